This is an optimization exercise on Yosys and OpenROAD, whose aim is small area, a short achievable clock period and few clock cycles, not a production implementation. Only simulation tests tie the RTL to the original design; equivalence was not proved. Order is by start time. A run may have started before the one above it ended, and the first run may already hold edits. Some runs may be left out. An edit can pass the tests and still lose a function that they never use.

`design/flow/config.mk`:
```
export PLATFORM = sky130hd
export DESIGN_NAME = KGP_RISC
export DESIGN_NICKNAME = KGP_RISC
export VERILOG_FILES = /design/flow/design.v
export SDC_FILE = /design/flow/constraint.sdc
export NUM_CORES = 4
export LEC_CHECK = 0
export CAP_MARGIN = 20
export CORE_MARGIN = 2
export CORE_UTILIZATION = 40
export SLEW_MARGIN = 20
```
`design/flow/constraint.sdc`:
```
create_clock -name core_clock -period 40.0 [get_ports {clk}]
set_input_delay 8.0000 -clock core_clock [delete_from_list [all_inputs] [get_ports {clk}]]
set_output_delay 8.0000 -clock core_clock [all_outputs]
set_load 0.01 [all_outputs]
```
`design/flow/design.v`:
```
`timescale 1ns / 1ps
module MUX_2x1(
    input [31:0] in1,
    input [31:0] w1,
    input s,
    output [31:0] out
    );
	 assign out=s?w1:in1;
endmodule
`timescale 1ns / 1ps
module hybrid_adder(
    input [31:0] a,
    input [31:0] b,
    output [31:0] sum,
    output cout
    );
	 wire cin = 0;  
	 wire [7:0] c;			 
	 four_bit_CLA_adder Adder1(a[3:0], b[3:0], cin, sum[3:0], c[0]); 
	 four_bit_CLA_adder Adder2(a[7:4], b[7:4], c[0], sum[7:4], c[1]); 
	 four_bit_CLA_adder Adder3(a[11:8], b[11:8], c[1], sum[11:8], c[2]);
	 four_bit_CLA_adder Adder4(a[15:12], b[15:12], c[2], sum[15:12], c[3]);
	 four_bit_CLA_adder Adder5(a[19:16], b[19:16], c[3], sum[19:16], c[4]);
	 four_bit_CLA_adder Adder6(a[23:20], b[23:20], c[4], sum[23:20], c[5]);
	 four_bit_CLA_adder Adder7(a[27:24], b[27:24], c[5], sum[27:24], c[6]);
	 four_bit_CLA_adder Adder8(a[31:28], b[31:28], c[6], sum[31:28], cout);
endmodule
module four_bit_CLA_adder(input [3:0]a, input [3:0]b, input cin, output [3:0]sum, output cout);
	 wire [3:0]G,P,C; 	 
	 assign G = a&b; 		 
	 assign P = a^b;		 
	 assign C[0] = cin; 	 
	 assign C[1]=G[0] + (P[0]&C[0]);
	 assign C[2]=G[1] + (P[1]&G[0]) + (P[1]&P[0]&cin);
	 assign C[3]=G[2] + (P[2]&G[1]) + (P[2]&P[1]&G[0]) +  (P[2]&P[1]&P[0]&cin);
	 assign cout=G[3]+ (P[3]&G[2]) + (P[3]&P[2]&G[1]) +  (P[3]&P[2]&P[1]&G[0]) + (P[3]&P[2]&P[1]&P[0]&cin);	 
	 assign sum = P^C;
endmodule
`timescale 1ns / 1ps
module twos_complement(
    input [31:0] inp1,
    output [31:0] out
    );
	 wire c;
	 hybrid_adder HA1(~inp1,32'd1,out,c);
endmodule
`timescale 1ns / 1ps
module twos_complement_64(
    input [63:0] inp1,
    output [63:0] out
    );
	 wire c;	 
	 assign out = ~inp1 + 64'd1;
endmodule
`timescale 1ns / 1ps
module Barrel_Shifter(
   input [31:0] in,
	input [4:0] shamt,
	input dir,
	output [31:0] out
	);
	 wire [31:0] w1;
	 wire [31:0] w2;
	 wire [31:0] w3;
	 wire [31:0] w4;
	 wire [31:0] w5;
	 wire [31:0] out1;
	 wire [31:0] out2;
	 wire [31:0] out3;
	 wire [31:0] out4;
	 assign w1=dir?{in[15:0],16'b0}:{16'b0,in[31:16]};
	 MUX_2x1 M1(in,w1,shamt[4],out1);
	 assign w2=dir?{out1[23:0],8'b0}:{8'b0,out1[31:8]};
	 MUX_2x1 M2(out1,w2,shamt[3],out2);
	 assign w3=dir?{out2[27:0],4'b0}:{4'b0,out2[31:4]};
	 MUX_2x1 M3(out2,w3,shamt[2],out3);
	 assign w4=dir?{out3[29:0],2'b0}:{2'b0,out3[31:2]};
	 MUX_2x1 M4(out3,w4,shamt[1],out4);
	 assign w5=dir?{out4[30:0],1'b0}:{1'b0,out4[31:1]};
	 MUX_2x1 M5(out4,w5,shamt[0],out);
endmodule
`timescale 1ns / 1ps
module Arithmetic_Barrel_Right_Shifter(
   input [31:0] in,
	input [4:0] shamt,
	output [31:0] out
	);
	 wire [31:0] w1;
	 wire [31:0] w2;
	 wire [31:0] w3;
	 wire [31:0] w4;
	 wire [31:0] w5;
	 wire [31:0] out1;
	 wire [31:0] out2;
	 wire [31:0] out3;
	 wire [31:0] out4;
	 assign w1=in[31]?{16'b1111111111111111,in[31:16]}:{16'b0,in[31:16]};
	 MUX_2x1 M1(in,w1,shamt[4],out1);
	 assign w2=out1[31]?{8'b11111111,out1[31:8]}:{8'b0,out1[31:8]};
	 MUX_2x1 M2(out1,w2,shamt[3],out2);
	 assign w3=out2[31]?{4'b1111,out2[31:4]}:{4'b0,out2[31:4]};
	 MUX_2x1 M3(out2,w3,shamt[2],out3);
	 assign w4=out3[31]?{2'b11,out3[31:2]}:{2'b0,out3[31:2]};
	 MUX_2x1 M4(out3,w4,shamt[1],out4);
	 assign w5=out4[31]?{1'b1,out4[31:1]}:{1'b0,out4[31:1]};
	 MUX_2x1 M5(out4,w5,shamt[0],out);
endmodule
`timescale 1ns / 1ps
module Combinational_32x32_Multiplier(
   input [31:0] inp1,
	input [31:0] inp2,
	output [63:0] result
		 );
	parameter size = 32;   
	wire [(2*size*size)-1:0] p;         
	genvar i;        
	assign p[(2*size)-1 : 0] = inp1[0] ? inp2 : 0;   
	generate          
	for (i = 1; i < size; i = i+1)      
		begin: branch
			assign p[(size*(4+(2*(i-1))))-1 : (size*2)*i] = (inp1[i]? inp2<<i :0)+ p[(size*(4+(2*(i-2))))-1:(size*2)*(i-1)];      
		end
	endgenerate
	assign result=p[(2*size*size)-1:(2*size)*(size-1)];      
endmodule
`timescale 1ns / 1ps
module ALU(
    input clk,
    input reset,
    input en,
    input [31:0] ALU_inp1,
    input [31:0] ALU_inp2,
    input [2:0] opcode,
    input [3:0] fcode,
    output reg [31:0] ALUout,
    output reg [31:0] ALU_extout,
    output reg carryFlag,
    output reg zeroFlag,
    output reg signFlag,
    output reg overflowFlag
    );
reg [31:0] mag1, mag2;
reg c_n, z_n, s_n, v_n, f_we;
wire w_c31;
wire [31:0] in1;
wire [31:0] in2;
wire [31:0] w_sum_out;
wire [31:0] sr,sl,as;   
wire [63:0] p, p_comp, p_unsigned;  
wire [31:0] inp1_comp, inp2_comp;
twos_complement C1 (ALU_inp1,inp1_comp);
twos_complement C2 (ALU_inp2,inp2_comp);
always @(*) begin
    mag1 = (ALU_inp1[31]) ? inp1_comp : ALU_inp1;
    mag2 = (ALU_inp2[31]) ? inp2_comp : ALU_inp2;
end
assign in1 = mag1;
assign in2 = mag2;
hybrid_adder HA(ALU_inp1,ALU_inp2,w_sum_out,w_c31);
Barrel_Shifter BSR(ALU_inp1,ALU_inp2[4:0],1'b0,sr);
Barrel_Shifter BSL(ALU_inp1,ALU_inp2[4:0],1'b1,sl);
Arithmetic_Barrel_Right_Shifter ABRS(ALU_inp1, ALU_inp2[4:0], as);
Combinational_32x32_Multiplier Mult_32x32(in1, in2, p);
Combinational_32x32_Multiplier Mult_32x32_unsigned(ALU_inp1, ALU_inp2, p_unsigned);
twos_complement_64 C3(p, p_comp);
always @(*)
    begin
        f_we = 1'b1;
        c_n = 1'b0;
        v_n = 1'b0;
        z_n = 1'b0;
        s_n = 1'b0;
        ALUout = 32'b0;
        ALU_extout = 32'b0;
        case(opcode)
            3'b000: begin
                    case(fcode)
                        4'b0000: ALUout=ALU_inp1^ALU_inp2;
                        4'b0001: ALUout=ALU_inp1&ALU_inp2;
                        4'b0010: ALUout=inp2_comp;
                        4'b0011: begin
                            ALUout = w_sum_out;
                            c_n=w_c31;
                            v_n=w_c31^w_sum_out[31]^ALU_inp1[31]^ALU_inp2[31];
                        end
                        4'b0100, 4'b0110: ALUout=sl;
                        4'b0101, 4'b0111: ALUout=sr;
                        4'b1000, 4'b1001: ALUout=as;
                        4'b1011: begin
                            z_n=(p==0)?1'b1:1'b0;
                            s_n=(p==0)?1'b0:(ALU_inp1[31]^ALU_inp2[31]);
                            {ALU_extout, ALUout}=(s_n)? p_comp : p;
                        end
                        4'b1010: begin
                            {ALU_extout, ALUout} = p_unsigned;
                            z_n=(p_unsigned==0)?1'b1:1'b0;
                        end
                        default: f_we = 1'b0;
                    endcase
                end
             3'b001:
                begin
                    case(fcode)             
                        4'b0000: begin                
                            ALUout = w_sum_out;
                            c_n=w_c31;
                            v_n=w_c31^w_sum_out[31]^ALU_inp1[31]^ALU_inp2[31];
                        end
                        4'b0001: ALUout=inp2_comp;       
                        default: f_we = 1'b0;
                    endcase
                end
            default: f_we = 1'b0;
        endcase
        if (f_we && !(opcode==3'b000 && (fcode==4'b1010 || fcode==4'b1011))) begin
            z_n=(ALUout==0)?1'b1:1'b0;
            s_n=ALUout[31];
        end
    end
always @(posedge clk)
    begin
        if (reset) begin
            carryFlag <= 1'b0;
            zeroFlag <= 1'b0;
            signFlag <= 1'b0;
            overflowFlag <= 1'b0;
        end
        else if (en && f_we) begin
            carryFlag <= c_n;
            zeroFlag <= z_n;
            signFlag <= s_n;
            overflowFlag <= v_n;
        end
    end
endmodule
`timescale 1ns / 1ps
module InstrFetch(
	input clk,
	input rst,
	input PC_select,
	input [7:0] branch_PC,
	input [31:0] imem_data,
	output [31:0] instr,
	output [7:0] next_PC,
	output halted
    );
	reg [7:0] pc;
	wire [7:0] npc;
	assign halted = (pc == 8'b11111111);
	assign instr = halted ? 32'hE0000000 : imem_data;	 
	assign next_PC = pc;
	always @(posedge clk)
	begin
		if(rst)
			pc <= 8'b0;		 
		else if(!halted)
			pc <= (PC_select)? branch_PC: npc; 	 
	end
	assign npc = pc + 8'd1; 								 
endmodule
`timescale 1ns / 1ps
module InstDecode( 
    input [31:0] inst,
    output reg [2:0] opcode,
    output reg [4:0] rsAddr,
    output reg [4:0] rtAddr,
    output reg [4:0] shamt,
    output reg [3:0] fcode,
    output reg [21:0] imm,
    output reg [24:0] label,
    output reg ROM_write
    );
always @(*)            
    begin
        if(fcode==4'd1 & opcode==3'd2)
            ROM_write=1;
        else
            ROM_write=0;
    end
always @(*)
    begin
        opcode=inst[31:29];     
        case(opcode)
            3'b000:      
                begin
                rsAddr=inst[28:24];
                rtAddr=inst[23:19];
                shamt=inst[18:14];
                fcode=inst[13:10];
                imm=22'b0;
                label=25'b0;
                end
            3'b001:  
                begin
                rsAddr=inst[28:24];
                rtAddr=5'b0;
                shamt=5'b0;
                fcode={2'b0,inst[1:0]};
                imm=inst[23:2];
                label=25'b0;
                end
            3'b010:
                begin
                rsAddr=inst[28:24];
                rtAddr=inst[23:19];
                shamt=5'b0;
                fcode={3'b0,inst[0]};
                imm={5'b0,inst[18:1]};
                label=25'b0;
                end
            3'b011:   
                begin
                rsAddr=5'b11111;
                rtAddr=5'b0;
                shamt=5'b0;
                fcode=inst[3:0];
                imm=22'b0;
                label=inst[28:4];
                end
            3'b100: 
                begin
                rsAddr=inst[28:24];
                rtAddr=5'b0;
                shamt=5'b0;
                fcode=4'b0;
                imm=22'b0;
                label=25'b0;
                end
            default:             
                begin
                rsAddr=5'b0;
                rtAddr=5'b0;
                shamt=5'b0;
                fcode=4'b0;
                imm=22'b0;
                label=25'b0;
                end
            endcase
    end
endmodule
`timescale 1ns / 1ps
module regBank(
    input reset,
    input clk,
    input RegWrite,
    input ExtWrite,
    input [4:0] wrAddr,
    input [31:0] wrData,
    input [31:0] wrDataExt,
    input [4:0] rdAddrA,
    output [31:0] rdDataA,
    input [4:0] rdAddrB,
    output [31:0] rdDataB,
    output [31:0] rout
  );
    reg [31:0] r[31:0];
    integer i;
    assign rout=r[7];
    assign rdDataA=r[rdAddrA];        
    assign rdDataB=r[rdAddrB];
    always @(posedge clk)             
        begin
        if(reset)
            begin
                for(i=0;i<32;i=i+1)
                    r[i] <= 32'b0;
            end
        else
            begin
                if (RegWrite)
                    r[wrAddr] <= wrData;
                if (ExtWrite)
                    r[19] <= wrDataExt;      
            end
        end
endmodule
`timescale 1ns / 1ps
module writeAddress(
        input [2:0] opcode,
        input [3:0] fcode,
        input [4:0] rsAddr,
        input [4:0] rtAddr,
        input [31:0] ALU_Out,
        input [31:0] ALU_ExtOut,
        input [31:0] ra,
        input [31:0] ROM_Out,
        output reg [4:0] wrAddr,
        output reg RegWrite,
        output reg [31:0] wrData,
        output reg [31:0] wrDataExt,
        output reg ExtWrite
    );
always @(*)
    begin
        wrDataExt = ALU_ExtOut;
        ExtWrite = 1'b0;
        RegWrite = 1'b0;
        wrAddr = 5'b0;
        wrData = 32'b0;
        if(opcode==3'd3)
            begin
            if(fcode==4'd9)
                begin
                    RegWrite = 1'b1;
                    wrAddr = 5'b11111;
                    wrData = ra;
                end
            end
        else if(opcode==3'b000 | opcode==3'b001)
            begin
                RegWrite = 1'b1;
                if(opcode==3'b000 & (fcode==4'b1010 | fcode==4'b1011))
                    begin
                        wrAddr = 5'b10100;
                        ExtWrite = 1'b1;
                    end
                else
                    wrAddr = rsAddr;
                wrData = ALU_Out;
            end
        else if(opcode==3'd2)
            begin
                if(fcode==4'd0)
                    begin
                    RegWrite = 1'b1;
                    wrAddr = rtAddr;
                    wrData = ROM_Out;
                    end
            end
    end
endmodule
`timescale 1ns / 1ps
module assignInputs(
        input [31:0] rsData,
        input [31:0] rtData,
        input [4:0] shamt,
        input [21:0] imm,
        input [2:0] opcode,
        input [3:0] fcode,
        output reg [31:0] ALU_inp1,
        output reg [31:0] ALU_inp2
    );
	always @(*) begin
        if(opcode==3'b0)
            begin 
                ALU_inp1<=rsData;
                if(fcode==4'd4 | fcode==4'd5 | fcode==4'd8)
                    ALU_inp2<={27'b0,shamt};
                else
                    ALU_inp2<=rtData;
            end
        else if(opcode==3'd1)
            begin
                ALU_inp1<=rsData;
                if(imm[21]==1'b1)
                    ALU_inp2<={10'b1111111111,imm};
                else ALU_inp2<={10'b0,imm};
            end
        else
            begin
                ALU_inp1<=0;
                ALU_inp2<=0;
            end
    end
endmodule
`timescale 1ns / 1ps
module branch(
    input [2:0] opcode,
    input [3:0] fcode,
    input [7:0] branch_addr,
    input carryFlag,
    input zeroFlag,
    input overflowFlag,
    input signFlag,
    input [7:0] PC,
    input [7:0] reg_target,      
    output reg [7:0] branch_PC,
    output reg PC_select,
    output [31:0] ra
    );
assign ra = {24'b0, PC + 8'd1};
always @(*)
    begin
        PC_select = 1'b0;
        branch_PC = branch_addr;
        case(opcode)
            3'b011:
                case(fcode)
                    4'd0: PC_select = 1'b1;
                    4'd1: PC_select = zeroFlag;
                    4'd2: PC_select = ~zeroFlag;
                    4'd3: PC_select = carryFlag;
                    4'd4: PC_select = ~carryFlag;
                    4'd5: PC_select = signFlag;
                    4'd6: PC_select = ~signFlag;
                    4'd7: PC_select = overflowFlag;
                    4'd8: PC_select = ~overflowFlag;
                    4'd9: PC_select = 1'b1;
                    4'd10: begin
                        branch_PC = reg_target;
                        PC_select = 1'b1;
                    end
                    default: PC_select = 1'b0;
                endcase
            3'b100: begin
                branch_PC = reg_target;
                PC_select = 1'b1;
            end
            default: PC_select = 1'b0;
        endcase
    end
endmodule
`timescale 1ns / 1ps
module KGP_RISC(
        input clk,
        input reset,
        output [7:0] imem_addr,
        input [31:0] imem_data,
        output [7:0] dmem_addr,
        output [31:0] dmem_wdata,
        output dmem_we,
        input [31:0] dmem_rdata,
        output halted,
        output [15:0] routa
    );
wire [31:0] reg_out;
assign routa = reg_out[15:0];
wire PC_select;	 
wire [7:0] branch_PC;   
wire [2:0] opcode;
wire [4:0] rsAddr,rtAddr,shamt,wrAddr;
wire [7:0] next_PC;
wire [31:0] next_instruction;
wire [3:0] fcode;
wire [21:0] imm;
wire [24:0] label;
wire RegWrite, ExtWrite;
wire ROMWrite;
wire carryFlag,overflowFlag,zeroFlag,signFlag;
wire [31:0] rsData,rtData,wrData,wrDataExt;
wire [31:0] ra;
wire [31:0] rout2;
wire [31:0] ALU_Out,ALU_ExtOut,ALU_inp1,ALU_inp2;
wire [31:0] ROM_Out;
wire [31:0] ROMAddr_Extended;
wire [7:0] ROMAddr;
InstrFetch IF(clk,reset,PC_select,branch_PC,imem_data,next_instruction,next_PC,halted);
assign imem_addr = next_PC;
InstDecode ID(next_instruction, opcode, rsAddr, rtAddr, shamt, fcode, imm, label, ROMWrite );
writeAddress WA(opcode, fcode, rsAddr, rtAddr, ALU_Out, ALU_ExtOut, ra, ROM_Out, wrAddr, RegWrite, wrData, wrDataExt, ExtWrite);
assign reg_out = rout2;
regBank RB(reset, clk, RegWrite, ExtWrite, wrAddr, wrData, wrDataExt, rsAddr, rsData, rtAddr, rtData, rout2);
assignInputs AI(rsData, rtData, shamt, imm, opcode, fcode, ALU_inp1, ALU_inp2 );
ALU alu(clk, reset, 1'b1, ALU_inp1, ALU_inp2, opcode, fcode, ALU_Out, ALU_ExtOut, carryFlag, zeroFlag, signFlag, overflowFlag);
branch B(opcode, fcode, label[7:0], carryFlag, zeroFlag, overflowFlag, signFlag, next_PC, rsData[7:0], branch_PC, PC_select, ra);
assign ROMAddr_Extended=rsData+imm;
assign ROMAddr=ROMAddr_Extended[7:0];
assign dmem_addr = ROMAddr;
assign dmem_wdata = rtData;
assign dmem_we = ROMWrite;
assign ROM_Out = dmem_rdata;
endmodule
```
`design/flow/run.sh`:
```
#!/bin/bash
# synth_recipe.tcl (not shown) runs the flow's synth.tcl, then flattens the netlist and writes it again
# the make line also repeats each setting of config.mk as NAME=value (left out here)
make -C /OpenROAD-flow-scripts/flow DESIGN_CONFIG=/design/flow/config.mk WORK_HOME=/design/flow/orfs CLKGATE_MAP_FILE= SYNTH_SCRIPT=/design/flow/synth_recipe.tcl finish
```
==> reports/qor.csv, run 1 <==
metric,value,unit
worstSetupEndpointType,flip-flop,
drv_cap,0,
fillers,31434,
io_pins,132,
layout_min_cycle_time,33900,ps
synth_top_area_cell,fa_1,
reg2reg_to,RB.r[10][30]$_SDFFCE_PN0P_,
synth_mux_area_share,1.73,%
root_buffer,clkbuf_16,
grt_start_max_net_pins,171,
status,finished clean,
slowest_delay,890,ps
hold_viol,0,
die_w,571,um
path_depth,83,
synth-adder-area-share,32.4,%
wirelength,599,mm
drt-initial-drc-count,15818,
crit_path_end,RB.r[10][30]$_SDFFCE_PN0P_,
rsz0062_at_grt,false,
yosys_warnings,7,
wire_per_inst,32.2,um
crit_path_max_fanout,57,
h-tree-depth,3,
syn_to_final_growth,8.63,%
startpoint,imem_data[31],
tritoncts,built,
drive_gt1_share,7.43,%
core,0.320,sq mm
slew_violations,0,
ys.flop_type,edfxtp_1,
path_buf_inv,9,
drc,0,
synth-seq-cells,1036,
row_count,208,
synth_area,0.128,sq mm
r2r_slack,12580,ps
vias,116103,
grt_usage,36.4,%
hold_path.class,reg2reg,
cpMostUsedCell,o21ai_0,
start_kind,input pin,
multi_input_area,0.0878,sq mm
grt_remaining_overflow,0,
vias_per_cell,6.24,
synth_edf_count,1024,
skew,53.0,ps
avgSynthCellArea,8.77,sq um
first_pass_iters,9,
ys_types,123,
worst_pin_slew,1380,ps
grt_antenna_before_repair,42,
synthXorXnorAreaFrac,2.25,%
clk_latency,790,ps
io_buffer_count,131,
hp-start,alu.carryFlag$_SDFFE_PP0P_,
clk_path_buf_depth,3,
worst-setup-path-type,in2reg,
cts_setup_buffers,0,
grt_pass1_wl,847,mm
die_h,571,um
synth.area.top_cells,"fa_1 (27%), edfxtp_1 (24%), nand2_1 (6.7%)",
synth_top_area_share,27.4,%
yosys.area_share.simple,19.7,%
ys_seq_area_share,24.1,%
synth_compound_area_share,11.0,%
syn-num-nets,16977,
cts.sinks,1036,
dieArea,0.326,sq mm
regArea,0.0310,sq mm
critPathArrivalTime,34370,ps
critPathTopFamily,compound AO/OA/AOI/OAI gates,
dp_hpwl,415,mm
critPathSlowestCell,nor4b_2,
syn-instance-count,14645,
gp_congestion,1.10,
clk_pin_slew_worst_paths,70,ps
cts_hold_buf,0,
start_util,40.1,%
async_reset_ff_share,0,%
ant_nets,0,
required,40470,ps
cts-resized-gates,0,
slew_headroom,7.36,%
tns,0,ps
setup_violations,0,
cts_made_buffers,106,
grt_pass1_vias,113500,
r2r_cells,85,
max_freq,29.5,MHz
worstReg2RegStart,IF.pc[0]$_SDFFE_PP0N_,
fin_nets,16497,
synth_top_family_by_area,adder cells,
min_period_over_period,84.8,%
[sequential cells by signal, summed over array words and instances, names as in the netlist]
signal / flops
RB.r: 1024
IF.pc: 8
alu.carryFlag: 1
alu.overflowFlag: 1
alu.signFlag: 1
alu.zeroFlag: 1
[layout by cell type, fill, tap and decap left out, types with 64 or more instances in the layout]
master           instances
nand2_1               2262
nor2_1                2019
fa_1                  1759
inv_1                 1741
edfxtp_1              1024
nand3_1                610
ha_1                   507
buf_4                  434
a21oi_1                391
o21ai_0                326
nor3_1                 314
a221oi_1               289
o221ai_1               192
xnor2_1                174
and2_1                 149
clkdlybuf4s50_1        128
and3_1                 125
xor2_1                 112
clkbuf_16              107
a31oi_1                102
o22ai_1                 88
mux4_2                  77
a311oi_1                72
nand2b_1                69
a211oi_1                64
[through the flow]
stage          hold WS [ps]  setup WS [ps]  instances  area, sq um  util, %
2_1_floorplan           473          10910      14645       128000        -
3_3_place_gp            512           6400      18354       135000     42.3
3_5_place_dp            502           6070      18356       136000     42.3
4_1_cts                 525           6760      18557       139000     43.5
5_1_grt                 546           4710      18572       139000     43.5
6_report                537           6100      18599       140000     43.5
[routing by layer]
metal	wire length, um	global-route usage [%]
met5	327	0.0588
met3	78800	11.0
met1	210000	44.8
met4	56400	27.8
met2	253000	53.6
[worst min path at each step]
| stage | endpoint | slack (ps) | cells after the start |
|---|---|---|---|
| floorplan | alu.overflowFlag$_SDFFE_PP0P_ | 470 | 1 |
| global placement | alu.carryFlag$_SDFFE_PP0P_ | 510 | 1 |
| detailed placement | alu.carryFlag$_SDFFE_PP0P_ | 500 | 1 |
| CTS | alu.carryFlag$_SDFFE_PP0P_ | 530 | 1 |
| global route | alu.carryFlag$_SDFFE_PP0P_ | 550 | 1 |
| finish | alu.carryFlag$_SDFFE_PP0P_ | 540 | 1 |
[logic make-up (layout without fill, tap and decap cells)]
kind of cell,Yosys count,in the layout
and+or+nand+nor,5936,5936
adders and majority gates,2266,2266
xor gates and xnor gates,327,327
DFF,1036,1036
AOI/OAI and AO/OA,2031,2031
other,0,36
buffers and inverters,2925,2538
muxes,124,124
[cells in the mapped netlist (all sizes together) (159+ instances only)]
| cell type | number |
|---|---|
| o21ai | 357 |
| inv | 1746 |
| xnor2 | 199 |
| nand2 | 2302 |
| a221oi | 295 |
| edfxtp | 1024 |
| nor3 | 321 |
| clkbuf | 853 |
| buf | 313 |
| and2 | 159 |
| fa | 1759 |
| a21oi | 423 |
| ha | 507 |
| o221ai | 193 |
| nor2 | 2075 |
| nand3 | 610 |
[layout make-up]
class                           instances  area share (%)
Sequential cell                      1036            22.2
Timing Repair Buffer                  582            3.57
Antenna cell                           36          0.0646
Multi-Input combinational cell      10684            62.9
Inverter                             1755            4.72
Tap cell                             4305            3.86
Clock inverter                         77           0.657
Clock buffer                          124            1.97
Testbench counts, summed over its fixed seeds: cycles 38,576.
Power of run 1 is not shown: the default activity estimate is doubtful for this run.
==> run 2, diff against run 1 <==
==> design/flow/design.v (replaced) <==
module mulpass(
    input  [32:0] a,
    input  [17:0] d,
    input  dm1,
    input  [45:0] si,
    input  [45:0] ci,
    input  cy,
    output [63:0] s,
    output [63:0] c
    );
wire one1;
wire two2;
wire neg3;
wire pp4;
wire pp5;
wire pp6;
wire pp7;
wire pp8;
wire pp9;
wire pp10;
wire pp11;
wire pp12;
wire pp13;
wire pp14;
wire pp15;
wire pp16;
wire pp17;
wire pp18;
wire pp19;
wire pp20;
wire pp21;
wire pp22;
wire pp23;
wire pp24;
wire pp25;
wire pp26;
wire pp27;
wire pp28;
wire pp29;
wire pp30;
wire pp31;
wire pp32;
wire pp33;
wire pp34;
wire pp35;
wire pp36;
wire pp37;
wire one38;
wire two39;
wire neg40;
wire pp41;
wire pp42;
wire pp43;
wire pp44;
wire pp45;
wire pp46;
wire pp47;
wire pp48;
wire pp49;
wire pp50;
wire pp51;
wire pp52;
wire pp53;
wire pp54;
wire pp55;
wire pp56;
wire pp57;
wire pp58;
wire pp59;
wire pp60;
wire pp61;
wire pp62;
wire pp63;
wire pp64;
wire pp65;
wire pp66;
wire pp67;
wire pp68;
wire pp69;
wire pp70;
wire pp71;
wire pp72;
wire pp73;
wire pp74;
wire one75;
wire two76;
wire neg77;
wire pp78;
wire pp79;
wire pp80;
wire pp81;
wire pp82;
wire pp83;
wire pp84;
wire pp85;
wire pp86;
wire pp87;
wire pp88;
wire pp89;
wire pp90;
wire pp91;
wire pp92;
wire pp93;
wire pp94;
wire pp95;
wire pp96;
wire pp97;
wire pp98;
wire pp99;
wire pp100;
wire pp101;
wire pp102;
wire pp103;
wire pp104;
wire pp105;
wire pp106;
wire pp107;
wire pp108;
wire pp109;
wire pp110;
wire pp111;
wire one112;
wire two113;
wire neg114;
wire pp115;
wire pp116;
wire pp117;
wire pp118;
wire pp119;
wire pp120;
wire pp121;
wire pp122;
wire pp123;
wire pp124;
wire pp125;
wire pp126;
wire pp127;
wire pp128;
wire pp129;
wire pp130;
wire pp131;
wire pp132;
wire pp133;
wire pp134;
wire pp135;
wire pp136;
wire pp137;
wire pp138;
wire pp139;
wire pp140;
wire pp141;
wire pp142;
wire pp143;
wire pp144;
wire pp145;
wire pp146;
wire pp147;
wire pp148;
wire one149;
wire two150;
wire neg151;
wire pp152;
wire pp153;
wire pp154;
wire pp155;
wire pp156;
wire pp157;
wire pp158;
wire pp159;
wire pp160;
wire pp161;
wire pp162;
wire pp163;
wire pp164;
wire pp165;
wire pp166;
wire pp167;
wire pp168;
wire pp169;
wire pp170;
wire pp171;
wire pp172;
wire pp173;
wire pp174;
wire pp175;
wire pp176;
wire pp177;
wire pp178;
wire pp179;
wire pp180;
wire pp181;
wire pp182;
wire pp183;
wire pp184;
wire pp185;
wire one186;
wire two187;
wire neg188;
wire pp189;
wire pp190;
wire pp191;
wire pp192;
wire pp193;
wire pp194;
wire pp195;
wire pp196;
wire pp197;
wire pp198;
wire pp199;
wire pp200;
wire pp201;
wire pp202;
wire pp203;
wire pp204;
wire pp205;
wire pp206;
wire pp207;
wire pp208;
wire pp209;
wire pp210;
wire pp211;
wire pp212;
wire pp213;
wire pp214;
wire pp215;
wire pp216;
wire pp217;
wire pp218;
wire pp219;
wire pp220;
wire pp221;
wire pp222;
wire one223;
wire two224;
wire neg225;
wire pp226;
wire pp227;
wire pp228;
wire pp229;
wire pp230;
wire pp231;
wire pp232;
wire pp233;
wire pp234;
wire pp235;
wire pp236;
wire pp237;
wire pp238;
wire pp239;
wire pp240;
wire pp241;
wire pp242;
wire pp243;
wire pp244;
wire pp245;
wire pp246;
wire pp247;
wire pp248;
wire pp249;
wire pp250;
wire pp251;
wire pp252;
wire pp253;
wire pp254;
wire pp255;
wire pp256;
wire pp257;
wire pp258;
wire pp259;
wire one260;
wire two261;
wire neg262;
wire pp263;
wire pp264;
wire pp265;
wire pp266;
wire pp267;
wire pp268;
wire pp269;
wire pp270;
wire pp271;
wire pp272;
wire pp273;
wire pp274;
wire pp275;
wire pp276;
wire pp277;
wire pp278;
wire pp279;
wire pp280;
wire pp281;
wire pp282;
wire pp283;
wire pp284;
wire pp285;
wire pp286;
wire pp287;
wire pp288;
wire pp289;
wire pp290;
wire pp291;
wire pp292;
wire pp293;
wire pp294;
wire pp295;
wire pp296;
wire one297;
wire two298;
wire neg299;
wire pp300;
wire pp301;
wire pp302;
wire pp303;
wire pp304;
wire pp305;
wire pp306;
wire pp307;
wire pp308;
wire pp309;
wire pp310;
wire pp311;
wire pp312;
wire pp313;
wire pp314;
wire pp315;
wire pp316;
wire pp317;
wire pp318;
wire pp319;
wire pp320;
wire pp321;
wire pp322;
wire pp323;
wire pp324;
wire pp325;
wire pp326;
wire pp327;
wire pp328;
wire pp329;
wire pp330;
wire pp331;
wire pp332;
wire pp333;
wire s334;
wire c335;
wire s336;
wire c337;
wire s338;
wire c339;
wire s340;
wire c341;
wire s342;
wire c343;
wire s344;
wire c345;
wire s346;
wire c347;
wire s348;
wire c349;
wire s350;
wire c351;
wire s352;
wire c353;
wire s354;
wire c355;
wire s356;
wire c357;
wire s358;
wire c359;
wire s360;
wire c361;
wire s362;
wire c363;
wire s364;
wire c365;
wire s366;
wire c367;
wire s368;
wire c369;
wire s370;
wire c371;
wire s372;
wire c373;
wire s374;
wire c375;
wire s376;
wire c377;
wire s378;
wire c379;
wire s380;
wire c381;
wire s382;
wire c383;
wire s384;
wire c385;
wire s386;
wire c387;
wire s388;
wire c389;
wire s390;
wire c391;
wire s392;
wire c393;
wire s394;
wire c395;
wire s396;
wire c397;
wire s398;
wire c399;
wire s400;
wire c401;
wire s402;
wire c403;
wire s404;
wire c405;
wire s406;
wire c407;
wire s408;
wire c409;
wire s410;
wire c411;
wire s412;
wire c413;
wire s414;
wire c415;
wire s416;
wire c417;
wire s418;
wire c419;
wire s420;
wire c421;
wire s422;
wire c423;
wire s424;
wire c425;
wire s426;
wire c427;
wire s428;
wire c429;
wire s430;
wire c431;
wire s432;
wire c433;
wire s434;
wire c435;
wire s436;
wire c437;
wire s438;
wire c439;
wire s440;
wire c441;
wire s442;
wire c443;
wire s444;
wire c445;
wire s446;
wire c447;
wire s448;
wire c449;
wire s450;
wire c451;
wire s452;
wire c453;
wire s454;
wire c455;
wire s456;
wire c457;
wire s458;
wire c459;
wire s460;
wire c461;
wire s462;
wire c463;
wire s464;
wire c465;
wire s466;
wire c467;
wire s468;
wire c469;
wire s470;
wire c471;
wire s472;
wire c473;
wire s474;
wire c475;
wire s476;
wire c477;
wire s478;
wire c479;
wire s480;
wire c481;
wire s482;
wire c483;
wire s484;
wire c485;
wire s486;
wire c487;
wire s488;
wire c489;
wire s490;
wire c491;
wire s492;
wire c493;
wire s494;
wire c495;
wire s496;
wire c497;
wire s498;
wire c499;
wire s500;
wire c501;
wire s502;
wire c503;
wire s504;
wire c505;
wire s506;
wire c507;
wire s508;
wire c509;
wire s510;
wire c511;
wire s512;
wire c513;
wire s514;
wire c515;
wire s516;
wire c517;
wire s518;
wire c519;
wire s520;
wire c521;
wire s522;
wire c523;
wire s524;
wire c525;
wire s526;
wire c527;
wire s528;
wire c529;
wire s530;
wire c531;
wire s532;
wire c533;
wire s534;
wire c535;
wire s536;
wire c537;
wire s538;
wire c539;
wire s540;
wire c541;
wire s542;
wire c543;
wire s544;
wire c545;
wire s546;
wire c547;
wire s548;
wire c549;
wire s550;
wire c551;
wire s552;
wire c553;
wire s554;
wire c555;
wire s556;
wire c557;
wire s558;
wire c559;
wire s560;
wire c561;
wire s562;
wire c563;
wire s564;
wire c565;
wire s566;
wire c567;
wire s568;
wire c569;
wire s570;
wire c571;
wire s572;
wire c573;
wire s574;
wire c575;
wire s576;
wire c577;
wire s578;
wire c579;
wire s580;
wire c581;
wire s582;
wire c583;
wire s584;
wire c585;
wire s586;
wire c587;
wire s588;
wire c589;
wire s590;
wire c591;
wire s592;
wire c593;
wire s594;
wire c595;
wire s596;
wire c597;
wire s598;
wire c599;
wire s600;
wire c601;
wire s602;
wire c603;
wire s604;
wire c605;
wire s606;
wire c607;
wire s608;
wire c609;
wire s610;
wire c611;
wire s612;
wire c613;
wire s614;
wire c615;
wire s616;
wire c617;
wire s618;
wire c619;
wire s620;
wire c621;
wire s622;
wire c623;
wire s624;
wire c625;
wire s626;
wire c627;
wire s628;
wire c629;
wire s630;
wire c631;
wire s632;
wire c633;
wire s634;
wire c635;
wire s636;
wire c637;
wire s638;
wire c639;
wire s640;
wire c641;
wire s642;
wire c643;
wire s644;
wire c645;
wire s646;
wire c647;
wire s648;
wire c649;
wire s650;
wire c651;
wire s652;
wire c653;
wire s654;
wire c655;
wire s656;
wire c657;
wire s658;
wire c659;
wire s660;
wire c661;
wire s662;
wire c663;
wire s664;
wire c665;
wire s666;
wire c667;
wire s668;
wire c669;
wire s670;
wire c671;
wire s672;
wire c673;
wire s674;
wire c675;
wire s676;
wire c677;
wire s678;
wire c679;
wire s680;
wire c681;
wire s682;
wire c683;
wire s684;
wire c685;
wire s686;
wire c687;
wire s688;
wire c689;
wire s690;
wire c691;
wire s692;
wire c693;
wire s694;
wire c695;
wire s696;
wire c697;
wire s698;
wire c699;
wire s700;
wire c701;
wire s702;
wire c703;
wire s704;
wire c705;
wire s706;
wire c707;
wire s708;
wire c709;
wire s710;
wire c711;
wire s712;
wire c713;
wire s714;
wire c715;
wire s716;
wire c717;
wire s718;
wire c719;
wire s720;
wire c721;
wire s722;
wire c723;
wire s724;
wire c725;
wire s726;
wire c727;
wire s728;
wire c729;
wire s730;
wire c731;
wire s732;
wire c733;
wire s734;
wire c735;
wire s736;
wire c737;
wire s738;
wire c739;
wire s740;
wire c741;
wire s742;
wire c743;
wire s744;
wire c745;
wire s746;
wire c747;
wire s748;
wire c749;
wire s750;
wire c751;
wire s752;
wire c753;
wire s754;
wire c755;
wire s756;
wire c757;
wire s758;
wire c759;
wire s760;
wire c761;
wire s762;
wire c763;
wire s764;
wire c765;
wire s766;
wire c767;
wire s768;
wire c769;
wire s770;
wire c771;
wire s772;
wire c773;
wire s774;
wire c775;
wire s776;
wire c777;
wire s778;
wire c779;
wire s780;
wire c781;
wire s782;
wire c783;
wire s784;
wire c785;
wire s786;
wire c787;
wire s788;
wire c789;
wire s790;
wire c791;
wire s792;
wire c793;
wire s794;
wire c795;
wire s796;
wire c797;
wire s798;
wire c799;
wire s800;
wire c801;
wire s802;
wire c803;
wire s804;
wire c805;
wire s806;
wire c807;
wire s808;
wire c809;
wire s810;
wire c811;
wire s812;
wire c813;
wire s814;
wire c815;
wire s816;
wire c817;
wire s818;
wire c819;
wire s820;
wire c821;
wire s822;
wire c823;
wire s824;
wire c825;
wire s826;
wire c827;
wire s828;
wire c829;
wire s830;
wire c831;
wire s832;
wire c833;
wire s834;
wire c835;
wire s836;
wire c837;
wire s838;
wire c839;
wire s840;
wire c841;
wire s842;
wire c843;
wire s844;
wire c845;
wire s846;
wire c847;
wire s848;
wire c849;
wire s850;
wire c851;
wire s852;
wire c853;
wire s854;
wire c855;
wire s856;
wire c857;
wire s858;
wire c859;
wire s860;
wire c861;
wire s862;
wire c863;
wire s864;
wire c865;
wire s866;
wire c867;
wire s868;
wire c869;
wire s870;
wire c871;
wire s872;
wire c873;
wire s874;
wire c875;
wire s876;
wire c877;
wire s878;
wire c879;
wire s880;
wire c881;
wire s882;
wire c883;
wire s884;
wire c885;
wire s886;
wire c887;
wire s888;
wire c889;
wire s890;
wire c891;
wire s892;
wire c893;
wire s894;
wire c895;
wire s896;
wire c897;
wire s898;
wire c899;
wire s900;
wire c901;
wire s902;
wire c903;
wire s904;
wire c905;
wire s906;
wire c907;
wire s908;
wire c909;
wire s910;
wire c911;
wire s912;
wire c913;
wire s914;
wire c915;
wire s916;
wire c917;
wire s918;
wire c919;
wire s920;
wire c921;
wire s922;
wire c923;
wire s924;
wire c925;
wire s926;
wire c927;
wire s928;
wire c929;
wire s930;
wire c931;
wire s932;
wire c933;
wire s934;
wire c935;
wire s936;
wire c937;
wire s938;
wire c939;
wire s940;
wire c941;
wire s942;
wire c943;
wire s944;
wire c945;
wire s946;
wire c947;
wire s948;
wire c949;
wire s950;
wire c951;
wire s952;
wire c953;
wire s954;
wire c955;
wire s956;
wire c957;
wire s958;
wire c959;
wire s960;
wire c961;
wire s962;
wire c963;
wire s964;
wire c965;
wire s966;
wire c967;
wire s968;
wire c969;
wire s970;
wire c971;
wire s972;
wire c973;
wire s974;
wire c975;
wire s976;
wire c977;
wire s978;
wire c979;
wire s980;
wire c981;
wire s982;
wire c983;
wire s984;
wire c985;
wire s986;
wire c987;
wire s988;
wire c989;
wire s990;
wire c991;
wire s992;
wire c993;
wire s994;
wire c995;
wire s996;
wire c997;
wire s998;
wire c999;
wire s1000;
wire c1001;
wire s1002;
wire c1003;
wire s1004;
wire c1005;
wire s1006;
wire c1007;
wire s1008;
wire c1009;
wire s1010;
wire c1011;
wire s1012;
wire c1013;
wire s1014;
wire c1015;
wire s1016;
wire c1017;
wire s1018;
wire c1019;
wire s1020;
wire c1021;
wire s1022;
wire c1023;
wire s1024;
wire c1025;
wire s1026;
wire c1027;
wire s1028;
wire c1029;
wire s1030;
wire c1031;
wire s1032;
wire c1033;
wire s1034;
wire c1035;
wire s1036;
wire c1037;
wire s1038;
wire c1039;
wire s1040;
wire c1041;
wire s1042;
wire c1043;
wire s1044;
wire c1045;
wire s1046;
wire c1047;
wire s1048;
wire c1049;
wire s1050;
wire c1051;
assign one1 = d[0] ^ dm1;
assign two2 = (d[1] & ~d[0] & ~dm1) | (~d[1] & d[0] & dm1);
assign neg3 = d[1];
assign pp4 = ((one1 & a[0]) | (two2 & 1'b0)) ^ neg3;
assign pp5 = ((one1 & a[1]) | (two2 & a[0])) ^ neg3;
assign pp6 = ((one1 & a[2]) | (two2 & a[1])) ^ neg3;
assign pp7 = ((one1 & a[3]) | (two2 & a[2])) ^ neg3;
assign pp8 = ((one1 & a[4]) | (two2 & a[3])) ^ neg3;
assign pp9 = ((one1 & a[5]) | (two2 & a[4])) ^ neg3;
assign pp10 = ((one1 & a[6]) | (two2 & a[5])) ^ neg3;
assign pp11 = ((one1 & a[7]) | (two2 & a[6])) ^ neg3;
assign pp12 = ((one1 & a[8]) | (two2 & a[7])) ^ neg3;
assign pp13 = ((one1 & a[9]) | (two2 & a[8])) ^ neg3;
assign pp14 = ((one1 & a[10]) | (two2 & a[9])) ^ neg3;
assign pp15 = ((one1 & a[11]) | (two2 & a[10])) ^ neg3;
assign pp16 = ((one1 & a[12]) | (two2 & a[11])) ^ neg3;
assign pp17 = ((one1 & a[13]) | (two2 & a[12])) ^ neg3;
assign pp18 = ((one1 & a[14]) | (two2 & a[13])) ^ neg3;
assign pp19 = ((one1 & a[15]) | (two2 & a[14])) ^ neg3;
assign pp20 = ((one1 & a[16]) | (two2 & a[15])) ^ neg3;
assign pp21 = ((one1 & a[17]) | (two2 & a[16])) ^ neg3;
assign pp22 = ((one1 & a[18]) | (two2 & a[17])) ^ neg3;
assign pp23 = ((one1 & a[19]) | (two2 & a[18])) ^ neg3;
assign pp24 = ((one1 & a[20]) | (two2 & a[19])) ^ neg3;
assign pp25 = ((one1 & a[21]) | (two2 & a[20])) ^ neg3;
assign pp26 = ((one1 & a[22]) | (two2 & a[21])) ^ neg3;
assign pp27 = ((one1 & a[23]) | (two2 & a[22])) ^ neg3;
assign pp28 = ((one1 & a[24]) | (two2 & a[23])) ^ neg3;
assign pp29 = ((one1 & a[25]) | (two2 & a[24])) ^ neg3;
assign pp30 = ((one1 & a[26]) | (two2 & a[25])) ^ neg3;
assign pp31 = ((one1 & a[27]) | (two2 & a[26])) ^ neg3;
assign pp32 = ((one1 & a[28]) | (two2 & a[27])) ^ neg3;
assign pp33 = ((one1 & a[29]) | (two2 & a[28])) ^ neg3;
assign pp34 = ((one1 & a[30]) | (two2 & a[29])) ^ neg3;
assign pp35 = ((one1 & a[31]) | (two2 & a[30])) ^ neg3;
assign pp36 = ((one1 & a[32]) | (two2 & a[31])) ^ neg3;
assign pp37 = ~(((one1 & a[32]) | (two2 & a[32])) ^ neg3);
assign one38 = d[2] ^ d[1];
assign two39 = (d[3] & ~d[2] & ~d[1]) | (~d[3] & d[2] & d[1]);
assign neg40 = d[3];
assign pp41 = ((one38 & a[0]) | (two39 & 1'b0)) ^ neg40;
assign pp42 = ((one38 & a[1]) | (two39 & a[0])) ^ neg40;
assign pp43 = ((one38 & a[2]) | (two39 & a[1])) ^ neg40;
assign pp44 = ((one38 & a[3]) | (two39 & a[2])) ^ neg40;
assign pp45 = ((one38 & a[4]) | (two39 & a[3])) ^ neg40;
assign pp46 = ((one38 & a[5]) | (two39 & a[4])) ^ neg40;
assign pp47 = ((one38 & a[6]) | (two39 & a[5])) ^ neg40;
assign pp48 = ((one38 & a[7]) | (two39 & a[6])) ^ neg40;
assign pp49 = ((one38 & a[8]) | (two39 & a[7])) ^ neg40;
assign pp50 = ((one38 & a[9]) | (two39 & a[8])) ^ neg40;
assign pp51 = ((one38 & a[10]) | (two39 & a[9])) ^ neg40;
assign pp52 = ((one38 & a[11]) | (two39 & a[10])) ^ neg40;
assign pp53 = ((one38 & a[12]) | (two39 & a[11])) ^ neg40;
assign pp54 = ((one38 & a[13]) | (two39 & a[12])) ^ neg40;
assign pp55 = ((one38 & a[14]) | (two39 & a[13])) ^ neg40;
assign pp56 = ((one38 & a[15]) | (two39 & a[14])) ^ neg40;
assign pp57 = ((one38 & a[16]) | (two39 & a[15])) ^ neg40;
assign pp58 = ((one38 & a[17]) | (two39 & a[16])) ^ neg40;
assign pp59 = ((one38 & a[18]) | (two39 & a[17])) ^ neg40;
assign pp60 = ((one38 & a[19]) | (two39 & a[18])) ^ neg40;
assign pp61 = ((one38 & a[20]) | (two39 & a[19])) ^ neg40;
assign pp62 = ((one38 & a[21]) | (two39 & a[20])) ^ neg40;
assign pp63 = ((one38 & a[22]) | (two39 & a[21])) ^ neg40;
assign pp64 = ((one38 & a[23]) | (two39 & a[22])) ^ neg40;
assign pp65 = ((one38 & a[24]) | (two39 & a[23])) ^ neg40;
assign pp66 = ((one38 & a[25]) | (two39 & a[24])) ^ neg40;
assign pp67 = ((one38 & a[26]) | (two39 & a[25])) ^ neg40;
assign pp68 = ((one38 & a[27]) | (two39 & a[26])) ^ neg40;
assign pp69 = ((one38 & a[28]) | (two39 & a[27])) ^ neg40;
assign pp70 = ((one38 & a[29]) | (two39 & a[28])) ^ neg40;
assign pp71 = ((one38 & a[30]) | (two39 & a[29])) ^ neg40;
assign pp72 = ((one38 & a[31]) | (two39 & a[30])) ^ neg40;
assign pp73 = ((one38 & a[32]) | (two39 & a[31])) ^ neg40;
assign pp74 = ~(((one38 & a[32]) | (two39 & a[32])) ^ neg40);
assign one75 = d[4] ^ d[3];
assign two76 = (d[5] & ~d[4] & ~d[3]) | (~d[5] & d[4] & d[3]);
assign neg77 = d[5];
assign pp78 = ((one75 & a[0]) | (two76 & 1'b0)) ^ neg77;
assign pp79 = ((one75 & a[1]) | (two76 & a[0])) ^ neg77;
assign pp80 = ((one75 & a[2]) | (two76 & a[1])) ^ neg77;
assign pp81 = ((one75 & a[3]) | (two76 & a[2])) ^ neg77;
assign pp82 = ((one75 & a[4]) | (two76 & a[3])) ^ neg77;
assign pp83 = ((one75 & a[5]) | (two76 & a[4])) ^ neg77;
assign pp84 = ((one75 & a[6]) | (two76 & a[5])) ^ neg77;
assign pp85 = ((one75 & a[7]) | (two76 & a[6])) ^ neg77;
assign pp86 = ((one75 & a[8]) | (two76 & a[7])) ^ neg77;
assign pp87 = ((one75 & a[9]) | (two76 & a[8])) ^ neg77;
assign pp88 = ((one75 & a[10]) | (two76 & a[9])) ^ neg77;
assign pp89 = ((one75 & a[11]) | (two76 & a[10])) ^ neg77;
assign pp90 = ((one75 & a[12]) | (two76 & a[11])) ^ neg77;
assign pp91 = ((one75 & a[13]) | (two76 & a[12])) ^ neg77;
assign pp92 = ((one75 & a[14]) | (two76 & a[13])) ^ neg77;
assign pp93 = ((one75 & a[15]) | (two76 & a[14])) ^ neg77;
assign pp94 = ((one75 & a[16]) | (two76 & a[15])) ^ neg77;
assign pp95 = ((one75 & a[17]) | (two76 & a[16])) ^ neg77;
assign pp96 = ((one75 & a[18]) | (two76 & a[17])) ^ neg77;
assign pp97 = ((one75 & a[19]) | (two76 & a[18])) ^ neg77;
assign pp98 = ((one75 & a[20]) | (two76 & a[19])) ^ neg77;
assign pp99 = ((one75 & a[21]) | (two76 & a[20])) ^ neg77;
assign pp100 = ((one75 & a[22]) | (two76 & a[21])) ^ neg77;
assign pp101 = ((one75 & a[23]) | (two76 & a[22])) ^ neg77;
assign pp102 = ((one75 & a[24]) | (two76 & a[23])) ^ neg77;
assign pp103 = ((one75 & a[25]) | (two76 & a[24])) ^ neg77;
assign pp104 = ((one75 & a[26]) | (two76 & a[25])) ^ neg77;
assign pp105 = ((one75 & a[27]) | (two76 & a[26])) ^ neg77;
assign pp106 = ((one75 & a[28]) | (two76 & a[27])) ^ neg77;
assign pp107 = ((one75 & a[29]) | (two76 & a[28])) ^ neg77;
assign pp108 = ((one75 & a[30]) | (two76 & a[29])) ^ neg77;
assign pp109 = ((one75 & a[31]) | (two76 & a[30])) ^ neg77;
assign pp110 = ((one75 & a[32]) | (two76 & a[31])) ^ neg77;
assign pp111 = ~(((one75 & a[32]) | (two76 & a[32])) ^ neg77);
assign one112 = d[6] ^ d[5];
assign two113 = (d[7] & ~d[6] & ~d[5]) | (~d[7] & d[6] & d[5]);
assign neg114 = d[7];
assign pp115 = ((one112 & a[0]) | (two113 & 1'b0)) ^ neg114;
assign pp116 = ((one112 & a[1]) | (two113 & a[0])) ^ neg114;
assign pp117 = ((one112 & a[2]) | (two113 & a[1])) ^ neg114;
assign pp118 = ((one112 & a[3]) | (two113 & a[2])) ^ neg114;
assign pp119 = ((one112 & a[4]) | (two113 & a[3])) ^ neg114;
assign pp120 = ((one112 & a[5]) | (two113 & a[4])) ^ neg114;
assign pp121 = ((one112 & a[6]) | (two113 & a[5])) ^ neg114;
assign pp122 = ((one112 & a[7]) | (two113 & a[6])) ^ neg114;
assign pp123 = ((one112 & a[8]) | (two113 & a[7])) ^ neg114;
assign pp124 = ((one112 & a[9]) | (two113 & a[8])) ^ neg114;
assign pp125 = ((one112 & a[10]) | (two113 & a[9])) ^ neg114;
assign pp126 = ((one112 & a[11]) | (two113 & a[10])) ^ neg114;
assign pp127 = ((one112 & a[12]) | (two113 & a[11])) ^ neg114;
assign pp128 = ((one112 & a[13]) | (two113 & a[12])) ^ neg114;
assign pp129 = ((one112 & a[14]) | (two113 & a[13])) ^ neg114;
assign pp130 = ((one112 & a[15]) | (two113 & a[14])) ^ neg114;
assign pp131 = ((one112 & a[16]) | (two113 & a[15])) ^ neg114;
assign pp132 = ((one112 & a[17]) | (two113 & a[16])) ^ neg114;
assign pp133 = ((one112 & a[18]) | (two113 & a[17])) ^ neg114;
assign pp134 = ((one112 & a[19]) | (two113 & a[18])) ^ neg114;
assign pp135 = ((one112 & a[20]) | (two113 & a[19])) ^ neg114;
assign pp136 = ((one112 & a[21]) | (two113 & a[20])) ^ neg114;
assign pp137 = ((one112 & a[22]) | (two113 & a[21])) ^ neg114;
assign pp138 = ((one112 & a[23]) | (two113 & a[22])) ^ neg114;
assign pp139 = ((one112 & a[24]) | (two113 & a[23])) ^ neg114;
assign pp140 = ((one112 & a[25]) | (two113 & a[24])) ^ neg114;
assign pp141 = ((one112 & a[26]) | (two113 & a[25])) ^ neg114;
assign pp142 = ((one112 & a[27]) | (two113 & a[26])) ^ neg114;
assign pp143 = ((one112 & a[28]) | (two113 & a[27])) ^ neg114;
assign pp144 = ((one112 & a[29]) | (two113 & a[28])) ^ neg114;
assign pp145 = ((one112 & a[30]) | (two113 & a[29])) ^ neg114;
assign pp146 = ((one112 & a[31]) | (two113 & a[30])) ^ neg114;
assign pp147 = ((one112 & a[32]) | (two113 & a[31])) ^ neg114;
assign pp148 = ~(((one112 & a[32]) | (two113 & a[32])) ^ neg114);
assign one149 = d[8] ^ d[7];
assign two150 = (d[9] & ~d[8] & ~d[7]) | (~d[9] & d[8] & d[7]);
assign neg151 = d[9];
assign pp152 = ((one149 & a[0]) | (two150 & 1'b0)) ^ neg151;
assign pp153 = ((one149 & a[1]) | (two150 & a[0])) ^ neg151;
assign pp154 = ((one149 & a[2]) | (two150 & a[1])) ^ neg151;
assign pp155 = ((one149 & a[3]) | (two150 & a[2])) ^ neg151;
assign pp156 = ((one149 & a[4]) | (two150 & a[3])) ^ neg151;
assign pp157 = ((one149 & a[5]) | (two150 & a[4])) ^ neg151;
assign pp158 = ((one149 & a[6]) | (two150 & a[5])) ^ neg151;
assign pp159 = ((one149 & a[7]) | (two150 & a[6])) ^ neg151;
assign pp160 = ((one149 & a[8]) | (two150 & a[7])) ^ neg151;
assign pp161 = ((one149 & a[9]) | (two150 & a[8])) ^ neg151;
assign pp162 = ((one149 & a[10]) | (two150 & a[9])) ^ neg151;
assign pp163 = ((one149 & a[11]) | (two150 & a[10])) ^ neg151;
assign pp164 = ((one149 & a[12]) | (two150 & a[11])) ^ neg151;
assign pp165 = ((one149 & a[13]) | (two150 & a[12])) ^ neg151;
assign pp166 = ((one149 & a[14]) | (two150 & a[13])) ^ neg151;
assign pp167 = ((one149 & a[15]) | (two150 & a[14])) ^ neg151;
assign pp168 = ((one149 & a[16]) | (two150 & a[15])) ^ neg151;
assign pp169 = ((one149 & a[17]) | (two150 & a[16])) ^ neg151;
assign pp170 = ((one149 & a[18]) | (two150 & a[17])) ^ neg151;
assign pp171 = ((one149 & a[19]) | (two150 & a[18])) ^ neg151;
assign pp172 = ((one149 & a[20]) | (two150 & a[19])) ^ neg151;
assign pp173 = ((one149 & a[21]) | (two150 & a[20])) ^ neg151;
assign pp174 = ((one149 & a[22]) | (two150 & a[21])) ^ neg151;
assign pp175 = ((one149 & a[23]) | (two150 & a[22])) ^ neg151;
assign pp176 = ((one149 & a[24]) | (two150 & a[23])) ^ neg151;
assign pp177 = ((one149 & a[25]) | (two150 & a[24])) ^ neg151;
assign pp178 = ((one149 & a[26]) | (two150 & a[25])) ^ neg151;
assign pp179 = ((one149 & a[27]) | (two150 & a[26])) ^ neg151;
assign pp180 = ((one149 & a[28]) | (two150 & a[27])) ^ neg151;
assign pp181 = ((one149 & a[29]) | (two150 & a[28])) ^ neg151;
assign pp182 = ((one149 & a[30]) | (two150 & a[29])) ^ neg151;
assign pp183 = ((one149 & a[31]) | (two150 & a[30])) ^ neg151;
assign pp184 = ((one149 & a[32]) | (two150 & a[31])) ^ neg151;
assign pp185 = ~(((one149 & a[32]) | (two150 & a[32])) ^ neg151);
assign one186 = d[10] ^ d[9];
assign two187 = (d[11] & ~d[10] & ~d[9]) | (~d[11] & d[10] & d[9]);
assign neg188 = d[11];
assign pp189 = ((one186 & a[0]) | (two187 & 1'b0)) ^ neg188;
assign pp190 = ((one186 & a[1]) | (two187 & a[0])) ^ neg188;
assign pp191 = ((one186 & a[2]) | (two187 & a[1])) ^ neg188;
assign pp192 = ((one186 & a[3]) | (two187 & a[2])) ^ neg188;
assign pp193 = ((one186 & a[4]) | (two187 & a[3])) ^ neg188;
assign pp194 = ((one186 & a[5]) | (two187 & a[4])) ^ neg188;
assign pp195 = ((one186 & a[6]) | (two187 & a[5])) ^ neg188;
assign pp196 = ((one186 & a[7]) | (two187 & a[6])) ^ neg188;
assign pp197 = ((one186 & a[8]) | (two187 & a[7])) ^ neg188;
assign pp198 = ((one186 & a[9]) | (two187 & a[8])) ^ neg188;
assign pp199 = ((one186 & a[10]) | (two187 & a[9])) ^ neg188;
assign pp200 = ((one186 & a[11]) | (two187 & a[10])) ^ neg188;
assign pp201 = ((one186 & a[12]) | (two187 & a[11])) ^ neg188;
assign pp202 = ((one186 & a[13]) | (two187 & a[12])) ^ neg188;
assign pp203 = ((one186 & a[14]) | (two187 & a[13])) ^ neg188;
assign pp204 = ((one186 & a[15]) | (two187 & a[14])) ^ neg188;
assign pp205 = ((one186 & a[16]) | (two187 & a[15])) ^ neg188;
assign pp206 = ((one186 & a[17]) | (two187 & a[16])) ^ neg188;
assign pp207 = ((one186 & a[18]) | (two187 & a[17])) ^ neg188;
assign pp208 = ((one186 & a[19]) | (two187 & a[18])) ^ neg188;
assign pp209 = ((one186 & a[20]) | (two187 & a[19])) ^ neg188;
assign pp210 = ((one186 & a[21]) | (two187 & a[20])) ^ neg188;
assign pp211 = ((one186 & a[22]) | (two187 & a[21])) ^ neg188;
assign pp212 = ((one186 & a[23]) | (two187 & a[22])) ^ neg188;
assign pp213 = ((one186 & a[24]) | (two187 & a[23])) ^ neg188;
assign pp214 = ((one186 & a[25]) | (two187 & a[24])) ^ neg188;
assign pp215 = ((one186 & a[26]) | (two187 & a[25])) ^ neg188;
assign pp216 = ((one186 & a[27]) | (two187 & a[26])) ^ neg188;
assign pp217 = ((one186 & a[28]) | (two187 & a[27])) ^ neg188;
assign pp218 = ((one186 & a[29]) | (two187 & a[28])) ^ neg188;
assign pp219 = ((one186 & a[30]) | (two187 & a[29])) ^ neg188;
assign pp220 = ((one186 & a[31]) | (two187 & a[30])) ^ neg188;
assign pp221 = ((one186 & a[32]) | (two187 & a[31])) ^ neg188;
assign pp222 = ~(((one186 & a[32]) | (two187 & a[32])) ^ neg188);
assign one223 = d[12] ^ d[11];
assign two224 = (d[13] & ~d[12] & ~d[11]) | (~d[13] & d[12] & d[11]);
assign neg225 = d[13];
assign pp226 = ((one223 & a[0]) | (two224 & 1'b0)) ^ neg225;
assign pp227 = ((one223 & a[1]) | (two224 & a[0])) ^ neg225;
assign pp228 = ((one223 & a[2]) | (two224 & a[1])) ^ neg225;
assign pp229 = ((one223 & a[3]) | (two224 & a[2])) ^ neg225;
assign pp230 = ((one223 & a[4]) | (two224 & a[3])) ^ neg225;
assign pp231 = ((one223 & a[5]) | (two224 & a[4])) ^ neg225;
assign pp232 = ((one223 & a[6]) | (two224 & a[5])) ^ neg225;
assign pp233 = ((one223 & a[7]) | (two224 & a[6])) ^ neg225;
assign pp234 = ((one223 & a[8]) | (two224 & a[7])) ^ neg225;
assign pp235 = ((one223 & a[9]) | (two224 & a[8])) ^ neg225;
assign pp236 = ((one223 & a[10]) | (two224 & a[9])) ^ neg225;
assign pp237 = ((one223 & a[11]) | (two224 & a[10])) ^ neg225;
assign pp238 = ((one223 & a[12]) | (two224 & a[11])) ^ neg225;
assign pp239 = ((one223 & a[13]) | (two224 & a[12])) ^ neg225;
assign pp240 = ((one223 & a[14]) | (two224 & a[13])) ^ neg225;
assign pp241 = ((one223 & a[15]) | (two224 & a[14])) ^ neg225;
assign pp242 = ((one223 & a[16]) | (two224 & a[15])) ^ neg225;
assign pp243 = ((one223 & a[17]) | (two224 & a[16])) ^ neg225;
assign pp244 = ((one223 & a[18]) | (two224 & a[17])) ^ neg225;
assign pp245 = ((one223 & a[19]) | (two224 & a[18])) ^ neg225;
assign pp246 = ((one223 & a[20]) | (two224 & a[19])) ^ neg225;
assign pp247 = ((one223 & a[21]) | (two224 & a[20])) ^ neg225;
assign pp248 = ((one223 & a[22]) | (two224 & a[21])) ^ neg225;
assign pp249 = ((one223 & a[23]) | (two224 & a[22])) ^ neg225;
assign pp250 = ((one223 & a[24]) | (two224 & a[23])) ^ neg225;
assign pp251 = ((one223 & a[25]) | (two224 & a[24])) ^ neg225;
assign pp252 = ((one223 & a[26]) | (two224 & a[25])) ^ neg225;
assign pp253 = ((one223 & a[27]) | (two224 & a[26])) ^ neg225;
assign pp254 = ((one223 & a[28]) | (two224 & a[27])) ^ neg225;
assign pp255 = ((one223 & a[29]) | (two224 & a[28])) ^ neg225;
assign pp256 = ((one223 & a[30]) | (two224 & a[29])) ^ neg225;
assign pp257 = ((one223 & a[31]) | (two224 & a[30])) ^ neg225;
assign pp258 = ((one223 & a[32]) | (two224 & a[31])) ^ neg225;
assign pp259 = ~(((one223 & a[32]) | (two224 & a[32])) ^ neg225);
assign one260 = d[14] ^ d[13];
assign two261 = (d[15] & ~d[14] & ~d[13]) | (~d[15] & d[14] & d[13]);
assign neg262 = d[15];
assign pp263 = ((one260 & a[0]) | (two261 & 1'b0)) ^ neg262;
assign pp264 = ((one260 & a[1]) | (two261 & a[0])) ^ neg262;
assign pp265 = ((one260 & a[2]) | (two261 & a[1])) ^ neg262;
assign pp266 = ((one260 & a[3]) | (two261 & a[2])) ^ neg262;
assign pp267 = ((one260 & a[4]) | (two261 & a[3])) ^ neg262;
assign pp268 = ((one260 & a[5]) | (two261 & a[4])) ^ neg262;
assign pp269 = ((one260 & a[6]) | (two261 & a[5])) ^ neg262;
assign pp270 = ((one260 & a[7]) | (two261 & a[6])) ^ neg262;
assign pp271 = ((one260 & a[8]) | (two261 & a[7])) ^ neg262;
assign pp272 = ((one260 & a[9]) | (two261 & a[8])) ^ neg262;
assign pp273 = ((one260 & a[10]) | (two261 & a[9])) ^ neg262;
assign pp274 = ((one260 & a[11]) | (two261 & a[10])) ^ neg262;
assign pp275 = ((one260 & a[12]) | (two261 & a[11])) ^ neg262;
assign pp276 = ((one260 & a[13]) | (two261 & a[12])) ^ neg262;
assign pp277 = ((one260 & a[14]) | (two261 & a[13])) ^ neg262;
assign pp278 = ((one260 & a[15]) | (two261 & a[14])) ^ neg262;
assign pp279 = ((one260 & a[16]) | (two261 & a[15])) ^ neg262;
assign pp280 = ((one260 & a[17]) | (two261 & a[16])) ^ neg262;
assign pp281 = ((one260 & a[18]) | (two261 & a[17])) ^ neg262;
assign pp282 = ((one260 & a[19]) | (two261 & a[18])) ^ neg262;
assign pp283 = ((one260 & a[20]) | (two261 & a[19])) ^ neg262;
assign pp284 = ((one260 & a[21]) | (two261 & a[20])) ^ neg262;
assign pp285 = ((one260 & a[22]) | (two261 & a[21])) ^ neg262;
assign pp286 = ((one260 & a[23]) | (two261 & a[22])) ^ neg262;
assign pp287 = ((one260 & a[24]) | (two261 & a[23])) ^ neg262;
assign pp288 = ((one260 & a[25]) | (two261 & a[24])) ^ neg262;
assign pp289 = ((one260 & a[26]) | (two261 & a[25])) ^ neg262;
assign pp290 = ((one260 & a[27]) | (two261 & a[26])) ^ neg262;
assign pp291 = ((one260 & a[28]) | (two261 & a[27])) ^ neg262;
assign pp292 = ((one260 & a[29]) | (two261 & a[28])) ^ neg262;
assign pp293 = ((one260 & a[30]) | (two261 & a[29])) ^ neg262;
assign pp294 = ((one260 & a[31]) | (two261 & a[30])) ^ neg262;
assign pp295 = ((one260 & a[32]) | (two261 & a[31])) ^ neg262;
assign pp296 = ~(((one260 & a[32]) | (two261 & a[32])) ^ neg262);
assign one297 = d[16] ^ d[15];
assign two298 = (d[17] & ~d[16] & ~d[15]) | (~d[17] & d[16] & d[15]);
assign neg299 = d[17];
assign pp300 = ((one297 & a[0]) | (two298 & 1'b0)) ^ neg299;
assign pp301 = ((one297 & a[1]) | (two298 & a[0])) ^ neg299;
assign pp302 = ((one297 & a[2]) | (two298 & a[1])) ^ neg299;
assign pp303 = ((one297 & a[3]) | (two298 & a[2])) ^ neg299;
assign pp304 = ((one297 & a[4]) | (two298 & a[3])) ^ neg299;
assign pp305 = ((one297 & a[5]) | (two298 & a[4])) ^ neg299;
assign pp306 = ((one297 & a[6]) | (two298 & a[5])) ^ neg299;
assign pp307 = ((one297 & a[7]) | (two298 & a[6])) ^ neg299;
assign pp308 = ((one297 & a[8]) | (two298 & a[7])) ^ neg299;
assign pp309 = ((one297 & a[9]) | (two298 & a[8])) ^ neg299;
assign pp310 = ((one297 & a[10]) | (two298 & a[9])) ^ neg299;
assign pp311 = ((one297 & a[11]) | (two298 & a[10])) ^ neg299;
assign pp312 = ((one297 & a[12]) | (two298 & a[11])) ^ neg299;
assign pp313 = ((one297 & a[13]) | (two298 & a[12])) ^ neg299;
assign pp314 = ((one297 & a[14]) | (two298 & a[13])) ^ neg299;
assign pp315 = ((one297 & a[15]) | (two298 & a[14])) ^ neg299;
assign pp316 = ((one297 & a[16]) | (two298 & a[15])) ^ neg299;
assign pp317 = ((one297 & a[17]) | (two298 & a[16])) ^ neg299;
assign pp318 = ((one297 & a[18]) | (two298 & a[17])) ^ neg299;
assign pp319 = ((one297 & a[19]) | (two298 & a[18])) ^ neg299;
assign pp320 = ((one297 & a[20]) | (two298 & a[19])) ^ neg299;
assign pp321 = ((one297 & a[21]) | (two298 & a[20])) ^ neg299;
assign pp322 = ((one297 & a[22]) | (two298 & a[21])) ^ neg299;
assign pp323 = ((one297 & a[23]) | (two298 & a[22])) ^ neg299;
assign pp324 = ((one297 & a[24]) | (two298 & a[23])) ^ neg299;
assign pp325 = ((one297 & a[25]) | (two298 & a[24])) ^ neg299;
assign pp326 = ((one297 & a[26]) | (two298 & a[25])) ^ neg299;
assign pp327 = ((one297 & a[27]) | (two298 & a[26])) ^ neg299;
assign pp328 = ((one297 & a[28]) | (two298 & a[27])) ^ neg299;
assign pp329 = ((one297 & a[29]) | (two298 & a[28])) ^ neg299;
assign pp330 = ((one297 & a[30]) | (two298 & a[29])) ^ neg299;
assign pp331 = ((one297 & a[31]) | (two298 & a[30])) ^ neg299;
assign pp332 = ((one297 & a[32]) | (two298 & a[31])) ^ neg299;
assign pp333 = ~(((one297 & a[32]) | (two298 & a[32])) ^ neg299);
assign s334 = pp16 ^ pp51;
assign c335 = pp16 & pp51;
assign s336 = pp17 ^ pp52;
assign c337 = pp17 & pp52;
assign s338 = pp18 ^ pp53 ^ pp88;
assign c339 = (pp18 & pp53) | (pp18 & pp88) | (pp53 & pp88);
assign s340 = pp123 ^ pp158;
assign c341 = pp123 & pp158;
assign s342 = pp19 ^ pp54 ^ pp89;
assign c343 = (pp19 & pp54) | (pp19 & pp89) | (pp54 & pp89);
assign s344 = pp124 ^ pp159;
assign c345 = pp124 & pp159;
assign s346 = pp20 ^ pp55 ^ pp90;
assign c347 = (pp20 & pp55) | (pp20 & pp90) | (pp55 & pp90);
assign s348 = pp125 ^ pp160 ^ pp195;
assign c349 = (pp125 & pp160) | (pp125 & pp195) | (pp160 & pp195);
assign s350 = pp230 ^ pp265;
assign c351 = pp230 & pp265;
assign s352 = pp21 ^ pp56 ^ pp91;
assign c353 = (pp21 & pp56) | (pp21 & pp91) | (pp56 & pp91);
assign s354 = pp126 ^ pp161 ^ pp196;
assign c355 = (pp126 & pp161) | (pp126 & pp196) | (pp161 & pp196);
assign s356 = pp231 ^ pp266;
assign c357 = pp231 & pp266;
assign s358 = pp22 ^ pp57 ^ pp92;
assign c359 = (pp22 & pp57) | (pp22 & pp92) | (pp57 & pp92);
assign s360 = pp127 ^ pp162 ^ pp197;
assign c361 = (pp127 & pp162) | (pp127 & pp197) | (pp162 & pp197);
assign s362 = pp232 ^ pp267;
assign c363 = pp232 & pp267;
assign s364 = pp23 ^ pp58 ^ pp93;
assign c365 = (pp23 & pp58) | (pp23 & pp93) | (pp58 & pp93);
assign s366 = pp128 ^ pp163 ^ pp198;
assign c367 = (pp128 & pp163) | (pp128 & pp198) | (pp163 & pp198);
assign s368 = pp233 ^ pp268;
assign c369 = pp233 & pp268;
assign s370 = pp24 ^ pp59 ^ pp94;
assign c371 = (pp24 & pp59) | (pp24 & pp94) | (pp59 & pp94);
assign s372 = pp129 ^ pp164 ^ pp199;
assign c373 = (pp129 & pp164) | (pp129 & pp199) | (pp164 & pp199);
assign s374 = pp234 ^ pp269;
assign c375 = pp234 & pp269;
assign s376 = pp25 ^ pp60 ^ pp95;
assign c377 = (pp25 & pp60) | (pp25 & pp95) | (pp60 & pp95);
assign s378 = pp130 ^ pp165 ^ pp200;
assign c379 = (pp130 & pp165) | (pp130 & pp200) | (pp165 & pp200);
assign s380 = pp235 ^ pp270;
assign c381 = pp235 & pp270;
assign s382 = pp26 ^ pp61 ^ pp96;
assign c383 = (pp26 & pp61) | (pp26 & pp96) | (pp61 & pp96);
assign s384 = pp131 ^ pp166 ^ pp201;
assign c385 = (pp131 & pp166) | (pp131 & pp201) | (pp166 & pp201);
assign s386 = pp236 ^ pp271;
assign c387 = pp236 & pp271;
assign s388 = pp27 ^ pp62 ^ pp97;
assign c389 = (pp27 & pp62) | (pp27 & pp97) | (pp62 & pp97);
assign s390 = pp132 ^ pp167 ^ pp202;
assign c391 = (pp132 & pp167) | (pp132 & pp202) | (pp167 & pp202);
assign s392 = pp237 ^ pp272;
assign c393 = pp237 & pp272;
assign s394 = pp28 ^ pp63 ^ pp98;
assign c395 = (pp28 & pp63) | (pp28 & pp98) | (pp63 & pp98);
assign s396 = pp133 ^ pp168 ^ pp203;
assign c397 = (pp133 & pp168) | (pp133 & pp203) | (pp168 & pp203);
assign s398 = pp238 ^ pp273;
assign c399 = pp238 & pp273;
assign s400 = pp29 ^ pp64 ^ pp99;
assign c401 = (pp29 & pp64) | (pp29 & pp99) | (pp64 & pp99);
assign s402 = pp134 ^ pp169 ^ pp204;
assign c403 = (pp134 & pp169) | (pp134 & pp204) | (pp169 & pp204);
assign s404 = pp239 ^ pp274;
assign c405 = pp239 & pp274;
assign s406 = pp30 ^ pp65 ^ pp100;
assign c407 = (pp30 & pp65) | (pp30 & pp100) | (pp65 & pp100);
assign s408 = pp135 ^ pp170 ^ pp205;
assign c409 = (pp135 & pp170) | (pp135 & pp205) | (pp170 & pp205);
assign s410 = pp240 ^ pp275;
assign c411 = pp240 & pp275;
assign s412 = pp31 ^ pp66 ^ pp101;
assign c413 = (pp31 & pp66) | (pp31 & pp101) | (pp66 & pp101);
assign s414 = pp136 ^ pp171 ^ pp206;
assign c415 = (pp136 & pp171) | (pp136 & pp206) | (pp171 & pp206);
assign s416 = pp241 ^ pp276;
assign c417 = pp241 & pp276;
assign s418 = pp32 ^ pp67 ^ pp102;
assign c419 = (pp32 & pp67) | (pp32 & pp102) | (pp67 & pp102);
assign s420 = pp137 ^ pp172 ^ pp207;
assign c421 = (pp137 & pp172) | (pp137 & pp207) | (pp172 & pp207);
assign s422 = pp242 ^ pp277;
assign c423 = pp242 & pp277;
assign s424 = pp33 ^ pp68 ^ pp103;
assign c425 = (pp33 & pp68) | (pp33 & pp103) | (pp68 & pp103);
assign s426 = pp138 ^ pp173 ^ pp208;
assign c427 = (pp138 & pp173) | (pp138 & pp208) | (pp173 & pp208);
assign s428 = pp243 ^ pp278;
assign c429 = pp243 & pp278;
assign s430 = pp34 ^ pp69 ^ pp104;
assign c431 = (pp34 & pp69) | (pp34 & pp104) | (pp69 & pp104);
assign s432 = pp139 ^ pp174 ^ pp209;
assign c433 = (pp139 & pp174) | (pp139 & pp209) | (pp174 & pp209);
assign s434 = pp244 ^ pp279;
assign c435 = pp244 & pp279;
assign s436 = pp35 ^ pp70 ^ pp105;
assign c437 = (pp35 & pp70) | (pp35 & pp105) | (pp70 & pp105);
assign s438 = pp140 ^ pp175 ^ pp210;
assign c439 = (pp140 & pp175) | (pp140 & pp210) | (pp175 & pp210);
assign s440 = pp245 ^ pp280;
assign c441 = pp245 & pp280;
assign s442 = pp36 ^ pp71 ^ pp106;
assign c443 = (pp36 & pp71) | (pp36 & pp106) | (pp71 & pp106);
assign s444 = pp141 ^ pp176 ^ pp211;
assign c445 = (pp141 & pp176) | (pp141 & pp211) | (pp176 & pp211);
assign s446 = pp246 ^ pp281;
assign c447 = pp246 & pp281;
assign s448 = pp37 ^ pp72 ^ pp107;
assign c449 = (pp37 & pp72) | (pp37 & pp107) | (pp72 & pp107);
assign s450 = pp142 ^ pp177 ^ pp212;
assign c451 = (pp142 & pp177) | (pp142 & pp212) | (pp177 & pp212);
assign s452 = pp247 ^ pp282 ^ pp317;
assign c453 = (pp247 & pp282) | (pp247 & pp317) | (pp282 & pp317);
assign s454 = pp73 ^ pp108 ^ pp143;
assign c455 = (pp73 & pp108) | (pp73 & pp143) | (pp108 & pp143);
assign s456 = pp178 ^ pp213 ^ pp248;
assign c457 = (pp178 & pp213) | (pp178 & pp248) | (pp213 & pp248);
assign s458 = pp283 ^ pp318;
assign c459 = pp283 & pp318;
assign s460 = pp74 ^ pp109 ^ pp144;
assign c461 = (pp74 & pp109) | (pp74 & pp144) | (pp109 & pp144);
assign s462 = pp179 ^ pp214 ^ pp249;
assign c463 = (pp179 & pp214) | (pp179 & pp249) | (pp214 & pp249);
assign s464 = pp110 ^ pp145 ^ pp180;
assign c465 = (pp110 & pp145) | (pp110 & pp180) | (pp145 & pp180);
assign s466 = pp215 ^ pp250;
assign c467 = pp215 & pp250;
assign s468 = pp111 ^ pp146 ^ pp181;
assign c469 = (pp111 & pp146) | (pp111 & pp181) | (pp146 & pp181);
assign s470 = pp147 ^ pp182;
assign c471 = pp147 & pp182;
assign s472 = pp10 ^ pp45;
assign c473 = pp10 & pp45;
assign s474 = pp11 ^ pp46;
assign c475 = pp11 & pp46;
assign s476 = pp12 ^ pp47 ^ pp82;
assign c477 = (pp12 & pp47) | (pp12 & pp82) | (pp47 & pp82);
assign s478 = pp117 ^ pp152;
assign c479 = pp117 & pp152;
assign s480 = pp13 ^ pp48 ^ pp83;
assign c481 = (pp13 & pp48) | (pp13 & pp83) | (pp48 & pp83);
assign s482 = pp118 ^ pp153;
assign c483 = pp118 & pp153;
assign s484 = pp14 ^ pp49 ^ pp84;
assign c485 = (pp14 & pp49) | (pp14 & pp84) | (pp49 & pp84);
assign s486 = pp119 ^ pp154 ^ pp189;
assign c487 = (pp119 & pp154) | (pp119 & pp189) | (pp154 & pp189);
assign s488 = neg188 ^ si[10];
assign c489 = neg188 & si[10];
assign s490 = pp15 ^ pp50 ^ pp85;
assign c491 = (pp15 & pp50) | (pp15 & pp85) | (pp50 & pp85);
assign s492 = pp120 ^ pp155 ^ pp190;
assign c493 = (pp120 & pp155) | (pp120 & pp190) | (pp155 & pp190);
assign s494 = si[11] ^ ci[11];
assign c495 = si[11] & ci[11];
assign s496 = pp86 ^ pp121 ^ pp156;
assign c497 = (pp86 & pp121) | (pp86 & pp156) | (pp121 & pp156);
assign s498 = pp191 ^ pp226 ^ neg225;
assign c499 = (pp191 & pp226) | (pp191 & neg225) | (pp226 & neg225);
assign s500 = si[12] ^ ci[12] ^ s334;
assign c501 = (si[12] & ci[12]) | (si[12] & s334) | (ci[12] & s334);
assign s502 = pp87 ^ pp122 ^ pp157;
assign c503 = (pp87 & pp122) | (pp87 & pp157) | (pp122 & pp157);
assign s504 = pp192 ^ pp227 ^ si[13];
assign c505 = (pp192 & pp227) | (pp192 & si[13]) | (pp227 & si[13]);
assign s506 = ci[13] ^ s336 ^ c335;
assign c507 = (ci[13] & s336) | (ci[13] & c335) | (s336 & c335);
assign s508 = pp193 ^ pp228 ^ pp263;
assign c509 = (pp193 & pp228) | (pp193 & pp263) | (pp228 & pp263);
assign s510 = neg262 ^ si[14] ^ ci[14];
assign c511 = (neg262 & si[14]) | (neg262 & ci[14]) | (si[14] & ci[14]);
assign s512 = s338 ^ s340 ^ c337;
assign c513 = (s338 & s340) | (s338 & c337) | (s340 & c337);
assign s514 = pp194 ^ pp229 ^ pp264;
assign c515 = (pp194 & pp229) | (pp194 & pp264) | (pp229 & pp264);
assign s516 = si[15] ^ ci[15] ^ s342;
assign c517 = (si[15] & ci[15]) | (si[15] & s342) | (ci[15] & s342);
assign s518 = s344 ^ c339 ^ c341;
assign c519 = (s344 & c339) | (s344 & c341) | (c339 & c341);
assign s520 = pp300 ^ neg299 ^ si[16];
assign c521 = (pp300 & neg299) | (pp300 & si[16]) | (neg299 & si[16]);
assign s522 = ci[16] ^ s346 ^ s348;
assign c523 = (ci[16] & s346) | (ci[16] & s348) | (s346 & s348);
assign s524 = s350 ^ c343 ^ c345;
assign c525 = (s350 & c343) | (s350 & c345) | (c343 & c345);
assign s526 = pp301 ^ si[17] ^ ci[17];
assign c527 = (pp301 & si[17]) | (pp301 & ci[17]) | (si[17] & ci[17]);
assign s528 = s352 ^ s354 ^ s356;
assign c529 = (s352 & s354) | (s352 & s356) | (s354 & s356);
assign s530 = c347 ^ c349 ^ c351;
assign c531 = (c347 & c349) | (c347 & c351) | (c349 & c351);
assign s532 = pp302 ^ si[18] ^ ci[18];
assign c533 = (pp302 & si[18]) | (pp302 & ci[18]) | (si[18] & ci[18]);
assign s534 = s358 ^ s360 ^ s362;
assign c535 = (s358 & s360) | (s358 & s362) | (s360 & s362);
assign s536 = c353 ^ c355 ^ c357;
assign c537 = (c353 & c355) | (c353 & c357) | (c355 & c357);
assign s538 = pp303 ^ si[19] ^ ci[19];
assign c539 = (pp303 & si[19]) | (pp303 & ci[19]) | (si[19] & ci[19]);
assign s540 = s364 ^ s366 ^ s368;
assign c541 = (s364 & s366) | (s364 & s368) | (s366 & s368);
assign s542 = c359 ^ c361 ^ c363;
assign c543 = (c359 & c361) | (c359 & c363) | (c361 & c363);
assign s544 = pp304 ^ si[20] ^ ci[20];
assign c545 = (pp304 & si[20]) | (pp304 & ci[20]) | (si[20] & ci[20]);
assign s546 = s370 ^ s372 ^ s374;
assign c547 = (s370 & s372) | (s370 & s374) | (s372 & s374);
assign s548 = c365 ^ c367 ^ c369;
assign c549 = (c365 & c367) | (c365 & c369) | (c367 & c369);
assign s550 = pp305 ^ si[21] ^ ci[21];
assign c551 = (pp305 & si[21]) | (pp305 & ci[21]) | (si[21] & ci[21]);
assign s552 = s376 ^ s378 ^ s380;
assign c553 = (s376 & s378) | (s376 & s380) | (s378 & s380);
assign s554 = c371 ^ c373 ^ c375;
assign c555 = (c371 & c373) | (c371 & c375) | (c373 & c375);
assign s556 = pp306 ^ si[22] ^ ci[22];
assign c557 = (pp306 & si[22]) | (pp306 & ci[22]) | (si[22] & ci[22]);
assign s558 = s382 ^ s384 ^ s386;
assign c559 = (s382 & s384) | (s382 & s386) | (s384 & s386);
assign s560 = c377 ^ c379 ^ c381;
assign c561 = (c377 & c379) | (c377 & c381) | (c379 & c381);
assign s562 = pp307 ^ si[23] ^ ci[23];
assign c563 = (pp307 & si[23]) | (pp307 & ci[23]) | (si[23] & ci[23]);
assign s564 = s388 ^ s390 ^ s392;
assign c565 = (s388 & s390) | (s388 & s392) | (s390 & s392);
assign s566 = c383 ^ c385 ^ c387;
assign c567 = (c383 & c385) | (c383 & c387) | (c385 & c387);
assign s568 = pp308 ^ si[24] ^ ci[24];
assign c569 = (pp308 & si[24]) | (pp308 & ci[24]) | (si[24] & ci[24]);
assign s570 = s394 ^ s396 ^ s398;
assign c571 = (s394 & s396) | (s394 & s398) | (s396 & s398);
assign s572 = c389 ^ c391 ^ c393;
assign c573 = (c389 & c391) | (c389 & c393) | (c391 & c393);
assign s574 = pp309 ^ si[25] ^ ci[25];
assign c575 = (pp309 & si[25]) | (pp309 & ci[25]) | (si[25] & ci[25]);
assign s576 = s400 ^ s402 ^ s404;
assign c577 = (s400 & s402) | (s400 & s404) | (s402 & s404);
assign s578 = c395 ^ c397 ^ c399;
assign c579 = (c395 & c397) | (c395 & c399) | (c397 & c399);
assign s580 = pp310 ^ si[26] ^ ci[26];
assign c581 = (pp310 & si[26]) | (pp310 & ci[26]) | (si[26] & ci[26]);
assign s582 = s406 ^ s408 ^ s410;
assign c583 = (s406 & s408) | (s406 & s410) | (s408 & s410);
assign s584 = c401 ^ c403 ^ c405;
assign c585 = (c401 & c403) | (c401 & c405) | (c403 & c405);
assign s586 = pp311 ^ si[27] ^ ci[27];
assign c587 = (pp311 & si[27]) | (pp311 & ci[27]) | (si[27] & ci[27]);
assign s588 = s412 ^ s414 ^ s416;
assign c589 = (s412 & s414) | (s412 & s416) | (s414 & s416);
assign s590 = c407 ^ c409 ^ c411;
assign c591 = (c407 & c409) | (c407 & c411) | (c409 & c411);
assign s592 = pp312 ^ si[28] ^ ci[28];
assign c593 = (pp312 & si[28]) | (pp312 & ci[28]) | (si[28] & ci[28]);
assign s594 = s418 ^ s420 ^ s422;
assign c595 = (s418 & s420) | (s418 & s422) | (s420 & s422);
assign s596 = c413 ^ c415 ^ c417;
assign c597 = (c413 & c415) | (c413 & c417) | (c415 & c417);
assign s598 = pp313 ^ si[29] ^ ci[29];
assign c599 = (pp313 & si[29]) | (pp313 & ci[29]) | (si[29] & ci[29]);
assign s600 = s424 ^ s426 ^ s428;
assign c601 = (s424 & s426) | (s424 & s428) | (s426 & s428);
assign s602 = c419 ^ c421 ^ c423;
assign c603 = (c419 & c421) | (c419 & c423) | (c421 & c423);
assign s604 = pp314 ^ si[30] ^ ci[30];
assign c605 = (pp314 & si[30]) | (pp314 & ci[30]) | (si[30] & ci[30]);
assign s606 = s430 ^ s432 ^ s434;
assign c607 = (s430 & s432) | (s430 & s434) | (s432 & s434);
assign s608 = c425 ^ c427 ^ c429;
assign c609 = (c425 & c427) | (c425 & c429) | (c427 & c429);
assign s610 = pp315 ^ si[31] ^ ci[31];
assign c611 = (pp315 & si[31]) | (pp315 & ci[31]) | (si[31] & ci[31]);
assign s612 = s436 ^ s438 ^ s440;
assign c613 = (s436 & s438) | (s436 & s440) | (s438 & s440);
assign s614 = c431 ^ c433 ^ c435;
assign c615 = (c431 & c433) | (c431 & c435) | (c433 & c435);
assign s616 = pp316 ^ si[32] ^ ci[32];
assign c617 = (pp316 & si[32]) | (pp316 & ci[32]) | (si[32] & ci[32]);
assign s618 = s442 ^ s444 ^ s446;
assign c619 = (s442 & s444) | (s442 & s446) | (s444 & s446);
assign s620 = c437 ^ c439 ^ c441;
assign c621 = (c437 & c439) | (c437 & c441) | (c439 & c441);
assign s622 = si[33] ^ ci[33] ^ 1'b1;
assign c623 = (si[33] & ci[33]) | (si[33] & 1'b1) | (ci[33] & 1'b1);
assign s624 = s448 ^ s450 ^ s452;
assign c625 = (s448 & s450) | (s448 & s452) | (s450 & s452);
assign s626 = c443 ^ c445 ^ c447;
assign c627 = (c443 & c445) | (c443 & c447) | (c445 & c447);
assign s628 = si[34] ^ ci[34] ^ 1'b1;
assign c629 = (si[34] & ci[34]) | (si[34] & 1'b1) | (ci[34] & 1'b1);
assign s630 = s454 ^ s456 ^ s458;
assign c631 = (s454 & s456) | (s454 & s458) | (s456 & s458);
assign s632 = c449 ^ c451 ^ c453;
assign c633 = (c449 & c451) | (c449 & c453) | (c451 & c453);
assign s634 = pp284 ^ pp319 ^ si[35];
assign c635 = (pp284 & pp319) | (pp284 & si[35]) | (pp319 & si[35]);
assign s636 = ci[35] ^ s460 ^ s462;
assign c637 = (ci[35] & s460) | (ci[35] & s462) | (s460 & s462);
assign s638 = c455 ^ c457 ^ c459;
assign c639 = (c455 & c457) | (c455 & c459) | (c457 & c459);
assign s640 = pp285 ^ pp320 ^ si[36];
assign c641 = (pp285 & pp320) | (pp285 & si[36]) | (pp320 & si[36]);
assign s642 = ci[36] ^ 1'b1 ^ s464;
assign c643 = (ci[36] & 1'b1) | (ci[36] & s464) | (1'b1 & s464);
assign s644 = s466 ^ c461 ^ c463;
assign c645 = (s466 & c461) | (s466 & c463) | (c461 & c463);
assign s646 = pp216 ^ pp251 ^ pp286;
assign c647 = (pp216 & pp251) | (pp216 & pp286) | (pp251 & pp286);
assign s648 = pp321 ^ si[37] ^ ci[37];
assign c649 = (pp321 & si[37]) | (pp321 & ci[37]) | (si[37] & ci[37]);
assign s650 = s468 ^ c465 ^ c467;
assign c651 = (s468 & c465) | (s468 & c467) | (c465 & c467);
assign s652 = pp217 ^ pp252 ^ pp287;
assign c653 = (pp217 & pp252) | (pp217 & pp287) | (pp252 & pp287);
assign s654 = pp322 ^ si[38] ^ ci[38];
assign c655 = (pp322 & si[38]) | (pp322 & ci[38]) | (si[38] & ci[38]);
assign s656 = 1'b1 ^ s470 ^ c469;
assign c657 = (1'b1 & s470) | (1'b1 & c469) | (s470 & c469);
assign s658 = pp148 ^ pp183 ^ pp218;
assign c659 = (pp148 & pp183) | (pp148 & pp218) | (pp183 & pp218);
assign s660 = pp253 ^ pp288 ^ pp323;
assign c661 = (pp253 & pp288) | (pp253 & pp323) | (pp288 & pp323);
assign s662 = si[39] ^ ci[39] ^ c471;
assign c663 = (si[39] & ci[39]) | (si[39] & c471) | (ci[39] & c471);
assign s664 = pp184 ^ pp219 ^ pp254;
assign c665 = (pp184 & pp219) | (pp184 & pp254) | (pp219 & pp254);
assign s666 = pp289 ^ pp324 ^ si[40];
assign c667 = (pp289 & pp324) | (pp289 & si[40]) | (pp324 & si[40]);
assign s668 = ci[40] ^ 1'b1;
assign c669 = ci[40] & 1'b1;
assign s670 = pp185 ^ pp220 ^ pp255;
assign c671 = (pp185 & pp220) | (pp185 & pp255) | (pp220 & pp255);
assign s672 = pp290 ^ pp325 ^ si[41];
assign c673 = (pp290 & pp325) | (pp290 & si[41]) | (pp325 & si[41]);
assign s674 = pp221 ^ pp256 ^ pp291;
assign c675 = (pp221 & pp256) | (pp221 & pp291) | (pp256 & pp291);
assign s676 = pp326 ^ si[42];
assign c677 = pp326 & si[42];
assign s678 = pp222 ^ pp257 ^ pp292;
assign c679 = (pp222 & pp257) | (pp222 & pp292) | (pp257 & pp292);
assign s680 = pp258 ^ pp293;
assign c681 = pp258 & pp293;
assign s682 = pp4 ^ neg3;
assign c683 = pp4 & neg3;
assign s684 = pp6 ^ pp41;
assign c685 = pp6 & pp41;
assign s686 = pp7 ^ pp42;
assign c687 = pp7 & pp42;
assign s688 = pp8 ^ pp43 ^ pp78;
assign c689 = (pp8 & pp43) | (pp8 & pp78) | (pp43 & pp78);
assign s690 = neg77 ^ si[4];
assign c691 = neg77 & si[4];
assign s692 = pp9 ^ pp44 ^ pp79;
assign c693 = (pp9 & pp44) | (pp9 & pp79) | (pp44 & pp79);
assign s694 = si[5] ^ ci[5];
assign c695 = si[5] & ci[5];
assign s696 = pp80 ^ pp115 ^ neg114;
assign c697 = (pp80 & pp115) | (pp80 & neg114) | (pp115 & neg114);
assign s698 = si[6] ^ ci[6] ^ s472;
assign c699 = (si[6] & ci[6]) | (si[6] & s472) | (ci[6] & s472);
assign s700 = pp81 ^ pp116 ^ si[7];
assign c701 = (pp81 & pp116) | (pp81 & si[7]) | (pp116 & si[7]);
assign s702 = ci[7] ^ s474 ^ c473;
assign c703 = (ci[7] & s474) | (ci[7] & c473) | (s474 & c473);
assign s704 = neg151 ^ si[8] ^ ci[8];
assign c705 = (neg151 & si[8]) | (neg151 & ci[8]) | (si[8] & ci[8]);
assign s706 = s476 ^ s478 ^ c475;
assign c707 = (s476 & s478) | (s476 & c475) | (s478 & c475);
assign s708 = si[9] ^ ci[9] ^ s480;
assign c709 = (si[9] & ci[9]) | (si[9] & s480) | (ci[9] & s480);
assign s710 = s482 ^ c477 ^ c479;
assign c711 = (s482 & c477) | (s482 & c479) | (c477 & c479);
assign s712 = ci[10] ^ s484 ^ s486;
assign c713 = (ci[10] & s484) | (ci[10] & s486) | (s484 & s486);
assign s714 = s488 ^ c481 ^ c483;
assign c715 = (s488 & c481) | (s488 & c483) | (c481 & c483);
assign s716 = s490 ^ s492 ^ s494;
assign c717 = (s490 & s492) | (s490 & s494) | (s492 & s494);
assign s718 = c485 ^ c487 ^ c489;
assign c719 = (c485 & c487) | (c485 & c489) | (c487 & c489);
assign s720 = s496 ^ s498 ^ s500;
assign c721 = (s496 & s498) | (s496 & s500) | (s498 & s500);
assign s722 = c491 ^ c493 ^ c495;
assign c723 = (c491 & c493) | (c491 & c495) | (c493 & c495);
assign s724 = s502 ^ s504 ^ s506;
assign c725 = (s502 & s504) | (s502 & s506) | (s504 & s506);
assign s726 = c497 ^ c499 ^ c501;
assign c727 = (c497 & c499) | (c497 & c501) | (c499 & c501);
assign s728 = s508 ^ s510 ^ s512;
assign c729 = (s508 & s510) | (s508 & s512) | (s510 & s512);
assign s730 = c503 ^ c505 ^ c507;
assign c731 = (c503 & c505) | (c503 & c507) | (c505 & c507);
assign s732 = s514 ^ s516 ^ s518;
assign c733 = (s514 & s516) | (s514 & s518) | (s516 & s518);
assign s734 = c509 ^ c511 ^ c513;
assign c735 = (c509 & c511) | (c509 & c513) | (c511 & c513);
assign s736 = s520 ^ s522 ^ s524;
assign c737 = (s520 & s522) | (s520 & s524) | (s522 & s524);
assign s738 = c515 ^ c517 ^ c519;
assign c739 = (c515 & c517) | (c515 & c519) | (c517 & c519);
assign s740 = s526 ^ s528 ^ s530;
assign c741 = (s526 & s528) | (s526 & s530) | (s528 & s530);
assign s742 = c521 ^ c523 ^ c525;
assign c743 = (c521 & c523) | (c521 & c525) | (c523 & c525);
assign s744 = s532 ^ s534 ^ s536;
assign c745 = (s532 & s534) | (s532 & s536) | (s534 & s536);
assign s746 = c527 ^ c529 ^ c531;
assign c747 = (c527 & c529) | (c527 & c531) | (c529 & c531);
assign s748 = s538 ^ s540 ^ s542;
assign c749 = (s538 & s540) | (s538 & s542) | (s540 & s542);
assign s750 = c533 ^ c535 ^ c537;
assign c751 = (c533 & c535) | (c533 & c537) | (c535 & c537);
assign s752 = s544 ^ s546 ^ s548;
assign c753 = (s544 & s546) | (s544 & s548) | (s546 & s548);
assign s754 = c539 ^ c541 ^ c543;
assign c755 = (c539 & c541) | (c539 & c543) | (c541 & c543);
assign s756 = s550 ^ s552 ^ s554;
assign c757 = (s550 & s552) | (s550 & s554) | (s552 & s554);
assign s758 = c545 ^ c547 ^ c549;
assign c759 = (c545 & c547) | (c545 & c549) | (c547 & c549);
assign s760 = s556 ^ s558 ^ s560;
assign c761 = (s556 & s558) | (s556 & s560) | (s558 & s560);
assign s762 = c551 ^ c553 ^ c555;
assign c763 = (c551 & c553) | (c551 & c555) | (c553 & c555);
assign s764 = s562 ^ s564 ^ s566;
assign c765 = (s562 & s564) | (s562 & s566) | (s564 & s566);
assign s766 = c557 ^ c559 ^ c561;
assign c767 = (c557 & c559) | (c557 & c561) | (c559 & c561);
assign s768 = s568 ^ s570 ^ s572;
assign c769 = (s568 & s570) | (s568 & s572) | (s570 & s572);
assign s770 = c563 ^ c565 ^ c567;
assign c771 = (c563 & c565) | (c563 & c567) | (c565 & c567);
assign s772 = s574 ^ s576 ^ s578;
assign c773 = (s574 & s576) | (s574 & s578) | (s576 & s578);
assign s774 = c569 ^ c571 ^ c573;
assign c775 = (c569 & c571) | (c569 & c573) | (c571 & c573);
assign s776 = s580 ^ s582 ^ s584;
assign c777 = (s580 & s582) | (s580 & s584) | (s582 & s584);
assign s778 = c575 ^ c577 ^ c579;
assign c779 = (c575 & c577) | (c575 & c579) | (c577 & c579);
assign s780 = s586 ^ s588 ^ s590;
assign c781 = (s586 & s588) | (s586 & s590) | (s588 & s590);
assign s782 = c581 ^ c583 ^ c585;
assign c783 = (c581 & c583) | (c581 & c585) | (c583 & c585);
assign s784 = s592 ^ s594 ^ s596;
assign c785 = (s592 & s594) | (s592 & s596) | (s594 & s596);
assign s786 = c587 ^ c589 ^ c591;
assign c787 = (c587 & c589) | (c587 & c591) | (c589 & c591);
assign s788 = s598 ^ s600 ^ s602;
assign c789 = (s598 & s600) | (s598 & s602) | (s600 & s602);
assign s790 = c593 ^ c595 ^ c597;
assign c791 = (c593 & c595) | (c593 & c597) | (c595 & c597);
assign s792 = s604 ^ s606 ^ s608;
assign c793 = (s604 & s606) | (s604 & s608) | (s606 & s608);
assign s794 = c599 ^ c601 ^ c603;
assign c795 = (c599 & c601) | (c599 & c603) | (c601 & c603);
assign s796 = s610 ^ s612 ^ s614;
assign c797 = (s610 & s612) | (s610 & s614) | (s612 & s614);
assign s798 = c605 ^ c607 ^ c609;
assign c799 = (c605 & c607) | (c605 & c609) | (c607 & c609);
assign s800 = s616 ^ s618 ^ s620;
assign c801 = (s616 & s618) | (s616 & s620) | (s618 & s620);
assign s802 = c611 ^ c613 ^ c615;
assign c803 = (c611 & c613) | (c611 & c615) | (c613 & c615);
assign s804 = s622 ^ s624 ^ s626;
assign c805 = (s622 & s624) | (s622 & s626) | (s624 & s626);
assign s806 = c617 ^ c619 ^ c621;
assign c807 = (c617 & c619) | (c617 & c621) | (c619 & c621);
assign s808 = s628 ^ s630 ^ s632;
assign c809 = (s628 & s630) | (s628 & s632) | (s630 & s632);
assign s810 = c623 ^ c625 ^ c627;
assign c811 = (c623 & c625) | (c623 & c627) | (c625 & c627);
assign s812 = s634 ^ s636 ^ s638;
assign c813 = (s634 & s636) | (s634 & s638) | (s636 & s638);
assign s814 = c629 ^ c631 ^ c633;
assign c815 = (c629 & c631) | (c629 & c633) | (c631 & c633);
assign s816 = s640 ^ s642 ^ s644;
assign c817 = (s640 & s642) | (s640 & s644) | (s642 & s644);
assign s818 = c635 ^ c637 ^ c639;
assign c819 = (c635 & c637) | (c635 & c639) | (c637 & c639);
assign s820 = s646 ^ s648 ^ s650;
assign c821 = (s646 & s648) | (s646 & s650) | (s648 & s650);
assign s822 = c641 ^ c643 ^ c645;
assign c823 = (c641 & c643) | (c641 & c645) | (c643 & c645);
assign s824 = s652 ^ s654 ^ s656;
assign c825 = (s652 & s654) | (s652 & s656) | (s654 & s656);
assign s826 = c647 ^ c649 ^ c651;
assign c827 = (c647 & c649) | (c647 & c651) | (c649 & c651);
assign s828 = s658 ^ s660 ^ s662;
assign c829 = (s658 & s660) | (s658 & s662) | (s660 & s662);
assign s830 = c653 ^ c655 ^ c657;
assign c831 = (c653 & c655) | (c653 & c657) | (c655 & c657);
assign s832 = s664 ^ s666 ^ s668;
assign c833 = (s664 & s666) | (s664 & s668) | (s666 & s668);
assign s834 = c659 ^ c661 ^ c663;
assign c835 = (c659 & c661) | (c659 & c663) | (c661 & c663);
assign s836 = ci[41] ^ s670 ^ s672;
assign c837 = (ci[41] & s670) | (ci[41] & s672) | (s670 & s672);
assign s838 = c665 ^ c667 ^ c669;
assign c839 = (c665 & c667) | (c665 & c669) | (c667 & c669);
assign s840 = ci[42] ^ 1'b1 ^ s674;
assign c841 = (ci[42] & 1'b1) | (ci[42] & s674) | (1'b1 & s674);
assign s842 = s676 ^ c671 ^ c673;
assign c843 = (s676 & c671) | (s676 & c673) | (c671 & c673);
assign s844 = pp327 ^ si[43] ^ ci[43];
assign c845 = (pp327 & si[43]) | (pp327 & ci[43]) | (si[43] & ci[43]);
assign s846 = s678 ^ c675 ^ c677;
assign c847 = (s678 & c675) | (s678 & c677) | (c675 & c677);
assign s848 = pp328 ^ si[44] ^ ci[44];
assign c849 = (pp328 & si[44]) | (pp328 & ci[44]) | (si[44] & ci[44]);
assign s850 = 1'b1 ^ s680 ^ c679;
assign c851 = (1'b1 & s680) | (1'b1 & c679) | (s680 & c679);
assign s852 = pp259 ^ pp294 ^ pp329;
assign c853 = (pp259 & pp294) | (pp259 & pp329) | (pp294 & pp329);
assign s854 = si[45] ^ ci[45] ^ c681;
assign c855 = (si[45] & ci[45]) | (si[45] & c681) | (ci[45] & c681);
assign s856 = pp295 ^ pp330;
assign c857 = pp295 & pp330;
assign s858 = si[0] ^ ci[0];
assign c859 = si[0] & ci[0];
assign s860 = pp5 ^ si[1] ^ ci[1];
assign c861 = (pp5 & si[1]) | (pp5 & ci[1]) | (si[1] & ci[1]);
assign s862 = neg40 ^ si[2] ^ ci[2];
assign c863 = (neg40 & si[2]) | (neg40 & ci[2]) | (si[2] & ci[2]);
assign s864 = si[3] ^ ci[3] ^ s686;
assign c865 = (si[3] & ci[3]) | (si[3] & s686) | (ci[3] & s686);
assign s866 = ci[4] ^ s688 ^ s690;
assign c867 = (ci[4] & s688) | (ci[4] & s690) | (s688 & s690);
assign s868 = s692 ^ s694 ^ c689;
assign c869 = (s692 & s694) | (s692 & c689) | (s694 & c689);
assign s870 = s696 ^ s698 ^ c693;
assign c871 = (s696 & s698) | (s696 & c693) | (s698 & c693);
assign s872 = s700 ^ s702 ^ c697;
assign c873 = (s700 & s702) | (s700 & c697) | (s702 & c697);
assign s874 = s704 ^ s706 ^ c701;
assign c875 = (s704 & s706) | (s704 & c701) | (s706 & c701);
assign s876 = s708 ^ s710 ^ c705;
assign c877 = (s708 & s710) | (s708 & c705) | (s710 & c705);
assign s878 = s712 ^ s714 ^ c709;
assign c879 = (s712 & s714) | (s712 & c709) | (s714 & c709);
assign s880 = s716 ^ s718 ^ c713;
assign c881 = (s716 & s718) | (s716 & c713) | (s718 & c713);
assign s882 = s720 ^ s722 ^ c717;
assign c883 = (s720 & s722) | (s720 & c717) | (s722 & c717);
assign s884 = s724 ^ s726 ^ c721;
assign c885 = (s724 & s726) | (s724 & c721) | (s726 & c721);
assign s886 = s728 ^ s730 ^ c725;
assign c887 = (s728 & s730) | (s728 & c725) | (s730 & c725);
assign s888 = s732 ^ s734 ^ c729;
assign c889 = (s732 & s734) | (s732 & c729) | (s734 & c729);
assign s890 = s736 ^ s738 ^ c733;
assign c891 = (s736 & s738) | (s736 & c733) | (s738 & c733);
assign s892 = s740 ^ s742 ^ c737;
assign c893 = (s740 & s742) | (s740 & c737) | (s742 & c737);
assign s894 = s744 ^ s746 ^ c741;
assign c895 = (s744 & s746) | (s744 & c741) | (s746 & c741);
assign s896 = s748 ^ s750 ^ c745;
assign c897 = (s748 & s750) | (s748 & c745) | (s750 & c745);
assign s898 = s752 ^ s754 ^ c749;
assign c899 = (s752 & s754) | (s752 & c749) | (s754 & c749);
assign s900 = s756 ^ s758 ^ c753;
assign c901 = (s756 & s758) | (s756 & c753) | (s758 & c753);
assign s902 = s760 ^ s762 ^ c757;
assign c903 = (s760 & s762) | (s760 & c757) | (s762 & c757);
assign s904 = s764 ^ s766 ^ c761;
assign c905 = (s764 & s766) | (s764 & c761) | (s766 & c761);
assign s906 = s768 ^ s770 ^ c765;
assign c907 = (s768 & s770) | (s768 & c765) | (s770 & c765);
assign s908 = s772 ^ s774 ^ c769;
assign c909 = (s772 & s774) | (s772 & c769) | (s774 & c769);
assign s910 = s776 ^ s778 ^ c773;
assign c911 = (s776 & s778) | (s776 & c773) | (s778 & c773);
assign s912 = s780 ^ s782 ^ c777;
assign c913 = (s780 & s782) | (s780 & c777) | (s782 & c777);
assign s914 = s784 ^ s786 ^ c781;
assign c915 = (s784 & s786) | (s784 & c781) | (s786 & c781);
assign s916 = s788 ^ s790 ^ c785;
assign c917 = (s788 & s790) | (s788 & c785) | (s790 & c785);
assign s918 = s792 ^ s794 ^ c789;
assign c919 = (s792 & s794) | (s792 & c789) | (s794 & c789);
assign s920 = s796 ^ s798 ^ c793;
assign c921 = (s796 & s798) | (s796 & c793) | (s798 & c793);
assign s922 = s800 ^ s802 ^ c797;
assign c923 = (s800 & s802) | (s800 & c797) | (s802 & c797);
assign s924 = s804 ^ s806 ^ c801;
assign c925 = (s804 & s806) | (s804 & c801) | (s806 & c801);
assign s926 = s808 ^ s810 ^ c805;
assign c927 = (s808 & s810) | (s808 & c805) | (s810 & c805);
assign s928 = s812 ^ s814 ^ c809;
assign c929 = (s812 & s814) | (s812 & c809) | (s814 & c809);
assign s930 = s816 ^ s818 ^ c813;
assign c931 = (s816 & s818) | (s816 & c813) | (s818 & c813);
assign s932 = s820 ^ s822 ^ c817;
assign c933 = (s820 & s822) | (s820 & c817) | (s822 & c817);
assign s934 = s824 ^ s826 ^ c821;
assign c935 = (s824 & s826) | (s824 & c821) | (s826 & c821);
assign s936 = s828 ^ s830 ^ c825;
assign c937 = (s828 & s830) | (s828 & c825) | (s830 & c825);
assign s938 = s832 ^ s834 ^ c829;
assign c939 = (s832 & s834) | (s832 & c829) | (s834 & c829);
assign s940 = s836 ^ s838 ^ c833;
assign c941 = (s836 & s838) | (s836 & c833) | (s838 & c833);
assign s942 = s840 ^ s842 ^ c837;
assign c943 = (s840 & s842) | (s840 & c837) | (s842 & c837);
assign s944 = s844 ^ s846 ^ c841;
assign c945 = (s844 & s846) | (s844 & c841) | (s846 & c841);
assign s946 = s848 ^ s850 ^ c845;
assign c947 = (s848 & s850) | (s848 & c845) | (s850 & c845);
assign s948 = s852 ^ s854 ^ c849;
assign c949 = (s852 & s854) | (s852 & c849) | (s854 & c849);
assign s950 = 1'b1 ^ s856 ^ c853;
assign c951 = (1'b1 & s856) | (1'b1 & c853) | (s856 & c853);
assign s952 = pp296 ^ pp331;
assign c953 = pp296 & pp331;
assign s954 = cy ^ s682;
assign c955 = cy & s682;
assign s956 = c683 ^ s860 ^ c859;
assign c957 = (c683 & s860) | (c683 & c859) | (s860 & c859);
assign s958 = s684 ^ s862 ^ c861;
assign c959 = (s684 & s862) | (s684 & c861) | (s862 & c861);
assign s960 = c685 ^ s864 ^ c863;
assign c961 = (c685 & s864) | (c685 & c863) | (s864 & c863);
assign s962 = c687 ^ s866 ^ c865;
assign c963 = (c687 & s866) | (c687 & c865) | (s866 & c865);
assign s964 = c691 ^ s868 ^ c867;
assign c965 = (c691 & s868) | (c691 & c867) | (s868 & c867);
assign s966 = c695 ^ s870 ^ c869;
assign c967 = (c695 & s870) | (c695 & c869) | (s870 & c869);
assign s968 = c699 ^ s872 ^ c871;
assign c969 = (c699 & s872) | (c699 & c871) | (s872 & c871);
assign s970 = c703 ^ s874 ^ c873;
assign c971 = (c703 & s874) | (c703 & c873) | (s874 & c873);
assign s972 = c707 ^ s876 ^ c875;
assign c973 = (c707 & s876) | (c707 & c875) | (s876 & c875);
assign s974 = c711 ^ s878 ^ c877;
assign c975 = (c711 & s878) | (c711 & c877) | (s878 & c877);
assign s976 = c715 ^ s880 ^ c879;
assign c977 = (c715 & s880) | (c715 & c879) | (s880 & c879);
assign s978 = c719 ^ s882 ^ c881;
assign c979 = (c719 & s882) | (c719 & c881) | (s882 & c881);
assign s980 = c723 ^ s884 ^ c883;
assign c981 = (c723 & s884) | (c723 & c883) | (s884 & c883);
assign s982 = c727 ^ s886 ^ c885;
assign c983 = (c727 & s886) | (c727 & c885) | (s886 & c885);
assign s984 = c731 ^ s888 ^ c887;
assign c985 = (c731 & s888) | (c731 & c887) | (s888 & c887);
assign s986 = c735 ^ s890 ^ c889;
assign c987 = (c735 & s890) | (c735 & c889) | (s890 & c889);
assign s988 = c739 ^ s892 ^ c891;
assign c989 = (c739 & s892) | (c739 & c891) | (s892 & c891);
assign s990 = c743 ^ s894 ^ c893;
assign c991 = (c743 & s894) | (c743 & c893) | (s894 & c893);
assign s992 = c747 ^ s896 ^ c895;
assign c993 = (c747 & s896) | (c747 & c895) | (s896 & c895);
assign s994 = c751 ^ s898 ^ c897;
assign c995 = (c751 & s898) | (c751 & c897) | (s898 & c897);
assign s996 = c755 ^ s900 ^ c899;
assign c997 = (c755 & s900) | (c755 & c899) | (s900 & c899);
assign s998 = c759 ^ s902 ^ c901;
assign c999 = (c759 & s902) | (c759 & c901) | (s902 & c901);
assign s1000 = c763 ^ s904 ^ c903;
assign c1001 = (c763 & s904) | (c763 & c903) | (s904 & c903);
assign s1002 = c767 ^ s906 ^ c905;
assign c1003 = (c767 & s906) | (c767 & c905) | (s906 & c905);
assign s1004 = c771 ^ s908 ^ c907;
assign c1005 = (c771 & s908) | (c771 & c907) | (s908 & c907);
assign s1006 = c775 ^ s910 ^ c909;
assign c1007 = (c775 & s910) | (c775 & c909) | (s910 & c909);
assign s1008 = c779 ^ s912 ^ c911;
assign c1009 = (c779 & s912) | (c779 & c911) | (s912 & c911);
assign s1010 = c783 ^ s914 ^ c913;
assign c1011 = (c783 & s914) | (c783 & c913) | (s914 & c913);
assign s1012 = c787 ^ s916 ^ c915;
assign c1013 = (c787 & s916) | (c787 & c915) | (s916 & c915);
assign s1014 = c791 ^ s918 ^ c917;
assign c1015 = (c791 & s918) | (c791 & c917) | (s918 & c917);
assign s1016 = c795 ^ s920 ^ c919;
assign c1017 = (c795 & s920) | (c795 & c919) | (s920 & c919);
assign s1018 = c799 ^ s922 ^ c921;
assign c1019 = (c799 & s922) | (c799 & c921) | (s922 & c921);
assign s1020 = c803 ^ s924 ^ c923;
assign c1021 = (c803 & s924) | (c803 & c923) | (s924 & c923);
assign s1022 = c807 ^ s926 ^ c925;
assign c1023 = (c807 & s926) | (c807 & c925) | (s926 & c925);
assign s1024 = c811 ^ s928 ^ c927;
assign c1025 = (c811 & s928) | (c811 & c927) | (s928 & c927);
assign s1026 = c815 ^ s930 ^ c929;
assign c1027 = (c815 & s930) | (c815 & c929) | (s930 & c929);
assign s1028 = c819 ^ s932 ^ c931;
assign c1029 = (c819 & s932) | (c819 & c931) | (s932 & c931);
assign s1030 = c823 ^ s934 ^ c933;
assign c1031 = (c823 & s934) | (c823 & c933) | (s934 & c933);
assign s1032 = c827 ^ s936 ^ c935;
assign c1033 = (c827 & s936) | (c827 & c935) | (s936 & c935);
assign s1034 = c831 ^ s938 ^ c937;
assign c1035 = (c831 & s938) | (c831 & c937) | (s938 & c937);
assign s1036 = c835 ^ s940 ^ c939;
assign c1037 = (c835 & s940) | (c835 & c939) | (s940 & c939);
assign s1038 = c839 ^ s942 ^ c941;
assign c1039 = (c839 & s942) | (c839 & c941) | (s942 & c941);
assign s1040 = c843 ^ s944 ^ c943;
assign c1041 = (c843 & s944) | (c843 & c943) | (s944 & c943);
assign s1042 = c847 ^ s946 ^ c945;
assign c1043 = (c847 & s946) | (c847 & c945) | (s946 & c945);
assign s1044 = c851 ^ s948 ^ c947;
assign c1045 = (c851 & s948) | (c851 & c947) | (s948 & c947);
assign s1046 = c855 ^ s950 ^ c949;
assign c1047 = (c855 & s950) | (c855 & c949) | (s950 & c949);
assign s1048 = c857 ^ s952 ^ c951;
assign c1049 = (c857 & s952) | (c857 & c951) | (s952 & c951);
assign s1050 = pp332 ^ 1'b1 ^ c953;
assign c1051 = (pp332 & 1'b1) | (pp332 & c953) | (1'b1 & c953);
assign s = {1'b1, 1'b1, 1'b1, 1'b1, 1'b1, 1'b1, 1'b1, 1'b1, 1'b1, 1'b1, 1'b1, 1'b1, 1'b1, 1'b1, pp333, s1050, s1048, s1046, s1044, s1042, s1040, s1038, s1036, s1034, s1032, s1030, s1028, s1026, s1024, s1022, s1020, s1018, s1016, s1014, s1012, s1010, s1008, s1006, s1004, s1002, s1000, s998, s996, s994, s992, s990, s988, s986, s984, s982, s980, s978, s976, s974, s972, s970, s968, s966, s964, s962, s960, s958, s956, s858};
assign c = {1'b0, 1'b0, 1'b0, 1'b0, 1'b0, 1'b0, 1'b0, 1'b0, 1'b0, 1'b0, 1'b0, 1'b0, 1'b0, 1'b0, c1051, c1049, c1047, c1045, c1043, c1041, c1039, c1037, c1035, c1033, c1031, c1029, c1027, c1025, c1023, c1021, c1019, c1017, c1015, c1013, c1011, c1009, c1007, c1005, c1003, c1001, c999, c997, c995, c993, c991, c989, c987, c985, c983, c981, c979, c977, c975, c973, c971, c969, c967, c965, c963, c961, c959, c957, c955, s954};
endmodule
`timescale 1ns / 1ps
module KGP_RISC(
        input clk,
        input reset,
        output [7:0] imem_addr,
        input [31:0] imem_data,
        output [7:0] dmem_addr,
        output [31:0] dmem_wdata,
        output dmem_we,
        input [31:0] dmem_rdata,
        output halted,
        output [15:0] routa
    );
reg  [7:0]  pc;
reg  [31:0] ir;
reg  [7:0]  link;        
reg         cf, zf, sf, vf;
reg         w_we;        
reg  [4:0]  w_addr;
reg         w_ld;        
reg  [31:0] m_data;      
reg         mp2;         
reg         mw;          
reg  [63:0] p_s, p_c;    
reg  [32:0] ma_r;        
reg  [15:0] mb_hi;       
reg  [17:0] plo;         
reg         st;          
reg  [7:0]  m_addr;
reg  [31:0] wdo;         
reg         hlt;         
reg  [15:0] ra7;         
reg  [1023:0] rf;        
reg  [31:0]   rv;        
reg  [31:0]   sa, sb;    
wire [2:0] op    = ir[31:29];
wire [4:0] ra    = ir[28:24];
wire [4:0] rb    = ir[23:19];
wire [4:0] shamt = ir[18:14];
wire [3:0] f     = ir[13:10];
wire [1:0] fi    = ir[1:0];
wire op_r  = (op == 3'd0);
wire op_i  = (op == 3'd1);
wire op_m  = (op == 3'd2);
wire op_b  = (op == 3'd3);
wire op_j  = (op == 3'd4);
wire is_ld = op_m & ~ir[0];
wire is_st = op_m & ir[0];
wire is_call = op_b & (ir[3:0] == 4'd9);
wire is_mul  = op_r & (f[3:1] == 3'b101);
wire is_add  = (op_r & (f == 4'd3)) | (op_i & (fi == 2'd0));
wire is_neg  = (op_r & (f == 4'd2)) | (op_i & (fi == 2'd1));
wire is_sh   = op_r & ((f[3:2] == 2'b01) | (f[3:1] == 3'b100));
wire is_xor  = op_r & (f == 4'd0);
wire is_and  = op_r & (f == 4'd1);
wire set_fl  = (op_r & ~(f[3] & f[2])) | (op_i & ~fi[1]);
wire use_a = (op_r & (f != 4'd2) & ~(f[3] & f[2])) | (op_i & (fi == 2'd0)) | op_m | op_j;
wire use_b = op_r & ~(f == 4'd4 | f == 4'd5 | f == 4'd8 | (f[3] & f[2]));
reg [31:0] rfa, rfb;
integer i;
always @(*) begin
    rfa = 32'b0;
    rfb = 32'b0;
    for (i = 0; i < 32; i = i + 1) begin
        rfa = rfa | ({32{sa[i]}} & rf[32*i +: 32]);
        rfb = rfb | ({32{sb[i]}} & rf[32*i +: 32]);
    end
end
wire va = |(sa & rv);
wire vb = |(sb & rv);
wire fa_w = w_we & (w_addr == ra);
wire fb_w = w_we & (w_addr == rb);
wire [31:0] A = fa_w ? m_data : (rfa & {32{va}});
wire [31:0] B = fb_w ? m_data : (rfb & {32{vb}});
wire a_hl = (ra == 5'd19) | (ra == 5'd20);
wire b_hl = (rb == 5'd19) | (rb == 5'd20);
wire stall = (w_we & w_ld & ((fa_w & use_a) | (fb_w & use_b)))
           | ((mp2 | mw) & ((a_hl & use_a) | (b_hl & (use_b | is_st))))
           | (mp2 & is_mul);
wire [31:0] imm = {{10{ir[23]}}, ir[23:2]};
wire [31:0] opb = op_i ? imm : B;
wire [31:0] add_a = is_neg ? 32'b0 : A;
wire [31:0] add_b = is_neg ? ~opb : opb;
wire [33:0] sum34 = {1'b0, add_a, 1'b1} + {1'b0, add_b, is_neg};
wire [31:0] sum = sum34[32:1];
wire        cout = sum34[33];
wire        ovf = (A[31] == opb[31]) & (sum[31] != A[31]);
wire [31:0] add_p = add_a ^ add_b;
wire [31:0] add_k = {add_a[30:0] | add_b[30:0], is_neg};
wire        sum_zero = ((add_p ^ add_k) == 32'b0);
wire [4:0] amt = (f == 4'd4 | f == 4'd5 | f == 4'd8) ? shamt : B[4:0];
wire sh_left = (f == 4'd4) | (f == 4'd6);
wire sh_fill = f[3] & A[31];
reg  [31:0] a_rev, sr_rev;
wire [31:0] sin = sh_left ? a_rev : A;
wire [31:0] sr1  = amt[0] ? {sh_fill, sin[31:1]}        : sin;
wire [31:0] sr2  = amt[1] ? {{2{sh_fill}}, sr1[31:2]}   : sr1;
wire [31:0] sr4  = amt[2] ? {{4{sh_fill}}, sr2[31:4]}   : sr2;
wire [31:0] sr8  = amt[3] ? {{8{sh_fill}}, sr4[31:8]}   : sr4;
wire [31:0] sr   = amt[4] ? {{16{sh_fill}}, sr8[31:16]} : sr8;
always @(*) begin
    for (i = 0; i < 32; i = i + 1) begin
        a_rev[i] = A[31-i];
        sr_rev[i] = sr[31-i];
    end
end
wire [31:0] shres = sh_left ? sr_rev : sr;
wire msgn = f[0];
wire [32:0] ma = {msgn & A[31], A};
wire [32:0] mb = {msgn & B[31], B};
wire [18:0] lo19 = {1'b0, p_s[17:0]} + {1'b0, p_c[17:0]};
wire [32:0] t_a  = mp2 ? ma_r : ma;
wire [17:0] t_d  = mp2 ? {{3{mb_hi[15]}}, mb_hi[15:1]} : mb[17:0];
wire        t_dm = mp2 & mb_hi[0];
wire [45:0] t_si = mp2 ? p_s[63:18] : 46'b0;
wire [45:0] t_ci = mp2 ? p_c[63:18] : 46'b0;
wire        t_cy = mp2 & lo19[18];
wire [63:0] ms, mc;
mulpass MUL(t_a, t_d, t_dm, t_si, t_ci, t_cy, ms, mc);
wire a_zero = (A == 32'b0);
wire b_zero = (B == 32'b0);
reg [31:0] lres;
always @(*) begin
    lres = 32'b0;
    if (is_xor) lres = A ^ B;
    if (is_and) lres = A & B;
    if (is_sh)  lres = shres;
end
wire [31:0] res = (is_add | is_neg) ? sum : lres;
wire z_new = is_mul ? (a_zero | b_zero) : (is_add | is_neg) ? sum_zero : (lres == 32'b0);
wire s_new = is_mul ? (msgn & ~a_zero & ~b_zero & (A[31] ^ B[31])) : res[31];
wire c_new = is_add & cout;
wire v_new = is_add & ovf;
wire fl_we = set_fl & ~stall;
wire cf_d = fl_we ? c_new : cf;
wire zf_d = fl_we ? z_new : zf;
wire sf_d = fl_we ? s_new : sf;
wire vf_d = fl_we ? v_new : vf;
wire [7:0] maddr = A[7:0] + ir[8:1];
wire st_fwd = w_we & w_ld & (w_addr == rb);
wire [31:0] st_data = st_fwd ? dmem_rdata : B;
wire e_we = (op_r & ~is_mul) | op_i | is_ld | is_call;
wire mul_go = is_mul & ~stall;
wire [4:0] e_waddr = is_ld ? rb : is_call ? 5'd31 : ra;
wire [31:0] e_data = is_call ? {24'b0, link} : res;
always @(posedge clk) begin
    if (reset) begin
        cf <= 1'b0; zf <= 1'b0; sf <= 1'b0; vf <= 1'b0;
    end else begin
        cf <= cf_d; zf <= zf_d; sf <= sf_d; vf <= vf_d;
    end
end
always @(posedge clk) begin
    if (reset) begin
        mp2 <= 1'b0;
        mw <= 1'b0;
    end else begin
        mp2 <= mul_go;
        mw <= mp2;
    end
    if (reset | stall) begin
        w_we <= 1'b0;
        st <= 1'b0;
    end else begin
        w_we <= e_we;
        st <= is_st;
    end
    w_addr <= e_waddr;
    w_ld <= is_ld;
    m_data <= e_data;
    wdo <= st_data;
    p_s <= ms;
    p_c <= mc;
    ma_r <= ma;
    mb_hi <= mb[32:17];
    plo <= lo19[17:0];
    m_addr <= maddr;
end
wire [63:0] prod = {p_s[45:0] + p_c[45:0], plo};
wire [31:0] wd = w_ld ? dmem_rdata : m_data;
genvar g;
generate
    for (g = 0; g < 32; g = g + 1) begin : wb
        if (g == 19) begin : hi
            always @(posedge clk)
                if (w_we & (w_addr == g)) rf[32*g +: 32] <= wd;
                else if (mw) rf[32*g +: 32] <= prod[63:32];
        end else if (g == 20) begin : lo
            always @(posedge clk)
                if (w_we & (w_addr == g)) rf[32*g +: 32] <= wd;
                else if (mw) rf[32*g +: 32] <= prod[31:0];
        end else begin : gen
            always @(posedge clk)
                if (w_we & (w_addr == g)) rf[32*g +: 32] <= wd;
        end
    end
endgenerate
always @(posedge clk) begin
    if (reset)
        ra7 <= 16'b0;
    else if (w_we & (w_addr == 5'd7))
        ra7 <= wd[15:0];
end
always @(posedge clk) begin
    if (reset)
        rv <= 32'b0;
    else begin
        if (w_we) rv[w_addr] <= 1'b1;
        if (mw) begin
            rv[19] <= 1'b1;
            rv[20] <= 1'b1;
        end
    end
end
wire [2:0] fop = imem_data[31:29];
wire [3:0] ff  = imem_data[3:0];
wire f_br  = (fop == 3'd3);
wire f_ret = f_br & (ff == 4'd10);
reg  taken;
always @(*) begin
    case (ff)
        4'd0: taken = 1'b1;
        4'd1: taken = zf_d;
        4'd2: taken = ~zf_d;
        4'd3: taken = cf_d;
        4'd4: taken = ~cf_d;
        4'd5: taken = sf_d;
        4'd6: taken = ~sf_d;
        4'd7: taken = vf_d;
        4'd8: taken = ~vf_d;
        4'd9: taken = 1'b1;
        default: taken = 1'b0;
    endcase
end
wire [7:0] r31 = rv[31] ? rf[32*31 +: 8] : 8'b0;
wire r31_busy = (e_we & (e_waddr == 5'd31)) | (w_we & (w_addr == 5'd31));
wire at_halt = (pc == 8'hFF);
wire [7:0] pc1 = pc + 8'd1;
reg  [7:0]  pc_d;
reg  [31:0] ir_d;
reg         pcff_d;      
always @(*) begin
    pc_d = pc;
    ir_d = ir;
    pcff_d = at_halt;
    if (!stall) begin
        ir_d = imem_data;
        if (op_j | at_halt)
            ir_d[31:29] = 3'b111;
        if (op_j) begin
            pc_d = A[7:0];
            pcff_d = (A[7:0] == 8'hFF);
        end else if (at_halt) begin
            pc_d = pc;
            pcff_d = 1'b1;
        end else if (f_ret) begin
            pc_d = r31_busy ? pc : r31;
            pcff_d = ~r31_busy & (r31 == 8'hFF);
        end else if (f_br & taken) begin
            pc_d = imem_data[11:4];
            pcff_d = (imem_data[11:4] == 8'hFF);
        end else begin
            pc_d = pc1;
            pcff_d = (pc == 8'hFE);
        end
    end
end
always @(posedge clk) begin
    if (reset) begin
        pc <= 8'b0;
        ir[31:29] <= 3'b111;
    end else begin
        pc <= pc_d;
        ir <= ir_d;
    end
    if (!stall) begin
        for (i = 0; i < 32; i = i + 1) begin
            sa[i] <= (imem_data[28:24] == i);
            sb[i] <= (imem_data[23:19] == i);
        end
        link <= pc1;
    end
end
assign imem_addr = pc;
assign dmem_addr = m_addr;
assign dmem_wdata = wdo;
assign dmem_we = st;
wire [2:0] op_d = ir_d[31:29];
wire e_eff_d = ((op_d == 3'd2) & (ir_d[0] | (ir_d[23:19] == 5'd7)))
             | (op_d == 3'd4)
             | (((op_d == 3'd0) | (op_d == 3'd1)) & (ir_d[28:24] == 5'd7));
wire m_eff_d = ~stall & (is_st | (e_we & (e_waddr == 5'd7)));
always @(posedge clk)
    hlt <= ~reset & pcff_d & ~e_eff_d & ~m_eff_d;
assign halted = hlt;
assign routa = ra7;
endmodule
==> design/flow/flow/run.sh (new file) <==
#!/bin/bash
set -euo pipefail
export SETUP_SLACK_MARGIN=31
export TNS_END_PERCENT=100
export BUFFER_PORTS_ARGS="-buffer_cell sky130_fd_sc_hd__buf_4"
bash standard.sh > standard.log 2>&1
==> design/flow/standard.sh (new file) <==
#!/bin/bash
# synth_recipe.tcl (not shown) runs the flow's synth.tcl, then flattens the netlist and writes it again
# the make line also repeats each setting of config.mk as NAME=value (left out here)
make -C /OpenROAD-flow-scripts/flow DESIGN_CONFIG=/design/flow/config.mk WORK_HOME=/design/flow/orfs CLKGATE_MAP_FILE= SYNTH_SCRIPT=/design/flow/synth_recipe.tcl "${@:-finish}"
--- a/design/flow/config.mk
+++ b/design/flow/config.mk
@@ -7,5 +7,5 @@
 export LEC_CHECK = 0
 export CAP_MARGIN = 20
 export CORE_MARGIN = 2
-export CORE_UTILIZATION = 40
+export CORE_UTILIZATION = 30
 export SLEW_MARGIN = 20
removed: design/flow/run.sh
==> run 2 against run 1 <==
Largest cell class unchanged; non-clock buffer count shrank 42; synthesized area shrank 34%; critical endpoint is now routa[4]; critical path depth shrank 82; cell area shrank 30%; die area shrank 12%; clock skew grew 55 ps; critical path type is now reg2out; global-route usage shrank 4.8 points; first-iteration DRC count grew 32%; worst setup slack gained 24000 ps; fmax grew to 3.6 times the previous value; synthesized cell count shrank 46%.
==> reports/qor.csv, run 2 <==
metric,value,unit,change
path_buf_inv,1,,was 9
vias,83094,,was 116103
h-tree-depth,4,,was 3
io_buffer_count,131,,unchanged
worst_pin_slew,1360,ps,was 1380 ps
critPathArrivalTime,1520,ps,was 34370 ps
ys.flop_type,edfxtp_1,,unchanged
fin_nets,8553,,was 16497
drt-initial-drc-count,20831,,was 15818
setup_violations,0,,unchanged
grt_remaining_overflow,0,,unchanged
start_util,30.1,%,was 40.1%
first_pass_iters,17,,was 9
dp_hpwl,294,mm,was 415 mm
slew_headroom,8.46,%,was 7.36%
cts_made_buffers,154,,was 106
clk_pin_slew_worst_paths,60,ps,was 70 ps
cts_hold_buf,0,,unchanged
ys_types,97,,was 123
slowest_delay,480,ps,was 890 ps
synth_top_area_share,39.9,%,was 27.4%
grt_pass1_vias,77081,,was 113500
drive_gt1_share,14.2,%,was 7.43%
crit_path_cell_trace,buf_6,,
synth_area,0.0847,sq mm,was 0.128 sq mm
worstSetupEndpointType,output port,,was flip-flop
ys_seq_area_share,47.3,%,was 24.1%
required,32000,ps,was 40470 ps
hold_viol,0,,unchanged
synth.area.top_cells,"edfxtp_1 (40%), a22oi_1 (10%), dfxtp_1 (7.4%)",,"was fa_1 (27%), edfxtp_1 (24%), nand2_1 (6.7%)"
wirelength,474,mm,was 599 mm
r2r_cells,24,,was 85
layout_min_cycle_time,9520,ps,was 33900 ps
grt_start_max_net_pins,75,,was 171
setup_ws,30480,ps,was 6100 ps
layout_common_cells,"a22oi_1 (1129), edfxtp_1 (1125), buf_4 (464)",,"was nand2_1 (2262), nor2_1 (2019), fa_1 (1759)"
holdPathEnd,m_data[6]$_DFF_P_,,was alu.carryFlag$_SDFFE_PP0P_
mostFrequentLayoutCell,a22oi_1,,was nand2_1
hp-start,link[6]$_DFFE_PP_,,was alu.carryFlag$_SDFFE_PP0P_
grt_usage,31.6,%,was 36.4%
min_period_over_period,23.8,%,was 84.8%
dp_worst_setup_slack,29830,ps,was 6070 ps
clk_path_buf_depth,3,,unchanged
start_kind,flip-flop,,was input pin
root_buffer,clkbuf_16,,unchanged
synth_edf_count,1125,,was 1024
largest_register,rf,,was RB.r
synth_top_area_cell,edfxtp_1,,was fa_1
row_count,195,,was 208
grt_antenna_before_repair,46,,was 42
async_reset_ff_share,0,%,unchanged
critPathTopFamily,flip-flops,,was compound AO/OA/AOI/OAI gates
skew,108,ps,was 53.0 ps
wire_per_inst,39.9,um,was 32.2 um
crit_path_max_fanout,2,,was 57
holdWs,473,ps,was 537 ps
tns,0,ps,unchanged
hold_path.class,reg2reg,,unchanged
dieArea,0.287,sq mm,was 0.326 sq mm
syn-num-nets,8524,,was 16977
reg_top3,"rf (1024), p_c (50), p_s (50)",,"was RB.r (1024), IF.pc (8)"
synth_common_cells,"a22oi_1 (1129), edfxtp_1 (1125), clkbuf_1 (550)",,"was nand2_1 (2301), nor2_1 (2052), fa_1 (1759)"
drv_cap,0,,unchanged
critPathSlowestCell,dfxtp_4,,was nor4b_2
gp_congestion,1.06,,was 1.10
tritoncts,built,,unchanged
core,0.282,sq mm,was 0.320 sq mm
cts.sinks,1438,,was 1036
drc,0,,unchanged
ant_nets,0,,unchanged
io_pins,132,,unchanged
die_h,535,um,was 571 um
status,finished clean,,unchanged
worst-setup-path-type,reg2out,,was in2reg
avgSynthCellArea,10.7,sq um,was 8.77 sq um
yosysMostFrequentCell,a22oi_1,,was nand2_1
slew_violations,0,,unchanged
reg2reg_to,p_s[28]$_DFF_P_,,was RB.r[10][30]$_SDFFCE_PN0P_
max_freq,105,MHz,was 29.5 MHz
vias_per_cell,7.00,,was 6.24
synth-seq-cells,1438,,was 1036
grt_pass1_wl,635,mm,was 847 mm
hold-path-cell-count,2,,was 1
r2r_slack,30980,ps,was 12580 ps
syn-instance-count,7949,,was 14645
syn_to_final_growth,15.3,%,was 8.63%
largest_reg_flops,1024,,unchanged
fillers,27973,,was 31434
worstReg2RegStart,sb[24]$_DFFE_PP_,,was IF.pc[0]$_SDFFE_PP0N_
yosys_warnings,1,,was 7
clk_latency,890,ps,was 790 ps
die_w,535,um,was 571 um
rsz0062_at_grt,true,,was false
## run 2: cell types whose count changed after synthesis, moves of 542 or more
cell / before / now
nand2_1: 2301 / 434
nor2_1: 2052 / 311
fa_1: 1759 / 297
a22oi_1: 47 / 1129
nand3_1: 610 / 68
inv_1: 1743 / 458
## run 2: worst max path at each step
| stage | to | slack [ps] | cells past startpoint | start |
|---|---|---|---|---|
| final | routa[4] | 30480 | 1 | ra7[4]$_SDFFE_PP0P_ |
| after global routing | routa[4] | 30510 | 1 | ra7[4]$_SDFFE_PP0P_ |
| after CTS | routa[4] | 30490 | 1 | ra7[4]$_SDFFE_PP0P_ |
| after detailed placement | rf[192]$_DFFE_PP_ | 29830 | 3 | dmem_rdata[0] |
| after global placement | pc[5]$_SDFFE_PP0P_ | 29680 | 9 | imem_data[1] |
| after floorplan | pc[0]$_SDFFE_PP0P_ | 30510 | 10 | imem_data[31] |
## run 2: cells by family (layout without fill, tap and decap cells)
group / count (synthesis) / in the layout / share of synthesized area, %
flops: 1438 / 1438 / 47.3
mux: 240 / 240 / 3.01
other cells: 0 / 31 / 0
xor+xnor: 201 / 201 / 2.08
fa+ha+maj: 509 / 509 / 10.1
compound gates: 2926 / 2926 / 23.5
buf+inv: 1131 / 1285 / 5.10
simple gates: 1504 / 1505 / 8.93
## run 2: repair_timing
item,in CTS,in global routing
cloned,0,3
gates resized for setup,155,28
setup endpoints to repair,274,135
pin swaps,2,12
setup buffers,13,7
## run 2: cell type report
class | count | area, sq um | area share, %
multi-input combinational | 5381 | 41300 | 42.3
clock buffer | 201 | 4180 | 4.28
sequential | 1438 | 40200 | 41.1
clock inverter | 81 | 1150 | 1.17
inverter | 461 | 1750 | 1.79
antenna | 31 | 77.6 | 0.0794
timing repair buffer | 540 | 4370 | 4.47
tap | 3743 | 4680 | 4.79
timing repair inverter | 2 | 12.5 | 0.0128
## run 2: per-layer routing
| layer | wire (um) | global-route usage, % |
|---|---|---|
| met5 | 897 | 1.68 |
| met2 | 181000 | 42.7 |
| met1 | 159000 | 37.9 |
| met3 | 87700 | 17.0 |
| met4 | 45100 | 21.7 |
## run 2: through the flow
stage,std cells,utilization (%),cell area [sq um]
floorplan,7949,-,84800
detailed placement,11540,32.5,91500
finish,11878,34.7,97700
global placement,11539,32.5,91500
global route,11851,34.7,97600
CTS,11835,34.6,97400
Testbench counts for the RTL of run 2, summed over its fixed seeds: cycles 40,628.
Power of run 2 is not shown: the default activity estimate is doubtful for this run.
--- run 3: outline of the changes from run 2 ---
design/flow/design.v: 2412 -> 4856 lines; modules unchanged: 0
  mulpass: edited, 2115 -> 4561 lines, shown in part
  KGP_RISC: edited, 296 -> 294 lines
==> module mulpass, changes in run 3, first 128 of 5951 lines <==
@@ -1,16 +1,16 @@
 module mulpass(
     input  [32:0] a,
-    input  [17:0] d,
-    input  dm1,
-    input  [45:0] si,
-    input  [45:0] ci,
+    input  [16:0] x,
+    input  p2,
+    input  [46:0] si,
+    input  [46:0] ci,
     input  cy,
     output [63:0] s,
     output [63:0] c
     );
-wire one1;
-wire two2;
-wire neg3;
+wire pp1;
+wire pp2;
+wire pp3;
 wire pp4;
 wire pp5;
 wire pp6;
@@ -45,9 +45,9 @@
 wire pp35;
 wire pp36;
 wire pp37;
-wire one38;
-wire two39;
-wire neg40;
+wire pp38;
+wire pp39;
+wire pp40;
 wire pp41;
 wire pp42;
 wire pp43;
@@ -82,9 +82,9 @@
 wire pp72;
 wire pp73;
 wire pp74;
-wire one75;
-wire two76;
-wire neg77;
+wire pp75;
+wire pp76;
+wire pp77;
 wire pp78;
 wire pp79;
 wire pp80;
@@ -119,9 +119,9 @@
 wire pp109;
 wire pp110;
 wire pp111;
-wire one112;
-wire two113;
-wire neg114;
+wire pp112;
+wire pp113;
+wire pp114;
 wire pp115;
 wire pp116;
 wire pp117;
@@ -156,9 +156,9 @@
 wire pp146;
 wire pp147;
 wire pp148;
-wire one149;
-wire two150;
-wire neg151;
+wire pp149;
+wire pp150;
+wire pp151;
 wire pp152;
 wire pp153;
 wire pp154;
@@ -193,9 +193,9 @@
 wire pp183;
 wire pp184;
 wire pp185;
-wire one186;
-wire two187;
-wire neg188;
+wire pp186;
+wire pp187;
+wire pp188;
 wire pp189;
 wire pp190;
 wire pp191;
@@ -230,9 +230,9 @@
 wire pp220;
 wire pp221;
 wire pp222;
-wire one223;
-wire two224;
-wire neg225;
+wire pp223;
+wire pp224;
+wire pp225;
 wire pp226;
 wire pp227;
 wire pp228;
@@ -267,9 +267,9 @@
 wire pp257;
 wire pp258;
 wire pp259;
-wire one260;
-wire two261;
-wire neg262;
+wire pp260;
+wire pp261;
+wire pp262;
 wire pp263;
 wire pp264;
 wire pp265;
@@ -304,9 +304,9 @@
 wire pp294;
 wire pp295;
 wire pp296;
-wire one297;
-wire two298;
-wire neg299;
+wire pp297;
+wire pp298;
+wire pp299;
 wire pp300;
 wire pp301;
 wire pp302;
==> module KGP_RISC, changes in run 3 <==
@@ -23,7 +23,7 @@
 reg  [63:0] p_s, p_c;    
 reg  [32:0] ma_r;        
 reg  [15:0] mb_hi;       
-reg  [17:0] plo;         
+reg  [16:0] plo;         
 reg         st;          
 reg  [7:0]  m_addr;
 reg  [31:0] wdo;         
@@ -107,15 +107,14 @@
 wire msgn = f[0];
 wire [32:0] ma = {msgn & A[31], A};
 wire [32:0] mb = {msgn & B[31], B};
-wire [18:0] lo19 = {1'b0, p_s[17:0]} + {1'b0, p_c[17:0]};
+wire [17:0] lo18 = {1'b0, p_s[16:0]} + {1'b0, p_c[16:0]};
 wire [32:0] t_a  = mp2 ? ma_r : ma;
-wire [17:0] t_d  = mp2 ? {{3{mb_hi[15]}}, mb_hi[15:1]} : mb[17:0];
-wire        t_dm = mp2 & mb_hi[0];
-wire [45:0] t_si = mp2 ? p_s[63:18] : 46'b0;
-wire [45:0] t_ci = mp2 ? p_c[63:18] : 46'b0;
-wire        t_cy = mp2 & lo19[18];
+wire [16:0] t_x  = mp2 ? {1'b0, mb_hi} : mb[16:0];
+wire [46:0] t_si = mp2 ? p_s[63:17] : 47'b0;
+wire [46:0] t_ci = mp2 ? p_c[63:17] : 47'b0;
+wire        t_cy = mp2 & lo18[17];
 wire [63:0] ms, mc;
-mulpass MUL(t_a, t_d, t_dm, t_si, t_ci, t_cy, ms, mc);
+mulpass MUL(t_a, t_x, mp2, t_si, t_ci, t_cy, ms, mc);
 wire a_zero = (A == 32'b0);
 wire b_zero = (B == 32'b0);
 reg [31:0] lres;
@@ -172,10 +171,10 @@
     p_c <= mc;
     ma_r <= ma;
     mb_hi <= mb[32:17];
-    plo <= lo19[17:0];
+    plo <= lo18[16:0];
     m_addr <= maddr;
 end
-wire [63:0] prod = {p_s[45:0] + p_c[45:0], plo};
+wire [63:0] prod = {p_s[46:0] + p_c[46:0], plo};
 wire [31:0] wd = w_ld ? dmem_rdata : m_data;
 genvar g;
 generate
@@ -272,13 +271,12 @@
         pc <= pc_d;
         ir <= ir_d;
     end
-    if (!stall) begin
-        for (i = 0; i < 32; i = i + 1) begin
-            sa[i] <= (imem_data[28:24] == i);
-            sb[i] <= (imem_data[23:19] == i);
-        end
+    for (i = 0; i < 32; i = i + 1) begin
+        sa[i] <= (ir_d[28:24] == i);
+        sb[i] <= (ir_d[23:19] == i);
+    end
+    if (!stall)
         link <= pc1;
-    end
 end
 assign imem_addr = pc;
 assign dmem_addr = m_addr;
--- a/design/flow/config.mk
+++ b/design/flow/config.mk
@@ -8,4 +8,5 @@
 export CAP_MARGIN = 20
 export CORE_MARGIN = 2
 export CORE_UTILIZATION = 30
+export PLACE_DENSITY = 0.5
 export SLEW_MARGIN = 20
==> run 3 against run 2 <==
First-iteration DRC count shrank 36%; routed wire length is 3.4% lower; clock skew decreased by 17 ps; critical path type unchanged; highest routed layer unchanged.
==> reports/qor.csv, run 3 <==
metric,value,unit,change
clk_latency,920,ps,was 890 ps
synth_top_area_share,38.4,%,was 39.9%
setup_violations,0,,unchanged
status,finished clean,,unchanged
first_pass_iters,13,,was 17
slowest_delay,470,ps,was 480 ps
mostFrequentLayoutCell,a22oi_1,,unchanged
synth.area.top_cells,"edfxtp_1 (38%), fa_1 (13%), a22oi_1 (10%)",,"was edfxtp_1 (40%), a22oi_1 (10%), dfxtp_1 (7.4%)"
crit_path_max_fanout,2,,unchanged
worst-setup-path-type,reg2out,,unchanged
cts_hold_buf,0,,unchanged
holdPathEnd,m_data[4]$_DFF_P_,,was m_data[6]$_DFF_P_
r2r_slack,31020,ps,was 30980 ps
grt_usage,31.6,%,about the same
critPathArrivalTime,1500,ps,was 1520 ps
ys_types,104,,was 97
row_count,193,,was 195
worst_pin_slew,1390,ps,was 1360 ps
r2r_cells,26,,was 24
slew_violations,0,,unchanged
reg_top3,"rf (1024), p_c (50), p_s (49)",,"was rf (1024), p_c (50), p_s (50)"
required,32000,ps,about the same
largest_register,rf,,unchanged
clk_pin_slew_worst_paths,60,ps,about the same
tritoncts,built,,unchanged
hold-path-cell-count,2,,unchanged
worstReg2RegStart,sb[27]$_DFF_P_,,was sb[24]$_DFFE_PP_
slew_headroom,6.64,%,was 8.46%
start_util,30.1,%,about the same
cts_made_buffers,164,,was 154
yosysMostFrequentCell,a22oi_1,,unchanged
skew,91.6,ps,was 108 ps
grt_antenna_before_repair,42,,was 46
vias,73952,,was 83094
start_kind,flip-flop,,unchanged
synth_edf_count,1061,,was 1125
layout_common_cells,"a22oi_1 (1107), edfxtp_1 (1061), nand2_1 (799)",,"was a22oi_1 (1129), edfxtp_1 (1125), buf_4 (464)"
avgSynthCellArea,11.2,sq um,was 10.7 sq um
fillers,27342,,was 27973
h-tree-depth,4,,unchanged
grt_start_max_net_pins,81,,was 75
vias_per_cell,6.43,,was 7.00
ys_seq_area_share,47.4,%,was 47.3%
grt_pass1_vias,71281,,was 77081
worstSetupEndpointType,output port,,unchanged
syn-num-nets,8194,,was 8524
die_w,530,um,was 535 um
rsz0062_at_grt,true,,unchanged
tns,0,ps,unchanged
async_reset_ff_share,0,%,unchanged
hold_path.class,reg2reg,,unchanged
synth_top_area_cell,edfxtp_1,,unchanged
io_buffer_count,131,,unchanged
largest_reg_flops,1024,,unchanged
synth_common_cells,"a22oi_1 (1107), edfxtp_1 (1061), nand2_1 (804)",,"was a22oi_1 (1129), edfxtp_1 (1125), clkbuf_1 (550)"
critPathSlowestCell,dfxtp_4,,unchanged
dieArea,0.281,sq mm,was 0.287 sq mm
root_buffer,clkbuf_16,,unchanged
syn_to_final_growth,16.6,%,was 15.3%
synth_area,0.0830,sq mm,was 0.0847 sq mm
drt-initial-drc-count,13278,,was 20831
clk_path_buf_depth,3,,unchanged
io_pins,132,,unchanged
synth-seq-cells,1436,,was 1438
fin_nets,8403,,was 8553
yosys_warnings,1,,unchanged
critPathTopFamily,flip-flops,,unchanged
hold_viol,0,,unchanged
path_buf_inv,1,,unchanged
max_freq,105,MHz,about the same
drive_gt1_share,15.3,%,was 14.2%
hp-start,link[4]$_DFFE_PP_,,was link[6]$_DFFE_PP_
wirelength,458,mm,was 474 mm
core,0.276,sq mm,was 0.282 sq mm
grt_remaining_overflow,0,,unchanged
dp_hpwl,295,mm,was 294 mm
min_period_over_period,23.7,%,was 23.8%
grt_pass1_wl,609,mm,was 635 mm
drc,0,,unchanged
die_h,530,um,was 535 um
reg2reg_to,pc[1]$_SDFFE_PP0P_,,was p_s[28]$_DFF_P_
ys.flop_type,edfxtp_1,,unchanged
ant_nets,0,,unchanged
drv_cap,0,,unchanged
syn-instance-count,7397,,was 7949
cts.sinks,1436,,was 1438
wire_per_inst,39.8,um,was 39.9 um
layout_min_cycle_time,9500,ps,was 9520 ps
crit_path_cell_trace,buf_6,,unchanged
gp_congestion,0.990,,was 1.06
-- run 3: changes by cell type in the layout (fill, tap and decap cells not counted), sizes merged, moves of 57 or more --
cell,change
o21ai,-265
nor2,+94
o22ai,-215
o221ai,-226
a21oi,-226
buf,-57
dfxtp,+62
edfxtp,-64
fa,+245
nand2,+372
-- run 3: logic make-up after synthesis --
kind of cell	after synthesis	synth area share (%)
mux	198	2.59
xor+xnor	157	1.66
compound gates	1955	16.7
buf+inv	934	4.34
fa+ha+maj	731	15.9
simple gates	1986	11.4
flops	1436	47.4
-- run 3: worst max path at each step --
stage,startpoint,to,slack (ps),cells after the start
detailed placement,imem_data[31],pc[0]$_SDFFE_PP0P_,29180,10
CTS,ra7[5]$_SDFFE_PP0P_,routa[5],30530,1
global route,ra7[4]$_SDFFE_PP0P_,routa[4],30500,1
finish,ra7[4]$_SDFFE_PP0P_,routa[4],30500,1
global placement,imem_data[31],pc[0]$_SDFFE_PP0P_,29080,10
floorplan,imem_data[31],pc[0]$_SDFFE_PP0P_,30310,10
-- run 3: through the flow --
stage | worst slack (ps) | utilization [%] | hold WS (ps) | cells | cell area (sq um)
6_report | 30500 | 35.1 | 511 | 11494 | 96800
3_5_place_dp | 29180 | 32.6 | 495 | 11110 | 90000
5_1_grt | 30500 | 35.0 | 525 | 11456 | 96700
4_1_cts | 30530 | 34.9 | 502 | 11435 | 96300
3_3_place_gp | 29080 | 32.6 | 483 | 11109 | 89900
2_1_floorplan | 30310 | - | 408 | 7397 | 83100
-- run 3: layer usage --
layer	global-route usage (%)	part of all wire (%)	vias to the layer above
li1	-	-	27925
met1	37.3	34	36885
met2	46.3	42	7082
met4	23.2	9.4	28
met3	12.7	15	2032
met5	0.444	0.12	-
-- run 3: tightest hold or removal path, delay by kind of cell (launching register included) --
kind / cells / cell delay (ps)
flops: 1 / 330
simple gates: 2 / 150
-- run 3: final cells by class --
type                       instances  area (sq um)  area share (%)
antenna                           41           103           0.106
clock inverter                    98          1240            1.28
tap                             3705          4640            4.79
inverter                         488          1870            1.94
timing repair inverter             6          37.5          0.0388
timing repair buffer             483          3950            4.08
clock buffer                     210          4440            4.59
sequential                      1436         39600            40.9
multi-input combinational       5027         40900            42.3
-- run 3: timing repair --
action                                 4_1_cts  5_1_grt
gates cloned                                 2        4
endpoints found under the hold margin        0        0
pin swaps                                    7       17
buffers inserted                            15       10
setup endpoints to repair                  221      230
gates resized for setup                    175       49
Testbench counts for the RTL of run 3, summed over its fixed seeds: cycles 40,628.
Power of run 3 is not shown: the default activity estimate is doubtful for this run.
==> run 4, diff against run 3 <==
--- a/design/flow/config.mk
+++ b/design/flow/config.mk
@@ -8,5 +8,7 @@
 export CAP_MARGIN = 20
 export CORE_MARGIN = 2
 export CORE_UTILIZATION = 30
+export CTS_CLUSTER_DIAMETER = 60
+export CTS_CLUSTER_SIZE = 20
 export PLACE_DENSITY = 0.5
 export SLEW_MARGIN = 20
==> run 4 against run 3 <==
Sequential cell count stayed put; cell count down 0.71%; worst setup slack got worse by 8.9 ps; highest routed layer unchanged.
==> reports/qor.csv, run 4 <==
metric,value,unit,change
status,finished clean,,unchanged
reg_top3,"rf (1024), p_c (50), p_s (49)",,unchanged
syn-num-nets,8194,,unchanged
largest_reg_flops,1024,,unchanged
drt-initial-drc-count,13407,,was 13278
crit_path_max_fanout,2,,unchanged
drv_cap,0,,unchanged
r2r_cells,26,,unchanged
vias_per_cell,6.42,,was 6.43
clk_pin_slew_worst_paths,90,ps,was 60 ps
synth_top_area_cell,edfxtp_1,,unchanged
worstSetupEndpointType,output port,,unchanged
clk_latency,880,ps,was 920 ps
synth_edf_count,1061,,unchanged
start_util,30.1,%,unchanged
fillers,27420,,was 27342
holdPathEnd,rf[644]$_DFFE_PP_,,was m_data[4]$_DFF_P_
tns,0,ps,unchanged
layout_common_cells,"a22oi_1 (1107), edfxtp_1 (1061), nand2_1 (799)",,unchanged
mostFrequentLayoutCell,a22oi_1,,unchanged
synth_common_cells,"a22oi_1 (1107), edfxtp_1 (1061), nand2_1 (804)",,unchanged
slew_headroom,10.0,%,was 6.64%
grt_antenna_before_repair,46,,was 42
wire_per_inst,40.0,um,was 39.8 um
slew_violations,0,,unchanged
use_met1,37.2,%,was 37.3%
max_freq,105,MHz,about the same
ant_nets,0,,unchanged
die_h,530,um,unchanged
hold_path.class,reg2reg,,unchanged
cts_hold_buf,0,,unchanged
first_pass_iters,19,,was 13
wirelength,456,mm,was 458 mm
rsz0062_at_grt,true,,unchanged
synth_area,0.0830,sq mm,unchanged
startpoint,ra7[5]$_SDFFE_PP0P_,,was ra7[4]$_SDFFE_PP0P_
reg2reg_to,hlt$_DFF_P_,,was pc[1]$_SDFFE_PP0P_
die_w,530,um,unchanged
hold-path-cell-count,2,,unchanged
drive_gt1_share,15.0,%,was 15.3%
synth.area.top_cells,"edfxtp_1 (38%), fa_1 (13%), a22oi_1 (10%)",,unchanged
grt_remaining_overflow,0,,unchanged
ys_types,104,,unchanged
synth_top_area_share,38.4,%,unchanged
top_usage_layer,met2,,unchanged
worst-setup-path-type,reg2out,,unchanged
root_buffer,clkbuf_16,,unchanged
grt_pass1_wl,607,mm,was 609 mm
critPathSlowestCell,dfxtp_4,,unchanged
avgSynthCellArea,11.2,sq um,unchanged
r2r_slack,30980,ps,was 31020 ps
grt_usage,31.6,%,about the same
required,32000,ps,about the same
dieArea,0.281,sq mm,unchanged
layout_min_cycle_time,9510,ps,was 9500 ps
critPathTopFamily,flip-flops,,unchanged
fin_nets,8369,,was 8403
largest_register,rf,,unchanged
start_kind,flip-flop,,unchanged
worst_pin_slew,1340,ps,was 1390 ps
min_period_over_period,23.8,%,was 23.7%
hold_viol,0,,unchanged
io_buffer_count,131,,unchanged
cts_made_buffers,134,,was 164
met2_usage,46.3,%,about the same
gp_congestion,0.990,,unchanged
critPathArrivalTime,1510,ps,was 1500 ps
yosysMostFrequentCell,a22oi_1,,unchanged
core,0.276,sq mm,unchanged
async_reset_ff_share,0,%,unchanged
syn_to_final_growth,15.2,%,was 16.6%
gr-usage-met3,12.8,%,was 12.7%
h-tree-depth,4,,unchanged
cts.sinks,1436,,unchanged
vias,73274,,was 73952
setup_violations,0,,unchanged
io_pins,132,,unchanged
yosys_warnings,1,,unchanged
slowest_delay,490,ps,was 470 ps
tritoncts,built,,unchanged
hp-start,plo[4]$_DFF_P_,,was link[4]$_DFFE_PP_
worstReg2RegStart,sb[21]$_DFF_P_,,was sb[27]$_DFF_P_
grt_pass1_vias,70836,,was 71281
row_count,193,,unchanged
syn-instance-count,7397,,unchanged
ys.flop_type,edfxtp_1,,unchanged
ys_seq_area_share,47.4,%,unchanged
grt_start_max_net_pins,81,,unchanged
skew,62.8,ps,was 91.6 ps
drc,0,,unchanged
clk_path_buf_depth,3,,unchanged
synth-seq-cells,1436,,unchanged
crit_path_cell_trace,buf_6,,unchanged
dp_hpwl,295,mm,unchanged
path_buf_inv,1,,unchanged
-- run 4: changes by cell type in the layout (fill, tap and decap cells not counted), moves of 7 or more --
cell | previous run | this run
clkinv_8 | 2 | 9
diode_2 | 41 | 28
clkinv_2 | 35 | 6
inv_8 | 0 | 14
clkbuf_8 | 10 | 2
bufinv_16 | 18 | 7
clkinv_1 | 16 | 3
clkbuf_1 | 33 | 10
clkbuf_16 | 167 | 137
inv_6 | 4 | 24
clkinv_4 | 1 | 11
-- run 4: area by class of cell --
type,instances,area [sq um],area share (%)
clock buffers,149,3490,3.65
repair buffers,479,3900,4.08
repair inverters,6,37.5,0.0393
flip-flops and latches,1436,39600,41.4
multi-input cells,5027,40900,42.7
clock inverters,94,1140,1.20
well taps,3705,4640,4.85
diodes,28,70.1,0.0733
inverters,488,1870,1.96
-- run 4: routing by layer --
metal	part of all wire (%)	vias to the layer above
met1	34	36692
met4	9.1	40
li1	-	27826
met2	42	6804
met5	0.11	-
met3	15	1912
-- run 4: what timing repair did --
| action | CTS | global route |
|---|---|---|
| gates resized for setup | 172 | 47 |
| gates cloned | 1 | 5 |
| pin swaps | 7 | 11 |
| setup buffers | 17 | 5 |
| hold endpoints to repair | 0 | 0 |
| setup endpoints to repair | 198 | 275 |
-- run 4: metrics by stage --
step / setup slack (ps) / cell area, sq um / hold slack (ps) / cells / utilization, %
after detailed placement: 29180 / 90000 / 495 / 11110 / 32.6
after floorplan: 30310 / 83100 / 408 / 7397 / -
after global placement: 29080 / 89900 / 483 / 11109 / 32.6
after CTS: 30540 / 95200 / 487 / 11371 / 34.5
final: 30490 / 95600 / 503 / 11412 / 34.6
after global routing: 30500 / 95600 / 517 / 11387 / 34.6
-- run 4: how the worst max path moves through the flow --
stage / to / cells after the start
floorplan: pc[0]$_SDFFE_PP0P_ / 10
global placement: pc[0]$_SDFFE_PP0P_ / 10
detailed placement: pc[0]$_SDFFE_PP0P_ / 10
CTS: routa[5] / 1
global route: routa[5] / 1
finish: routa[5] / 1
-- run 4: kinds of logic after synthesis --
| group | count (synthesis) | share of synthesized area (%) |
|---|---|---|
| simple gates | 1986 | 11.4 |
| mux | 198 | 2.59 |
| compound gates | 1955 | 16.7 |
| flops | 1436 | 47.4 |
| buf+inv | 934 | 4.34 |
| xor+xnor | 157 | 1.66 |
| fa+ha+maj | 731 | 15.9 |
Power of run 4 is not shown: the default activity estimate is doubtful for this run.
==> run 5, diff against run 4 <==
==> design/flow/design.v (replaced) <==
module mulpass(
    input  [32:0] a,
    input  [10:0] x,
    input  p2,
    input  [52:0] si,
    input  [52:0] ci,
    input  cy,
    output [63:0] s,
    output [63:0] c
    );
wire pp1;
wire pp2;
wire pp3;
wire pp4;
wire pp5;
wire pp6;
wire pp7;
wire pp8;
wire pp9;
wire pp10;
wire pp11;
wire pp12;
wire pp13;
wire pp14;
wire pp15;
wire pp16;
wire pp17;
wire pp18;
wire pp19;
wire pp20;
wire pp21;
wire pp22;
wire pp23;
wire pp24;
wire pp25;
wire pp26;
wire pp27;
wire pp28;
wire pp29;
wire pp30;
wire pp31;
wire pp32;
wire pp33;
wire pp34;
wire pp35;
wire pp36;
wire pp37;
wire pp38;
wire pp39;
wire pp40;
wire pp41;
wire pp42;
wire pp43;
wire pp44;
wire pp45;
wire pp46;
wire pp47;
wire pp48;
wire pp49;
wire pp50;
wire pp51;
wire pp52;
wire pp53;
wire pp54;
wire pp55;
wire pp56;
wire pp57;
wire pp58;
wire pp59;
wire pp60;
wire pp61;
wire pp62;
wire pp63;
wire pp64;
wire pp65;
wire pp66;
wire pp67;
wire pp68;
wire pp69;
wire pp70;
wire pp71;
wire pp72;
wire pp73;
wire pp74;
wire pp75;
wire pp76;
wire pp77;
wire pp78;
wire pp79;
wire pp80;
wire pp81;
wire pp82;
wire pp83;
wire pp84;
wire pp85;
wire pp86;
wire pp87;
wire pp88;
wire pp89;
wire pp90;
wire pp91;
wire pp92;
wire pp93;
wire pp94;
wire pp95;
wire pp96;
wire pp97;
wire pp98;
wire pp99;
wire pp100;
wire pp101;
wire pp102;
wire pp103;
wire pp104;
wire pp105;
wire pp106;
wire pp107;
wire pp108;
wire pp109;
wire pp110;
wire pp111;
wire pp112;
wire pp113;
wire pp114;
wire pp115;
wire pp116;
wire pp117;
wire pp118;
wire pp119;
wire pp120;
wire pp121;
wire pp122;
wire pp123;
wire pp124;
wire pp125;
wire pp126;
wire pp127;
wire pp128;
wire pp129;
wire pp130;
wire pp131;
wire pp132;
wire pp133;
wire pp134;
wire pp135;
wire pp136;
wire pp137;
wire pp138;
wire pp139;
wire pp140;
wire pp141;
wire pp142;
wire pp143;
wire pp144;
wire pp145;
wire pp146;
wire pp147;
wire pp148;
wire pp149;
wire pp150;
wire pp151;
wire pp152;
wire pp153;
wire pp154;
wire pp155;
wire pp156;
wire pp157;
wire pp158;
wire pp159;
wire pp160;
wire pp161;
wire pp162;
wire pp163;
wire pp164;
wire pp165;
wire pp166;
wire pp167;
wire pp168;
wire pp169;
wire pp170;
wire pp171;
wire pp172;
wire pp173;
wire pp174;
wire pp175;
wire pp176;
wire pp177;
wire pp178;
wire pp179;
wire pp180;
wire pp181;
wire pp182;
wire pp183;
wire pp184;
wire pp185;
wire pp186;
wire pp187;
wire pp188;
wire pp189;
wire pp190;
wire pp191;
wire pp192;
wire pp193;
wire pp194;
wire pp195;
wire pp196;
wire pp197;
wire pp198;
wire pp199;
wire pp200;
wire pp201;
wire pp202;
wire pp203;
wire pp204;
wire pp205;
wire pp206;
wire pp207;
wire pp208;
wire pp209;
wire pp210;
wire pp211;
wire pp212;
wire pp213;
wire pp214;
wire pp215;
wire pp216;
wire pp217;
wire pp218;
wire pp219;
wire pp220;
wire pp221;
wire pp222;
wire pp223;
wire pp224;
wire pp225;
wire pp226;
wire pp227;
wire pp228;
wire pp229;
wire pp230;
wire pp231;
wire pp232;
wire pp233;
wire pp234;
wire pp235;
wire pp236;
wire pp237;
wire pp238;
wire pp239;
wire pp240;
wire pp241;
wire pp242;
wire pp243;
wire pp244;
wire pp245;
wire pp246;
wire pp247;
wire pp248;
wire pp249;
wire pp250;
wire pp251;
wire pp252;
wire pp253;
wire pp254;
wire pp255;
wire pp256;
wire pp257;
wire pp258;
wire pp259;
wire pp260;
wire pp261;
wire pp262;
wire pp263;
wire pp264;
wire pp265;
wire pp266;
wire pp267;
wire pp268;
wire pp269;
wire pp270;
wire pp271;
wire pp272;
wire pp273;
wire pp274;
wire pp275;
wire pp276;
wire pp277;
wire pp278;
wire pp279;
wire pp280;
wire pp281;
wire pp282;
wire pp283;
wire pp284;
wire pp285;
wire pp286;
wire pp287;
wire pp288;
wire pp289;
wire pp290;
wire pp291;
wire pp292;
wire pp293;
wire pp294;
wire pp295;
wire pp296;
wire pp297;
wire pp298;
wire pp299;
wire pp300;
wire pp301;
wire pp302;
wire pp303;
wire pp304;
wire pp305;
wire pp306;
wire pp307;
wire pp308;
wire pp309;
wire pp310;
wire pp311;
wire pp312;
wire pp313;
wire pp314;
wire pp315;
wire pp316;
wire pp317;
wire pp318;
wire pp319;
wire pp320;
wire pp321;
wire pp322;
wire pp323;
wire pp324;
wire pp325;
wire pp326;
wire pp327;
wire pp328;
wire pp329;
wire pp330;
wire pp331;
wire pp332;
wire pp333;
wire pp334;
wire pp335;
wire pp336;
wire pp337;
wire pp338;
wire pp339;
wire pp340;
wire pp341;
wire pp342;
wire pp343;
wire pp344;
wire pp345;
wire pp346;
wire pp347;
wire pp348;
wire pp349;
wire pp350;
wire pp351;
wire pp352;
wire pp353;
wire pp354;
wire pp355;
wire pp356;
wire pp357;
wire pp358;
wire pp359;
wire pp360;
wire pp361;
wire pp362;
wire pp363;
wire s364;
wire c365;
wire s366;
wire c367;
wire s368;
wire c369;
wire s370;
wire c371;
wire s372;
wire c373;
wire s374;
wire c375;
wire s376;
wire c377;
wire s378;
wire c379;
wire s380;
wire c381;
wire s382;
wire c383;
wire s384;
wire c385;
wire s386;
wire c387;
wire s388;
wire c389;
wire s390;
wire c391;
wire s392;
wire c393;
wire s394;
wire c395;
wire s396;
wire c397;
wire s398;
wire c399;
wire s400;
wire c401;
wire s402;
wire c403;
wire s404;
wire c405;
wire s406;
wire c407;
wire s408;
wire c409;
wire x410;
wire s411;
wire c412;
wire s413;
wire c414;
wire x415;
wire s416;
wire c417;
wire s418;
wire c419;
wire x420;
wire s421;
wire c422;
wire x423;
wire s424;
wire c425;
wire s426;
wire c427;
wire x428;
wire s429;
wire c430;
wire x431;
wire s432;
wire c433;
wire x434;
wire s435;
wire c436;
wire s437;
wire c438;
wire x439;
wire s440;
wire c441;
wire x442;
wire s443;
wire c444;
wire x445;
wire s446;
wire c447;
wire x448;
wire s449;
wire c450;
wire x451;
wire s452;
wire c453;
wire x454;
wire s455;
wire c456;
wire x457;
wire s458;
wire c459;
wire x460;
wire s461;
wire c462;
wire x463;
wire s464;
wire c465;
wire x466;
wire s467;
wire c468;
wire x469;
wire s470;
wire c471;
wire x472;
wire s473;
wire c474;
wire x475;
wire s476;
wire c477;
wire x478;
wire s479;
wire c480;
wire x481;
wire s482;
wire c483;
wire x484;
wire s485;
wire c486;
wire x487;
wire s488;
wire c489;
wire x490;
wire s491;
wire c492;
wire x493;
wire s494;
wire c495;
wire x496;
wire s497;
wire c498;
wire x499;
wire s500;
wire c501;
wire x502;
wire s503;
wire c504;
wire x505;
wire s506;
wire c507;
wire x508;
wire s509;
wire c510;
wire x511;
wire s512;
wire c513;
wire x514;
wire s515;
wire c516;
wire x517;
wire s518;
wire c519;
wire x520;
wire s521;
wire c522;
wire x523;
wire s524;
wire c525;
wire x526;
wire s527;
wire c528;
wire x529;
wire s530;
wire c531;
wire x532;
wire s533;
wire c534;
wire x535;
wire s536;
wire c537;
wire x538;
wire s539;
wire c540;
wire x541;
wire s542;
wire c543;
wire x544;
wire s545;
wire c546;
wire x547;
wire s548;
wire c549;
wire x550;
wire s551;
wire c552;
wire x553;
wire s554;
wire c555;
wire x556;
wire s557;
wire c558;
wire x559;
wire s560;
wire c561;
wire x562;
wire s563;
wire c564;
wire x565;
wire s566;
wire c567;
wire x568;
wire s569;
wire c570;
wire x571;
wire s572;
wire c573;
wire x574;
wire s575;
wire c576;
wire x577;
wire s578;
wire c579;
wire x580;
wire s581;
wire c582;
wire x583;
wire s584;
wire c585;
wire x586;
wire s587;
wire c588;
wire x589;
wire s590;
wire c591;
wire x592;
wire s593;
wire c594;
wire x595;
wire s596;
wire c597;
wire x598;
wire s599;
wire c600;
wire x601;
wire s602;
wire c603;
wire x604;
wire s605;
wire c606;
wire x607;
wire s608;
wire c609;
wire x610;
wire s611;
wire c612;
wire x613;
wire s614;
wire c615;
wire x616;
wire s617;
wire c618;
wire x619;
wire s620;
wire c621;
wire x622;
wire s623;
wire c624;
wire x625;
wire s626;
wire c627;
wire x628;
wire s629;
wire c630;
wire x631;
wire s632;
wire c633;
wire x634;
wire s635;
wire c636;
wire x637;
wire s638;
wire c639;
wire x640;
wire s641;
wire c642;
wire x643;
wire s644;
wire c645;
wire x646;
wire s647;
wire c648;
wire x649;
wire s650;
wire c651;
wire x652;
wire s653;
wire c654;
wire x655;
wire s656;
wire c657;
wire x658;
wire s659;
wire c660;
wire x661;
wire s662;
wire c663;
wire x664;
wire s665;
wire c666;
wire x667;
wire s668;
wire c669;
wire x670;
wire s671;
wire c672;
wire x673;
wire s674;
wire c675;
wire x676;
wire s677;
wire c678;
wire x679;
wire s680;
wire c681;
wire x682;
wire s683;
wire c684;
wire x685;
wire s686;
wire c687;
wire x688;
wire s689;
wire c690;
wire x691;
wire s692;
wire c693;
wire x694;
wire s695;
wire c696;
wire x697;
wire s698;
wire c699;
wire x700;
wire s701;
wire c702;
wire x703;
wire s704;
wire c705;
wire x706;
wire s707;
wire c708;
wire x709;
wire s710;
wire c711;
wire x712;
wire s713;
wire c714;
wire x715;
wire s716;
wire c717;
wire x718;
wire s719;
wire c720;
wire x721;
wire s722;
wire c723;
wire x724;
wire s725;
wire c726;
wire x727;
wire s728;
wire c729;
wire x730;
wire s731;
wire c732;
wire s733;
wire c734;
wire x735;
wire s736;
wire c737;
wire s738;
wire c739;
wire x740;
wire s741;
wire c742;
wire x743;
wire s744;
wire c745;
wire s746;
wire c747;
wire x748;
wire s749;
wire c750;
wire x751;
wire s752;
wire c753;
wire x754;
wire s755;
wire c756;
wire x757;
wire s758;
wire c759;
wire x760;
wire s761;
wire c762;
wire x763;
wire s764;
wire c765;
wire x766;
wire s767;
wire c768;
wire x769;
wire s770;
wire c771;
wire x772;
wire s773;
wire c774;
wire x775;
wire s776;
wire c777;
wire x778;
wire s779;
wire c780;
wire x781;
wire s782;
wire c783;
wire x784;
wire s785;
wire c786;
wire x787;
wire s788;
wire c789;
wire x790;
wire s791;
wire c792;
wire x793;
wire s794;
wire c795;
wire x796;
wire s797;
wire c798;
wire x799;
wire s800;
wire c801;
wire x802;
wire s803;
wire c804;
wire x805;
wire s806;
wire c807;
wire x808;
wire s809;
wire c810;
wire x811;
wire s812;
wire c813;
wire x814;
wire s815;
wire c816;
wire x817;
wire s818;
wire c819;
wire x820;
wire s821;
wire c822;
wire x823;
wire s824;
wire c825;
wire x826;
wire s827;
wire c828;
wire x829;
wire s830;
wire c831;
wire x832;
wire s833;
wire c834;
wire x835;
wire s836;
wire c837;
wire x838;
wire s839;
wire c840;
wire x841;
wire s842;
wire c843;
wire x844;
wire s845;
wire c846;
wire x847;
wire s848;
wire c849;
wire x850;
wire s851;
wire c852;
wire x853;
wire s854;
wire c855;
wire x856;
wire s857;
wire c858;
wire x859;
wire s860;
wire c861;
wire x862;
wire s863;
wire c864;
wire x865;
wire s866;
wire c867;
wire x868;
wire s869;
wire c870;
wire x871;
wire s872;
wire c873;
wire x874;
wire s875;
wire c876;
wire x877;
wire s878;
wire c879;
wire x880;
wire s881;
wire c882;
wire x883;
wire s884;
wire c885;
wire x886;
wire s887;
wire c888;
wire x889;
wire s890;
wire c891;
wire x892;
wire s893;
wire c894;
wire x895;
wire s896;
wire c897;
wire x898;
wire s899;
wire c900;
wire x901;
wire s902;
wire c903;
wire x904;
wire s905;
wire c906;
wire x907;
wire s908;
wire c909;
wire x910;
wire s911;
wire c912;
wire x913;
wire s914;
wire c915;
wire x916;
wire s917;
wire c918;
wire x919;
wire s920;
wire c921;
wire x922;
wire s923;
wire c924;
wire x925;
wire s926;
wire c927;
wire x928;
wire s929;
wire c930;
wire x931;
wire s932;
wire c933;
wire x934;
wire s935;
wire c936;
wire x937;
wire s938;
wire c939;
wire x940;
wire s941;
wire c942;
wire x943;
wire s944;
wire c945;
wire x946;
wire s947;
wire c948;
wire x949;
wire s950;
wire c951;
wire x952;
wire s953;
wire c954;
wire x955;
wire s956;
wire c957;
wire x958;
wire s959;
wire c960;
wire x961;
wire s962;
wire c963;
wire x964;
wire s965;
wire c966;
wire x967;
wire s968;
wire c969;
wire x970;
wire s971;
wire c972;
wire x973;
wire s974;
wire c975;
wire x976;
wire s977;
wire c978;
wire x979;
wire s980;
wire c981;
wire x982;
wire s983;
wire c984;
wire x985;
wire s986;
wire c987;
wire x988;
wire s989;
wire c990;
wire x991;
wire s992;
wire c993;
wire x994;
wire s995;
wire c996;
wire x997;
wire s998;
wire c999;
wire x1000;
wire s1001;
wire c1002;
wire x1003;
wire s1004;
wire c1005;
wire x1006;
wire s1007;
wire c1008;
wire x1009;
wire s1010;
wire c1011;
wire x1012;
wire s1013;
wire c1014;
wire x1015;
wire s1016;
wire c1017;
wire x1018;
wire s1019;
wire c1020;
wire x1021;
wire s1022;
wire c1023;
wire x1024;
wire s1025;
wire c1026;
wire x1027;
wire s1028;
wire c1029;
wire x1030;
wire s1031;
wire c1032;
wire x1033;
wire s1034;
wire c1035;
wire s1036;
wire c1037;
wire x1038;
wire s1039;
wire c1040;
wire s1041;
wire c1042;
wire x1043;
wire s1044;
wire c1045;
wire x1046;
wire s1047;
wire c1048;
wire x1049;
wire s1050;
wire c1051;
wire x1052;
wire s1053;
wire c1054;
wire x1055;
wire s1056;
wire c1057;
wire x1058;
wire s1059;
wire c1060;
wire x1061;
wire s1062;
wire c1063;
wire x1064;
wire s1065;
wire c1066;
wire x1067;
wire s1068;
wire c1069;
wire x1070;
wire s1071;
wire c1072;
wire x1073;
wire s1074;
wire c1075;
wire x1076;
wire s1077;
wire c1078;
wire x1079;
wire s1080;
wire c1081;
wire x1082;
wire s1083;
wire c1084;
wire x1085;
wire s1086;
wire c1087;
wire x1088;
wire s1089;
wire c1090;
wire x1091;
wire s1092;
wire c1093;
wire x1094;
wire s1095;
wire c1096;
wire x1097;
wire s1098;
wire c1099;
wire x1100;
wire s1101;
wire c1102;
wire x1103;
wire s1104;
wire c1105;
wire x1106;
wire s1107;
wire c1108;
wire x1109;
wire s1110;
wire c1111;
wire x1112;
wire s1113;
wire c1114;
wire x1115;
wire s1116;
wire c1117;
wire x1118;
wire s1119;
wire c1120;
wire x1121;
wire s1122;
wire c1123;
wire x1124;
wire s1125;
wire c1126;
wire x1127;
wire s1128;
wire c1129;
wire x1130;
wire s1131;
wire c1132;
wire x1133;
wire s1134;
wire c1135;
wire x1136;
wire s1137;
wire c1138;
wire x1139;
wire s1140;
wire c1141;
wire x1142;
wire s1143;
wire c1144;
wire x1145;
wire s1146;
wire c1147;
wire x1148;
wire s1149;
wire c1150;
wire x1151;
wire s1152;
wire c1153;
wire x1154;
wire s1155;
wire c1156;
wire x1157;
wire s1158;
wire c1159;
wire x1160;
wire s1161;
wire c1162;
wire x1163;
wire s1164;
wire c1165;
wire x1166;
wire s1167;
wire c1168;
wire x1169;
wire s1170;
wire c1171;
wire x1172;
wire s1173;
wire c1174;
wire x1175;
wire s1176;
wire c1177;
wire x1178;
wire s1179;
wire c1180;
wire x1181;
wire s1182;
wire c1183;
wire x1184;
wire s1185;
wire c1186;
wire x1187;
wire s1188;
wire c1189;
wire x1190;
wire s1191;
wire c1192;
wire x1193;
wire s1194;
wire c1195;
wire x1196;
wire s1197;
wire c1198;
wire x1199;
wire s1200;
wire c1201;
wire x1202;
wire s1203;
wire c1204;
wire x1205;
wire s1206;
wire c1207;
wire x1208;
wire s1209;
wire c1210;
wire x1211;
wire s1212;
wire c1213;
wire x1214;
wire s1215;
wire c1216;
wire x1217;
wire s1218;
wire c1219;
wire x1220;
wire s1221;
wire c1222;
wire x1223;
wire s1224;
wire c1225;
wire x1226;
wire s1227;
wire c1228;
wire x1229;
wire s1230;
wire c1231;
wire x1232;
wire s1233;
wire c1234;
wire x1235;
wire s1236;
wire c1237;
wire x1238;
wire s1239;
wire c1240;
wire x1241;
wire s1242;
wire c1243;
wire x1244;
wire s1245;
wire c1246;
wire x1247;
wire s1248;
wire c1249;
wire x1250;
wire s1251;
wire c1252;
wire x1253;
wire s1254;
wire c1255;
wire x1256;
wire s1257;
wire c1258;
wire x1259;
wire s1260;
wire c1261;
wire x1262;
wire s1263;
wire c1264;
wire x1265;
wire s1266;
wire c1267;
wire s1268;
wire c1269;
wire x1270;
wire s1271;
wire c1272;
wire x1273;
wire s1274;
wire c1275;
wire x1276;
wire s1277;
wire c1278;
wire x1279;
wire s1280;
wire c1281;
wire x1282;
wire s1283;
wire c1284;
wire x1285;
wire s1286;
wire c1287;
wire x1288;
wire s1289;
wire c1290;
wire x1291;
wire s1292;
wire c1293;
wire x1294;
wire s1295;
wire c1296;
wire x1297;
wire s1298;
wire c1299;
wire x1300;
wire s1301;
wire c1302;
wire x1303;
wire s1304;
wire c1305;
wire x1306;
wire s1307;
wire c1308;
wire x1309;
wire s1310;
wire c1311;
wire x1312;
wire s1313;
wire c1314;
wire x1315;
wire s1316;
wire c1317;
wire x1318;
wire s1319;
wire c1320;
wire x1321;
wire s1322;
wire c1323;
wire x1324;
wire s1325;
wire c1326;
wire x1327;
wire s1328;
wire c1329;
wire x1330;
wire s1331;
wire c1332;
wire x1333;
wire s1334;
wire c1335;
wire x1336;
wire s1337;
wire c1338;
wire x1339;
wire s1340;
wire c1341;
wire x1342;
wire s1343;
wire c1344;
wire x1345;
wire s1346;
wire c1347;
wire x1348;
wire s1349;
wire c1350;
wire x1351;
wire s1352;
wire c1353;
wire x1354;
wire s1355;
wire c1356;
wire x1357;
wire s1358;
wire c1359;
wire x1360;
wire s1361;
wire c1362;
wire x1363;
wire s1364;
wire c1365;
wire x1366;
wire s1367;
wire c1368;
wire x1369;
wire s1370;
wire c1371;
wire x1372;
wire s1373;
wire c1374;
wire x1375;
wire s1376;
wire c1377;
wire x1378;
wire s1379;
wire c1380;
wire x1381;
wire s1382;
wire c1383;
wire x1384;
wire s1385;
wire c1386;
wire x1387;
wire s1388;
wire c1389;
wire x1390;
wire s1391;
wire c1392;
wire x1393;
wire s1394;
wire c1395;
wire s1396;
wire c1397;
wire s1398;
wire c1399;
wire s1400;
wire c1401;
wire s1402;
wire c1403;
wire s1404;
wire c1405;
wire s1406;
wire c1407;
wire s1408;
wire c1409;
wire s1410;
wire c1411;
wire s1412;
wire c1413;
wire s1414;
wire c1415;
wire s1416;
wire c1417;
wire x1418;
wire s1419;
wire c1420;
wire x1421;
wire s1422;
wire c1423;
wire x1424;
wire s1425;
wire c1426;
wire x1427;
wire s1428;
wire c1429;
wire x1430;
wire s1431;
wire c1432;
wire x1433;
wire s1434;
wire c1435;
wire x1436;
wire s1437;
wire c1438;
wire x1439;
wire s1440;
wire c1441;
wire x1442;
wire s1443;
wire c1444;
wire x1445;
wire s1446;
wire c1447;
wire x1448;
wire s1449;
wire c1450;
wire x1451;
wire s1452;
wire c1453;
wire x1454;
wire s1455;
wire c1456;
wire x1457;
wire s1458;
wire c1459;
wire x1460;
wire s1461;
wire c1462;
wire x1463;
wire s1464;
wire c1465;
wire x1466;
wire s1467;
wire c1468;
wire x1469;
wire s1470;
wire c1471;
wire x1472;
wire s1473;
wire c1474;
wire x1475;
wire s1476;
wire c1477;
wire x1478;
wire s1479;
wire c1480;
wire x1481;
wire s1482;
wire c1483;
wire x1484;
wire s1485;
wire c1486;
wire x1487;
wire s1488;
wire c1489;
wire x1490;
wire s1491;
wire c1492;
wire x1493;
wire s1494;
wire c1495;
wire x1496;
wire s1497;
wire c1498;
wire x1499;
wire s1500;
wire c1501;
wire x1502;
wire s1503;
wire c1504;
wire x1505;
wire s1506;
wire c1507;
wire x1508;
wire s1509;
wire c1510;
wire x1511;
wire s1512;
wire c1513;
wire x1514;
wire s1515;
wire c1516;
wire x1517;
wire s1518;
wire c1519;
wire x1520;
wire s1521;
wire c1522;
wire x1523;
wire s1524;
wire c1525;
wire x1526;
wire s1527;
wire c1528;
wire x1529;
wire s1530;
wire c1531;
wire x1532;
wire s1533;
wire c1534;
wire x1535;
wire s1536;
wire c1537;
wire x1538;
wire s1539;
wire c1540;
wire x1541;
wire s1542;
wire c1543;
wire x1544;
wire s1545;
wire c1546;
wire x1547;
wire s1548;
wire c1549;
wire x1550;
wire s1551;
wire c1552;
wire x1553;
wire s1554;
wire c1555;
wire x1556;
wire s1557;
wire c1558;
wire x1559;
wire s1560;
wire c1561;
wire x1562;
wire s1563;
wire c1564;
wire x1565;
wire s1566;
wire c1567;
wire x1568;
wire s1569;
wire c1570;
wire x1571;
wire s1572;
wire c1573;
assign pp1 = a[0] & x[0];
assign pp2 = a[1] & x[0];
assign pp3 = a[2] & x[0];
assign pp4 = a[3] & x[0];
assign pp5 = a[4] & x[0];
assign pp6 = a[5] & x[0];
assign pp7 = a[6] & x[0];
assign pp8 = a[7] & x[0];
assign pp9 = a[8] & x[0];
assign pp10 = a[9] & x[0];
assign pp11 = a[10] & x[0];
assign pp12 = a[11] & x[0];
assign pp13 = a[12] & x[0];
assign pp14 = a[13] & x[0];
assign pp15 = a[14] & x[0];
assign pp16 = a[15] & x[0];
assign pp17 = a[16] & x[0];
assign pp18 = a[17] & x[0];
assign pp19 = a[18] & x[0];
assign pp20 = a[19] & x[0];
assign pp21 = a[20] & x[0];
assign pp22 = a[21] & x[0];
assign pp23 = a[22] & x[0];
assign pp24 = a[23] & x[0];
assign pp25 = a[24] & x[0];
assign pp26 = a[25] & x[0];
assign pp27 = a[26] & x[0];
assign pp28 = a[27] & x[0];
assign pp29 = a[28] & x[0];
assign pp30 = a[29] & x[0];
assign pp31 = a[30] & x[0];
assign pp32 = a[31] & x[0];
assign pp33 = ~(a[32] & x[0]);
assign pp34 = a[0] & x[1];
assign pp35 = a[1] & x[1];
assign pp36 = a[2] & x[1];
assign pp37 = a[3] & x[1];
assign pp38 = a[4] & x[1];
assign pp39 = a[5] & x[1];
assign pp40 = a[6] & x[1];
assign pp41 = a[7] & x[1];
assign pp42 = a[8] & x[1];
assign pp43 = a[9] & x[1];
assign pp44 = a[10] & x[1];
assign pp45 = a[11] & x[1];
assign pp46 = a[12] & x[1];
assign pp47 = a[13] & x[1];
assign pp48 = a[14] & x[1];
assign pp49 = a[15] & x[1];
assign pp50 = a[16] & x[1];
assign pp51 = a[17] & x[1];
assign pp52 = a[18] & x[1];
assign pp53 = a[19] & x[1];
assign pp54 = a[20] & x[1];
assign pp55 = a[21] & x[1];
assign pp56 = a[22] & x[1];
assign pp57 = a[23] & x[1];
assign pp58 = a[24] & x[1];
assign pp59 = a[25] & x[1];
assign pp60 = a[26] & x[1];
assign pp61 = a[27] & x[1];
assign pp62 = a[28] & x[1];
assign pp63 = a[29] & x[1];
assign pp64 = a[30] & x[1];
assign pp65 = a[31] & x[1];
assign pp66 = ~(a[32] & x[1]);
assign pp67 = a[0] & x[2];
assign pp68 = a[1] & x[2];
assign pp69 = a[2] & x[2];
assign pp70 = a[3] & x[2];
assign pp71 = a[4] & x[2];
assign pp72 = a[5] & x[2];
assign pp73 = a[6] & x[2];
assign pp74 = a[7] & x[2];
assign pp75 = a[8] & x[2];
assign pp76 = a[9] & x[2];
assign pp77 = a[10] & x[2];
assign pp78 = a[11] & x[2];
assign pp79 = a[12] & x[2];
assign pp80 = a[13] & x[2];
assign pp81 = a[14] & x[2];
assign pp82 = a[15] & x[2];
assign pp83 = a[16] & x[2];
assign pp84 = a[17] & x[2];
assign pp85 = a[18] & x[2];
assign pp86 = a[19] & x[2];
assign pp87 = a[20] & x[2];
assign pp88 = a[21] & x[2];
assign pp89 = a[22] & x[2];
assign pp90 = a[23] & x[2];
assign pp91 = a[24] & x[2];
assign pp92 = a[25] & x[2];
assign pp93 = a[26] & x[2];
assign pp94 = a[27] & x[2];
assign pp95 = a[28] & x[2];
assign pp96 = a[29] & x[2];
assign pp97 = a[30] & x[2];
assign pp98 = a[31] & x[2];
assign pp99 = ~(a[32] & x[2]);
assign pp100 = a[0] & x[3];
assign pp101 = a[1] & x[3];
assign pp102 = a[2] & x[3];
assign pp103 = a[3] & x[3];
assign pp104 = a[4] & x[3];
assign pp105 = a[5] & x[3];
assign pp106 = a[6] & x[3];
assign pp107 = a[7] & x[3];
assign pp108 = a[8] & x[3];
assign pp109 = a[9] & x[3];
assign pp110 = a[10] & x[3];
assign pp111 = a[11] & x[3];
assign pp112 = a[12] & x[3];
assign pp113 = a[13] & x[3];
assign pp114 = a[14] & x[3];
assign pp115 = a[15] & x[3];
assign pp116 = a[16] & x[3];
assign pp117 = a[17] & x[3];
assign pp118 = a[18] & x[3];
assign pp119 = a[19] & x[3];
assign pp120 = a[20] & x[3];
assign pp121 = a[21] & x[3];
assign pp122 = a[22] & x[3];
assign pp123 = a[23] & x[3];
assign pp124 = a[24] & x[3];
assign pp125 = a[25] & x[3];
assign pp126 = a[26] & x[3];
assign pp127 = a[27] & x[3];
assign pp128 = a[28] & x[3];
assign pp129 = a[29] & x[3];
assign pp130 = a[30] & x[3];
assign pp131 = a[31] & x[3];
assign pp132 = ~(a[32] & x[3]);
assign pp133 = a[0] & x[4];
assign pp134 = a[1] & x[4];
assign pp135 = a[2] & x[4];
assign pp136 = a[3] & x[4];
assign pp137 = a[4] & x[4];
assign pp138 = a[5] & x[4];
assign pp139 = a[6] & x[4];
assign pp140 = a[7] & x[4];
assign pp141 = a[8] & x[4];
assign pp142 = a[9] & x[4];
assign pp143 = a[10] & x[4];
assign pp144 = a[11] & x[4];
assign pp145 = a[12] & x[4];
assign pp146 = a[13] & x[4];
assign pp147 = a[14] & x[4];
assign pp148 = a[15] & x[4];
assign pp149 = a[16] & x[4];
assign pp150 = a[17] & x[4];
assign pp151 = a[18] & x[4];
assign pp152 = a[19] & x[4];
assign pp153 = a[20] & x[4];
assign pp154 = a[21] & x[4];
assign pp155 = a[22] & x[4];
assign pp156 = a[23] & x[4];
assign pp157 = a[24] & x[4];
assign pp158 = a[25] & x[4];
assign pp159 = a[26] & x[4];
assign pp160 = a[27] & x[4];
assign pp161 = a[28] & x[4];
assign pp162 = a[29] & x[4];
assign pp163 = a[30] & x[4];
assign pp164 = a[31] & x[4];
assign pp165 = ~(a[32] & x[4]);
assign pp166 = a[0] & x[5];
assign pp167 = a[1] & x[5];
assign pp168 = a[2] & x[5];
assign pp169 = a[3] & x[5];
assign pp170 = a[4] & x[5];
assign pp171 = a[5] & x[5];
assign pp172 = a[6] & x[5];
assign pp173 = a[7] & x[5];
assign pp174 = a[8] & x[5];
assign pp175 = a[9] & x[5];
assign pp176 = a[10] & x[5];
assign pp177 = a[11] & x[5];
assign pp178 = a[12] & x[5];
assign pp179 = a[13] & x[5];
assign pp180 = a[14] & x[5];
assign pp181 = a[15] & x[5];
assign pp182 = a[16] & x[5];
assign pp183 = a[17] & x[5];
assign pp184 = a[18] & x[5];
assign pp185 = a[19] & x[5];
assign pp186 = a[20] & x[5];
assign pp187 = a[21] & x[5];
assign pp188 = a[22] & x[5];
assign pp189 = a[23] & x[5];
assign pp190 = a[24] & x[5];
assign pp191 = a[25] & x[5];
assign pp192 = a[26] & x[5];
assign pp193 = a[27] & x[5];
assign pp194 = a[28] & x[5];
assign pp195 = a[29] & x[5];
assign pp196 = a[30] & x[5];
assign pp197 = a[31] & x[5];
assign pp198 = ~(a[32] & x[5]);
assign pp199 = a[0] & x[6];
assign pp200 = a[1] & x[6];
assign pp201 = a[2] & x[6];
assign pp202 = a[3] & x[6];
assign pp203 = a[4] & x[6];
assign pp204 = a[5] & x[6];
assign pp205 = a[6] & x[6];
assign pp206 = a[7] & x[6];
assign pp207 = a[8] & x[6];
assign pp208 = a[9] & x[6];
assign pp209 = a[10] & x[6];
assign pp210 = a[11] & x[6];
assign pp211 = a[12] & x[6];
assign pp212 = a[13] & x[6];
assign pp213 = a[14] & x[6];
assign pp214 = a[15] & x[6];
assign pp215 = a[16] & x[6];
assign pp216 = a[17] & x[6];
assign pp217 = a[18] & x[6];
assign pp218 = a[19] & x[6];
assign pp219 = a[20] & x[6];
assign pp220 = a[21] & x[6];
assign pp221 = a[22] & x[6];
assign pp222 = a[23] & x[6];
assign pp223 = a[24] & x[6];
assign pp224 = a[25] & x[6];
assign pp225 = a[26] & x[6];
assign pp226 = a[27] & x[6];
assign pp227 = a[28] & x[6];
assign pp228 = a[29] & x[6];
assign pp229 = a[30] & x[6];
assign pp230 = a[31] & x[6];
assign pp231 = ~(a[32] & x[6]);
assign pp232 = a[0] & x[7];
assign pp233 = a[1] & x[7];
assign pp234 = a[2] & x[7];
assign pp235 = a[3] & x[7];
assign pp236 = a[4] & x[7];
assign pp237 = a[5] & x[7];
assign pp238 = a[6] & x[7];
assign pp239 = a[7] & x[7];
assign pp240 = a[8] & x[7];
assign pp241 = a[9] & x[7];
assign pp242 = a[10] & x[7];
assign pp243 = a[11] & x[7];
assign pp244 = a[12] & x[7];
assign pp245 = a[13] & x[7];
assign pp246 = a[14] & x[7];
assign pp247 = a[15] & x[7];
assign pp248 = a[16] & x[7];
assign pp249 = a[17] & x[7];
assign pp250 = a[18] & x[7];
assign pp251 = a[19] & x[7];
assign pp252 = a[20] & x[7];
assign pp253 = a[21] & x[7];
assign pp254 = a[22] & x[7];
assign pp255 = a[23] & x[7];
assign pp256 = a[24] & x[7];
assign pp257 = a[25] & x[7];
assign pp258 = a[26] & x[7];
assign pp259 = a[27] & x[7];
assign pp260 = a[28] & x[7];
assign pp261 = a[29] & x[7];
assign pp262 = a[30] & x[7];
assign pp263 = a[31] & x[7];
assign pp264 = ~(a[32] & x[7]);
assign pp265 = a[0] & x[8];
assign pp266 = a[1] & x[8];
assign pp267 = a[2] & x[8];
assign pp268 = a[3] & x[8];
assign pp269 = a[4] & x[8];
assign pp270 = a[5] & x[8];
assign pp271 = a[6] & x[8];
assign pp272 = a[7] & x[8];
assign pp273 = a[8] & x[8];
assign pp274 = a[9] & x[8];
assign pp275 = a[10] & x[8];
assign pp276 = a[11] & x[8];
assign pp277 = a[12] & x[8];
assign pp278 = a[13] & x[8];
assign pp279 = a[14] & x[8];
assign pp280 = a[15] & x[8];
assign pp281 = a[16] & x[8];
assign pp282 = a[17] & x[8];
assign pp283 = a[18] & x[8];
assign pp284 = a[19] & x[8];
assign pp285 = a[20] & x[8];
assign pp286 = a[21] & x[8];
assign pp287 = a[22] & x[8];
assign pp288 = a[23] & x[8];
assign pp289 = a[24] & x[8];
assign pp290 = a[25] & x[8];
assign pp291 = a[26] & x[8];
assign pp292 = a[27] & x[8];
assign pp293 = a[28] & x[8];
assign pp294 = a[29] & x[8];
assign pp295 = a[30] & x[8];
assign pp296 = a[31] & x[8];
assign pp297 = ~(a[32] & x[8]);
assign pp298 = a[0] & x[9];
assign pp299 = a[1] & x[9];
assign pp300 = a[2] & x[9];
assign pp301 = a[3] & x[9];
assign pp302 = a[4] & x[9];
assign pp303 = a[5] & x[9];
assign pp304 = a[6] & x[9];
assign pp305 = a[7] & x[9];
assign pp306 = a[8] & x[9];
assign pp307 = a[9] & x[9];
assign pp308 = a[10] & x[9];
assign pp309 = a[11] & x[9];
assign pp310 = a[12] & x[9];
assign pp311 = a[13] & x[9];
assign pp312 = a[14] & x[9];
assign pp313 = a[15] & x[9];
assign pp314 = a[16] & x[9];
assign pp315 = a[17] & x[9];
assign pp316 = a[18] & x[9];
assign pp317 = a[19] & x[9];
assign pp318 = a[20] & x[9];
assign pp319 = a[21] & x[9];
assign pp320 = a[22] & x[9];
assign pp321 = a[23] & x[9];
assign pp322 = a[24] & x[9];
assign pp323 = a[25] & x[9];
assign pp324 = a[26] & x[9];
assign pp325 = a[27] & x[9];
assign pp326 = a[28] & x[9];
assign pp327 = a[29] & x[9];
assign pp328 = a[30] & x[9];
assign pp329 = a[31] & x[9];
assign pp330 = ~(a[32] & x[9]);
assign pp331 = (a[0] & x[10]) ^ p2;
assign pp332 = (a[1] & x[10]) ^ p2;
assign pp333 = (a[2] & x[10]) ^ p2;
assign pp334 = (a[3] & x[10]) ^ p2;
assign pp335 = (a[4] & x[10]) ^ p2;
assign pp336 = (a[5] & x[10]) ^ p2;
assign pp337 = (a[6] & x[10]) ^ p2;
assign pp338 = (a[7] & x[10]) ^ p2;
assign pp339 = (a[8] & x[10]) ^ p2;
assign pp340 = (a[9] & x[10]) ^ p2;
assign pp341 = (a[10] & x[10]) ^ p2;
assign pp342 = (a[11] & x[10]) ^ p2;
assign pp343 = (a[12] & x[10]) ^ p2;
assign pp344 = (a[13] & x[10]) ^ p2;
assign pp345 = (a[14] & x[10]) ^ p2;
assign pp346 = (a[15] & x[10]) ^ p2;
assign pp347 = (a[16] & x[10]) ^ p2;
assign pp348 = (a[17] & x[10]) ^ p2;
assign pp349 = (a[18] & x[10]) ^ p2;
assign pp350 = (a[19] & x[10]) ^ p2;
assign pp351 = (a[20] & x[10]) ^ p2;
assign pp352 = (a[21] & x[10]) ^ p2;
assign pp353 = (a[22] & x[10]) ^ p2;
assign pp354 = (a[23] & x[10]) ^ p2;
assign pp355 = (a[24] & x[10]) ^ p2;
assign pp356 = (a[25] & x[10]) ^ p2;
assign pp357 = (a[26] & x[10]) ^ p2;
assign pp358 = (a[27] & x[10]) ^ p2;
assign pp359 = (a[28] & x[10]) ^ p2;
assign pp360 = (a[29] & x[10]) ^ p2;
assign pp361 = (a[30] & x[10]) ^ p2;
assign pp362 = (a[31] & x[10]) ^ p2;
assign pp363 = (a[32] & x[10]) ^ ~p2;
assign s364 = pp11 ^ pp43;
assign c365 = pp11 & pp43;
assign s366 = pp12 ^ pp44;
assign c367 = pp12 & pp44;
assign s368 = pp13 ^ pp45;
assign c369 = pp13 & pp45;
assign s370 = pp14 ^ pp46;
assign c371 = pp14 & pp46;
assign s372 = pp15 ^ pp47;
assign c373 = pp15 & pp47;
assign s374 = pp16 ^ pp48;
assign c375 = pp16 & pp48;
assign s376 = pp17 ^ pp49;
assign c377 = pp17 & pp49;
assign s378 = pp18 ^ pp50;
assign c379 = pp18 & pp50;
assign s380 = pp19 ^ pp51;
assign c381 = pp19 & pp51;
assign s382 = pp20 ^ pp52;
assign c383 = pp20 & pp52;
assign s384 = pp21 ^ pp53;
assign c385 = pp21 & pp53;
assign s386 = pp22 ^ pp54;
assign c387 = pp22 & pp54;
assign s388 = pp23 ^ pp55;
assign c389 = pp23 & pp55;
assign s390 = pp24 ^ pp56;
assign c391 = pp24 & pp56;
assign s392 = pp25 ^ pp57;
assign c393 = pp25 & pp57;
assign s394 = pp26 ^ pp58;
assign c395 = pp26 & pp58;
assign s396 = pp27 ^ pp59;
assign c397 = pp27 & pp59;
assign s398 = pp28 ^ pp60;
assign c399 = pp28 & pp60;
assign s400 = pp29 ^ pp61;
assign c401 = pp29 & pp61;
assign s402 = pp30 ^ pp62;
assign c403 = pp30 & pp62;
assign s404 = pp31 ^ pp63;
assign c405 = pp31 & pp63;
assign s406 = pp32 ^ pp64;
assign c407 = pp32 & pp64;
assign x410 = pp33 ^ pp65;
assign s408 = x410 ^ pp97;
assign c409 = (pp33 & pp65) | (pp97 & x410);
assign s411 = pp8 ^ pp40;
assign c412 = pp8 & pp40;
assign x415 = pp9 ^ pp41;
assign s413 = x415 ^ pp73;
assign c414 = (pp9 & pp41) | (pp73 & x415);
assign s416 = pp105 ^ pp137;
assign c417 = pp105 & pp137;
assign x420 = pp10 ^ pp42;
assign s418 = x420 ^ pp74;
assign c419 = (pp10 & pp42) | (pp74 & x420);
assign x423 = pp106 ^ pp138;
assign s421 = x423 ^ pp170;
assign c422 = (pp106 & pp138) | (pp170 & x423);
assign s424 = pp202 ^ pp234;
assign c425 = pp202 & pp234;
assign x428 = pp75 ^ pp107;
assign s426 = x428 ^ pp139;
assign c427 = (pp75 & pp107) | (pp139 & x428);
assign x431 = pp171 ^ pp203;
assign s429 = x431 ^ pp235;
assign c430 = (pp171 & pp203) | (pp235 & x431);
assign x434 = pp267 ^ pp299;
assign s432 = x434 ^ pp331;
assign c433 = (pp267 & pp299) | (pp331 & x434);
assign s435 = si[10] ^ ci[10];
assign c436 = si[10] & ci[10];
assign x439 = pp76 ^ pp108;
assign s437 = x439 ^ pp140;
assign c438 = (pp76 & pp108) | (pp140 & x439);
assign x442 = pp172 ^ pp204;
assign s440 = x442 ^ pp236;
assign c441 = (pp172 & pp204) | (pp236 & x442);
assign x445 = pp268 ^ pp300;
assign s443 = x445 ^ pp332;
assign c444 = (pp268 & pp300) | (pp332 & x445);
assign x448 = si[11] ^ ci[11];
assign s446 = x448 ^ s366;
assign c447 = (si[11] & ci[11]) | (s366 & x448);
assign x451 = pp77 ^ pp109;
assign s449 = x451 ^ pp141;
assign c450 = (pp77 & pp109) | (pp141 & x451);
assign x454 = pp173 ^ pp205;
assign s452 = x454 ^ pp237;
assign c453 = (pp173 & pp205) | (pp237 & x454);
assign x457 = pp269 ^ pp301;
assign s455 = x457 ^ pp333;
assign c456 = (pp269 & pp301) | (pp333 & x457);
assign x460 = si[12] ^ ci[12];
assign s458 = x460 ^ s368;
assign c459 = (si[12] & ci[12]) | (s368 & x460);
assign x463 = pp78 ^ pp110;
assign s461 = x463 ^ pp142;
assign c462 = (pp78 & pp110) | (pp142 & x463);
assign x466 = pp174 ^ pp206;
assign s464 = x466 ^ pp238;
assign c465 = (pp174 & pp206) | (pp238 & x466);
assign x469 = pp270 ^ pp302;
assign s467 = x469 ^ pp334;
assign c468 = (pp270 & pp302) | (pp334 & x469);
assign x472 = si[13] ^ ci[13];
assign s470 = x472 ^ s370;
assign c471 = (si[13] & ci[13]) | (s370 & x472);
assign x475 = pp79 ^ pp111;
assign s473 = x475 ^ pp143;
assign c474 = (pp79 & pp111) | (pp143 & x475);
assign x478 = pp175 ^ pp207;
assign s476 = x478 ^ pp239;
assign c477 = (pp175 & pp207) | (pp239 & x478);
assign x481 = pp271 ^ pp303;
assign s479 = x481 ^ pp335;
assign c480 = (pp271 & pp303) | (pp335 & x481);
assign x484 = si[14] ^ ci[14];
assign s482 = x484 ^ s372;
assign c483 = (si[14] & ci[14]) | (s372 & x484);
assign x487 = pp80 ^ pp112;
assign s485 = x487 ^ pp144;
assign c486 = (pp80 & pp112) | (pp144 & x487);
assign x490 = pp176 ^ pp208;
assign s488 = x490 ^ pp240;
assign c489 = (pp176 & pp208) | (pp240 & x490);
assign x493 = pp272 ^ pp304;
assign s491 = x493 ^ pp336;
assign c492 = (pp272 & pp304) | (pp336 & x493);
assign x496 = si[15] ^ ci[15];
assign s494 = x496 ^ s374;
assign c495 = (si[15] & ci[15]) | (s374 & x496);
assign x499 = pp81 ^ pp113;
assign s497 = x499 ^ pp145;
assign c498 = (pp81 & pp113) | (pp145 & x499);
assign x502 = pp177 ^ pp209;
assign s500 = x502 ^ pp241;
assign c501 = (pp177 & pp209) | (pp241 & x502);
assign x505 = pp273 ^ pp305;
assign s503 = x505 ^ pp337;
assign c504 = (pp273 & pp305) | (pp337 & x505);
assign x508 = si[16] ^ ci[16];
assign s506 = x508 ^ s376;
assign c507 = (si[16] & ci[16]) | (s376 & x508);
assign x511 = pp82 ^ pp114;
assign s509 = x511 ^ pp146;
assign c510 = (pp82 & pp114) | (pp146 & x511);
assign x514 = pp178 ^ pp210;
assign s512 = x514 ^ pp242;
assign c513 = (pp178 & pp210) | (pp242 & x514);
assign x517 = pp274 ^ pp306;
assign s515 = x517 ^ pp338;
assign c516 = (pp274 & pp306) | (pp338 & x517);
assign x520 = si[17] ^ ci[17];
assign s518 = x520 ^ s378;
assign c519 = (si[17] & ci[17]) | (s378 & x520);
assign x523 = pp83 ^ pp115;
assign s521 = x523 ^ pp147;
assign c522 = (pp83 & pp115) | (pp147 & x523);
assign x526 = pp179 ^ pp211;
assign s524 = x526 ^ pp243;
assign c525 = (pp179 & pp211) | (pp243 & x526);
assign x529 = pp275 ^ pp307;
assign s527 = x529 ^ pp339;
assign c528 = (pp275 & pp307) | (pp339 & x529);
assign x532 = si[18] ^ ci[18];
assign s530 = x532 ^ s380;
assign c531 = (si[18] & ci[18]) | (s380 & x532);
assign x535 = pp84 ^ pp116;
assign s533 = x535 ^ pp148;
assign c534 = (pp84 & pp116) | (pp148 & x535);
assign x538 = pp180 ^ pp212;
assign s536 = x538 ^ pp244;
assign c537 = (pp180 & pp212) | (pp244 & x538);
assign x541 = pp276 ^ pp308;
assign s539 = x541 ^ pp340;
assign c540 = (pp276 & pp308) | (pp340 & x541);
assign x544 = si[19] ^ ci[19];
assign s542 = x544 ^ s382;
assign c543 = (si[19] & ci[19]) | (s382 & x544);
assign x547 = pp85 ^ pp117;
assign s545 = x547 ^ pp149;
assign c546 = (pp85 & pp117) | (pp149 & x547);
assign x550 = pp181 ^ pp213;
assign s548 = x550 ^ pp245;
assign c549 = (pp181 & pp213) | (pp245 & x550);
assign x553 = pp277 ^ pp309;
assign s551 = x553 ^ pp341;
assign c552 = (pp277 & pp309) | (pp341 & x553);
assign x556 = si[20] ^ ci[20];
assign s554 = x556 ^ s384;
assign c555 = (si[20] & ci[20]) | (s384 & x556);
assign x559 = pp86 ^ pp118;
assign s557 = x559 ^ pp150;
assign c558 = (pp86 & pp118) | (pp150 & x559);
assign x562 = pp182 ^ pp214;
assign s560 = x562 ^ pp246;
assign c561 = (pp182 & pp214) | (pp246 & x562);
assign x565 = pp278 ^ pp310;
assign s563 = x565 ^ pp342;
assign c564 = (pp278 & pp310) | (pp342 & x565);
assign x568 = si[21] ^ ci[21];
assign s566 = x568 ^ s386;
assign c567 = (si[21] & ci[21]) | (s386 & x568);
assign x571 = pp87 ^ pp119;
assign s569 = x571 ^ pp151;
assign c570 = (pp87 & pp119) | (pp151 & x571);
assign x574 = pp183 ^ pp215;
assign s572 = x574 ^ pp247;
assign c573 = (pp183 & pp215) | (pp247 & x574);
assign x577 = pp279 ^ pp311;
assign s575 = x577 ^ pp343;
assign c576 = (pp279 & pp311) | (pp343 & x577);
assign x580 = si[22] ^ ci[22];
assign s578 = x580 ^ s388;
assign c579 = (si[22] & ci[22]) | (s388 & x580);
assign x583 = pp88 ^ pp120;
assign s581 = x583 ^ pp152;
assign c582 = (pp88 & pp120) | (pp152 & x583);
assign x586 = pp184 ^ pp216;
assign s584 = x586 ^ pp248;
assign c585 = (pp184 & pp216) | (pp248 & x586);
assign x589 = pp280 ^ pp312;
assign s587 = x589 ^ pp344;
assign c588 = (pp280 & pp312) | (pp344 & x589);
assign x592 = si[23] ^ ci[23];
assign s590 = x592 ^ s390;
assign c591 = (si[23] & ci[23]) | (s390 & x592);
assign x595 = pp89 ^ pp121;
assign s593 = x595 ^ pp153;
assign c594 = (pp89 & pp121) | (pp153 & x595);
assign x598 = pp185 ^ pp217;
assign s596 = x598 ^ pp249;
assign c597 = (pp185 & pp217) | (pp249 & x598);
assign x601 = pp281 ^ pp313;
assign s599 = x601 ^ pp345;
assign c600 = (pp281 & pp313) | (pp345 & x601);
assign x604 = si[24] ^ ci[24];
assign s602 = x604 ^ s392;
assign c603 = (si[24] & ci[24]) | (s392 & x604);
assign x607 = pp90 ^ pp122;
assign s605 = x607 ^ pp154;
assign c606 = (pp90 & pp122) | (pp154 & x607);
assign x610 = pp186 ^ pp218;
assign s608 = x610 ^ pp250;
assign c609 = (pp186 & pp218) | (pp250 & x610);
assign x613 = pp282 ^ pp314;
assign s611 = x613 ^ pp346;
assign c612 = (pp282 & pp314) | (pp346 & x613);
assign x616 = si[25] ^ ci[25];
assign s614 = x616 ^ s394;
assign c615 = (si[25] & ci[25]) | (s394 & x616);
assign x619 = pp91 ^ pp123;
assign s617 = x619 ^ pp155;
assign c618 = (pp91 & pp123) | (pp155 & x619);
assign x622 = pp187 ^ pp219;
assign s620 = x622 ^ pp251;
assign c621 = (pp187 & pp219) | (pp251 & x622);
assign x625 = pp283 ^ pp315;
assign s623 = x625 ^ pp347;
assign c624 = (pp283 & pp315) | (pp347 & x625);
assign x628 = si[26] ^ ci[26];
assign s626 = x628 ^ s396;
assign c627 = (si[26] & ci[26]) | (s396 & x628);
assign x631 = pp92 ^ pp124;
assign s629 = x631 ^ pp156;
assign c630 = (pp92 & pp124) | (pp156 & x631);
assign x634 = pp188 ^ pp220;
assign s632 = x634 ^ pp252;
assign c633 = (pp188 & pp220) | (pp252 & x634);
assign x637 = pp284 ^ pp316;
assign s635 = x637 ^ pp348;
assign c636 = (pp284 & pp316) | (pp348 & x637);
assign x640 = si[27] ^ ci[27];
assign s638 = x640 ^ s398;
assign c639 = (si[27] & ci[27]) | (s398 & x640);
assign x643 = pp93 ^ pp125;
assign s641 = x643 ^ pp157;
assign c642 = (pp93 & pp125) | (pp157 & x643);
assign x646 = pp189 ^ pp221;
assign s644 = x646 ^ pp253;
assign c645 = (pp189 & pp221) | (pp253 & x646);
assign x649 = pp285 ^ pp317;
assign s647 = x649 ^ pp349;
assign c648 = (pp285 & pp317) | (pp349 & x649);
assign x652 = si[28] ^ ci[28];
assign s650 = x652 ^ s400;
assign c651 = (si[28] & ci[28]) | (s400 & x652);
assign x655 = pp94 ^ pp126;
assign s653 = x655 ^ pp158;
assign c654 = (pp94 & pp126) | (pp158 & x655);
assign x658 = pp190 ^ pp222;
assign s656 = x658 ^ pp254;
assign c657 = (pp190 & pp222) | (pp254 & x658);
assign x661 = pp286 ^ pp318;
assign s659 = x661 ^ pp350;
assign c660 = (pp286 & pp318) | (pp350 & x661);
assign x664 = si[29] ^ ci[29];
assign s662 = x664 ^ s402;
assign c663 = (si[29] & ci[29]) | (s402 & x664);
assign x667 = pp95 ^ pp127;
assign s665 = x667 ^ pp159;
assign c666 = (pp95 & pp127) | (pp159 & x667);
assign x670 = pp191 ^ pp223;
assign s668 = x670 ^ pp255;
assign c669 = (pp191 & pp223) | (pp255 & x670);
assign x673 = pp287 ^ pp319;
assign s671 = x673 ^ pp351;
assign c672 = (pp287 & pp319) | (pp351 & x673);
assign x676 = si[30] ^ ci[30];
assign s674 = x676 ^ s404;
assign c675 = (si[30] & ci[30]) | (s404 & x676);
assign x679 = pp96 ^ pp128;
assign s677 = x679 ^ pp160;
assign c678 = (pp96 & pp128) | (pp160 & x679);
assign x682 = pp192 ^ pp224;
assign s680 = x682 ^ pp256;
assign c681 = (pp192 & pp224) | (pp256 & x682);
assign x685 = pp288 ^ pp320;
assign s683 = x685 ^ pp352;
assign c684 = (pp288 & pp320) | (pp352 & x685);
assign x688 = si[31] ^ ci[31];
assign s686 = x688 ^ s406;
assign c687 = (si[31] & ci[31]) | (s406 & x688);
assign x691 = pp129 ^ pp161;
assign s689 = x691 ^ pp193;
assign c690 = (pp129 & pp161) | (pp193 & x691);
assign x694 = pp225 ^ pp257;
assign s692 = x694 ^ pp289;
assign c693 = (pp225 & pp257) | (pp289 & x694);
assign x697 = pp321 ^ pp353;
assign s695 = x697 ^ si[32];
assign c696 = (pp321 & pp353) | (si[32] & x697);
assign x700 = ci[32] ^ 1'b1;
assign s698 = x700 ^ s408;
assign c699 = (ci[32] & 1'b1) | (s408 & x700);
assign x703 = pp66 ^ pp98;
assign s701 = x703 ^ pp130;
assign c702 = (pp66 & pp98) | (pp130 & x703);
assign x706 = pp162 ^ pp194;
assign s704 = x706 ^ pp226;
assign c705 = (pp162 & pp194) | (pp226 & x706);
assign x709 = pp258 ^ pp290;
assign s707 = x709 ^ pp322;
assign c708 = (pp258 & pp290) | (pp322 & x709);
assign x712 = pp354 ^ si[33];
assign s710 = x712 ^ ci[33];
assign c711 = (pp354 & si[33]) | (ci[33] & x712);
assign x715 = pp99 ^ pp131;
assign s713 = x715 ^ pp163;
assign c714 = (pp99 & pp131) | (pp163 & x715);
assign x718 = pp195 ^ pp227;
assign s716 = x718 ^ pp259;
assign c717 = (pp195 & pp227) | (pp259 & x718);
assign x721 = pp291 ^ pp323;
assign s719 = x721 ^ pp355;
assign c720 = (pp291 & pp323) | (pp355 & x721);
assign x724 = pp132 ^ pp164;
assign s722 = x724 ^ pp196;
assign c723 = (pp132 & pp164) | (pp196 & x724);
assign x727 = pp228 ^ pp260;
assign s725 = x727 ^ pp292;
assign c726 = (pp228 & pp260) | (pp292 & x727);
assign x730 = pp165 ^ pp197;
assign s728 = x730 ^ pp229;
assign c729 = (pp165 & pp197) | (pp229 & x730);
assign s731 = pp5 ^ pp37;
assign c732 = pp5 & pp37;
assign x735 = pp6 ^ pp38;
assign s733 = x735 ^ pp70;
assign c734 = (pp6 & pp38) | (pp70 & x735);
assign s736 = pp102 ^ pp134;
assign c737 = pp102 & pp134;
assign x740 = pp7 ^ pp39;
assign s738 = x740 ^ pp71;
assign c739 = (pp7 & pp39) | (pp71 & x740);
assign x743 = pp103 ^ pp135;
assign s741 = x743 ^ pp167;
assign c742 = (pp103 & pp135) | (pp167 & x743);
assign s744 = pp199 ^ si[6];
assign c745 = pp199 & si[6];
assign x748 = pp72 ^ pp104;
assign s746 = x748 ^ pp136;
assign c747 = (pp72 & pp104) | (pp136 & x748);
assign x751 = pp168 ^ pp200;
assign s749 = x751 ^ pp232;
assign c750 = (pp168 & pp200) | (pp232 & x751);
assign x754 = si[7] ^ ci[7];
assign s752 = x754 ^ s411;
assign c753 = (si[7] & ci[7]) | (s411 & x754);
assign x757 = pp169 ^ pp201;
assign s755 = x757 ^ pp233;
assign c756 = (pp169 & pp201) | (pp233 & x757);
assign x760 = pp265 ^ si[8];
assign s758 = x760 ^ ci[8];
assign c759 = (pp265 & si[8]) | (ci[8] & x760);
assign x763 = s413 ^ s416;
assign s761 = x763 ^ c412;
assign c762 = (s413 & s416) | (c412 & x763);
assign x766 = pp266 ^ pp298;
assign s764 = x766 ^ si[9];
assign c765 = (pp266 & pp298) | (si[9] & x766);
assign x769 = ci[9] ^ s418;
assign s767 = x769 ^ s421;
assign c768 = (ci[9] & s418) | (s421 & x769);
assign x772 = s424 ^ c414;
assign s770 = x772 ^ c417;
assign c771 = (s424 & c414) | (c417 & x772);
assign x775 = p2 ^ s364;
assign s773 = x775 ^ s426;
assign c774 = (p2 & s364) | (s426 & x775);
assign x778 = s429 ^ s432;
assign s776 = x778 ^ s435;
assign c777 = (s429 & s432) | (s435 & x778);
assign x781 = c419 ^ c422;
assign s779 = x781 ^ c425;
assign c780 = (c419 & c422) | (c425 & x781);
assign x784 = c365 ^ s437;
assign s782 = x784 ^ s440;
assign c783 = (c365 & s437) | (s440 & x784);
assign x787 = s443 ^ s446;
assign s785 = x787 ^ c427;
assign c786 = (s443 & s446) | (c427 & x787);
assign x790 = c430 ^ c433;
assign s788 = x790 ^ c436;
assign c789 = (c430 & c433) | (c436 & x790);
assign x793 = c367 ^ s449;
assign s791 = x793 ^ s452;
assign c792 = (c367 & s449) | (s452 & x793);
assign x796 = s455 ^ s458;
assign s794 = x796 ^ c438;
assign c795 = (s455 & s458) | (c438 & x796);
assign x799 = c441 ^ c444;
assign s797 = x799 ^ c447;
assign c798 = (c441 & c444) | (c447 & x799);
assign x802 = c369 ^ s461;
assign s800 = x802 ^ s464;
assign c801 = (c369 & s461) | (s464 & x802);
assign x805 = s467 ^ s470;
assign s803 = x805 ^ c450;
assign c804 = (s467 & s470) | (c450 & x805);
assign x808 = c453 ^ c456;
assign s806 = x808 ^ c459;
assign c807 = (c453 & c456) | (c459 & x808);
assign x811 = c371 ^ s473;
assign s809 = x811 ^ s476;
assign c810 = (c371 & s473) | (s476 & x811);
assign x814 = s479 ^ s482;
assign s812 = x814 ^ c462;
assign c813 = (s479 & s482) | (c462 & x814);
assign x817 = c465 ^ c468;
assign s815 = x817 ^ c471;
assign c816 = (c465 & c468) | (c471 & x817);
assign x820 = c373 ^ s485;
assign s818 = x820 ^ s488;
assign c819 = (c373 & s485) | (s488 & x820);
assign x823 = s491 ^ s494;
assign s821 = x823 ^ c474;
assign c822 = (s491 & s494) | (c474 & x823);
assign x826 = c477 ^ c480;
assign s824 = x826 ^ c483;
assign c825 = (c477 & c480) | (c483 & x826);
assign x829 = c375 ^ s497;
assign s827 = x829 ^ s500;
assign c828 = (c375 & s497) | (s500 & x829);
assign x832 = s503 ^ s506;
assign s830 = x832 ^ c486;
assign c831 = (s503 & s506) | (c486 & x832);
assign x835 = c489 ^ c492;
assign s833 = x835 ^ c495;
assign c834 = (c489 & c492) | (c495 & x835);
assign x838 = c377 ^ s509;
assign s836 = x838 ^ s512;
assign c837 = (c377 & s509) | (s512 & x838);
assign x841 = s515 ^ s518;
assign s839 = x841 ^ c498;
assign c840 = (s515 & s518) | (c498 & x841);
assign x844 = c501 ^ c504;
assign s842 = x844 ^ c507;
assign c843 = (c501 & c504) | (c507 & x844);
assign x847 = c379 ^ s521;
assign s845 = x847 ^ s524;
assign c846 = (c379 & s521) | (s524 & x847);
assign x850 = s527 ^ s530;
assign s848 = x850 ^ c510;
assign c849 = (s527 & s530) | (c510 & x850);
assign x853 = c513 ^ c516;
assign s851 = x853 ^ c519;
assign c852 = (c513 & c516) | (c519 & x853);
assign x856 = c381 ^ s533;
assign s854 = x856 ^ s536;
assign c855 = (c381 & s533) | (s536 & x856);
assign x859 = s539 ^ s542;
assign s857 = x859 ^ c522;
assign c858 = (s539 & s542) | (c522 & x859);
assign x862 = c525 ^ c528;
assign s860 = x862 ^ c531;
assign c861 = (c525 & c528) | (c531 & x862);
assign x865 = c383 ^ s545;
assign s863 = x865 ^ s548;
assign c864 = (c383 & s545) | (s548 & x865);
assign x868 = s551 ^ s554;
assign s866 = x868 ^ c534;
assign c867 = (s551 & s554) | (c534 & x868);
assign x871 = c537 ^ c540;
assign s869 = x871 ^ c543;
assign c870 = (c537 & c540) | (c543 & x871);
assign x874 = c385 ^ s557;
assign s872 = x874 ^ s560;
assign c873 = (c385 & s557) | (s560 & x874);
assign x877 = s563 ^ s566;
assign s875 = x877 ^ c546;
assign c876 = (s563 & s566) | (c546 & x877);
assign x880 = c549 ^ c552;
assign s878 = x880 ^ c555;
assign c879 = (c549 & c552) | (c555 & x880);
assign x883 = c387 ^ s569;
assign s881 = x883 ^ s572;
assign c882 = (c387 & s569) | (s572 & x883);
assign x886 = s575 ^ s578;
assign s884 = x886 ^ c558;
assign c885 = (s575 & s578) | (c558 & x886);
assign x889 = c561 ^ c564;
assign s887 = x889 ^ c567;
assign c888 = (c561 & c564) | (c567 & x889);
assign x892 = c389 ^ s581;
assign s890 = x892 ^ s584;
assign c891 = (c389 & s581) | (s584 & x892);
assign x895 = s587 ^ s590;
assign s893 = x895 ^ c570;
assign c894 = (s587 & s590) | (c570 & x895);
assign x898 = c573 ^ c576;
assign s896 = x898 ^ c579;
assign c897 = (c573 & c576) | (c579 & x898);
assign x901 = c391 ^ s593;
assign s899 = x901 ^ s596;
assign c900 = (c391 & s593) | (s596 & x901);
assign x904 = s599 ^ s602;
assign s902 = x904 ^ c582;
assign c903 = (s599 & s602) | (c582 & x904);
assign x907 = c585 ^ c588;
assign s905 = x907 ^ c591;
assign c906 = (c585 & c588) | (c591 & x907);
assign x910 = c393 ^ s605;
assign s908 = x910 ^ s608;
assign c909 = (c393 & s605) | (s608 & x910);
assign x913 = s611 ^ s614;
assign s911 = x913 ^ c594;
assign c912 = (s611 & s614) | (c594 & x913);
assign x916 = c597 ^ c600;
assign s914 = x916 ^ c603;
assign c915 = (c597 & c600) | (c603 & x916);
assign x919 = c395 ^ s617;
assign s917 = x919 ^ s620;
assign c918 = (c395 & s617) | (s620 & x919);
assign x922 = s623 ^ s626;
assign s920 = x922 ^ c606;
assign c921 = (s623 & s626) | (c606 & x922);
assign x925 = c609 ^ c612;
assign s923 = x925 ^ c615;
assign c924 = (c609 & c612) | (c615 & x925);
assign x928 = c397 ^ s629;
assign s926 = x928 ^ s632;
assign c927 = (c397 & s629) | (s632 & x928);
assign x931 = s635 ^ s638;
assign s929 = x931 ^ c618;
assign c930 = (s635 & s638) | (c618 & x931);
assign x934 = c621 ^ c624;
assign s932 = x934 ^ c627;
assign c933 = (c621 & c624) | (c627 & x934);
assign x937 = c399 ^ s641;
assign s935 = x937 ^ s644;
assign c936 = (c399 & s641) | (s644 & x937);
assign x940 = s647 ^ s650;
assign s938 = x940 ^ c630;
assign c939 = (s647 & s650) | (c630 & x940);
assign x943 = c633 ^ c636;
assign s941 = x943 ^ c639;
assign c942 = (c633 & c636) | (c639 & x943);
assign x946 = c401 ^ s653;
assign s944 = x946 ^ s656;
assign c945 = (c401 & s653) | (s656 & x946);
assign x949 = s659 ^ s662;
assign s947 = x949 ^ c642;
assign c948 = (s659 & s662) | (c642 & x949);
assign x952 = c645 ^ c648;
assign s950 = x952 ^ c651;
assign c951 = (c645 & c648) | (c651 & x952);
assign x955 = c403 ^ s665;
assign s953 = x955 ^ s668;
assign c954 = (c403 & s665) | (s668 & x955);
assign x958 = s671 ^ s674;
assign s956 = x958 ^ c654;
assign c957 = (s671 & s674) | (c654 & x958);
assign x961 = c657 ^ c660;
assign s959 = x961 ^ c663;
assign c960 = (c657 & c660) | (c663 & x961);
assign x964 = c405 ^ s677;
assign s962 = x964 ^ s680;
assign c963 = (c405 & s677) | (s680 & x964);
assign x967 = s683 ^ s686;
assign s965 = x967 ^ c666;
assign c966 = (s683 & s686) | (c666 & x967);
assign x970 = c669 ^ c672;
assign s968 = x970 ^ c675;
assign c969 = (c669 & c672) | (c675 & x970);
assign x973 = c407 ^ s689;
assign s971 = x973 ^ s692;
assign c972 = (c407 & s689) | (s692 & x973);
assign x976 = s695 ^ s698;
assign s974 = x976 ^ c678;
assign c975 = (s695 & s698) | (c678 & x976);
assign x979 = c681 ^ c684;
assign s977 = x979 ^ c687;
assign c978 = (c681 & c684) | (c687 & x979);
assign x982 = c409 ^ s701;
assign s980 = x982 ^ s704;
assign c981 = (c409 & s701) | (s704 & x982);
assign x985 = s707 ^ s710;
assign s983 = x985 ^ c690;
assign c984 = (s707 & s710) | (c690 & x985);
assign x988 = c693 ^ c696;
assign s986 = x988 ^ c699;
assign c987 = (c693 & c696) | (c699 & x988);
assign x991 = si[34] ^ ci[34];
assign s989 = x991 ^ s713;
assign c990 = (si[34] & ci[34]) | (s713 & x991);
assign x994 = s716 ^ s719;
assign s992 = x994 ^ c702;
assign c993 = (s716 & s719) | (c702 & x994);
assign x997 = c705 ^ c708;
assign s995 = x997 ^ c711;
assign c996 = (c705 & c708) | (c711 & x997);
assign x1000 = pp324 ^ pp356;
assign s998 = x1000 ^ si[35];
assign c999 = (pp324 & pp356) | (si[35] & x1000);
assign x1003 = ci[35] ^ s722;
assign s1001 = x1003 ^ s725;
assign c1002 = (ci[35] & s722) | (s725 & x1003);
assign x1006 = c714 ^ c717;
assign s1004 = x1006 ^ c720;
assign c1005 = (c714 & c717) | (c720 & x1006);
assign x1009 = pp261 ^ pp293;
assign s1007 = x1009 ^ pp325;
assign c1008 = (pp261 & pp293) | (pp325 & x1009);
assign x1012 = pp357 ^ si[36];
assign s1010 = x1012 ^ ci[36];
assign c1011 = (pp357 & si[36]) | (ci[36] & x1012);
assign x1015 = s728 ^ c723;
assign s1013 = x1015 ^ c726;
assign c1014 = (s728 & c723) | (c726 & x1015);
assign x1018 = pp198 ^ pp230;
assign s1016 = x1018 ^ pp262;
assign c1017 = (pp198 & pp230) | (pp262 & x1018);
assign x1021 = pp294 ^ pp326;
assign s1019 = x1021 ^ pp358;
assign c1020 = (pp294 & pp326) | (pp358 & x1021);
assign x1024 = si[37] ^ ci[37];
assign s1022 = x1024 ^ c729;
assign c1023 = (si[37] & ci[37]) | (c729 & x1024);
assign x1027 = pp231 ^ pp263;
assign s1025 = x1027 ^ pp295;
assign c1026 = (pp231 & pp263) | (pp295 & x1027);
assign x1030 = pp327 ^ pp359;
assign s1028 = x1030 ^ si[38];
assign c1029 = (pp327 & pp359) | (si[38] & x1030);
assign x1033 = pp264 ^ pp296;
assign s1031 = x1033 ^ pp328;
assign c1032 = (pp264 & pp296) | (pp328 & x1033);
assign s1034 = pp3 ^ pp35;
assign c1035 = pp3 & pp35;
assign x1038 = pp4 ^ pp36;
assign s1036 = x1038 ^ pp68;
assign c1037 = (pp4 & pp36) | (pp68 & x1038);
assign s1039 = pp100 ^ si[3];
assign c1040 = pp100 & si[3];
assign x1043 = pp69 ^ pp101;
assign s1041 = x1043 ^ pp133;
assign c1042 = (pp69 & pp101) | (pp133 & x1043);
assign x1046 = si[4] ^ ci[4];
assign s1044 = x1046 ^ s731;
assign c1045 = (si[4] & ci[4]) | (s731 & x1046);
assign x1049 = pp166 ^ si[5];
assign s1047 = x1049 ^ ci[5];
assign c1048 = (pp166 & si[5]) | (ci[5] & x1049);
assign x1052 = s733 ^ s736;
assign s1050 = x1052 ^ c732;
assign c1051 = (s733 & s736) | (c732 & x1052);
assign x1055 = ci[6] ^ s738;
assign s1053 = x1055 ^ s741;
assign c1054 = (ci[6] & s738) | (s741 & x1055);
assign x1058 = s744 ^ c734;
assign s1056 = x1058 ^ c737;
assign c1057 = (s744 & c734) | (c737 & x1058);
assign x1061 = s746 ^ s749;
assign s1059 = x1061 ^ s752;
assign c1060 = (s746 & s749) | (s752 & x1061);
assign x1064 = c739 ^ c742;
assign s1062 = x1064 ^ c745;
assign c1063 = (c739 & c742) | (c745 & x1064);
assign x1067 = s755 ^ s758;
assign s1065 = x1067 ^ s761;
assign c1066 = (s755 & s758) | (s761 & x1067);
assign x1070 = c747 ^ c750;
assign s1068 = x1070 ^ c753;
assign c1069 = (c747 & c750) | (c753 & x1070);
assign x1073 = s764 ^ s767;
assign s1071 = x1073 ^ s770;
assign c1072 = (s764 & s767) | (s770 & x1073);
assign x1076 = c756 ^ c759;
assign s1074 = x1076 ^ c762;
assign c1075 = (c756 & c759) | (c762 & x1076);
assign x1079 = s773 ^ s776;
assign s1077 = x1079 ^ s779;
assign c1078 = (s773 & s776) | (s779 & x1079);
assign x1082 = c765 ^ c768;
assign s1080 = x1082 ^ c771;
assign c1081 = (c765 & c768) | (c771 & x1082);
assign x1085 = s782 ^ s785;
assign s1083 = x1085 ^ s788;
assign c1084 = (s782 & s785) | (s788 & x1085);
assign x1088 = c774 ^ c777;
assign s1086 = x1088 ^ c780;
assign c1087 = (c774 & c777) | (c780 & x1088);
assign x1091 = s791 ^ s794;
assign s1089 = x1091 ^ s797;
assign c1090 = (s791 & s794) | (s797 & x1091);
assign x1094 = c783 ^ c786;
assign s1092 = x1094 ^ c789;
assign c1093 = (c783 & c786) | (c789 & x1094);
assign x1097 = s800 ^ s803;
assign s1095 = x1097 ^ s806;
assign c1096 = (s800 & s803) | (s806 & x1097);
assign x1100 = c792 ^ c795;
assign s1098 = x1100 ^ c798;
assign c1099 = (c792 & c795) | (c798 & x1100);
assign x1103 = s809 ^ s812;
assign s1101 = x1103 ^ s815;
assign c1102 = (s809 & s812) | (s815 & x1103);
assign x1106 = c801 ^ c804;
assign s1104 = x1106 ^ c807;
assign c1105 = (c801 & c804) | (c807 & x1106);
assign x1109 = s818 ^ s821;
assign s1107 = x1109 ^ s824;
assign c1108 = (s818 & s821) | (s824 & x1109);
assign x1112 = c810 ^ c813;
assign s1110 = x1112 ^ c816;
assign c1111 = (c810 & c813) | (c816 & x1112);
assign x1115 = s827 ^ s830;
assign s1113 = x1115 ^ s833;
assign c1114 = (s827 & s830) | (s833 & x1115);
assign x1118 = c819 ^ c822;
assign s1116 = x1118 ^ c825;
assign c1117 = (c819 & c822) | (c825 & x1118);
assign x1121 = s836 ^ s839;
assign s1119 = x1121 ^ s842;
assign c1120 = (s836 & s839) | (s842 & x1121);
assign x1124 = c828 ^ c831;
assign s1122 = x1124 ^ c834;
assign c1123 = (c828 & c831) | (c834 & x1124);
assign x1127 = s845 ^ s848;
assign s1125 = x1127 ^ s851;
assign c1126 = (s845 & s848) | (s851 & x1127);
assign x1130 = c837 ^ c840;
assign s1128 = x1130 ^ c843;
assign c1129 = (c837 & c840) | (c843 & x1130);
assign x1133 = s854 ^ s857;
assign s1131 = x1133 ^ s860;
assign c1132 = (s854 & s857) | (s860 & x1133);
assign x1136 = c846 ^ c849;
assign s1134 = x1136 ^ c852;
assign c1135 = (c846 & c849) | (c852 & x1136);
assign x1139 = s863 ^ s866;
assign s1137 = x1139 ^ s869;
assign c1138 = (s863 & s866) | (s869 & x1139);
assign x1142 = c855 ^ c858;
assign s1140 = x1142 ^ c861;
assign c1141 = (c855 & c858) | (c861 & x1142);
assign x1145 = s872 ^ s875;
assign s1143 = x1145 ^ s878;
assign c1144 = (s872 & s875) | (s878 & x1145);
assign x1148 = c864 ^ c867;
assign s1146 = x1148 ^ c870;
assign c1147 = (c864 & c867) | (c870 & x1148);
assign x1151 = s881 ^ s884;
assign s1149 = x1151 ^ s887;
assign c1150 = (s881 & s884) | (s887 & x1151);
assign x1154 = c873 ^ c876;
assign s1152 = x1154 ^ c879;
assign c1153 = (c873 & c876) | (c879 & x1154);
assign x1157 = s890 ^ s893;
assign s1155 = x1157 ^ s896;
assign c1156 = (s890 & s893) | (s896 & x1157);
assign x1160 = c882 ^ c885;
assign s1158 = x1160 ^ c888;
assign c1159 = (c882 & c885) | (c888 & x1160);
assign x1163 = s899 ^ s902;
assign s1161 = x1163 ^ s905;
assign c1162 = (s899 & s902) | (s905 & x1163);
assign x1166 = c891 ^ c894;
assign s1164 = x1166 ^ c897;
assign c1165 = (c891 & c894) | (c897 & x1166);
assign x1169 = s908 ^ s911;
assign s1167 = x1169 ^ s914;
assign c1168 = (s908 & s911) | (s914 & x1169);
assign x1172 = c900 ^ c903;
assign s1170 = x1172 ^ c906;
assign c1171 = (c900 & c903) | (c906 & x1172);
assign x1175 = s917 ^ s920;
assign s1173 = x1175 ^ s923;
assign c1174 = (s917 & s920) | (s923 & x1175);
assign x1178 = c909 ^ c912;
assign s1176 = x1178 ^ c915;
assign c1177 = (c909 & c912) | (c915 & x1178);
assign x1181 = s926 ^ s929;
assign s1179 = x1181 ^ s932;
assign c1180 = (s926 & s929) | (s932 & x1181);
assign x1184 = c918 ^ c921;
assign s1182 = x1184 ^ c924;
assign c1183 = (c918 & c921) | (c924 & x1184);
assign x1187 = s935 ^ s938;
assign s1185 = x1187 ^ s941;
assign c1186 = (s935 & s938) | (s941 & x1187);
assign x1190 = c927 ^ c930;
assign s1188 = x1190 ^ c933;
assign c1189 = (c927 & c930) | (c933 & x1190);
assign x1193 = s944 ^ s947;
assign s1191 = x1193 ^ s950;
assign c1192 = (s944 & s947) | (s950 & x1193);
assign x1196 = c936 ^ c939;
assign s1194 = x1196 ^ c942;
assign c1195 = (c936 & c939) | (c942 & x1196);
assign x1199 = s953 ^ s956;
assign s1197 = x1199 ^ s959;
assign c1198 = (s953 & s956) | (s959 & x1199);
assign x1202 = c945 ^ c948;
assign s1200 = x1202 ^ c951;
assign c1201 = (c945 & c948) | (c951 & x1202);
assign x1205 = s962 ^ s965;
assign s1203 = x1205 ^ s968;
assign c1204 = (s962 & s965) | (s968 & x1205);
assign x1208 = c954 ^ c957;
assign s1206 = x1208 ^ c960;
assign c1207 = (c954 & c957) | (c960 & x1208);
assign x1211 = s971 ^ s974;
assign s1209 = x1211 ^ s977;
assign c1210 = (s971 & s974) | (s977 & x1211);
assign x1214 = c963 ^ c966;
assign s1212 = x1214 ^ c969;
assign c1213 = (c963 & c966) | (c969 & x1214);
assign x1217 = s980 ^ s983;
assign s1215 = x1217 ^ s986;
assign c1216 = (s980 & s983) | (s986 & x1217);
assign x1220 = c972 ^ c975;
assign s1218 = x1220 ^ c978;
assign c1219 = (c972 & c975) | (c978 & x1220);
assign x1223 = s989 ^ s992;
assign s1221 = x1223 ^ s995;
assign c1222 = (s989 & s992) | (s995 & x1223);
assign x1226 = c981 ^ c984;
assign s1224 = x1226 ^ c987;
assign c1225 = (c981 & c984) | (c987 & x1226);
assign x1229 = s998 ^ s1001;
assign s1227 = x1229 ^ s1004;
assign c1228 = (s998 & s1001) | (s1004 & x1229);
assign x1232 = c990 ^ c993;
assign s1230 = x1232 ^ c996;
assign c1231 = (c990 & c993) | (c996 & x1232);
assign x1235 = s1007 ^ s1010;
assign s1233 = x1235 ^ s1013;
assign c1234 = (s1007 & s1010) | (s1013 & x1235);
assign x1238 = c999 ^ c1002;
assign s1236 = x1238 ^ c1005;
assign c1237 = (c999 & c1002) | (c1005 & x1238);
assign x1241 = s1016 ^ s1019;
assign s1239 = x1241 ^ s1022;
assign c1240 = (s1016 & s1019) | (s1022 & x1241);
assign x1244 = c1008 ^ c1011;
assign s1242 = x1244 ^ c1014;
assign c1243 = (c1008 & c1011) | (c1014 & x1244);
assign x1247 = ci[38] ^ s1025;
assign s1245 = x1247 ^ s1028;
assign c1246 = (ci[38] & s1025) | (s1028 & x1247);
assign x1250 = c1017 ^ c1020;
assign s1248 = x1250 ^ c1023;
assign c1249 = (c1017 & c1020) | (c1023 & x1250);
assign x1253 = pp360 ^ si[39];
assign s1251 = x1253 ^ ci[39];
assign c1252 = (pp360 & si[39]) | (ci[39] & x1253);
assign x1256 = s1031 ^ c1026;
assign s1254 = x1256 ^ c1029;
assign c1255 = (s1031 & c1026) | (c1029 & x1256);
assign x1259 = pp297 ^ pp329;
assign s1257 = x1259 ^ pp361;
assign c1258 = (pp297 & pp329) | (pp361 & x1259);
assign x1262 = si[40] ^ ci[40];
assign s1260 = x1262 ^ c1032;
assign c1261 = (si[40] & ci[40]) | (c1032 & x1262);
assign x1265 = pp330 ^ pp362;
assign s1263 = x1265 ^ si[41];
assign c1264 = (pp330 & pp362) | (si[41] & x1265);
assign s1266 = pp1 ^ si[0];
assign c1267 = pp1 & si[0];
assign x1270 = pp2 ^ pp34;
assign s1268 = x1270 ^ si[1];
assign c1269 = (pp2 & pp34) | (si[1] & x1270);
assign x1273 = pp67 ^ si[2];
assign s1271 = x1273 ^ ci[2];
assign c1272 = (pp67 & si[2]) | (ci[2] & x1273);
assign x1276 = ci[3] ^ s1036;
assign s1274 = x1276 ^ s1039;
assign c1275 = (ci[3] & s1036) | (s1039 & x1276);
assign x1279 = s1041 ^ s1044;
assign s1277 = x1279 ^ c1037;
assign c1278 = (s1041 & s1044) | (c1037 & x1279);
assign x1282 = s1047 ^ s1050;
assign s1280 = x1282 ^ c1042;
assign c1281 = (s1047 & s1050) | (c1042 & x1282);
assign x1285 = s1053 ^ s1056;
assign s1283 = x1285 ^ c1048;
assign c1284 = (s1053 & s1056) | (c1048 & x1285);
assign x1288 = s1059 ^ s1062;
assign s1286 = x1288 ^ c1054;
assign c1287 = (s1059 & s1062) | (c1054 & x1288);
assign x1291 = s1065 ^ s1068;
assign s1289 = x1291 ^ c1060;
assign c1290 = (s1065 & s1068) | (c1060 & x1291);
assign x1294 = s1071 ^ s1074;
assign s1292 = x1294 ^ c1066;
assign c1293 = (s1071 & s1074) | (c1066 & x1294);
assign x1297 = s1077 ^ s1080;
assign s1295 = x1297 ^ c1072;
assign c1296 = (s1077 & s1080) | (c1072 & x1297);
assign x1300 = s1083 ^ s1086;
assign s1298 = x1300 ^ c1078;
assign c1299 = (s1083 & s1086) | (c1078 & x1300);
assign x1303 = s1089 ^ s1092;
assign s1301 = x1303 ^ c1084;
assign c1302 = (s1089 & s1092) | (c1084 & x1303);
assign x1306 = s1095 ^ s1098;
assign s1304 = x1306 ^ c1090;
assign c1305 = (s1095 & s1098) | (c1090 & x1306);
assign x1309 = s1101 ^ s1104;
assign s1307 = x1309 ^ c1096;
assign c1308 = (s1101 & s1104) | (c1096 & x1309);
assign x1312 = s1107 ^ s1110;
assign s1310 = x1312 ^ c1102;
assign c1311 = (s1107 & s1110) | (c1102 & x1312);
assign x1315 = s1113 ^ s1116;
assign s1313 = x1315 ^ c1108;
assign c1314 = (s1113 & s1116) | (c1108 & x1315);
assign x1318 = s1119 ^ s1122;
assign s1316 = x1318 ^ c1114;
assign c1317 = (s1119 & s1122) | (c1114 & x1318);
assign x1321 = s1125 ^ s1128;
assign s1319 = x1321 ^ c1120;
assign c1320 = (s1125 & s1128) | (c1120 & x1321);
assign x1324 = s1131 ^ s1134;
assign s1322 = x1324 ^ c1126;
assign c1323 = (s1131 & s1134) | (c1126 & x1324);
assign x1327 = s1137 ^ s1140;
assign s1325 = x1327 ^ c1132;
assign c1326 = (s1137 & s1140) | (c1132 & x1327);
assign x1330 = s1143 ^ s1146;
assign s1328 = x1330 ^ c1138;
assign c1329 = (s1143 & s1146) | (c1138 & x1330);
assign x1333 = s1149 ^ s1152;
assign s1331 = x1333 ^ c1144;
assign c1332 = (s1149 & s1152) | (c1144 & x1333);
assign x1336 = s1155 ^ s1158;
assign s1334 = x1336 ^ c1150;
assign c1335 = (s1155 & s1158) | (c1150 & x1336);
assign x1339 = s1161 ^ s1164;
assign s1337 = x1339 ^ c1156;
assign c1338 = (s1161 & s1164) | (c1156 & x1339);
assign x1342 = s1167 ^ s1170;
assign s1340 = x1342 ^ c1162;
assign c1341 = (s1167 & s1170) | (c1162 & x1342);
assign x1345 = s1173 ^ s1176;
assign s1343 = x1345 ^ c1168;
assign c1344 = (s1173 & s1176) | (c1168 & x1345);
assign x1348 = s1179 ^ s1182;
assign s1346 = x1348 ^ c1174;
assign c1347 = (s1179 & s1182) | (c1174 & x1348);
assign x1351 = s1185 ^ s1188;
assign s1349 = x1351 ^ c1180;
assign c1350 = (s1185 & s1188) | (c1180 & x1351);
assign x1354 = s1191 ^ s1194;
assign s1352 = x1354 ^ c1186;
assign c1353 = (s1191 & s1194) | (c1186 & x1354);
assign x1357 = s1197 ^ s1200;
assign s1355 = x1357 ^ c1192;
assign c1356 = (s1197 & s1200) | (c1192 & x1357);
assign x1360 = s1203 ^ s1206;
assign s1358 = x1360 ^ c1198;
assign c1359 = (s1203 & s1206) | (c1198 & x1360);
assign x1363 = s1209 ^ s1212;
assign s1361 = x1363 ^ c1204;
assign c1362 = (s1209 & s1212) | (c1204 & x1363);
assign x1366 = s1215 ^ s1218;
assign s1364 = x1366 ^ c1210;
assign c1365 = (s1215 & s1218) | (c1210 & x1366);
assign x1369 = s1221 ^ s1224;
assign s1367 = x1369 ^ c1216;
assign c1368 = (s1221 & s1224) | (c1216 & x1369);
assign x1372 = s1227 ^ s1230;
assign s1370 = x1372 ^ c1222;
assign c1371 = (s1227 & s1230) | (c1222 & x1372);
assign x1375 = s1233 ^ s1236;
assign s1373 = x1375 ^ c1228;
assign c1374 = (s1233 & s1236) | (c1228 & x1375);
assign x1378 = s1239 ^ s1242;
assign s1376 = x1378 ^ c1234;
assign c1377 = (s1239 & s1242) | (c1234 & x1378);
assign x1381 = s1245 ^ s1248;
assign s1379 = x1381 ^ c1240;
assign c1380 = (s1245 & s1248) | (c1240 & x1381);
assign x1384 = s1251 ^ s1254;
assign s1382 = x1384 ^ c1246;
assign c1383 = (s1251 & s1254) | (c1246 & x1384);
assign x1387 = s1257 ^ s1260;
assign s1385 = x1387 ^ c1252;
assign c1386 = (s1257 & s1260) | (c1252 & x1387);
assign x1390 = ci[41] ^ s1263;
assign s1388 = x1390 ^ c1258;
assign c1389 = (ci[41] & s1263) | (c1258 & x1390);
assign x1393 = pp363 ^ si[42];
assign s1391 = x1393 ^ ci[42];
assign c1392 = (pp363 & si[42]) | (ci[42] & x1393);
assign s1394 = si[43] ^ ci[43];
assign c1395 = si[43] & ci[43];
assign s1396 = si[44] ^ ci[44];
assign c1397 = si[44] & ci[44];
assign s1398 = si[45] ^ ci[45];
assign c1399 = si[45] & ci[45];
assign s1400 = si[46] ^ ci[46];
assign c1401 = si[46] & ci[46];
assign s1402 = si[47] ^ ci[47];
assign c1403 = si[47] & ci[47];
assign s1404 = si[48] ^ ci[48];
assign c1405 = si[48] & ci[48];
assign s1406 = si[49] ^ ci[49];
assign c1407 = si[49] & ci[49];
assign s1408 = si[50] ^ ci[50];
assign c1409 = si[50] & ci[50];
assign s1410 = si[51] ^ ci[51];
assign c1411 = si[51] & ci[51];
assign s1412 = si[52] ^ ci[52];
assign c1413 = si[52] & ci[52];
assign s1414 = ci[0] ^ cy;
assign c1415 = ci[0] & cy;
assign x1418 = ci[1] ^ s1268;
assign s1416 = x1418 ^ c1267;
assign c1417 = (ci[1] & s1268) | (c1267 & x1418);
assign x1421 = s1034 ^ s1271;
assign s1419 = x1421 ^ c1269;
assign c1420 = (s1034 & s1271) | (c1269 & x1421);
assign x1424 = c1035 ^ s1274;
assign s1422 = x1424 ^ c1272;
assign c1423 = (c1035 & s1274) | (c1272 & x1424);
assign x1427 = c1040 ^ s1277;
assign s1425 = x1427 ^ c1275;
assign c1426 = (c1040 & s1277) | (c1275 & x1427);
assign x1430 = c1045 ^ s1280;
assign s1428 = x1430 ^ c1278;
assign c1429 = (c1045 & s1280) | (c1278 & x1430);
assign x1433 = c1051 ^ s1283;
assign s1431 = x1433 ^ c1281;
assign c1432 = (c1051 & s1283) | (c1281 & x1433);
assign x1436 = c1057 ^ s1286;
assign s1434 = x1436 ^ c1284;
assign c1435 = (c1057 & s1286) | (c1284 & x1436);
assign x1439 = c1063 ^ s1289;
assign s1437 = x1439 ^ c1287;
assign c1438 = (c1063 & s1289) | (c1287 & x1439);
assign x1442 = c1069 ^ s1292;
assign s1440 = x1442 ^ c1290;
assign c1441 = (c1069 & s1292) | (c1290 & x1442);
assign x1445 = c1075 ^ s1295;
assign s1443 = x1445 ^ c1293;
assign c1444 = (c1075 & s1295) | (c1293 & x1445);
assign x1448 = c1081 ^ s1298;
assign s1446 = x1448 ^ c1296;
assign c1447 = (c1081 & s1298) | (c1296 & x1448);
assign x1451 = c1087 ^ s1301;
assign s1449 = x1451 ^ c1299;
assign c1450 = (c1087 & s1301) | (c1299 & x1451);
assign x1454 = c1093 ^ s1304;
assign s1452 = x1454 ^ c1302;
assign c1453 = (c1093 & s1304) | (c1302 & x1454);
assign x1457 = c1099 ^ s1307;
assign s1455 = x1457 ^ c1305;
assign c1456 = (c1099 & s1307) | (c1305 & x1457);
assign x1460 = c1105 ^ s1310;
assign s1458 = x1460 ^ c1308;
assign c1459 = (c1105 & s1310) | (c1308 & x1460);
assign x1463 = c1111 ^ s1313;
assign s1461 = x1463 ^ c1311;
assign c1462 = (c1111 & s1313) | (c1311 & x1463);
assign x1466 = c1117 ^ s1316;
assign s1464 = x1466 ^ c1314;
assign c1465 = (c1117 & s1316) | (c1314 & x1466);
assign x1469 = c1123 ^ s1319;
assign s1467 = x1469 ^ c1317;
assign c1468 = (c1123 & s1319) | (c1317 & x1469);
assign x1472 = c1129 ^ s1322;
assign s1470 = x1472 ^ c1320;
assign c1471 = (c1129 & s1322) | (c1320 & x1472);
assign x1475 = c1135 ^ s1325;
assign s1473 = x1475 ^ c1323;
assign c1474 = (c1135 & s1325) | (c1323 & x1475);
assign x1478 = c1141 ^ s1328;
assign s1476 = x1478 ^ c1326;
assign c1477 = (c1141 & s1328) | (c1326 & x1478);
assign x1481 = c1147 ^ s1331;
assign s1479 = x1481 ^ c1329;
assign c1480 = (c1147 & s1331) | (c1329 & x1481);
assign x1484 = c1153 ^ s1334;
assign s1482 = x1484 ^ c1332;
assign c1483 = (c1153 & s1334) | (c1332 & x1484);
assign x1487 = c1159 ^ s1337;
assign s1485 = x1487 ^ c1335;
assign c1486 = (c1159 & s1337) | (c1335 & x1487);
assign x1490 = c1165 ^ s1340;
assign s1488 = x1490 ^ c1338;
assign c1489 = (c1165 & s1340) | (c1338 & x1490);
assign x1493 = c1171 ^ s1343;
assign s1491 = x1493 ^ c1341;
assign c1492 = (c1171 & s1343) | (c1341 & x1493);
assign x1496 = c1177 ^ s1346;
assign s1494 = x1496 ^ c1344;
assign c1495 = (c1177 & s1346) | (c1344 & x1496);
assign x1499 = c1183 ^ s1349;
assign s1497 = x1499 ^ c1347;
assign c1498 = (c1183 & s1349) | (c1347 & x1499);
assign x1502 = c1189 ^ s1352;
assign s1500 = x1502 ^ c1350;
assign c1501 = (c1189 & s1352) | (c1350 & x1502);
assign x1505 = c1195 ^ s1355;
assign s1503 = x1505 ^ c1353;
assign c1504 = (c1195 & s1355) | (c1353 & x1505);
assign x1508 = c1201 ^ s1358;
assign s1506 = x1508 ^ c1356;
assign c1507 = (c1201 & s1358) | (c1356 & x1508);
assign x1511 = c1207 ^ s1361;
assign s1509 = x1511 ^ c1359;
assign c1510 = (c1207 & s1361) | (c1359 & x1511);
assign x1514 = c1213 ^ s1364;
assign s1512 = x1514 ^ c1362;
assign c1513 = (c1213 & s1364) | (c1362 & x1514);
assign x1517 = c1219 ^ s1367;
assign s1515 = x1517 ^ c1365;
assign c1516 = (c1219 & s1367) | (c1365 & x1517);
assign x1520 = c1225 ^ s1370;
assign s1518 = x1520 ^ c1368;
assign c1519 = (c1225 & s1370) | (c1368 & x1520);
assign x1523 = c1231 ^ s1373;
assign s1521 = x1523 ^ c1371;
assign c1522 = (c1231 & s1373) | (c1371 & x1523);
assign x1526 = c1237 ^ s1376;
assign s1524 = x1526 ^ c1374;
assign c1525 = (c1237 & s1376) | (c1374 & x1526);
assign x1529 = c1243 ^ s1379;
assign s1527 = x1529 ^ c1377;
assign c1528 = (c1243 & s1379) | (c1377 & x1529);
assign x1532 = c1249 ^ s1382;
assign s1530 = x1532 ^ c1380;
assign c1531 = (c1249 & s1382) | (c1380 & x1532);
assign x1535 = c1255 ^ s1385;
assign s1533 = x1535 ^ c1383;
assign c1534 = (c1255 & s1385) | (c1383 & x1535);
assign x1538 = c1261 ^ s1388;
assign s1536 = x1538 ^ c1386;
assign c1537 = (c1261 & s1388) | (c1386 & x1538);
assign x1541 = c1264 ^ s1391;
assign s1539 = x1541 ^ c1389;
assign c1540 = (c1264 & s1391) | (c1389 & x1541);
assign x1544 = 1'b1 ^ s1394;
assign s1542 = x1544 ^ c1392;
assign c1543 = (1'b1 & s1394) | (c1392 & x1544);
assign x1547 = 1'b1 ^ s1396;
assign s1545 = x1547 ^ c1395;
assign c1546 = (1'b1 & s1396) | (c1395 & x1547);
assign x1550 = 1'b1 ^ s1398;
assign s1548 = x1550 ^ c1397;
assign c1549 = (1'b1 & s1398) | (c1397 & x1550);
assign x1553 = 1'b1 ^ s1400;
assign s1551 = x1553 ^ c1399;
assign c1552 = (1'b1 & s1400) | (c1399 & x1553);
assign x1556 = 1'b1 ^ s1402;
assign s1554 = x1556 ^ c1401;
assign c1555 = (1'b1 & s1402) | (c1401 & x1556);
assign x1559 = 1'b1 ^ s1404;
assign s1557 = x1559 ^ c1403;
assign c1558 = (1'b1 & s1404) | (c1403 & x1559);
assign x1562 = 1'b1 ^ s1406;
assign s1560 = x1562 ^ c1405;
assign c1561 = (1'b1 & s1406) | (c1405 & x1562);
assign x1565 = 1'b1 ^ s1408;
assign s1563 = x1565 ^ c1407;
assign c1564 = (1'b1 & s1408) | (c1407 & x1565);
assign x1568 = 1'b1 ^ s1410;
assign s1566 = x1568 ^ c1409;
assign c1567 = (1'b1 & s1410) | (c1409 & x1568);
assign x1571 = 1'b1 ^ s1412;
assign s1569 = x1571 ^ c1411;
assign c1570 = (1'b1 & s1412) | (c1411 & x1571);
assign s1572 = 1'b1 ^ c1413;
assign c1573 = 1'b1 & c1413;
assign s = {1'b1, 1'b1, 1'b1, 1'b1, 1'b1, 1'b1, 1'b1, 1'b1, 1'b1, 1'b1, s1572, s1569, s1566, s1563, s1560, s1557, s1554, s1551, s1548, s1545, s1542, s1539, s1536, s1533, s1530, s1527, s1524, s1521, s1518, s1515, s1512, s1509, s1506, s1503, s1500, s1497, s1494, s1491, s1488, s1485, s1482, s1479, s1476, s1473, s1470, s1467, s1464, s1461, s1458, s1455, s1452, s1449, s1446, s1443, s1440, s1437, s1434, s1431, s1428, s1425, s1422, s1419, s1416, s1266};
assign c = {1'b0, 1'b0, 1'b0, 1'b0, 1'b0, 1'b0, 1'b0, 1'b0, 1'b0, c1573, c1570, c1567, c1564, c1561, c1558, c1555, c1552, c1549, c1546, c1543, c1540, c1537, c1534, c1531, c1528, c1525, c1522, c1519, c1516, c1513, c1510, c1507, c1504, c1501, c1498, c1495, c1492, c1489, c1486, c1483, c1480, c1477, c1474, c1471, c1468, c1465, c1462, c1459, c1456, c1453, c1450, c1447, c1444, c1441, c1438, c1435, c1432, c1429, c1426, c1423, c1420, c1417, c1415, s1414};
endmodule
`timescale 1ns / 1ps
module KGP_RISC(
        input clk,
        input reset,
        output [7:0] imem_addr,
        input [31:0] imem_data,
        output [7:0] dmem_addr,
        output [31:0] dmem_wdata,
        output dmem_we,
        input [31:0] dmem_rdata,
        output halted,
        output [15:0] routa
    );
reg  [7:0]  pc;
reg  [31:0] ir;
reg  [7:0]  link;        
reg         cf, zf, sf, vf;
reg         w_we;        
reg  [4:0]  w_addr;
reg         w_ld;        
reg  [31:0] m_data;      
reg         mp2;         
reg         mp3;         
reg         mw;          
reg  [63:0] p_s, p_c;    
reg  [32:0] ma_r;        
reg  [21:0] mb_hi;       
reg  [21:0] plo;         
reg         st;          
reg  [7:0]  m_addr;
reg  [31:0] wdo;         
reg         hlt;         
reg  [15:0] ra7;         
reg  [1023:0] rf;        
reg  [31:0]   rv;        
reg  [31:0]   sa, sb;    
wire [2:0] op    = ir[31:29];
wire [4:0] ra    = ir[28:24];
wire [4:0] rb    = ir[23:19];
wire [4:0] shamt = ir[18:14];
wire [3:0] f     = ir[13:10];
wire [1:0] fi    = ir[1:0];
wire op_r  = (op == 3'd0);
wire op_i  = (op == 3'd1);
wire op_m  = (op == 3'd2);
wire op_b  = (op == 3'd3);
wire op_j  = (op == 3'd4);
wire is_ld = op_m & ~ir[0];
wire is_st = op_m & ir[0];
wire is_call = op_b & (ir[3:0] == 4'd9);
wire is_mul  = op_r & (f[3:1] == 3'b101);
wire is_add  = (op_r & (f == 4'd3)) | (op_i & (fi == 2'd0));
wire is_neg  = (op_r & (f == 4'd2)) | (op_i & (fi == 2'd1));
wire is_sh   = op_r & ((f[3:2] == 2'b01) | (f[3:1] == 3'b100));
wire is_xor  = op_r & (f == 4'd0);
wire is_and  = op_r & (f == 4'd1);
wire set_fl  = (op_r & ~(f[3] & f[2])) | (op_i & ~fi[1]);
wire use_a = (op_r & (f != 4'd2) & ~(f[3] & f[2])) | (op_i & (fi == 2'd0)) | op_m | op_j;
wire use_b = op_r & ~(f == 4'd4 | f == 4'd5 | f == 4'd8 | (f[3] & f[2]));
reg [31:0] rfa, rfb;
integer i;
always @(*) begin
    rfa = 32'b0;
    rfb = 32'b0;
    for (i = 0; i < 32; i = i + 1) begin
        rfa = rfa | ({32{sa[i]}} & rf[32*i +: 32]);
        rfb = rfb | ({32{sb[i]}} & rf[32*i +: 32]);
    end
end
wire va = |(sa & rv);
wire vb = |(sb & rv);
wire fa_w = w_we & (w_addr == ra);
wire fb_w = w_we & (w_addr == rb);
wire [31:0] A = fa_w ? m_data : (rfa & {32{va}});
wire [31:0] B = fb_w ? m_data : (rfb & {32{vb}});
wire a_hl = (ra == 5'd19) | (ra == 5'd20);
wire b_hl = (rb == 5'd19) | (rb == 5'd20);
wire stall = (w_we & w_ld & ((fa_w & use_a) | (fb_w & use_b)))
           | ((mp2 | mp3 | mw) & ((a_hl & use_a) | (b_hl & (use_b | is_st))))
           | ((mp2 | mp3) & is_mul)
           | (mp2 & (((((op_r & ~is_mul) | op_i) & a_hl)) | (is_ld & b_hl)));
wire [31:0] imm = {{10{ir[23]}}, ir[23:2]};
wire [31:0] opb = op_i ? imm : B;
wire [31:0] add_a = is_neg ? 32'b0 : A;
wire [31:0] add_b = is_neg ? ~opb : opb;
wire [33:0] sum34 = {1'b0, add_a, 1'b1} + {1'b0, add_b, is_neg};
wire [31:0] sum = sum34[32:1];
wire        cout = sum34[33];
wire        ovf = (A[31] == opb[31]) & (sum[31] != A[31]);
wire [31:0] add_p = add_a ^ add_b;
wire [31:0] add_k = {add_a[30:0] | add_b[30:0], is_neg};
wire        sum_zero = ((add_p ^ add_k) == 32'b0);
wire [4:0] amt = (f == 4'd4 | f == 4'd5 | f == 4'd8) ? shamt : B[4:0];
wire sh_left = (f == 4'd4) | (f == 4'd6);
wire sh_fill = f[3] & A[31];
reg  [31:0] a_rev, sr_rev;
wire [31:0] sin = sh_left ? a_rev : A;
wire [31:0] sr1  = amt[0] ? {sh_fill, sin[31:1]}        : sin;
wire [31:0] sr2  = amt[1] ? {{2{sh_fill}}, sr1[31:2]}   : sr1;
wire [31:0] sr4  = amt[2] ? {{4{sh_fill}}, sr2[31:4]}   : sr2;
wire [31:0] sr8  = amt[3] ? {{8{sh_fill}}, sr4[31:8]}   : sr4;
wire [31:0] sr   = amt[4] ? {{16{sh_fill}}, sr8[31:16]} : sr8;
always @(*) begin
    for (i = 0; i < 32; i = i + 1) begin
        a_rev[i] = A[31-i];
        sr_rev[i] = sr[31-i];
    end
end
wire [31:0] shres = sh_left ? sr_rev : sr;
wire msgn = f[0];
wire [32:0] ma = {msgn & A[31], A};
wire [32:0] mb = {msgn & B[31], B};
wire        mpx  = mp2 | mp3;
wire [11:0] lo12 = {1'b0, p_s[10:0]} + {1'b0, p_c[10:0]};
wire [32:0] t_a  = mpx ? ma_r : ma;
wire [10:0] t_x  = mp3 ? mb_hi[21:11] : mp2 ? mb_hi[10:0] : mb[10:0];
wire [52:0] t_si = mpx ? p_s[63:11] : 53'b0;
wire [52:0] t_ci = mpx ? p_c[63:11] : 53'b0;
wire        t_cy = mpx & lo12[11];
wire [63:0] ms, mc;
mulpass MUL(t_a, t_x, mp3, t_si, t_ci, t_cy, ms, mc);
wire a_zero = (A == 32'b0);
wire b_zero = (B == 32'b0);
reg [31:0] lres;
always @(*) begin
    lres = 32'b0;
    if (is_xor) lres = A ^ B;
    if (is_and) lres = A & B;
    if (is_sh)  lres = shres;
end
wire [31:0] res = (is_add | is_neg) ? sum : lres;
wire z_new = is_mul ? (a_zero | b_zero) : (is_add | is_neg) ? sum_zero : (lres == 32'b0);
wire s_new = is_mul ? (msgn & ~a_zero & ~b_zero & (A[31] ^ B[31])) : res[31];
wire c_new = is_add & cout;
wire v_new = is_add & ovf;
wire fl_we = set_fl & ~stall;
wire cf_d = fl_we ? c_new : cf;
wire zf_d = fl_we ? z_new : zf;
wire sf_d = fl_we ? s_new : sf;
wire vf_d = fl_we ? v_new : vf;
wire [7:0] maddr = A[7:0] + ir[8:1];
wire st_fwd = w_we & w_ld & (w_addr == rb);
wire [31:0] st_data = st_fwd ? dmem_rdata : B;
wire e_we = (op_r & ~is_mul) | op_i | is_ld | is_call;
wire mul_go = is_mul & ~stall;
wire [4:0] e_waddr = is_ld ? rb : is_call ? 5'd31 : ra;
wire [31:0] e_data = is_call ? {24'b0, link} : res;
always @(posedge clk) begin
    if (reset) begin
        cf <= 1'b0; zf <= 1'b0; sf <= 1'b0; vf <= 1'b0;
    end else begin
        cf <= cf_d; zf <= zf_d; sf <= sf_d; vf <= vf_d;
    end
end
always @(posedge clk) begin
    if (reset) begin
        mp2 <= 1'b0;
        mp3 <= 1'b0;
        mw <= 1'b0;
    end else begin
        mp2 <= mul_go;
        mp3 <= mp2;
        mw <= mp3;
    end
    if (reset | stall) begin
        w_we <= 1'b0;
        st <= 1'b0;
    end else begin
        w_we <= e_we;
        st <= is_st;
    end
    w_addr <= e_waddr;
    w_ld <= is_ld;
    m_data <= e_data;
    wdo <= st_data;
    p_s <= ms;
    p_c <= mc;
    if (mul_go) begin
        ma_r <= ma;
        mb_hi <= mb[32:11];
    end
    if (mp2)
        plo[10:0] <= lo12[10:0];
    if (mp3)
        plo[21:11] <= lo12[10:0];
    m_addr <= maddr;
end
wire [63:0] prod = {p_s[41:0] + p_c[41:0], plo};
wire [31:0] wd = w_ld ? dmem_rdata : m_data;
genvar g;
generate
    for (g = 0; g < 32; g = g + 1) begin : wb
        if (g == 19) begin : hi
            always @(posedge clk)
                if (w_we & (w_addr == g)) rf[32*g +: 32] <= wd;
                else if (mw) rf[32*g +: 32] <= prod[63:32];
        end else if (g == 20) begin : lo
            always @(posedge clk)
                if (w_we & (w_addr == g)) rf[32*g +: 32] <= wd;
                else if (mw) rf[32*g +: 32] <= prod[31:0];
        end else begin : gen
            always @(posedge clk)
                if (w_we & (w_addr == g)) rf[32*g +: 32] <= wd;
        end
    end
endgenerate
always @(posedge clk) begin
    if (reset)
        ra7 <= 16'b0;
    else if (w_we & (w_addr == 5'd7))
        ra7 <= wd[15:0];
end
always @(posedge clk) begin
    if (reset)
        rv <= 32'b0;
    else begin
        if (w_we) rv[w_addr] <= 1'b1;
        if (mw) begin
            rv[19] <= 1'b1;
            rv[20] <= 1'b1;
        end
    end
end
wire [2:0] fop = imem_data[31:29];
wire [3:0] ff  = imem_data[3:0];
wire f_br  = (fop == 3'd3);
wire f_ret = f_br & (ff == 4'd10);
reg  taken;
always @(*) begin
    case (ff)
        4'd0: taken = 1'b1;
        4'd1: taken = zf_d;
        4'd2: taken = ~zf_d;
        4'd3: taken = cf_d;
        4'd4: taken = ~cf_d;
        4'd5: taken = sf_d;
        4'd6: taken = ~sf_d;
        4'd7: taken = vf_d;
        4'd8: taken = ~vf_d;
        4'd9: taken = 1'b1;
        default: taken = 1'b0;
    endcase
end
wire [7:0] r31 = rv[31] ? rf[32*31 +: 8] : 8'b0;
wire r31_busy = (e_we & (e_waddr == 5'd31)) | (w_we & (w_addr == 5'd31));
wire at_halt = (pc == 8'hFF);
wire [7:0] pc1 = pc + 8'd1;
reg  [7:0]  pc_d;
reg  [31:0] ir_d;
reg         pcff_d;      
always @(*) begin
    pc_d = pc;
    ir_d = ir;
    pcff_d = at_halt;
    if (!stall) begin
        ir_d = imem_data;
        if (op_j | at_halt)
            ir_d[31:29] = 3'b111;
        if (op_j) begin
            pc_d = A[7:0];
            pcff_d = (A[7:0] == 8'hFF);
        end else if (at_halt) begin
            pc_d = pc;
            pcff_d = 1'b1;
        end else if (f_ret) begin
            pc_d = r31_busy ? pc : r31;
            pcff_d = ~r31_busy & (r31 == 8'hFF);
        end else if (f_br & taken) begin
            pc_d = imem_data[11:4];
            pcff_d = (imem_data[11:4] == 8'hFF);
        end else begin
            pc_d = pc1;
            pcff_d = (pc == 8'hFE);
        end
    end
end
always @(posedge clk) begin
    if (reset) begin
        pc <= 8'b0;
        ir[31:29] <= 3'b111;
    end else begin
        pc <= pc_d;
        ir <= ir_d;
    end
    for (i = 0; i < 32; i = i + 1) begin
        sa[i] <= (ir_d[28:24] == i);
        sb[i] <= (ir_d[23:19] == i);
    end
    if (!stall)
        link <= pc1;
end
assign imem_addr = pc;
assign dmem_addr = m_addr;
assign dmem_wdata = wdo;
assign dmem_we = st;
wire [2:0] op_d = ir_d[31:29];
wire e_eff_d = ((op_d == 3'd2) & (ir_d[0] | (ir_d[23:19] == 5'd7)))
             | (op_d == 3'd4)
             | (((op_d == 3'd0) | (op_d == 3'd1)) & (ir_d[28:24] == 5'd7));
wire m_eff_d = ~stall & (is_st | (e_we & (e_waddr == 5'd7)));
always @(posedge clk)
    hlt <= ~reset & pcff_d & ~e_eff_d & ~m_eff_d;
assign halted = hlt;
assign routa = ra7;
endmodule
==> run 5 against run 4 <==
Clock-buffer cell count is 1 higher; sequential cell count up 4; register-to-register slack improved by 330 ps; worst setup slack better by 96 ps; die area decreased by 4.0%; first-iteration DRC count hardly changed; worst hold slack worse by 67 ps; synthesized cell count decreased by 4.5%; global-route usage rose by 0.14 points; routed wire length decreased by 2.9%; synthesized area shrank 4.1%; critical endpoint is now routa[11]; largest cell class is now flip-flops and latches.
==> reports/qor.csv, run 5 <==
metric,value,unit,change
layout_common_cells,"edfxtp_1 (1138), a22oi_1 (1030), nand2_1 (691)",,"was a22oi_1 (1107), edfxtp_1 (1061), nand2_1 (799)"
synth.area.top_cells,"edfxtp_1 (43%), a22oi_1 (9.7%), fa_1 (9.2%)",,"was edfxtp_1 (38%), fa_1 (13%), a22oi_1 (10%)"
hold_path.class,reg2reg,,unchanged
critPathTopFamily,flip-flops,,unchanged
synth_top_family_by_area,compound AO/OA/AOI/OAI gates,,unchanged
status,finished clean,,unchanged
io_pins,132,,unchanged
setup_violations,0,,unchanged
ys_seq_area_share,50.5,%,was 47.4%
wirelength,443,mm,was 456 mm
avgSynthCellArea,11.3,sq um,was 11.2 sq um
tns,0,ps,unchanged
required,32000,ps,about the same
drc,0,,unchanged
clk_latency,870,ps,was 880 ps
crit_path_max_fanout,2,,unchanged
syn-num-nets,7679,,was 8194
max_freq,106,MHz,was 105 MHz
synth_common_cells,"edfxtp_1 (1138), a22oi_1 (1030), nand2_1 (698)",,"was a22oi_1 (1107), edfxtp_1 (1061), nand2_1 (804)"
synth_top_area_cell,edfxtp_1,,unchanged
io_buffer_count,131,,unchanged
skew,66.3,ps,was 62.8 ps
grt_pass1_vias,66766,,was 70836
die_w,519,um,was 530 um
synth_top_area_share,42.9,%,was 38.4%
path_buf_inv,1,,unchanged
worstSetupEndpointType,output port,,unchanged
drv_cap,0,,unchanged
cts.sinks,1440,,was 1436
rsz0062_at_grt,true,,unchanged
synth_compound_area_share,17.6,%,was 16.7%
reg_top3,"rf (1024), p_c (46), p_s (45)",,"was rf (1024), p_c (50), p_s (49)"
core,0.265,sq mm,was 0.276 sq mm
wire_per_inst,40.7,um,was 40.0 um
vias,70261,,was 73274
die_h,519,um,was 530 um
synthXorXnorAreaFrac,1.63,%,was 1.66%
yosys.area_share.simple,11.2,%,was 11.4%
slew_headroom,7.00,%,was 10.0%
synth_edf_count,1138,,was 1061
syn_to_final_growth,15.5,%,was 15.2%
ys.flop_type,edfxtp_1,,unchanged
grt_start_max_net_pins,91,,was 81
final_cells,10898,,was 11412
row_count,189,,was 193
drive_gt1_share,15.1,%,was 15.0%
critPathArrivalTime,1410,ps,was 1510 ps
worst_pin_slew,1380,ps,was 1340 ps
slew_violations,0,,unchanged
async_reset_ff_share,0,%,unchanged
synth_area,0.0796,sq mm,was 0.0830 sq mm
ys_types,105,,was 104
hold_viol,0,,unchanged
first_pass_iters,9,,was 19
tritoncts,built,,unchanged
yosysMostFrequentCell,edfxtp_1,,was a22oi_1
root_buffer,clkbuf_16,,unchanged
largest_reg_flops,1024,,unchanged
mostFrequentLayoutCell,edfxtp_1,,was a22oi_1
fin_util,34.8,%,was 34.6%
grt_antenna_before_repair,23,,was 46
fin_nets,7840,,was 8369
min_period_over_period,23.5,%,was 23.8%
drt-initial-drc-count,13408,,was 13407
critPathSlowestCell,dfxtp_4,,unchanged
vias_per_cell,6.45,,was 6.42
grt_pass1_wl,586,mm,was 607 mm
clk_pin_slew_worst_paths,90,ps,about the same
start_kind,flip-flop,,unchanged
grt_remaining_overflow,0,,unchanged
gp_congestion,1.01,,was 0.990
synth-adder-area-share,12.1,%,was 15.9%
clk_path_buf_depth,3,,unchanged
h-tree-depth,4,,unchanged
synth_mux_area_share,2.42,%,was 2.59%
synth-seq-cells,1440,,was 1436
dieArea,0.270,sq mm,was 0.281 sq mm
holdWs,436,ps,was 503 ps
ant_nets,0,,unchanged
dp_hpwl,285,mm,was 295 mm
syn-instance-count,7062,,was 7397
crit_path_cell_trace,buf_6,,unchanged
worst-setup-path-type,reg2out,,unchanged
layout_min_cycle_time,9410,ps,was 9510 ps
start_util,30.1,%,about the same
grt_usage,31.7,%,was 31.6%
yosys_warnings,1,,unchanged
slowest_delay,440,ps,was 490 ps
place_inst,10577,,was 11110
largest_register,rf,,unchanged
cts_made_buffers,141,,was 134
## run 5: metal layers
layer	GRT usage [%]	routed length [um]
met3	11.5	62000
met4	21.6	37600
met2	45.7	184000
met1	39.3	160000
met5	0.284	145
## run 5: tightest hold or removal path, delay by kind of cell, from the launching register on
kind             cells  cell delay (ps)
AND/OR/NAND/NOR      2               90
flip-flops           1              310
## run 5: cells by family (layout without fill, tap and decap cells)
group	count (synthesis)	count (layout)
multiplexers	184	184
flip-flops	1440	1440
buffers and inverters	928	1206
AND/OR/NAND/NOR	1869	1869
XOR/XNOR	147	147
adder cells (fa/ha/maj)	551	551
other	0	25
AO/OA/AOI/OAI	1943	1943
## run 5: layout make-up
class / count / area, sq um
antenna: 25 / 62.6
clock buffer: 150 / 3630
timing repair inverter: 3 / 17.5
fill: 26156 / 173000
timing repair buffer: 477 / 3870
inverter: 466 / 1770
multi-input combinational: 4694 / 36500
sequential: 1440 / 40400
tap: 3533 / 4420
clock inverter: 110 / 1350
## run 5: timing repair
item,4_1_cts,5_1_grt
buffers inserted,18,13
hold buffers,0,0
cloned,1,2
pin swaps,3,8
resized for setup,153,38
setup endpoints to repair,124,112
## run 5: worst paths after layout
check | startpoint | end | slack [ps] | cells past startpoint
worst max register to register | sb[4]$_DFF_P_ | pc[0]$_SDFFE_PP0P_ | 31310 | 25
worst min register to register | link[4]$_DFFE_PP_ | m_data[4]$_DFF_P_ | 440 | 2
worst min-delay path | link[4]$_DFFE_PP_ | m_data[4]$_DFF_P_ | 440 | 2
worst max-delay path | ra7[11]$_SDFFE_PP0P_ | routa[11] | 30590 | 1
## run 5: through the flow
step / setup slack, ps / cell area (sq um)
global route: 30580 / 92000
detailed placement: 29580 / 86200
floorplan: 30220 / 79700
global placement: 29440 / 86100
finish: 30590 / 92000
CTS: 30550 / 91700
Testbench counts for the RTL of run 5, summed over its fixed seeds: cycles 41,705.
Power of run 5 is not shown: the default activity estimate is doubtful for this run.

==> afterwards: timing with drivers on the ports <==
No port has a modelled driver above. Below, the same layouts with a new extraction and two added sets of constraints. Step 1 sets driving cells, clkbuf_16 on the clock port and buf_2 on the other inputs (assumed; they add their load-dependent delay and slew). Step 2 times the ports against the registers' clock, not the clock port: input delays grow and output delays shrink by t, the midpoint of the rising clock arrivals with the driver on. Three values: ideal ports, drivers, drivers and shift; two values: the first two.
run | shift t [ns] | setup WS [ns] | hold WS [ns] | worst setup path at the end | pins driven straight from the clock port
run 1 | 0.841 | 6.100 / 6.085 / 5.244 | 0.537 / 0.537 / 0.537 | input to register | 1
run 2 | 0.925 | 30.484 / 30.396 / 30.004 | 0.473 / 0.473 / 0.473 | input to register | 1
run 3 | 0.958 | 30.503 / 30.415 / 29.946 | 0.511 / 0.511 / 0.511 | input to register | 1
run 4 | 0.933 | 30.494 / 30.406 / 29.989 | 0.503 / 0.503 / 0.503 | input to register | 1
run 5 | 0.928 | 30.591 / 30.501 / 29.947 | 0.436 / 0.436 / 0.436 | input to register | 1
After both steps every run listed still meets setup and hold. The setup slack of run 1, which loses most, moves by -0.015 ns with the drivers and by -0.856 ns with both steps.
